Context: an optimization exercise on an open-source flow, tuned for small area, a short achievable clock period and few clock cycles. The choices shown serve that exercise and are no tape-out recipe.
Where RTL was checked, it was by simulation tests only, not by an equivalence proof against the original.
Runs are listed by start time; runs that overlapped did not see each other's results, and the first one shown may already differ from the original design.
The series may have gaps, and a smaller design here may also do less where the tests do not look.
Function not checked in runs 6, 7, 13, 16 and 17: the RTL went through the layout flow alone.
No activity file was given, so power comes from the tool's default toggle rates.

`design/flow/config.mk`:
```
export PLATFORM = sky130hd
export DESIGN_NAME = alu
export DESIGN_NICKNAME = alu
export VERILOG_FILES = /design/flow/design.v
export SDC_FILE = /design/flow/constraint.sdc
export NUM_CORES = 4
export LEC_CHECK = 0
export CAP_MARGIN = 20
export CORE_MARGIN = 2
export CORE_UTILIZATION = 40
export SLEW_MARGIN = 20
```
`design/flow/constraint.sdc`:
```
create_clock -name core_clock -period 18.0 [get_ports {clk}]
set_input_delay 3.6000 -clock core_clock [delete_from_list [all_inputs] [get_ports {clk}]]
set_output_delay 3.6000 -clock core_clock [all_outputs]
set_load 0.01 [all_outputs]
```
`design/flow/design.v`:
```
module full_adder(
    input a, 
    input b, 
    input cin, 
    output sum, 
    output cout
);
    wire ab, bc, ca, ab_xor_cin;
    xor (ab_xor_cin, a, b);     
    xor (sum, ab_xor_cin, cin);  
    and (ab, a, b);             
    and (bc, b, cin);           
    and (ca, cin, a);           
    or (cout, ab, bc, ca);      
endmodule
module cla_4bit(
    input [3:0] a, 
    input [3:0] b, 
    input cin, 
    output [3:0] sum, 
    output cout
);
    wire [3:0] g, p, c;
    and g0(g[0], a[0], b[0]);  
    and g1(g[1], a[1], b[1]);  
    and g2(g[2], a[2], b[2]);  
    and g3(g[3], a[3], b[3]);  
    xor p0(p[0], a[0], b[0]);  
    xor p1(p[1], a[1], b[1]);  
    xor p2(p[2], a[2], b[2]);  
    xor p3(p[3], a[3], b[3]);  
    buf (c[0], cin);
    or  c1_generate(c[1], g[0], (p[0] & c[0]));
    or  c2_generate(c[2], g[1], (p[1] & c[1]));
    or  c3_generate(c[3], g[2], (p[2] & c[2]));
    or  cout_generate(cout, g[3], (p[3] & c[3]));
    full_adder fa0(a[0], b[0], c[0], sum[0], );
    full_adder fa1(a[1], b[1], c[1], sum[1], );
    full_adder fa2(a[2], b[2], c[2], sum[2], );
    full_adder fa3(a[3], b[3], c[3], sum[3], );
endmodule
module adder(
    input [31:0] a, 
    input [31:0] b, 
    input cin,
    output [31:0] sum,
    output cout
);
    wire [7:0] carry;
    cla_4bit cla0(a[3:0], b[3:0], cin, sum[3:0], carry[0]);
    cla_4bit cla1(a[7:4], b[7:4], carry[0], sum[7:4], carry[1]);
    cla_4bit cla2(a[11:8], b[11:8], carry[1], sum[11:8], carry[2]);
    cla_4bit cla3(a[15:12], b[15:12], carry[2], sum[15:12], carry[3]);
    cla_4bit cla4(a[19:16], b[19:16], carry[3], sum[19:16], carry[4]);
    cla_4bit cla5(a[23:20], b[23:20], carry[4], sum[23:20], carry[5]);
    cla_4bit cla6(a[27:24], b[27:24], carry[5], sum[27:24], carry[6]);
    cla_4bit cla7(a[31:28], b[31:28], carry[6], sum[31:28], carry[7]);
    buf (cout, carry[7]);
endmodule
module subtractor(
    input [31:0] a,
    input [31:0] b,
    output [31:0] diff,
    output borrow_out
);
    wire [31:0] b_neg;
    wire cout;
    not inv0(b_neg[0], b[0]);
    not inv1(b_neg[1], b[1]);
    not inv2(b_neg[2], b[2]);
	 not inv3(b_neg[3], b[3]);
	 not inv4(b_neg[4], b[4]);
	 not inv5(b_neg[5], b[5]);
	 not inv6(b_neg[6], b[6]);
	 not inv7(b_neg[7], b[7]);
	 not inv8(b_neg[8], b[8]);
	 not inv9(b_neg[9], b[9]);
	 not inv10(b_neg[10], b[10]);
	 not inv11(b_neg[11], b[11]);
	 not inv12(b_neg[12], b[12]);
	 not inv13(b_neg[13], b[13]);
	 not inv14(b_neg[14], b[14]);
	 not inv15(b_neg[15], b[15]);
	 not inv16(b_neg[16], b[16]);
	 not inv17(b_neg[17], b[17]);
	 not inv18(b_neg[18], b[18]);
	 not inv19(b_neg[19], b[19]);
	 not inv20(b_neg[20], b[20]);
	 not inv21(b_neg[21], b[21]);
	 not inv22(b_neg[22], b[22]);
	 not inv23(b_neg[23], b[23]);
	 not inv24(b_neg[24], b[24]);
	 not inv25(b_neg[25], b[25]);
	 not inv26(b_neg[26], b[26]);
	 not inv27(b_neg[27], b[27]);
	 not inv28(b_neg[28], b[28]);
	 not inv29(b_neg[29], b[29]); 
    not inv30(b_neg[30], b[30]);
    not inv31(b_neg[31], b[31]);
    adder subtract_adder(
        .a(a),
        .b(b_neg),
        .cin(1'b1),  
        .sum(diff),
        .cout(cout)  
    );
    not borrow_not_gate(borrow_out, cout);
endmodule
module and_gate(
    input [31:0] a,
    input [31:0] b,
    output [31:0] y
);
    and and_gate_0(y[0], a[0], b[0]);
    and and_gate_1(y[1], a[1], b[1]);
	 and and_gate_2(y[2], a[2], b[2]);
	 and and_gate_3(y[3], a[3], b[3]);
	 and and_gate_4(y[4], a[4], b[4]);
	 and and_gate_5(y[5], a[5], b[5]);
	 and and_gate_6(y[6], a[6], b[6]);
	 and and_gate_7(y[7], a[7], b[7]);
	 and and_gate_8(y[8], a[8], b[8]);
	 and and_gate_9(y[9], a[9], b[9]);
	 and and_gate_10(y[10], a[10], b[10]);
    and and_gate_11(y[11], a[11], b[11]);
	 and and_gate_12(y[12], a[12], b[12]);
	 and and_gate_13(y[13], a[13], b[13]);
	 and and_gate_14(y[14], a[14], b[14]);
	 and and_gate_15(y[15], a[15], b[15]);
	 and and_gate_16(y[16], a[16], b[16]);
	 and and_gate_17(y[17], a[17], b[17]);
	 and and_gate_18(y[18], a[18], b[18]);
	 and and_gate_19(y[19], a[19], b[19]);
	 and and_gate_20(y[20], a[20], b[20]);
	 and and_gate_21(y[21], a[21], b[21]);
	 and and_gate_22(y[22], a[22], b[22]);
	 and and_gate_23(y[23], a[23], b[23]);
	 and and_gate_24(y[24], a[24], b[24]);
	 and and_gate_25(y[25], a[25], b[25]);
	 and and_gate_26(y[26], a[26], b[26]);
	 and and_gate_27(y[27], a[27], b[27]);
	 and and_gate_28(y[28], a[28], b[28]);
	 and and_gate_29(y[29], a[29], b[29]);
	 and and_gate_30(y[30], a[30], b[30]);
    and and_gate_31(y[31], a[31], b[31]);
endmodule
module or_gate(
    input [31:0] a,
    input [31:0] b,
    output [31:0] y
);
    or or_gate_0(y[0], a[0], b[0]);
    or or_gate_1(y[1], a[1], b[1]);
	 or or_gate_2(y[2], a[2], b[2]);
	 or or_gate_3(y[3], a[3], b[3]);
	 or or_gate_4(y[4], a[4], b[4]);
	 or or_gate_5(y[5], a[5], b[5]);
	 or or_gate_6(y[6], a[6], b[6]);
	 or or_gate_7(y[7], a[7], b[7]);
	 or or_gate_8(y[8], a[8], b[8]);
	 or or_gate_9(y[9], a[9], b[9]);
	 or or_gate_10(y[10], a[10], b[10]);
    or or_gate_11(y[11], a[11], b[11]);
	 or or_gate_12(y[12], a[12], b[12]);
	 or or_gate_13(y[13], a[13], b[13]);
	 or or_gate_14(y[14], a[14], b[14]);
	 or or_gate_15(y[15], a[15], b[15]);
	 or or_gate_16(y[16], a[16], b[16]);
	 or or_gate_17(y[17], a[17], b[17]);
	 or or_gate_18(y[18], a[18], b[18]);
	 or or_gate_19(y[19], a[19], b[19]);
	 or or_gate_20(y[20], a[20], b[20]);
	 or or_gate_21(y[21], a[21], b[21]);
	 or or_gate_22(y[22], a[22], b[22]);
	 or or_gate_23(y[23], a[23], b[23]);
	 or or_gate_24(y[24], a[24], b[24]);
	 or or_gate_25(y[25], a[25], b[25]);
	 or or_gate_26(y[26], a[26], b[26]);
	 or or_gate_27(y[27], a[27], b[27]);
	 or or_gate_28(y[28], a[28], b[28]);
	 or or_gate_29(y[29], a[29], b[29]);
	 or or_gate_30(y[30], a[30], b[30]);
    or or_gate_31(y[31], a[31], b[31]);
endmodule
module xor_gate(
    input [31:0] a,
    input [31:0] b,
    output [31:0] y
);
    xor xor_gate_0(y[0], a[0], b[0]);
    xor xor_gate_1(y[1], a[1], b[1]);
	 xor xor_gate_2(y[2], a[2], b[2]);
	 xor xor_gate_3(y[3], a[3], b[3]);
	 xor xor_gate_4(y[4], a[4], b[4]);
	 xor xor_gate_5(y[5], a[5], b[5]);
	 xor xor_gate_6(y[6], a[6], b[6]);
	 xor xor_gate_7(y[7], a[7], b[7]);
	 xor xor_gate_8(y[8], a[8], b[8]);
	 xor xor_gate_9(y[9], a[9], b[9]);
	 xor xor_gate_10(y[10], a[10], b[10]);
    xor xor_gate_11(y[11], a[11], b[11]);
	 xor xor_gate_12(y[12], a[12], b[12]);
	 xor xor_gate_13(y[13], a[13], b[13]);
	 xor xor_gate_14(y[14], a[14], b[14]);
	 xor xor_gate_15(y[15], a[15], b[15]);
	 xor xor_gate_16(y[16], a[16], b[16]);
	 xor xor_gate_17(y[17], a[17], b[17]);
	 xor xor_gate_18(y[18], a[18], b[18]);
	 xor xor_gate_19(y[19], a[19], b[19]);
	 xor xor_gate_20(y[20], a[20], b[20]);
	 xor xor_gate_21(y[21], a[21], b[21]);
	 xor xor_gate_22(y[22], a[22], b[22]);
	 xor xor_gate_23(y[23], a[23], b[23]);
	 xor xor_gate_24(y[24], a[24], b[24]);
	 xor xor_gate_25(y[25], a[25], b[25]);
	 xor xor_gate_26(y[26], a[26], b[26]);
	 xor xor_gate_27(y[27], a[27], b[27]);
	 xor xor_gate_28(y[28], a[28], b[28]);
	 xor xor_gate_29(y[29], a[29], b[29]);
	 xor xor_gate_30(y[30], a[30], b[30]);
    xor xor_gate_31(y[31], a[31], b[31]);
endmodule
module nor_gate(
    input [31:0] a,
    input [31:0] b,
    output [31:0] y
);
    nor nor_gate_0(y[0], a[0], b[0]);
    nor nor_gate_1(y[1], a[1], b[1]);
	 nor nor_gate_2(y[2], a[2], b[2]);
	 nor nor_gate_3(y[3], a[3], b[3]);
	 nor nor_gate_4(y[4], a[4], b[4]);
	 nor nor_gate_5(y[5], a[5], b[5]);
	 nor nor_gate_6(y[6], a[6], b[6]);
	 nor nor_gate_7(y[7], a[7], b[7]);
	 nor nor_gate_8(y[8], a[8], b[8]);
	 nor nor_gate_9(y[9], a[9], b[9]);
	 nor nor_gate_10(y[10], a[10], b[10]);
    nor nor_gate_11(y[11], a[11], b[11]);
	 nor nor_gate_12(y[12], a[12], b[12]);
	 nor nor_gate_13(y[13], a[13], b[13]);
	 nor nor_gate_14(y[14], a[14], b[14]);
	 nor nor_gate_15(y[15], a[15], b[15]);
	 nor nor_gate_16(y[16], a[16], b[16]);
	 nor nor_gate_17(y[17], a[17], b[17]);
	 nor nor_gate_18(y[18], a[18], b[18]);
	 nor nor_gate_19(y[19], a[19], b[19]);
	 nor nor_gate_20(y[20], a[20], b[20]);
	 nor nor_gate_21(y[21], a[21], b[21]);
	 nor nor_gate_22(y[22], a[22], b[22]);
	 nor nor_gate_23(y[23], a[23], b[23]);
	 nor nor_gate_24(y[24], a[24], b[24]);
	 nor nor_gate_25(y[25], a[25], b[25]);
	 nor nor_gate_26(y[26], a[26], b[26]);
	 nor nor_gate_27(y[27], a[27], b[27]);
	 nor nor_gate_28(y[28], a[28], b[28]);
	 nor nor_gate_29(y[29], a[29], b[29]);
	 nor nor_gate_30(y[30], a[30], b[30]);
    nor nor_gate_31(y[31], a[31], b[31]);
endmodule
module mux2to1(
    input sel,
    input in0,
    input in1,
    output out
);
    wire not_sel, and0, and1;
    not not_gate(not_sel, sel);
    and and_gate0(and0, in0, not_sel);
    and and_gate1(and1, in1, sel);
    or or_gate(out, and0, and1);
endmodule
module mux8to1(
    input [31:0] in0, in1, in2, in3, in4, in5, in6, in7,
    input [2:0] sel,
    output [31:0] out
);
    wire [2:0] sel_not;
    wire [31:0] and_out[7:0];
    not(sel_not[0], sel[0]);
    not(sel_not[1], sel[1]);
    not(sel_not[2], sel[2]);
    genvar i;
    generate
        for (i = 0; i < 32; i = i + 1) begin: and_conditions
            and(and_out[0][i], in0[i], sel_not[2], sel_not[1], sel_not[0]);
            and(and_out[1][i], in1[i], sel_not[2], sel_not[1], sel[0]);
            and(and_out[2][i], in2[i], sel_not[2], sel[1], sel_not[0]);
            and(and_out[3][i], in3[i], sel_not[2], sel[1], sel[0]);
            and(and_out[4][i], in4[i], sel[2], sel_not[1], sel_not[0]);
            and(and_out[5][i], in5[i], sel[2], sel_not[1], sel[0]);
            and(and_out[6][i], in6[i], sel[2], sel[1], sel_not[0]);
            and(and_out[7][i], in7[i], sel[2], sel[1], sel[0]);
        end
    endgenerate
    generate
        for (i = 0; i < 32; i = i + 1) begin: or_conditions
            or(out[i], and_out[0][i], and_out[1][i], and_out[2][i], and_out[3][i], and_out[4][i], and_out[5][i], and_out[6][i], and_out[7][i]);
        end
    endgenerate
endmodule
module mod_cu(
    input clk,
    input rst,
    input start,
    input done_calc,  
    output reg subtract,  
    output reg load,  
    output reg done  
);
    localparam IDLE = 1'b0,
               CALC = 1'b1;
    reg current_state;
    reg next_state;
    always @(posedge clk) begin
        if (rst)
            current_state <= IDLE;
        else
            current_state <= next_state;
    end
    always @(*) begin
        load = 1'b0;
        subtract = 1'b0;
        done = 1'b0;
        next_state = current_state;
        case (current_state)
            IDLE: begin
                if (start) begin
                    load = 1'b1;
                    next_state = CALC;
                end
            end
            CALC: begin
                if (!done_calc) begin
                    subtract = 1'b1;
                end else begin
                    done = 1'b1;
                    next_state = IDLE;
                end
            end
        endcase
    end
endmodule
module mod_dp(
    input clk,
    input [31:0] A,
    input [31:0] B,
    input subtract,
    input load,
    output reg [31:0] tempA,
    output reg done_calc  
);
    wire [31:0] subtracted_value;
    wire borrow_out;
    subtractor sub(
        .a(tempA),
        .b(B),
        .diff(subtracted_value),
        .borrow_out(borrow_out)
    );
    always @(posedge clk) begin
        if (load) begin
            tempA <= A;   
            done_calc <= 0;
        end
        else if (subtract) begin
            if (!borrow_out) begin
                tempA <= subtracted_value;   
            end
            else begin
                done_calc <= 1;   
            end
        end
    end
endmodule
module mod(
    input clk,
    input rst,
    input start,
    input [31:0] A,
    input [31:0] B,
    output [31:0] ModResult,
    output done
);
    wire subtract, load, done_calc;
    wire [31:0] tempA;
    mod_cu control_unit(
        .clk(clk),
        .rst(rst),
        .start(start),
        .done_calc(done_calc),
        .subtract(subtract),
        .load(load),
        .done(done)
    );
    mod_dp datapath(
        .clk(clk),
        .A(A),
        .B(B),
        .subtract(subtract),
        .load(load),
        .tempA(tempA),
        .done_calc(done_calc)
    );
    mux2to1 mux0(done, 1'b0, tempA[0], ModResult[0]);
    mux2to1 mux1(done, 1'b0, tempA[1], ModResult[1]);
    mux2to1 mux2(done, 1'b0, tempA[2], ModResult[2]);
	 mux2to1 mux3(done, 1'b0, tempA[3], ModResult[3]);
	 mux2to1 mux4(done, 1'b0, tempA[4], ModResult[4]);
	 mux2to1 mux5(done, 1'b0, tempA[5], ModResult[5]);
    mux2to1 mux6(done, 1'b0, tempA[6], ModResult[6]);
	 mux2to1 mux7(done, 1'b0, tempA[7], ModResult[7]);
	 mux2to1 mux8(done, 1'b0, tempA[8], ModResult[8]);
	 mux2to1 mux9(done, 1'b0, tempA[9], ModResult[9]);
	 mux2to1 mux10(done, 1'b0, tempA[10], ModResult[10]);
	 mux2to1 mux11(done, 1'b0, tempA[11], ModResult[11]);
	 mux2to1 mux12(done, 1'b0, tempA[12], ModResult[12]);
	 mux2to1 mux13(done, 1'b0, tempA[13], ModResult[13]);
	 mux2to1 mux14(done, 1'b0, tempA[14], ModResult[14]);
	 mux2to1 mux15(done, 1'b0, tempA[15], ModResult[15]);
	 mux2to1 mux16(done, 1'b0, tempA[16], ModResult[16]);
	 mux2to1 mux17(done, 1'b0, tempA[17], ModResult[17]);
	 mux2to1 mux18(done, 1'b0, tempA[18], ModResult[18]);
	 mux2to1 mux19(done, 1'b0, tempA[19], ModResult[19]);
	 mux2to1 mux20(done, 1'b0, tempA[20], ModResult[20]);
	 mux2to1 mux21(done, 1'b0, tempA[21], ModResult[21]);
	 mux2to1 mux22(done, 1'b0, tempA[22], ModResult[22]);
	 mux2to1 mux23(done, 1'b0, tempA[23], ModResult[23]);
	 mux2to1 mux24(done, 1'b0, tempA[24], ModResult[24]);
	 mux2to1 mux25(done, 1'b0, tempA[25], ModResult[25]);
	 mux2to1 mux26(done, 1'b0, tempA[26], ModResult[26]);
	 mux2to1 mux27(done, 1'b0, tempA[27], ModResult[27]);
	 mux2to1 mux28(done, 1'b0, tempA[28], ModResult[28]);
	 mux2to1 mux29(done, 1'b0, tempA[29], ModResult[29]);
	 mux2to1 mux30(done, 1'b0, tempA[30], ModResult[30]);
    mux2to1 mux31(done, 1'b0, tempA[31], ModResult[31]);
endmodule
module alu(
    input clk,
    input rst,
    input start,
    input [31:0] A,
    input [31:0] B,
    input [2:0] ALUop,
    output reg [31:0] Result,
    output reg done
);
    wire [31:0] and_result, or_result, xor_result, nor_result, sub_result;
    wire cout_add, cout_sub;
    wire borrow_out;
    and_gate and_inst(.a(A), .b(B), .y(and_result));
    or_gate or_inst(.a(A), .b(B), .y(or_result));
    nor_gate nor_inst(.a(A), .b(B), .y(nor_result));
    xor_gate xor_inst(.a(A), .b(B), .y(xor_result));
    subtractor alu_subtractor(
        .a(A),
        .b(B),
        .diff(sub_result),
        .borrow_out(borrow_out)  
    );
    wire [31:0] add_result;
    adder alu_adder(
        .a(A),
        .b(B),
        .cin(1'b0),
        .sum(add_result),
        .cout(cout_add)
    );
    wire [31:0] ModResult;
    wire mod_done;
    wire start_mod;
    mod mod_inst(
        .clk(clk),
        .rst(rst),
        .start(start_mod),
        .A(A),
        .B(B),
        .ModResult(ModResult),
        .done(mod_done)
    );
    wire aluop_eq_7;
    wire [2:0] aluop_and_7;
    and (aluop_and_7[0], ALUop[0], 1'b1);
    and (aluop_and_7[1], ALUop[1], 1'b1);
    and (aluop_and_7[2], ALUop[2], 1'b1);
    and (aluop_eq_7, aluop_and_7[0], aluop_and_7[1], aluop_and_7[2]);
    and (start_mod, aluop_eq_7, start);
	 wire [31:0] mux_output;
   mux8to1 alu_mux(
    .in0(and_result),
    .in1(or_result),
    .in2(xor_result),
    .in3(nor_result),
    .in4({31'b0, borrow_out}),  
    .in5(add_result),
    .in6(sub_result),
    .in7(ModResult),
    .sel(ALUop),
    .out(mux_output)
);
always @(posedge clk) begin
        if (rst) begin
            done <= 1'b0;
        end else if (ALUop == 3'b111 && mod_done) begin
            done <= 1'b1;
        end else begin
            done <= 1'b0;
        end
        Result <= mux_output;
    end
endmodule 
```
`design/flow/run.sh`:
```
#!/bin/bash
# synth_recipe.tcl (not shown) runs the flow's synth.tcl, then flattens the netlist and writes it again
# the make line also repeats each setting of config.mk as NAME=value (left out here)
make -C /OpenROAD-flow-scripts/flow DESIGN_CONFIG=/design/flow/config.mk WORK_HOME=/design/flow/orfs CLKGATE_MAP_FILE= SYNTH_SCRIPT=/design/flow/synth_recipe.tcl finish
```
==> impl_metrics.tcl, run 1 <==
set metrics [dict create \
    status "timing/DRC/antenna clean" \
    areaGrowthSynthToFinish_pct 20.0 \
    overflow 0 \
    synthCells 602 \
    synth_xor_area_frac 0.0394 \
    rr_worst_depth 35 \
    use_met1 0.230 \
    vias 4538 \
    routed_wl_um 15300 \
    stdcell_area_sq_um 8540 \
    grt_pass1_wl_um 25400 \
    cp_max_fo 32 \
    min_from "mod_inst.datapath.done_calc" \
    initial_core_util 0.410 \
    setup_ws_ns 0.742 \
    finalCriticalPeriod_ns 17.26 \
    end_kind "flop" \
    ir_worst_vdd_mv 0.0438 \
    p_switching_mw 0.159 \
    leakage_nw 3.76 \
    hold_slack_ns 0.494 \
    critPathSlowestCell "clkdlybuf4s50_1" \
    coreArea_sq_um 17400 \
    drc 0 \
    cts_inserted_buffers 9 \
    whs_endpoint "mod_inst.datapath.done_calc" \
    grt_max_degree 66 \
    die_h_um 137 \
    post_cts_buffers 0 \
    hold_path.class "reg2reg" \
    antenna_left 0 \
    detail_route.wl_per_cell_um 16.7 \
    grt_use_total 0.177 \
    place_ws_ns 0.397 \
    n_antenna_cell 0 \
    clkPwrFrac 0.310 \
    cts_tree "built" \
    clk_pin_slew_worst_paths_ns 0.06 \
    layout-drive-gt1-share 0.0748 \
    rr_endpoint "mod_inst.datapath.tempA[13]" \
    crit_type "in2reg" \
    std_cell_rows 48 \
    synth_top_cell_area_share 0.259 \
    dieArea_sq_um 18900 \
    p_comb_frac 0.346 \
    synth_top_family_by_area "adder cells" \
    cp-start-kind "input port" \
    p_int_mw 0.371 \
    swShare 0.300 \
    dpl.hpwl_um 11900 \
    cp_common_cell "fa_1" \
    yosysSeqAreaShare 0.233 \
    yosysWarnings 4 \
    die_w_um 137 \
    synth_compound_area_frac 0.0371 \
    clockBufferDepth 2 \
    ys_seq_elements 67 \
    period_share 0.959 \
    yosysUniqueCellTypes 34 \
    synth_area_leaders "fa_1 (26%), edfxtp_1 (13%), ha_1 (12%)" \
    cap_violations 0 \
    postCtsResizedCells 0 \
    synth_top_area_cell "fa_1" \
    drt-pass1-iter-count 4 \
    fin_nets 918 \
    syn_nets 830 \
    synth-adder-area-share 0.375 \
    path_delay_family "adder cells" \
    slew_headroom 0.299 \
    via_per_inst 4.93 \
    rsz0062_at_grt "no" \
    final_common_cell "inv_1" \
    met2_usage 0.302 \
    drt-initial-drc-count 183 \
    critPathRequiredTime_ns 17.99 \
    startpoint "B[0]" \
    power_mw 0.530 \
    tns_ns 0 \
    setup_viol 0 \
    synth_mux_area_frac 0.177 \
    ios 103 \
    clk-insertion-delay-late_ns 0.34 \
    place_area_sq_um 8280 \
    pwr-share-seq 0.344 \
    power_density_nw_per_um2 62.1 \
    r2r-start "mod_inst.datapath.tempA[0]" \
    cp.arrival_ns 17.25 \
    antenna_found_initial 0 \
    grt-busiest-layer "met2" \
    cp_num_buf_inv 2 \
    place_congestion 0.803 \
    synthesis.area_sq_um 7120 \
    clock_sinks 67 \
    port_buffers 102 \
    holdPathStages 1 \
    max_stage_delay_ns 0.50 \
    yosys.area_share.simple 0.0592 \
    finalHoldViolations 0 \
    grt_pass1_vias 5009 \
    fmax_mhz 57.9 \
    slew_viol_final 0 \
    clock-root-buffer "clkbuf_16" \
    rrSetupSlack_ns 4.16 \
    cts.htree.levels 3 \
    synth.avg_cell_area_sq_um 11.8 \
    met3_usage 0.0210 \
    skew_ns 0.00620 \
    cts_hold_buf 0 \
    final_cell_mix "inv_1 (102), clkdlybuf4s50_1 (99), fa_1 (92), ha_1 (66), mux2i_1 (63)" \
    worstMarginPinSlew_ns 1.05 \
]
==> power groups by stage <==
| stage | registers (mW) | clock network, mW | logic (mW) |
|---|---|---|---|
| after floorplan | 0.191 | 0 | 0.106 |
| after detailed placement | 0.186 | 0 | 0.185 |
| after CTS | 0.183 | 0.170 | 0.187 |
| after global placement | 0.185 | 0 | 0.178 |
| after global routing | 0.184 | 0.177 | 0.208 |
| final | 0.183 | 0.164 | 0.183 |
==> state kept, by name, indices dropped and copies added, names as in the netlist <==
name                                 flops
done                                     1
mod_inst.control_unit.current_state      1
Result                                  32
mod_inst.datapath.tempA                 32
mod_inst.datapath.done_calc              1
==> final cells by class <==
type,instances,area (sq um)
Timing Repair Buffer,107,1050
Multi-Input combinational cell,403,4910
Fill cell,1533,8810
Clock inverter,3,15.0
Tap cell,225,282
Clock buffer,13,250
Inverter,102,383
Sequential cell,67,1660
==> worst max-delay path by stage <==
| stage | endpoint | cells past startpoint | slack, ns |
|---|---|---|---|
| after global placement | mod_inst.datapath.tempA[10] | 35 | 0.54 |
| final | mod_inst.datapath.tempA[13] | 35 | 0.74 |
| after global routing | mod_inst.datapath.tempA[17] | 35 | 0.30 |
| after floorplan | mod_inst.datapath.tempA[0] | 33 | 0.53 |
| after detailed placement | mod_inst.datapath.tempA[18] | 35 | 0.40 |
| after CTS | mod_inst.datapath.tempA[17] | 35 | 0.74 |
==> cell families after synthesis <==
group                      Yosys count
xor gates and xnor gates            32
adders and majority gates          158
DFF                                 67
AOI/OAI and AO/OA                   45
buffers and inverters              132
and+or+nand+nor                     75
muxes                               93
==> synthesized netlist by cell type <==
library cell and number:
ha_1 66, nor3b_1 4, buf_1 1, mux2i_1 63, mux2_2 4, inv_1 102
and3b_1 6, xnor2_1 4, mux4_2 26, nor2_1 1, fa_1 92, nand3b_1 2
a22o_1 1, or2_1 4, o21ai_1 19, clkbuf_2 1, and2_1 2, o221ai_1 4
a21oi_1 2, a211o_1 2, dfxtp_1 35, clkbuf_1 7, buf_6 1, buf_2 7
o21ai_0 14, or2_0 21, xor2_1 28, nand2_1 27, buf_4 13, and3_1 3
edfxtp_1 32, o2111ai_1 2, a221o_1 1, nand2b_1 5
==> layer usage <==
metal,vias to the layer above,wire length (um)
met5,-,0
met4,0,320
met3,20,511
met2,90,7810
met1,2277,6700
li1,2151,-
==> through the flow <==
step,util,std cells
finish,0.492,920
global route,0.492,920
global placement,0.477,904
detailed placement,0.477,904
floorplan,-,602
CTS,0.492,920
Testbench counts, summed over its fixed seeds: cycles 941,888.
==> run 2: changes to the inputs <==
==> design/flow/design.v (replaced) <==
module alu(
    input clk,
    input rst,
    input start,
    input [31:0] A,
    input [31:0] B,
    input [2:0] ALUop,
    output reg [31:0] Result,
    output reg done
);
    reg        busy;    
    reg  [4:0] cnt;     
    reg        abit;    
    wire mod_start = start & (ALUop == 3'd7) & ~busy;
    wire        add_op = ~busy & (ALUop == 3'd5);
    wire [31:0] rs     = {Result[30:0], abit};
    wire [31:0] x      = busy ? rs : A;
    wire [31:0] y      = add_op ? B : ~B;
    wire [32:0] s      = {1'b0, x} + {1'b0, y} + {32'd0, ~add_op};
    wire        carry  = s[32];           
    wire        ge     = Result[31] | carry;
    wire lt8  = (B[31:24] != 8'd0)  | (A[31:8]  < B[23:0]);
    wire lt16 = (B[31:16] != 16'd0) | (A[31:16] < B[15:0]);
    wire lt24 = (B[31:8]  != 24'd0) | (A[31:24] < B[7:0]);
    reg  [4:0]  j0;
    reg  [31:0] r0;
    always @(*) begin
        if (lt8)       begin j0 = 5'd7;  r0 = {8'd0,  A[31:8]};  end
        else if (lt16) begin j0 = 5'd15; r0 = {16'd0, A[31:16]}; end
        else if (lt24) begin j0 = 5'd23; r0 = {24'd0, A[31:24]}; end
        else           begin j0 = 5'd31; r0 = 32'd0;             end
    end
    wire [4:0] cnt_next = busy ? cnt - 5'd1 : j0;
    reg [31:0] res_next;
    always @(*) begin
        if (busy)
            res_next = ge ? s[31:0] : rs;
        else case (ALUop)
            3'd0: res_next = A & B;
            3'd1: res_next = A | B;
            3'd2: res_next = A ^ B;
            3'd3: res_next = ~(A | B);
            3'd4: res_next = {31'd0, ~carry};
            3'd5: res_next = s[31:0];
            3'd6: res_next = s[31:0];
            default: res_next = r0;
        endcase
    end
    always @(posedge clk) begin
        Result <= res_next;
        abit   <= A[cnt_next];
        if (busy | mod_start)
            cnt <= cnt_next;
        if (rst) begin
            busy <= 1'b0;
            done <= 1'b0;
        end else begin
            done <= busy & (cnt == 5'd0);
            if (mod_start)
                busy <= 1'b1;
            else if (busy & (cnt == 5'd0))
                busy <= 1'b0;
        end
    end
endmodule
==> run 2 against run 1 <==
Global-route usage up 11 points. Die area up 10%. Clock-buffer cell count down 8. Worst hold slack better by 0.0043 ns. Core utilization down 1.6 points.
==> impl_metrics.tcl, run 2 <==
set metrics [dict create \
    status "timing/DRC/antenna clean" \
    tns_ns 0 \
    synth_top_area_cell "ha_1" \
    synthArstFlopShare 0 \
    ios 103 \
    largestRegisters "Result x32, cnt x5" \
    swShare 0.449 \
    finalCriticalPeriod_ns 8.26 \
    yosysWarnings 1 \
    clk_pin_slew_worst_paths_ns 0.08 \
    rsz0062_at_grt "no" \
    clkPwrFrac 0.193 \
    synth.avg_cell_area_sq_um 7.17 \
    clk-insertion-delay-late_ns 0.32 \
    cp_max_fo 33 \
    die_w_um 144 \
    whs_endpoint "done" \
    num-fill-cells 2031 \
    areaGrowthSynthToFinish_pct 17.5 \
    skew_ns 0.00945 \
    place_congestion 0.922 \
    synth_top_cell_area_share 0.226 \
    leakage_nw 4.13 \
    clock-root-buffer "clkbuf_16" \
    path_delay_family "buffers and inverters" \
    fmax_mhz 121 \
    stdcell_area_sq_um 9240 \
    end_kind "flop" \
    setup_ws_ns 9.74 \
    r2r-start "busy" \
    grt_max_degree 86 \
    max_stage_delay_ns 0.61 \
    layout-drive-gt1-share 0.0353 \
    drt-pass1-iter-count 7 \
    cap_violations 0 \
    postCtsResizedCells 0 \
    std_cell_rows 51 \
    final_core_util 0.476 \
    p_comb_frac 0.582 \
    grt_pass1_wl_um 45300 \
    critPathSlowestCell "nand2_1" \
    crit_type "in2reg" \
    grt_pass1_vias 7798 \
    synthCells 1096 \
    fin_nets 1374 \
    setup_viol 0 \
    antenna_found_initial 0 \
    clockBufferDepth 2 \
    synth_area_leaders "ha_1 (23%), dfxtp_1 (8.9%), o21ai_0 (6.6%)" \
    syn_nets 1309 \
    power_density_nw_per_um2 56.8 \
    pwr-share-seq 0.225 \
    final_common_cell "ha_1" \
    die_h_um 144 \
    place_ws_ns 9.43 \
    rr_worst_depth 14 \
    yosys-top-cells-count "ha_1 (142), nand2_1 (124), o21ai_0 (104), inv_1 (100), a21oi_1 (87)" \
    synth_ff_type "dfxtp_1" \
    n_antenna_cell 0 \
    cp.arrival_ns 8.44 \
    worstPathCellList "clkdlybuf4s50_1 > buf_4 > and4bb_2 > buf_4 > xnor2_1 > inv_1 > fa_1 > nor2b_4 > o31ai_4 > a31oi_1 > o211ai_1 > a21o_1 > nand2_1 > buf_4 > mux2i_1 > o221ai_1" \
    p_int_mw 0.289 \
    cts_hold_buf 0 \
    slew_viol_final 0 \
    hold_path.class "reg2reg" \
    synth-edff-count 5 \
    initial_core_util 0.405 \
    period_share 0.459 \
    cts_inserted_buffers 5 \
    worstMarginPinSlew_ns 1.09 \
    critPathRequiredTime_ns 18.18 \
    cts_tree "built" \
    largest_reg_flops 32 \
    overflow 0 \
    finalHoldViolations 0 \
    antenna_left 0 \
    coreArea_sq_um 19400 \
    drt-initial-drc-count 673 \
    ir_worst_vdd_mv 0.0385 \
    detail_route.wl_per_cell_um 20.9 \
    rrSetupSlack_ns 13.39 \
    final_cell_mix "ha_1 (142), nand2_1 (124), o21ai_0 (104), inv_1 (100), clkdlybuf4s50_1 (100)" \
    place_area_sq_um 9090 \
    synthesis.area_sq_um 7860 \
    yosysMostFrequentCell "ha_1" \
    ys_seq_elements 40 \
    holdPathStages 1 \
    yosysSeqAreaShare 0.108 \
    top_register "Result" \
    drc 0 \
    min_from "cnt[4]" \
    yosysUniqueCellTypes 64 \
    slew_headroom 0.267 \
    p_switching_mw 0.236 \
    post_cts_buffers 0 \
    cp_common_cell "buf_4" \
    cp-start-kind "input port" \
    grt_use_total 0.289 \
    cp_num_buf_inv 5 \
    dieArea_sq_um 20800 \
    routed_wl_um 29800 \
    via_per_inst 5.81 \
    clock_sinks 40 \
    rr_endpoint "Result[9]" \
    dpl.hpwl_um 23000 \
    worstSetupPathDepth 16 \
    port_buffers 102 \
    vias 8286 \
    hold_slack_ns 0.498 \
    cts.htree.levels 2 \
]
==> run 2: power groups by stage <==
stage                     combinational (mW)  clock [mW]  sequential [mW]
after floorplan                        0.190           0            0.121
after global placement                 0.298           0            0.120
after detailed placement               0.301           0            0.119
after CTS                              0.303       0.103            0.118
after global routing                   0.336       0.104            0.119
final                                  0.305       0.101            0.118
==> run 2: worst max-delay path by stage <==
stage	from	endpoint	slack, ns
global placement	ALUop[2]	Result[9]	9.51
CTS	ALUop[2]	Result[9]	9.78
global route	ALUop[2]	Result[14]	9.44
detailed placement	ALUop[2]	Result[9]	9.43
floorplan	ALUop[2]	Result[26]	11.14
finish	ALUop[2]	Result[9]	9.74
==> run 2: logic make-up after synthesis <==
family / count (synthesis) / synth area share
AO/OA/AOI/OAI: 362 / 0.287
AND/OR/NAND/NOR: 277 / 0.156
XOR/XNOR: 66 / 0.0736
multiplexers: 48 / 0.0675
buffers and inverters: 160 / 0.0783
flip-flops: 40 / 0.108
adder cells (fa/ha/maj): 143 / 0.229
==> run 2: area by class of cell <==
cell class | count | area [sq um] | area share
clock buffer | 5 | 125 | 0.0135
clock inverter | 3 | 23.8 | 0.00257
inverter | 101 | 379 | 0.0410
multi-input combinational | 896 | 6400 | 0.693
sequential | 40 | 852 | 0.0923
tap | 265 | 332 | 0.0359
timing repair buffer | 117 | 1130 | 0.122
==> run 2: routing by layer <==
| layer | routed length (um) | vias up | global-route usage | share of wire |
|---|---|---|---|---|
| met3 | 1900 | 68 | 0.0318 | 0.064 |
| met4 | 1230 | 0 | 0.115 | 0.041 |
| met2 | 13700 | 346 | 0.492 | 0.46 |
| li1 | - | 4058 | - | - |
| met5 | 0 | - | 0 | 0 |
| met1 | 12900 | 3814 | 0.375 | 0.43 |
==> run 2: metrics by stage <==
step           total power, mW  instances
6_report                 0.525       1427
5_1_grt                  0.559       1427
4_1_cts                  0.523       1427
3_5_place_dp             0.420       1419
3_3_place_gp             0.418       1418
2_1_floorplan            0.310       1096
Testbench counts for the RTL of run 2, summed over its fixed seeds: cycles 4,808.
==> run 3: changes to the inputs <==
==> design/flow/design.v (replaced) <==
module adder(
    input  [31:0] a,
    input  [31:0] b,
    input         cin,
    output [31:0] sum,
    output        cout
);
    wire [31:0] p = a ^ b;
    wire [31:0] g = a & b;
    wire [31:0] g0 = {g[31:1], g[0] | (p[0] & cin)};
    wire [31:0] g1, p1, g2, p2, g3, p3, g4, p4, g5, p5;
    sklansky_level #(0) l0(.gi(g0), .pi(p),  .go(g1), .po(p1));
    sklansky_level #(1) l1(.gi(g1), .pi(p1), .go(g2), .po(p2));
    sklansky_level #(2) l2(.gi(g2), .pi(p2), .go(g3), .po(p3));
    sklansky_level #(3) l3(.gi(g3), .pi(p3), .go(g4), .po(p4));
    sklansky_level #(4) l4(.gi(g4), .pi(p4), .go(g5), .po(p5));
    assign sum  = p ^ {g5[30:0], cin};
    assign cout = g5[31];
endmodule
module sklansky_level #(parameter L = 0) (
    input  [31:0] gi,
    input  [31:0] pi,
    output [31:0] go,
    output [31:0] po
);
    genvar i;
    generate
        for (i = 0; i < 32; i = i + 1) begin : bt
            if ((i >> L) & 1) begin : comb
                localparam integer J = ((i >> L) << L) - 1;
                assign go[i] = gi[i] | (pi[i] & gi[J]);
                assign po[i] = pi[i] & pi[J];
            end else begin : pass
                assign go[i] = gi[i];
                assign po[i] = pi[i];
            end
        end
    endgenerate
endmodule
module alu(
    input clk,
    input rst,
    input start,
    input [31:0] A,
    input [31:0] B,
    input [2:0] ALUop,
    output reg [31:0] Result,
    output reg done
);
    reg        busy;    
    reg        a_lt_b;   
    reg  [4:0] cnt;     
    reg        abit;    
    wire mod_start = start & (ALUop == 3'd7) & ~busy;
    wire        inv   = busy | ~ALUop[0] | ALUop[1];
    wire        xsel  = ~busy | a_lt_b;
    wire [31:0] x     = xsel ? A : {Result[30:0], abit};
    wire [31:0] y     = inv ? ~B : B;
    wire [31:0] sum;
    wire        carry;                    
    adder add0(.a(x), .b(y), .cin(inv), .sum(sum), .cout(carry));
    wire        ge    = (Result[31] | carry) & ~a_lt_b;
    wire lt8  = (B[31:24] != 8'd0)  | (A[31:8]  < B[23:0]);
    wire lt16 = (B[31:16] != 16'd0) | (A[31:16] < B[15:0]);
    wire [31:0] r0 = lt8 ? {8'd0, A[31:8]} : lt16 ? {16'd0, A[31:16]} : 32'd0;
    wire [4:0]  j0 = lt8 ? 5'd7 : lt16 ? 5'd15 : 5'd31;
    wire        a0 = lt8 ? A[7] : lt16 ? A[15] : A[31];
    wire        last = a_lt_b | (cnt == 5'd0);
    wire [4:0]  cnt_m1 = cnt - 5'd1;
    reg [31:0] res_next;
    always @(*) begin
        if (busy)
            res_next = ge ? sum : x;
        else case (ALUop)
            3'd0: res_next = A & B;
            3'd1: res_next = A | B;
            3'd2: res_next = A ^ B;
            3'd3: res_next = ~(A | B);
            3'd4: res_next = {31'd0, ~carry};
            3'd5: res_next = sum;
            3'd6: res_next = sum;
            default: res_next = r0;
        endcase
    end
    always @(posedge clk) begin
        Result <= res_next;
        if (busy) begin
            cnt  <= cnt_m1;
            abit <= A[cnt_m1];
        end else begin
            cnt  <= j0;
            abit <= a0;
            a_lt_b <= ~carry;
        end
        if (rst) begin
            busy <= 1'b0;
            done <= 1'b0;
        end else begin
            done <= busy & last;
            if (mod_start)
                busy <= 1'b1;
            else if (busy & last)
                busy <= 1'b0;
        end
    end
endmodule
==> run 3 against run 2 <==
Still clean on timing, DRC and antenna. Setup slack better by 0.072 ns. First-iteration DRC count up 12%. Combinational power hardly changed. Non-clock buffer count shrank 1. Global-route usage down 0.62 points. Clock power grew 14%. Via count down 9.1%. Clock skew rose by 0.0042 ns. Sequential power about the same. Worst hold slack improved by 0.17 ns. Routed wire length decreased by 4.3%. Total power rose by 2.1%. Critical endpoint is now Result[16]. Largest cell class unchanged.
==> impl_metrics.tcl, run 3 <==
set metrics [dict create \
    status "timing/DRC/antenna clean" \
    ios 103 \
    cp_common_cell "a21oi_1" \
    post_cts_buffers 0 \
    grt_pass1_wl_um 42300 \
    place_area_sq_um 8760 \
    final_cell_mix "ha_1 (134), clkdlybuf4s50_1 (100), inv_1 (80), nor2_1 (72), xnor2_1 (71)" \
    largestRegisters "Result x32, cnt x5" \
    synth_top_area_cell "ha_1" \
    path_delay_family "compound AO/OA/AOI/OAI gates" \
    holdPathStages 2 \
    dpl.hpwl_um 21200 \
    synth.avg_cell_area_sq_um 8.03 \
    r2r-start "busy" \
    yosys-top-cells-count "ha_1 (134), inv_1 (80), nor2_1 (73), xnor2_1 (71), nand2_1 (56)" \
    coreArea_sq_um 18600 \
    skew_ns 0.0137 \
    fmax_mhz 122 \
    syn_nets 1146 \
    grt_use_total 0.283 \
    final_core_util 0.481 \
    worstPathCellList "buf_4 > nand2b_1 > nor2_4 > buf_4 > mux2_2 > fa_1 > nand2b_1 > a211oi_1 > o21ai_0 > nand3_1 > inv_1 > fa_1 > a211oi_1 > a21oi_1 > a21oi_1 > a311oi_1 > a21oi_1" \
    rrSetupSlack_ns 13.10 \
    synth-edff-count 1 \
    slew_viol_final 0 \
    synth_top_cell_area_share 0.223 \
    grt_max_degree 70 \
    worstSetupPathDepth 17 \
    finalCriticalPeriod_ns 8.19 \
    cp_num_buf_inv 3 \
    fin_nets 1223 \
    cts_hold_buf 0 \
    yosysSeqAreaShare 0.110 \
    layout-drive-gt1-share 0.0778 \
    antenna_left 0 \
    routed_wl_um 28500 \
    yosysUniqueCellTypes 64 \
    synthesis.area_sq_um 7530 \
    cp-start-kind "input port" \
    critPathSlowestCell "buf_4" \
    period_share 0.455 \
    drt-initial-drc-count 755 \
    cts_inserted_buffers 5 \
    cts.htree.levels 2 \
    met2_usage 0.401 \
    tns_ns 0 \
    overflow 0 \
    drc 0 \
    largest_reg_flops 32 \
    std_cell_rows 50 \
    cp-endpoint "Result[16]" \
    yosysWarnings 1 \
    rsz0062_at_grt "no" \
    top_register "Result" \
    slew_headroom 0.232 \
    dieArea_sq_um 19900 \
    synthArstFlopShare 0 \
    finalHoldViolations 0 \
    worstMarginPinSlew_ns 1.15 \
    synth_area_leaders "ha_1 (22%), dfxtp_1 (11%), xnor2_1 (8.3%)" \
    die_w_um 141 \
    final_common_cell "ha_1" \
    clk_pin_slew_worst_paths_ns 0.07 \
    vias 7533 \
    setup_viol 0 \
    n_antenna_cell 0 \
    clk-insertion-delay-late_ns 0.32 \
    startpoint "ALUop[1]" \
    grt-busiest-layer "met1" \
    cp.arrival_ns 8.36 \
    ys_seq_elements 41 \
    die_h_um 141 \
    detail_route.wl_per_cell_um 22.8 \
    max_stage_delay_ns 0.73 \
    cp_max_fo 69 \
    synthCells 937 \
    min_from "cnt[4]" \
    synth_ff_type "dfxtp_1" \
    clockBufferDepth 2 \
    hold_path.class "reg2reg" \
    stdcell_area_sq_um 8930 \
    critPathRequiredTime_ns 18.18 \
    place_congestion 0.972 \
    instances_no_fill 1249 \
    hold_slack_ns 0.665 \
    postCtsResizedCells 0 \
    antenna_found_initial 0 \
    rr_endpoint "Result[16]" \
    use_met1 0.427 \
    rr_worst_depth 17 \
    crit_type "in2reg" \
    cap_violations 0 \
    leakage_nw 3.95 \
    drt-pass1-iter-count 5 \
    end_kind "flop" \
    clock-root-buffer "clkbuf_16" \
    power_density_nw_per_um2 60.0 \
    initial_core_util 0.405 \
    areaGrowthSynthToFinish_pct 18.7 \
    yosysMostFrequentCell "ha_1" \
    grt_pass1_vias 6772 \
    met3_usage 0.0622 \
    ir_worst_vdd_mv 0.0304 \
    place_inst 1241 \
    cts_tree "built" \
    via_per_inst 6.03 \
    clock_sinks 41 \
    port_buffers 102 \
]
## run 3: cell types whose count changed in the layout (fill, tap and decap cells not counted), moves of 12 or more
cell,previous run,this run
o21a_1,13,1
a21oi_1,87,53
nand2_1,124,56
o21ai_0,104,31
o211ai_1,31,15
mux2_2,0,32
inv_1,100,80
xnor2_1,48,71
## run 3: cell families (layout without fill, tap and decap cells)
kind of cell / Yosys count / count (layout) / share of synthesized area
xor+xnor: 80 / 80 / 0.0931
fa+ha+maj: 139 / 139 / 0.236
mux: 80 / 80 / 0.128
buf+inv: 127 / 205 / 0.0668
simple gates: 216 / 216 / 0.133
flops: 41 / 41 / 0.110
compound gates: 254 / 254 / 0.233
## run 3: worst register-to-register path, delay by kind of cell (launching register included)
family          cells  cell delay [ns]
simple gates        3             0.80
buf+inv             3             0.87
fa+ha+maj           2             0.94
flops               1             0.31
mux                 2             0.58
compound gates      7             1.28
## run 3: report_power, final
part | internal, mW | switching (mW) | leakage [nW]
clock | 0.0661 | 0.0491 | 0.0842
sequential | 0.105 | 0.0118 | 0.343
combinational | 0.135 | 0.168 | 3.52
## run 3: layout make-up
class | instances | area [sq um]
Clock buffer | 5 | 125
Timing Repair Buffer | 116 | 1120
Inverter | 81 | 304
Sequential cell | 41 | 831
Fill cell | 1831 | 9650
Clock inverter | 3 | 43.8
Tap cell | 234 | 293
Multi-Input combinational cell | 769 | 6220
## run 3: worst min path at each step
stage | to | slack [ns]
global route | cnt[4] | 0.68
CTS | cnt[4] | 0.66
finish | cnt[4] | 0.66
detailed placement | cnt[4] | 0.65
floorplan | done | 0.53
global placement | cnt[4] | 0.61
## run 3: stage by stage
stage / power, mW / setup slack [ns]
CTS: 0.529 / 9.90
global route: 0.568 / 9.53
detailed placement: 0.415 / 9.57
finish: 0.536 / 9.81
floorplan: 0.305 / 10.57
global placement: 0.413 / 9.70
## run 3: routing by layer
layer | share of wire | routed length, um | vias to the layer above
li1 | - | - | 3601
met1 | 0.47 | 13500 | 3530
met2 | 0.41 | 11600 | 356
met3 | 0.095 | 2700 | 46
met4 | 0.026 | 733 | 0
met5 | 0 | 0 | -
Testbench counts for the RTL of run 3, summed over its fixed seeds: cycles 4,605.
==> run 4: changes to the inputs <==
==> design/flow/flow/run.sh (new file) <==
#!/bin/bash
# The standard ORFS layout, with repair_timing asked to leave extra setup
# slack so that it shortens the paths the 18 ns clock never pressures.
# The clock period and all constraints stay those of the design.
set -euo pipefail
bash standard.sh SETUP_SLACK_MARGIN=11.5 finish > standard_flow.log 2>&1
==> design/flow/standard.sh (new file) <==
#!/bin/bash
# synth_recipe.tcl (not shown) runs the flow's synth.tcl, then flattens the netlist and writes it again
# the make line also repeats each setting of config.mk as NAME=value (left out here)
make -C /OpenROAD-flow-scripts/flow DESIGN_CONFIG=/design/flow/config.mk WORK_HOME=/design/flow/orfs CLKGATE_MAP_FILE= SYNTH_SCRIPT=/design/flow/synth_recipe.tcl "${@:-finish}"
removed: design/flow/run.sh
==> run 4 against run 3 <==
Register-to-register slack gained 0.73 ns. Critical path depth fell by 1. Die area unchanged. Largest power group unchanged. Clock-buffer cell count rose by 1. Worst hold slack worse by 0.022 ns. Core utilization increased by 7.2 points. Synthesized cell count unchanged.
==> impl_metrics.tcl, run 4 <==
set metrics [dict create \
    synth_top_family_by_area "adder cells" \
    synth_mux_area_frac 0.128 \
    clockBufferDepth 2 \
    finalCriticalPeriod_ns 6.66 \
    synth.avg_cell_area_sq_um 8.03 \
    yosysSeqAreaShare 0.110 \
    cp_max_fo 8 \
    multi_input_area_sq_um 6800 \
    grt_max_degree 38 \
    power_density_nw_per_um2 58.7 \
    hold_path.class "reg2reg" \
    skew_ns 0.00576 \
    die_h_um 141 \
    place_congestion 0.921 \
    clock_sinks 41 \
    yosysWarnings 1 \
    grt_use_total 0.309 \
    routed_wl_um 32000 \
    finalHoldViolations 0 \
    cap_violations 0 \
    coreArea_sq_um 18600 \
    synth-adder-area-share 0.236 \
    rr_endpoint "Result[3]" \
    synth_ff_type "dfxtp_1" \
    dpl.hpwl_um 21500 \
    place_area_sq_um 8810 \
    slew_headroom 0.155 \
    synth_xor_area_frac 0.0931 \
    final_cell_mix "ha_1 (124), inv_1 (79), clkdlybuf4s50_1 (76), buf_4 (60), nor2_1 (59)" \
    drt-initial-drc-count 920 \
    critPathRequiredTime_ns 18.19 \
    detail_route.wl_per_cell_um 24.3 \
    fmax_mhz 150 \
    port_buffers 102 \
    cp-start-kind "input port" \
    dieArea_sq_um 19900 \
    overflow 0 \
    top_register "Result" \
    syn_nets 1146 \
    leakage_nw 4.58 \
    status "timing/DRC/antenna clean" \
    grt_pass1_vias 7495 \
    rr_worst_depth 14 \
    drc 0 \
    cts_hold_buf 0 \
    cts.htree.levels 2 \
    cp.arrival_ns 6.85 \
    holdPathStages 2 \
    worstMarginPinSlew_ns 1.27 \
    largest_reg_flops 32 \
    drt-pass1-iter-count 6 \
    end_kind "flop" \
    cts_tree "built" \
    final_common_cell "ha_1" \
    fin_nets 1294 \
    ios 103 \
    cts_inserted_buffers 5 \
    rsz0062_at_grt "yes" \
    num-fill-cells 1678 \
    synth_top_cell_area_share 0.223 \
    synth_top_area_cell "ha_1" \
    seq_area_sq_um 831 \
    crit_type "in2reg" \
    slew_viol_final 0 \
    yosysMostFrequentCell "ha_1" \
    synthCells 937 \
    ir_worst_vdd_mv 0.0328 \
    vias 8200 \
    yosysUniqueCellTypes 64 \
    via_per_inst 6.21 \
    synth-edff-count 1 \
    min_from "cnt[4]" \
    std_cell_rows 50 \
    largestRegisters "Result x32, cnt x5" \
    areaGrowthSynthToFinish_pct 36.3 \
    layout-drive-gt1-share 0.210 \
    period_share 0.370 \
    clk-insertion-delay-late_ns 0.31 \
    synthArstFlopShare 0 \
    synth_area_leaders "ha_1 (22%), dfxtp_1 (11%), xnor2_1 (8.3%)" \
    antenna_left 0 \
    setup_viol 0 \
    synthesis.area_sq_um 7530 \
    clock-root-buffer "clkbuf_16" \
    n_antenna_cell 0 \
    clk_pin_slew_worst_paths_ns 0.07 \
    die_w_um 141 \
    antenna_found_initial 0 \
    stdcell_area_sq_um 10300 \
    initial_core_util 0.405 \
    yosys-top-cells-count "ha_1 (134), inv_1 (80), nor2_1 (73), xnor2_1 (71), nand2_1 (56)" \
    r2r-start "a_lt_b" \
    synth_compound_area_frac 0.233 \
    ys_seq_elements 41 \
    tns_ns 0 \
    rrSetupSlack_ns 13.83 \
    yosys.area_share.simple 0.133 \
    grt_pass1_wl_um 46000 \
    whs_endpoint "cnt[4]" \
]
run 4: cell counts after synthesis:
No cell type changed its count.
run 4: logic make-up (layout without fill, tap and decap cells):
group | count (synthesis) | count (layout)
compound gates | 254 | 257
xor+xnor | 80 | 80
fa+ha+maj | 139 | 139
buf+inv | 127 | 273
flops | 41 | 41
mux | 80 | 80
simple gates | 216 | 216
run 4: final cells by class:
| type | count | share of cell area |
|---|---|---|
| Multi-Input combinational cell | 772 | 0.663 |
| Timing Repair Buffer | 184 | 0.184 |
| Sequential cell | 41 | 0.0810 |
| Inverter | 81 | 0.0296 |
| Tap cell | 234 | 0.0285 |
| Clock buffer | 6 | 0.0126 |
| Clock inverter | 2 | 0.00146 |
run 4: how the worst max path moves through the flow:
| stage | startpoint | endpoint | slack, ns | depth (start not counted) |
|---|---|---|---|---|
| 5_1_grt | ALUop[1] | Result[29] | 11.20 | 18 |
| 6_report | ALUop[1] | Result[3] | 11.34 | 16 |
| 3_3_place_gp | ALUop[0] | Result[8] | 9.66 | 15 |
| 4_1_cts | ALUop[0] | Result[16] | 11.39 | 19 |
| 2_1_floorplan | ALUop[1] | Result[0] | 11.06 | 16 |
| 3_5_place_dp | ALUop[0] | Result[5] | 9.87 | 15 |
run 4: per-layer routing:
metal | track usage | part of all wire
met1 | 0.443 | 0.42
met2 | 0.464 | 0.43
met3 | 0.0618 | 0.11
met4 | 0.0974 | 0.039
met5 | 0 | 0.0014
run 4: where the power goes:
part           internal, mW  total [mW]  switching [mW]  leakage [nW]
Clock                0.0518      0.0992          0.0474        0.0631
Sequential            0.105       0.119          0.0136         0.343
Combinational         0.180       0.384           0.204          4.17
run 4: through the flow:
step           power, mW  instances  hold WS [ns]   util  setup WS, ns
3_5_place_dp       0.418       1245         0.627  0.474          9.87
3_3_place_gp       0.416       1245         0.625  0.474          9.66
5_1_grt            0.629       1320         0.678  0.552         11.20
6_report           0.602       1320         0.643  0.552         11.34
2_1_floorplan      0.308        937         0.529      -         11.06
4_1_cts            0.553       1295         0.644  0.521         11.39
run 4: worst max-delay path, cell delays in order:
cell and delay (ns):
buf_16 0.10, nand2b_4 0.15, nor2_4 0.15, buf_12 0.16
buf_12 0.15, xnor2_1 0.08, ha_1 0.38, and3_4 0.19
a221o_1 0.37, o211ai_1 0.18, buf_4 0.16, a31oi_4 0.12
o41a_4 0.59, nor2_2 0.11, a211oi_1 0.05, a221o_1 0.30
run 4: timing repair:
action	CTS	global route
gates resized for setup	99	68
pin swaps	29	35
setup buffers	33	23
endpoints found under the setup margin	35	33
gates cloned	9	2
==> run 5: changes to the inputs <==
==> design/flow/flow/run.sh (replaced) <==
#!/bin/bash
# The standard ORFS layout, with repair_timing asked to leave extra setup
# slack so that it shortens the paths the 18 ns clock never pressures.
# The clock period and all constraints stay those of the design.
set -euo pipefail
bash standard.sh SETUP_SLACK_MARGIN=12.5 finish > standard_flow.log 2>&1
==> run 5 against run 4 <==
Synthesized cell count stayed put. Total power increased by 4.2%. Die area unchanged. First-iteration DRC count is 12% higher. Clock skew rose by 0.0040 ns. Via count is 2.8% higher. Critical path type unchanged.
==> impl_metrics.tcl, run 5 <==
set metrics [dict create \
    status "timing/DRC/antenna clean" \
    clk_pin_slew_worst_paths_ns 0.07 \
    std_cell_rows 50 \
    clockBufferDepth 2 \
    yosysSeqAreaShare 0.110 \
    detail_route.wl_per_cell_um 25.0 \
    cap_violations 0 \
    drt-initial-drc-count 1031 \
    hold_path.class "reg2reg" \
    r2r-start "busy" \
    seq_area_sq_um 831 \
    place_ws_ns 9.97 \
    antenna_found_initial 1 \
    skew_ns 0.00972 \
    path_delay_family "buffers and inverters" \
    rrSetupSlack_ns 13.79 \
    cts_hold_buf 0 \
    initial_core_util 0.405 \
    synthesis.area_sq_um 7530 \
    period_share 0.369 \
    multi_input_area_sq_um 7040 \
    grt_max_degree 53 \
    rr_endpoint "Result[18]" \
    slew_headroom 0.227 \
    critPathRequiredTime_ns 18.22 \
    yosys-top-cells-count "ha_1 (134), inv_1 (80), nor2_1 (73), xnor2_1 (71), nand2_1 (56)" \
    cp_max_fo 8 \
    place_congestion 0.955 \
    coreArea_sq_um 18600 \
    overflow 0 \
    grt_use_total 0.329 \
    finalCriticalPeriod_ns 6.63 \
    ios 103 \
    die_w_um 141 \
    synth_top_cell_area_share 0.223 \
    dpl.hpwl_um 21300 \
    n_antenna_cell 0 \
    via_per_inst 6.24 \
    num-fill-cells 1622 \
    setup_ws_ns 11.37 \
    rsz0062_at_grt "yes" \
    top_register "Result" \
    largestRegisters "Result x32, cnt x5" \
    antenna_left 0 \
    yosysWarnings 1 \
    yosysUniqueCellTypes 64 \
    yosysMostFrequentCell "ha_1" \
    cp_num_buf_inv 8 \
    clock_sinks 41 \
    cts_tree "built" \
    areaGrowthSynthToFinish_pct 45.1 \
    leakage_nw 4.83 \
    synthArstFlopShare 0 \
    cp-endpoint "Result[2]" \
    rr_worst_depth 15 \
    cp-start-kind "input port" \
    finalHoldViolations 0 \
    setup_viol 0 \
    fmax_mhz 151 \
    syn_nets 1146 \
    worstPathCellList "buf_8 > buf_12 > nand2b_4 > nor2_4 > buf_12 > buf_16 > buf_12 > xnor2_2 > ha_1 > nand4_1 > a211oi_4 > o211ai_1 > buf_4 > a31oi_4 > o41a_1 > buf_12 > buf_8 > nor2_1 > or3_1 > o221ai_1" \
    final_cell_mix "ha_1 (112), inv_1 (74), nor2_1 (66), buf_4 (64), xnor2_1 (57)" \
    grt_pass1_vias 7657 \
    clock-root-buffer "clkbuf_16" \
    worstSetupPathDepth 20 \
    cp.arrival_ns 6.86 \
    synthCells 937 \
    synth_top_area_cell "ha_1" \
    vias 8430 \
    end_kind "flop" \
    port_buffers 102 \
    clk-insertion-delay-late_ns 0.31 \
    layout-drive-gt1-share 0.284 \
    max_stage_delay_ns 0.33 \
    fin_nets 1326 \
    ys_seq_elements 41 \
    routed_wl_um 33800 \
    tns_ns 0 \
    power_density_nw_per_um2 57.5 \
    final_core_util 0.588 \
    cts.htree.levels 2 \
    largest_reg_flops 32 \
    crit_type "in2reg" \
    critPathSlowestCell "or3_1" \
    cts_inserted_buffers 5 \
    worstMarginPinSlew_ns 1.13 \
    slew_viol_final 0 \
    dieArea_sq_um 19900 \
    die_h_um 141 \
    drt-pass1-iter-count 6 \
    synth.avg_cell_area_sq_um 8.03 \
    synth-edff-count 1 \
    startpoint "ALUop[0]" \
    synth_ff_type "dfxtp_1" \
    cp_common_cell "buf_12" \
    grt_pass1_wl_um 49000 \
    synth_area_leaders "ha_1 (22%), dfxtp_1 (11%), xnor2_1 (8.3%)" \
    drc 0 \
    ir_worst_vdd_mv 0.0308 \
    final_common_cell "ha_1" \
]
==> run 5: cell types whose count changed in the layout (fill, tap and decap cells not counted), sizes merged, moves of 2 or more <==
cell and delta:
dlymetal6s2s -2, o41a -3, buf +49, clkbuf +9, clkdlybuf4s50 -29, clkdlybuf4s15 +11, dlygate4sd2 -3
==> run 5: logic make-up (layout without fill, tap and decap cells) <==
| logic type | Yosys count | in the layout | synth area share |
|---|---|---|---|
| AOI/OAI and AO/OA | 254 | 254 | 0.233 |
| and+or+nand+nor | 216 | 217 | 0.133 |
| adders and majority gates | 139 | 139 | 0.236 |
| buffers and inverters | 127 | 307 | 0.0668 |
| xor gates and xnor gates | 80 | 80 | 0.0931 |
| muxes | 80 | 80 | 0.128 |
| DFF | 41 | 41 | 0.110 |
==> run 5: timing repair <==
action,4_1_cts,5_1_grt
setup endpoints to repair,36,36
gates cloned,8,1
buffers inserted,64,28
pin swaps,52,20
gates resized for setup,304,73
==> run 5: worst min path at each step <==
| stage | end | startpoint | cells past startpoint | slack (ns) |
|---|---|---|---|---|
| final | cnt[4] | cnt[4] | 2 | 0.65 |
| after global routing | cnt[2] | cnt[2] | 2 | 0.69 |
| after floorplan | done | a_lt_b | 2 | 0.53 |
| after detailed placement | cnt[4] | cnt[4] | 2 | 0.63 |
| after CTS | cnt[4] | cnt[4] | 2 | 0.63 |
| after global placement | cnt[4] | cnt[4] | 2 | 0.61 |
==> run 5: routing by layer <==
metal | GRT usage | up-vias | wire length (um) | share of wire
li1 | - | 3822 | - | -
met1 | 0.458 | 3977 | 14400 | 0.43
met2 | 0.481 | 517 | 14400 | 0.42
met3 | 0.0890 | 112 | 3560 | 0.11
met4 | 0.132 | 2 | 1520 | 0.045
met5 | 0 | - | 8 | 0.00024
==> run 5: power by group <==
group	internal (mW)	total [mW]	leakage [nW]	switching, mW
Sequential	0.105	0.118	0.343	0.0127
Clock	0.0519	0.100	0.0674	0.0482
Combinational	0.199	0.410	4.42	0.210
Total	0.357	0.628	4.83	0.271
==> run 5: area by class of cell <==
cell class / instances / share of cell area
inverter: 81 / 0.0285
multi-input combinational: 770 / 0.645
clock buffer: 6 / 0.0118
clock inverter: 2 / 0.00126
timing repair buffer: 218 / 0.211
tap: 234 / 0.0268
sequential: 41 / 0.0761
==> run 5: tightest hold or removal path, delay by kind of cell, from the launching register on <==
kind           cells  cell delay [ns]
AO/OA/AOI/OAI      1             0.14
XOR/XNOR           1             0.13
flip-flops         1             0.34
==> run 5: stage by stage <==
step                      power (mW)  hold WS (ns)  area, sq um  instances
after CTS                      0.581         0.625        10500       1323
after global routing           0.658         0.692        10900       1352
final                          0.628         0.646        10900       1352
after detailed placement       0.416         0.632         8810       1243
after global placement         0.414         0.610         8810       1243
after floorplan                0.308         0.529         7630        937
==> run 6: changes to the inputs <==
--- a/design/flow/design.v
+++ b/design/flow/design.v
@@ -3,10 +3,12 @@
     input  [31:0] b,
     input         cin,
     output [31:0] sum,
-    output        cout
+    output        cout,
+    output [31:0] p,         
+    output [31:0] g          
 );
-    wire [31:0] p = a ^ b;
-    wire [31:0] g = a & b;
+    assign p = a ^ b;
+    assign g = a & b;
     wire [31:0] g0 = {g[31:1], g[0] | (p[0] & cin)};
     wire [31:0] g1, p1, g2, p2, g3, p3, g4, p4, g5, p5;
     sklansky_level #(0) l0(.gi(g0), .pi(p),  .go(g1), .po(p1));
@@ -52,13 +54,14 @@
     reg  [4:0] cnt;     
     reg        abit;    
     wire mod_start = start & (ALUop == 3'd7) & ~busy;
-    wire        inv   = busy | ~ALUop[0] | ALUop[1];
+    wire        inv   = busy | (ALUop[2] & (~ALUop[0] | ALUop[1]));
     wire        xsel  = ~busy | a_lt_b;
     wire [31:0] x     = xsel ? A : {Result[30:0], abit};
     wire [31:0] y     = inv ? ~B : B;
     wire [31:0] sum;
     wire        carry;                    
-    adder add0(.a(x), .b(y), .cin(inv), .sum(sum), .cout(carry));
+    wire [31:0] p, g;
+    adder add0(.a(x), .b(y), .cin(inv), .sum(sum), .cout(carry), .p(p), .g(g));
     wire        ge    = (Result[31] | carry) & ~a_lt_b;
     wire lt8  = (B[31:24] != 8'd0)  | (A[31:8]  < B[23:0]);
     wire lt16 = (B[31:16] != 16'd0) | (A[31:16] < B[15:0]);
@@ -72,10 +75,10 @@
         if (busy)
             res_next = ge ? sum : x;
         else case (ALUop)
-            3'd0: res_next = A & B;
-            3'd1: res_next = A | B;
-            3'd2: res_next = A ^ B;
-            3'd3: res_next = ~(A | B);
+            3'd0: res_next = g;
+            3'd1: res_next = p | g;
+            3'd2: res_next = p;
+            3'd3: res_next = ~(p | g);
             3'd4: res_next = {31'd0, ~carry};
             3'd5: res_next = sum;
             3'd6: res_next = sum;
==> design/flow/flow/run.sh (replaced) <==
#!/bin/bash
# The standard ORFS layout with two changes in how it is made (the clock
# period and all constraints stay those of the design):
#  - every port still gets a buffer, but a plain buf_1 instead of the
#    larger delay buffer buffer_ports picks by itself; the resizer upsizes
#    the ones on critical paths;
#  - repair_timing is asked to leave extra setup slack, so that it shortens
#    the paths that the 18 ns clock never pressures.
set -euo pipefail
bash standard.sh "BUFFER_PORTS_ARGS=-buffer_cell sky130_fd_sc_hd__buf_1" \
    SETUP_SLACK_MARGIN=11.5 finish > standard_flow.log 2>&1
==> run 6 against run 5 <==
Non-clock buffer count fell by 41. Combinational power grew 4%. Total power up 6.7%. Via count fell by 6.5%. Synthesized cell count decreased by 0.85%. Worst hold slack worse by 0.073 ns. Routed wire length decreased by 13%. Synthesized area fell by 0.85%. Register-to-register slack worse by 0.67 ns. Clock power rose by 24%. Global-route usage is 3.9 points lower. Cell area decreased by 9.7%. Critical path type unchanged.
==> impl_metrics.tcl, run 6 <==
set metrics [dict create \
    skew_ns 0.0107 \
    finalCriticalPeriod_ns 6.90 \
    synthesis.area_sq_um 7460 \
    yosysSeqAreaShare 0.111 \
    antenna_left 0 \
    place_ws_ns 8.67 \
    grt_max_degree 59 \
    via_per_inst 6.12 \
    finalHoldViolations 0 \
    clockBufferDepth 2 \
    std_cell_rows 49 \
    port_buffers 102 \
    num-fill-cells 1664 \
    drt-pass1-iter-count 7 \
    top_register "Result" \
    rrSetupSlack_ns 13.12 \
    place_congestion 0.934 \
    fmax_mhz 145 \
    cp.arrival_ns 7.10 \
    synth-edff-count 1 \
    synth.avg_cell_area_sq_um 8.03 \
    cts_inserted_buffers 5 \
    synth_ff_type "dfxtp_1" \
    leakage_nw 4.44 \
    holdPathStages 2 \
    initial_core_util 0.411 \
    yosysMostFrequentCell "ha_1" \
    final_common_cell "buf_1" \
    setup_viol 0 \
    yosysUniqueCellTypes 73 \
    synth_top_cell_area_share 0.174 \
    wl_met2_um 12700 \
    synthArstFlopShare 0 \
    areaGrowthSynthToFinish_pct 32.1 \
    cts_tree "built" \
    tns_ns 0 \
    cts_hold_buf 0 \
    critPathRequiredTime_ns 18.20 \
    fin_nets 1238 \
    slew_headroom 0.289 \
    die_w_um 141 \
    path_delay_family "compound AO/OA/AOI/OAI gates" \
    whs_endpoint "done" \
    yosys.area_share.simple 0.136 \
    ios 103 \
    period_share 0.383 \
    routed_wl_um 29500 \
    synth_xor_area_frac 0.0939 \
    slew_viol_final 0 \
    cp-start-kind "input port" \
    rsz0062_at_grt "yes" \
    grt_pass1_wl_um 44000 \
    synthCells 929 \
    rr_endpoint "Result[31]" \
    synth-adder-area-share 0.189 \
    synth_top_family_by_area "compound AO/OA/AOI/OAI gates" \
    cap_violations 0 \
    dieArea_sq_um 19800 \
    grt_use_total 0.290 \
    coreArea_sq_um 18100 \
    top_layer "met4" \
    largest_reg_flops 32 \
    final_cell_mix "buf_1 (99), inv_1 (92), ha_1 (76), mux2i_1 (64), nor2_1 (63)" \
    clk-insertion-delay-late_ns 0.32 \
    min_from "a_lt_b" \
    r2r-start "busy" \
    clock_sinks 41 \
    cp_max_fo 7 \
    wl_met1_um 12800 \
    yosys-top-cells-count "ha_1 (104), inv_1 (99), mux2i_1 (64), nor2_1 (64), xnor2_1 (61)" \
    place_area_sq_um 8320 \
    crit_type "in2reg" \
    yosysWarnings 1 \
    synth_top_area_cell "ha_1" \
    power_density_nw_per_um2 67.9 \
    synth_area_leaders "ha_1 (17%), dfxtp_1 (11%), mux2i_1 (8.6%)" \
    ys_seq_elements 41 \
    end_kind "flop" \
    antenna_found_initial 0 \
    hold_path.class "reg2reg" \
    cp_common_cell "buf_12" \
    dr_wl_met3_um 3010 \
    n_antenna_cell 0 \
    synth_mux_area_frac 0.152 \
    detail_route.wl_per_cell_um 22.9 \
    cts.htree.levels 2 \
    stdcell_area_sq_um 9860 \
    clock-root-buffer "clkbuf_16" \
    critPathSlowestCell "o311a_1" \
    layout-drive-gt1-share 0.204 \
    drc 0 \
    die_h_um 141 \
    synth_compound_area_frac 0.235 \
    worstMarginPinSlew_ns 1.07 \
    cp_num_buf_inv 7 \
    ir_worst_vdd_mv 0.0426 \
    drt-initial-drc-count 736 \
    worstPathCellList "clkbuf_16 > buf_12 > nand2b_4 > a21oi_4 > buf_6 > buf_12 > buf_12 > xnor2_4 > inv_2 > ha_4 > o211ai_1 > nor3_4 > o21ai_4 > o311a_1 > a211oi_2 > o31a_4 > buf_12 > mux2_4 > a221o_1" \
    largestRegisters "Result x32, cnt x5" \
    grt_pass1_vias 7183 \
    overflow 0 \
    setup_ws_ns 11.11 \
    clk_pin_slew_worst_paths_ns 0.07 \
    vias 7885 \
    status "timing/DRC/antenna clean" \
    syn_nets 1108 \
    max_stage_delay_ns 0.34 \
    dpl.hpwl_um 19500 \
    rr_worst_depth 17 \
]
[run 6: changes by cell type in the layout (fill, tap and decap cells not counted), moves of 19 or more]
cell             change
buf_1               +99
clkdlybuf4s50_1     -47
ha_1                -36
mux2i_1             +30
a211oi_1            +21
buf_6               -21
buf_4               -19
[run 6: report_power, final]
part	internal (mW)	leakage (nW)	switching, mW
clock	0.0740	0.0920	0.0496
combinational	0.203	4.00	0.224
sequential	0.107	0.344	0.0121
[run 6: layout make-up]
cell class / count / area (sq um) / share of cell area
Multi-Input combinational cell: 735 / 6830 / 0.692
Timing Repair Buffer: 177 / 1360 / 0.138
Sequential cell: 41 / 832 / 0.0844
Inverter: 99 / 372 / 0.0377
Tap cell: 229 / 287 / 0.0291
Clock buffer: 6 / 150 / 0.0152
Clock inverter: 2 / 35.0 / 0.00355
[run 6: through the flow]
stage          hold slack [ns]   util  power [mW]  cells
3_3_place_gp             0.561  0.458       0.453   1220
6_report                 0.574  0.543       0.670   1289
4_1_cts                  0.581  0.526       0.638   1274
3_5_place_dp             0.565  0.458       0.455   1220
2_1_floorplan            0.520      -       0.376    929
5_1_grt                  0.616  0.543       0.703   1289
[run 6: worst max-delay path by stage]
stage | endpoint | start | cells past startpoint | slack, ns
after floorplan | Result[10] | ALUop[1] | 18 | 10.84
after global placement | Result[4] | ALUop[0] | 17 | 8.81
after detailed placement | Result[2] | ALUop[0] | 17 | 8.67
after CTS | Result[4] | ALUop[0] | 18 | 11.20
after global routing | Result[31] | ALUop[1] | 19 | 11.01
final | Result[13] | ALUop[0] | 19 | 11.11
[run 6: worst min-delay path, stage by stage (launching register included)]
cell and delay [ns]:
edfxtp_1 0.35, o21ai_0 0.11, nor2_1 0.09
[run 6: kinds of logic (layout without fill, tap and decap cells)]
logic type               after synthesis  in the layout
flip-flops                            41             41
multiplexers                          96             96
adder cells (fa/ha/maj)              110            110
AND/OR/NAND/NOR                      203            203
buffers and inverters                153            284
AO/OA/AOI/OAI                        246            246
XOR/XNOR                              80             80
[run 6: timing repair]
action	CTS	global route
endpoints found under the setup margin	33	32
cloned	9	0
resized for setup	84	38
buffers inserted	37	15
pin swaps	18	29
[run 6: routing by layer]
metal,GRT usage,up-vias
met4,0.0884,0
met2,0.444,416
met1,0.417,3742
li1,-,3650
met3,0.0513,77
met5,0,-
==> run 7: changes to the inputs <==
--- a/design/flow/design.v
+++ b/design/flow/design.v
@@ -3,12 +3,10 @@
     input  [31:0] b,
     input         cin,
     output [31:0] sum,
-    output        cout,
-    output [31:0] p,         
-    output [31:0] g          
+    output        cout
 );
-    assign p = a ^ b;
-    assign g = a & b;
+    wire [31:0] p = a ^ b;
+    wire [31:0] g = a & b;
     wire [31:0] g0 = {g[31:1], g[0] | (p[0] & cin)};
     wire [31:0] g1, p1, g2, p2, g3, p3, g4, p4, g5, p5;
     sklansky_level #(0) l0(.gi(g0), .pi(p),  .go(g1), .po(p1));
@@ -54,17 +52,23 @@
     reg  [4:0] cnt;     
     reg        abit;    
     wire mod_start = start & (ALUop == 3'd7) & ~busy;
-    wire        inv   = busy | (ALUop[2] & (~ALUop[0] | ALUop[1]));
+    wire        inv   = busy | ~ALUop[0] | ALUop[1];
     wire        xsel  = ~busy | a_lt_b;
     wire [31:0] x     = xsel ? A : {Result[30:0], abit};
     wire [31:0] y     = inv ? ~B : B;
     wire [31:0] sum;
     wire        carry;                    
-    wire [31:0] p, g;
-    adder add0(.a(x), .b(y), .cin(inv), .sum(sum), .cout(carry), .p(p), .g(g));
+    adder add0(.a(x), .b(y), .cin(inv), .sum(sum), .cout(carry));
     wire        ge    = (Result[31] | carry) & ~a_lt_b;
-    wire lt8  = (B[31:24] != 8'd0)  | (A[31:8]  < B[23:0]);
-    wire lt16 = (B[31:16] != 16'd0) | (A[31:16] < B[15:0]);
+    wire [31:0] bm;
+    genvar k;
+    generate
+        for (k = 0; k < 32; k = k + 1) begin : smear
+            assign bm[k] = |B[31:k];
+        end
+    endgenerate
+    wire lt8  = &(~A[31:8]  | bm[24:1]);
+    wire lt16 = &(~A[31:16] | bm[16:1]);
     wire [31:0] r0 = lt8 ? {8'd0, A[31:8]} : lt16 ? {16'd0, A[31:16]} : 32'd0;
     wire [4:0]  j0 = lt8 ? 5'd7 : lt16 ? 5'd15 : 5'd31;
     wire        a0 = lt8 ? A[7] : lt16 ? A[15] : A[31];
@@ -75,10 +79,10 @@
         if (busy)
             res_next = ge ? sum : x;
         else case (ALUop)
-            3'd0: res_next = g;
-            3'd1: res_next = p | g;
-            3'd2: res_next = p;
-            3'd3: res_next = ~(p | g);
+            3'd0: res_next = A & B;
+            3'd1: res_next = A | B;
+            3'd2: res_next = A ^ B;
+            3'd3: res_next = ~(A | B);
             3'd4: res_next = {31'd0, ~carry};
             3'd5: res_next = sum;
             3'd6: res_next = sum;
==> run 7 against run 6 <==
Worst hold slack gained 0.073 ns. Core utilization shrank 2.3 points. Global-route usage grew 2.1 points. Sequential power is essentially flat. Flip-flop and latch count is the same. Clock-buffer cell count is the same. Combinational power shrank 16%. Still clean on timing, DRC and antenna.
==> impl_metrics.tcl, run 7 <==
set metrics [dict create \
    hold_slack_ns 0.646 \
    ios 103 \
    hold_path.class "reg2reg" \
    instances_no_fill 1287 \
    yosysMostFrequentCell "ha_1" \
    yosysWarnings 1 \
    slew_viol_final 0 \
    whs_endpoint "cnt[4]" \
    synth-edff-count 1 \
    clock_sinks 41 \
    status "timing/DRC/antenna clean" \
    place_inst 1208 \
    synth_top_cell_area_share 0.164 \
    cts.htree.levels 2 \
    rrSetupSlack_ns 13.27 \
    leakage_nw 3.98 \
    finalHoldViolations 0 \
    synth_area_leaders "ha_1 (16%), dfxtp_1 (11%), xnor2_1 (5.5%)" \
    cts_tree "built" \
    final_common_cell "buf_1" \
    largestRegisters "Result x32, cnt x5" \
    dieArea_sq_um 19400 \
    rsz0062_at_grt "yes" \
    drc 0 \
    vias 8342 \
    period_share 0.382 \
    ys_seq_elements 41 \
    power_density_nw_per_um2 61.9 \
    max_stage_delay_ns 0.40 \
    drt-initial-drc-count 1029 \
    clk-insertion-delay-late_ns 0.32 \
    yosysSeqAreaShare 0.114 \
    multi_input_area_sq_um 6590 \
    min_from "cnt[4]" \
    finalCriticalPeriod_ns 6.87 \
    fmax_mhz 146 \
    synth_ff_type "dfxtp_1" \
    rr_worst_depth 14 \
    cp_common_cell "buf_6" \
    areaGrowthSynthToFinish_pct 27.8 \
    holdPathStages 2 \
    dpl.hpwl_um 21100 \
    synth.avg_cell_area_sq_um 8.01 \
    antenna_found_initial 0 \
    final_cell_mix "buf_1 (100), ha_1 (86), inv_1 (85), buf_4 (56), nand2_1 (49)" \
    skew_ns 0.0123 \
    grt_pass1_vias 7801 \
    fin_nets 1228 \
    top_register "Result" \
    drt-pass1-iter-count 6 \
    routed_wl_um 31500 \
    ir_worst_vdd_mv 0.0346 \
    coreArea_sq_um 18000 \
    critPathRequiredTime_ns 18.21 \
    grt_pass1_wl_um 46900 \
    clock-root-buffer "clkbuf_16" \
    rr_endpoint "Result[27]" \
    cts_inserted_buffers 5 \
    worstPathCellList "clkbuf_16 > clkinvlp_4 > nand2_8 > nor2_4 > buf_6 > buf_16 > xnor2_4 > fa_2 > nand2b_4 > a211oi_4 > o21ai_4 > buf_6 > a311oi_4 > o211ai_2 > and3_1 > a41o_1 > a221o_1" \
    worstMarginPinSlew_ns 0.943 \
    yosys-top-cells-count "ha_1 (96), inv_1 (86), nand2_1 (52), o21ai_0 (47), xnor2_1 (46)" \
    layout-drive-gt1-share 0.217 \
    synth_top_area_cell "ha_1" \
    std_cell_rows 49 \
    overflow 0 \
    cp.arrival_ns 7.08 \
    grt_use_total 0.311 \
    setup_viol 0 \
    crit_type "in2reg" \
    yosysUniqueCellTypes 84 \
    clockBufferDepth 2 \
    cts_hold_buf 0 \
    place_congestion 0.987 \
    end_kind "flop" \
    synthArstFlopShare 0 \
    syn_nets 1083 \
    synthCells 912 \
    detail_route.wl_per_cell_um 24.5 \
    r2r-start "busy" \
    cap_violations 0 \
    tns_ns 0 \
    synthesis.area_sq_um 7310 \
    cp-start-kind "input port" \
    cp_max_fo 4 \
    critPathSlowestCell "fa_2" \
    antenna_left 0 \
    seq_area_sq_um 832 \
    slew_headroom 0.371 \
    n_antenna_cell 0 \
    die_w_um 139 \
    die_h_um 139 \
    grt_max_degree 62 \
    initial_core_util 0.407 \
    via_per_inst 6.48 \
    num-fill-cells 1686 \
    clk_pin_slew_worst_paths_ns 0.08 \
    port_buffers 102 \
    largest_reg_flops 32 \
]
## run 7: worst max-delay path by stage
stage                   from    endpoint  slack (ns)  depth (start not counted)
CTS                 ALUop[1]  Result[16]       11.30                         19
global placement    ALUop[1]  Result[30]        9.58                         15
floorplan           ALUop[0]  Result[16]       11.23                         18
detailed placement  ALUop[1]  Result[30]        9.33                         15
global route        ALUop[1]  Result[27]       11.09                         18
finish              ALUop[1]  Result[27]       11.13                         17
## run 7: critical path: cells and delay by family
kind            cells  cell delay (ns)
fa+ha+maj           1             0.40
buf+inv             5             0.68
compound gates      6             1.61
simple gates        4             0.72
xor+xnor            1             0.06
## run 7: kinds of logic after synthesis
group / share of synthesized area
and+or+nand+nor: 0.132
AOI/OAI and AO/OA: 0.297
muxes: 0.129
DFF: 0.114
adders and majority gates: 0.182
buffers and inverters: 0.0734
xor gates and xnor gates: 0.0731
## run 7: through the flow
stage | util | worst slack, ns | area, sq um | power (mW)
global placement | 0.447 | 9.58 | 8030 | 0.395
global route | 0.520 | 11.09 | 9340 | 0.606
floorplan | - | 11.23 | 7530 | 0.317
finish | 0.520 | 11.13 | 9340 | 0.578
detailed placement | 0.447 | 9.33 | 8030 | 0.397
CTS | 0.494 | 11.30 | 8870 | 0.538
## run 7: routing by layer
layer | vias to the layer above | share of wire | GRT usage
met3 | 123 | 0.11 | 0.0780
met4 | 0 | 0.050 | 0.131
li1 | 3726 | - | -
met2 | 561 | 0.43 | 0.467
met5 | - | 0 | 0
met1 | 3932 | 0.41 | 0.424
## run 7: area by class of cell
class                           count  area share
Multi-Input combinational cell    741       0.706
Clock inverter                      2     0.00107
Sequential cell                    41      0.0891
Inverter                           87      0.0354
Timing Repair Buffer              181       0.124
Tap cell                          229      0.0307
Clock buffer                        6      0.0138
## run 7: where the power goes
group | total (mW) | internal, mW | switching [mW] | leakage [nW]
logic | 0.359 | 0.151 | 0.208 | 3.56
clock network | 0.101 | 0.0514 | 0.0500 | 0.0706
registers | 0.118 | 0.107 | 0.0114 | 0.345
## run 7: timing repair
item	in CTS	in global routing
gates resized for setup	41	50
cloned	7	2
buffers inserted	43	18
pin swaps	22	39
setup endpoints to repair	33	32
==> run 8: changes to the inputs <==
--- a/design/flow/design.v
+++ b/design/flow/design.v
@@ -67,11 +67,20 @@
             assign bm[k] = |B[31:k];
         end
     endgenerate
+    wire lt4  = &(~A[31:4]  | bm[28:1]);
     wire lt8  = &(~A[31:8]  | bm[24:1]);
+    wire lt12 = &(~A[31:12] | bm[20:1]);
     wire lt16 = &(~A[31:16] | bm[16:1]);
-    wire [31:0] r0 = lt8 ? {8'd0, A[31:8]} : lt16 ? {16'd0, A[31:16]} : 32'd0;
-    wire [4:0]  j0 = lt8 ? 5'd7 : lt16 ? 5'd15 : 5'd31;
-    wire        a0 = lt8 ? A[7] : lt16 ? A[15] : A[31];
+    reg [31:0] r0;
+    reg [4:0]  j0;
+    reg        a0;
+    always @(*) begin
+        if (lt4)       begin r0 = {4'd0,  A[31:4]};  j0 = 5'd3;  a0 = A[3];  end
+        else if (lt8)  begin r0 = {8'd0,  A[31:8]};  j0 = 5'd7;  a0 = A[7];  end
+        else if (lt12) begin r0 = {12'd0, A[31:12]}; j0 = 5'd11; a0 = A[11]; end
+        else if (lt16) begin r0 = {16'd0, A[31:16]}; j0 = 5'd15; a0 = A[15]; end
+        else           begin r0 = 32'd0;             j0 = 5'd31; a0 = A[31]; end
+    end
     wire        last = a_lt_b | (cnt == 5'd0);
     wire [4:0]  cnt_m1 = cnt - 5'd1;
     reg [31:0] res_next;
==> run 8 against run 7 <==
First-iteration DRC count up 8.7%. Die area up 8.7%. Cell area up 3.2%. Largest power group unchanged. Critical path depth unchanged. Clock skew down 0.0050 ns. Total power about the same. Core utilization down 2.6 points. Worst hold slack better by 0.013 ns. Synthesized cell count up 12%. Via count up 9.6%. Clock-buffer cell count unchanged.
==> impl_metrics.tcl, run 8 <==
set metrics [dict create \
    synth_top_area_cell "ha_1" \
    fin_nets 1300 \
    place_congestion 0.969 \
    grt_max_degree 64 \
    fmax_mhz 147 \
    setup_viol 0 \
    leakage_nw 3.98 \
    antenna_left 0 \
    cts_tree "built" \
    initial_core_util 0.408 \
    cp_max_fo 5 \
    yosysWarnings 1 \
    cap_violations 0 \
    via_per_inst 6.56 \
    drt-pass1-iter-count 9 \
    grt_pass1_vias 8615 \
    grt_pass1_wl_um 51100 \
    seq_area_sq_um 831 \
    synthesis.area_sq_um 7960 \
    end_kind "flop" \
    routed_wl_um 34800 \
    grt-busiest-layer "met2" \
    cp-start-kind "input port" \
    clock_sinks 41 \
    top_register "Result" \
    synth_ff_type "dfxtp_1" \
    yosysSeqAreaShare 0.104 \
    vias 9147 \
    setup_ws_ns 11.22 \
    drt-initial-drc-count 1119 \
    clk-insertion-delay-late_ns 0.30 \
    rr_worst_depth 18 \
    dpl.hpwl_um 23100 \
    worstMarginPinSlew_ns 1.21 \
    max_stage_delay_ns 0.57 \
    syn_nets 1190 \
    place_ws_ns 9.58 \
    synthArstFlopShare 0 \
    synth-edff-count 1 \
    cts_inserted_buffers 5 \
    drc 0 \
    critPathRequiredTime_ns 18.18 \
    detail_route.wl_per_cell_um 24.9 \
    holdPathStages 2 \
    ios 103 \
    cp.arrival_ns 6.96 \
    status "timing/DRC/antenna clean" \
    port_buffers 102 \
    antenna_found_initial 0 \
    clk_pin_slew_worst_paths_ns 0.07 \
    slew_headroom 0.188 \
    period_share 0.377 \
    clock-root-buffer "clkbuf_16" \
    hold_path.class "reg2reg" \
    die_w_um 145 \
    synthCells 1019 \
    critPathSlowestCell "fa_1" \
    met2_usage 0.481 \
    multi_input_area_sq_um 6860 \
    dieArea_sq_um 21100 \
    grt_use_total 0.310 \
    std_cell_rows 51 \
    yosysMostFrequentCell "ha_1" \
    yosys-top-cells-count "ha_1 (96), nand2_1 (79), inv_1 (78), a21oi_1 (70), nor2_1 (63)" \
    synth.avg_cell_area_sq_um 7.81 \
    yosysUniqueCellTypes 86 \
    areaGrowthSynthToFinish_pct 21.0 \
    finalHoldViolations 0 \
    cts.htree.levels 2 \
    final_common_cell "buf_1" \
    crit_type "in2reg" \
    synth_area_leaders "ha_1 (15%), dfxtp_1 (10%), xnor2_1 (6.8%)" \
    use_met1 0.415 \
    rrSetupSlack_ns 13.43 \
    power_density_nw_per_um2 60.0 \
    largest_reg_flops 32 \
    clockBufferDepth 2 \
    slew_viol_final 0 \
    largestRegisters "Result x32, cnt x5" \
    n_antenna_cell 0 \
    final_cell_mix "buf_1 (97), ha_1 (92), inv_1 (76), nand2_1 (75)" \
    layout-drive-gt1-share 0.175 \
    coreArea_sq_um 19500 \
    overflow 0 \
    ys_seq_elements 41 \
    met3_usage 0.0629 \
    whs_endpoint "cnt[1]" \
    rsz0062_at_grt "yes" \
    synth_top_cell_area_share 0.151 \
    min_from "busy" \
    rr_endpoint "Result[16]" \
    die_h_um 145 \
    num-fill-cells 1929 \
    skew_ns 0.00733 \
    finalCriticalPeriod_ns 6.78 \
    r2r-start "busy" \
    ir_worst_vdd_mv 0.0422 \
    worstPathCellList "clkbuf_16 > buf_12 > and3_4 > mux2_4 > fa_2 > nand2b_4 > a21oi_4 > o21a_4 > or2_4 > nand2_2 > fa_1 > o21ai_1 > a221oi_1 > a21oi_1 > a31oi_1 > nor2_1 > a221o_1" \
    tns_ns 0 \
]
==> run 8: changes by cell type in the layout (fill, tap and decap cells not counted), sizes merged, moves of 11 or more <==
cell    delta
a211oi    -11
nor2      +35
nor4      +12
nand2     +23
buf       -14
a22oi     +11
mux2i     +18
a222oi    +16
o31ai     -26
a31oi     -11
xnor2     +16
a21oi     +27
==> run 8: timing repair <==
action / 4_1_cts / 5_1_grt
pin swaps: 33 / 32
hold buffers: 0 / 0
resized for setup: 47 / 42
cloned: 4 / 3
setup buffers: 29 / 15
endpoints found under the setup margin: 33 / 32
==> run 8: cells by family after synthesis <==
kind of cell	synth area share
AND/OR/NAND/NOR	0.167
multiplexers	0.134
AO/OA/AOI/OAI	0.272
flip-flops	0.104
buffers and inverters	0.0746
adder cells (fa/ha/maj)	0.163
XOR/XNOR	0.0847
==> run 8: worst max path at each step <==
stage                   from         end  slack [ns]  depth (start not counted)
finish              ALUop[0]  Result[16]       11.22                         17
global route        ALUop[0]  Result[16]       11.14                         18
CTS                 ALUop[0]  Result[16]       11.26                         17
detailed placement  ALUop[0]  Result[13]        9.58                         15
global placement    ALUop[0]  Result[13]        9.62                         15
floorplan           ALUop[0]  Result[16]       11.03                         19
==> run 8: power by group <==
group / internal, mW / switching (mW)
clock: 0.0739 / 0.0445
sequential: 0.106 / 0.0111
combinational: 0.145 / 0.198
==> run 8: through the flow <==
step | hold slack [ns] | total power, mW | utilization | area [sq um] | instances
after global routing | 0.683 | 0.605 | 0.494 | 9640 | 1395
final | 0.659 | 0.578 | 0.494 | 9640 | 1395
after CTS | 0.651 | 0.542 | 0.477 | 9320 | 1377
after global placement | 0.632 | 0.392 | 0.440 | 8600 | 1336
after floorplan | 0.576 | 0.313 | - | 8080 | 1019
after detailed placement | 0.634 | 0.394 | 0.440 | 8600 | 1336
==> run 8: area by class of cell <==
cell class                      count  share of cell area
Clock buffer                        6              0.0156
Clock inverter                      2             0.00364
Inverter                           80              0.0319
Multi-Input combinational cell    830               0.712
Sequential cell                    41              0.0862
Tap cell                          265              0.0344
Timing Repair Buffer              171               0.116
==> run 8: critical path, delay by kind of cell <==
family                     cells  cell delay, ns
AOI/OAI and AO/OA              7            1.26
adders and majority gates      2            0.94
and+or+nand+nor                5            0.59
muxes                          1            0.29
buffers and inverters          2            0.25
==> run 8: metal layers <==
layer  vias up  part of all wire
li1       4007                 -
met1      4341              0.40
met2       668              0.44
met3       131              0.12
met4         0             0.045
met5         -                 0
Testbench counts for the RTL of run 8, summed over its fixed seeds: cycles 4,341.
==> run 9: changes to the inputs <==
==> design/flow/flow/run.sh (replaced) <==
#!/bin/bash
# The standard ORFS layout with these changes in how it is made (the clock
# period and all constraints stay those of the design):
#  - Yosys maps the adder logic through ABC instead of onto the library's
#    full/half adder cells (ADDER_MAP_FILE empty); registers are unchanged;
#  - every port still gets a buffer, but a plain buf_1 instead of the
#    larger delay buffer buffer_ports picks by itself; the resizer upsizes
#    the ones on critical paths;
#  - repair_timing is asked to leave extra setup slack, so that it shortens
#    the paths that the 18 ns clock never pressures.
set -euo pipefail
bash standard.sh "ADDER_MAP_FILE=" "BUFFER_PORTS_ARGS=-buffer_cell sky130_fd_sc_hd__buf_1" \
    SETUP_SLACK_MARGIN=11.5 finish > standard_flow.log 2>&1
==> run 9 against run 8 <==
Still clean on timing, DRC and antenna. Flip-flop and latch count unchanged. Critical path depth down 1. Register-to-register slack worse by 0.45 ns. Synthesized area up 12%.
==> impl_metrics.tcl, run 9 <==
set metrics [dict create \
    status "timing/DRC/antenna clean" \
    rr_endpoint "Result[17]" \
    clk_pin_slew_worst_paths_ns 0.08 \
    clockBufferDepth 2 \
    place_congestion 0.981 \
    ios 103 \
    finalCriticalPeriod_ns 6.81 \
    critPathSlowestCell "a211oi_1" \
    stdcell_area_sq_um 11100 \
    largest_reg_flops 32 \
    ys_seq_elements 41 \
    min_from "cnt[3]" \
    grt_use_total 0.331 \
    grt_max_degree 65 \
    cp_common_cell "o21ai_4" \
    rrSetupSlack_ns 12.98 \
    std_cell_rows 54 \
    synth_top_area_cell "xnor2_1" \
    path_delay_family "compound AO/OA/AOI/OAI gates" \
    yosysMostFrequentCell "nand2_1" \
    crit_type "in2reg" \
    finalHoldViolations 0 \
    slew_headroom 0.246 \
    hold_slack_ns 0.619 \
    areaGrowthSynthToFinish_pct 25.5 \
    cts_inserted_buffers 5 \
    yosysSeqAreaShare 0.0935 \
    final_cell_mix "nand2_1 (117), a21oi_1 (103), xnor2_1 (95), o21ai_0 (95), buf_4 (78)" \
    synthCells 1270 \
    largestRegisters "Result x32, cnt x5" \
    met3_usage 0.0692 \
    skew_ns 0.0121 \
    synth_area_leaders "xnor2_1 (9.9%), dfxtp_1 (9.0%), a21oi_1 (6.5%)" \
    vias 11200 \
    cp_num_buf_inv 4 \
    synth_top_cell_area_share 0.0986 \
    met2_usage 0.521 \
    setup_ws_ns 11.19 \
    cts_tree "built" \
    die_h_um 153 \
    fmax_mhz 147 \
    cp.arrival_ns 7.01 \
    dieArea_sq_um 23400 \
    synth.avg_cell_area_sq_um 6.99 \
    via_per_inst 6.83 \
    dpl.hpwl_um 25700 \
    synth_ff_type "dfxtp_1" \
    holdPathStages 2 \
    detail_route.wl_per_cell_um 24.9 \
    use_met1 0.430 \
    cp-start-kind "input port" \
    max_stage_delay_ns 0.38 \
    routed_wl_um 40900 \
    r2r-start "busy" \
    die_w_um 153 \
    grt_pass1_vias 10300 \
    syn_nets 1340 \
    cts_hold_buf 0 \
    drc 0 \
    ir_worst_vdd_mv 0.0424 \
    fin_nets 1431 \
    layout-drive-gt1-share 0.236 \
    whs_endpoint "cnt[3]" \
    tns_ns 0 \
    worstPathCellList "clkbuf_16 > or3b_4 > bufbuf_16 > nor2_1 > a211oi_1 > a21oi_2 > o221a_4 > o21ai_4 > a21o_1 > o21ai_4 > a21oi_4 > o21ai_4 > buf_6 > buf_16 > or3b_1 > a31o_1" \
    overflow 0 \
    synthesis.area_sq_um 8880 \
    top_register "Result" \
    clk-insertion-delay-late_ns 0.32 \
    rsz0062_at_grt "yes" \
    period_share 0.379 \
    place_inst 1552 \
    drt-pass1-iter-count 6 \
    clock_sinks 41 \
    power_density_nw_per_um2 55.0 \
    synth-edff-count 1 \
    worstSetupPathDepth 16 \
    synthArstFlopShare 0 \
    hold_path.class "reg2reg" \
    instances_no_fill 1644 \
    power_mw 0.613 \
    place_area_sq_um 9340 \
    port_buffers 102 \
    final_core_util 0.511 \
    grt-busiest-layer "met2" \
    antenna_found_initial 1 \
    cap_violations 0 \
    grt_pass1_wl_um 61400 \
    leakage_nw 4.10 \
    cts.htree.levels 2 \
    cp_max_fo 24 \
    rr_worst_depth 15 \
    final_common_cell "nand2_1" \
    yosysWarnings 1 \
    antenna_left 0 \
    drt-initial-drc-count 1590 \
    critPathRequiredTime_ns 18.20 \
    yosys-top-cells-count "nand2_1 (122), a21oi_1 (115), o21ai_0 (108), xnor2_1 (100), nor2_1 (85)" \
    slew_viol_final 0 \
    coreArea_sq_um 21800 \
    setup_viol 0 \
    yosysUniqueCellTypes 101 \
    end_kind "flop" \
    initial_core_util 0.407 \
    worstMarginPinSlew_ns 1.13 \
    place_ws_ns 9.64 \
    clock-root-buffer "clkbuf_16" \
]
-- run 9: cell types whose count changed in the layout (fill, tap and decap cells not counted), moves of 21 or more --
cell     change
mux2_2      -23
buf_1       -29
a21oi_1     +42
xnor2_1     +34
ha_1        -92
inv_1       -49
o21ai_0     +46
nand3_1     +22
xor2_1      +28
buf_4       +28
mux2i_1     -21
nand2_1     +42
buf_2       +21
-- run 9: kinds of logic after synthesis --
kind of cell,count (synthesis),share of synthesized area
XOR/XNOR,144,0.144
AND/OR/NAND/NOR,388,0.220
AO/OA/AOI/OAI,460,0.345
adder cells (fa/ha/maj),12,0.0137
buffers and inverters,159,0.0793
flip-flops,41,0.0935
multiplexers,66,0.105
-- run 9: power by group --
part / internal (mW) / switching [mW]
Sequential: 0.105 / 0.0177
Combinational: 0.165 / 0.222
Clock: 0.0514 / 0.0520
-- run 9: worst max path at each step --
stage / to / startpoint
2_1_floorplan: Result[17] / ALUop[0]
3_3_place_gp: Result[18] / ALUop[1]
3_5_place_dp: Result[18] / ALUop[0]
4_1_cts: Result[17] / ALUop[1]
5_1_grt: Result[17] / ALUop[0]
6_report: Result[17] / ALUop[0]
-- run 9: timing repair --
item / in CTS / in global routing
pin swaps: 54 / 38
gates cloned: 13 / 0
buffers inserted: 53 / 16
endpoints found under the setup margin: 35 / 33
gates resized for setup: 137 / 70
-- run 9: final cells by class --
| cell class | instances | area, sq um |
|---|---|---|
| Tap cell | 280 | 350 |
| Timing Repair inverter | 1 | 5.00 |
| Multi-Input combinational cell | 1072 | 8040 |
| Fill cell | 2126 | 10700 |
| Clock inverter | 3 | 17.5 |
| Inverter | 29 | 113 |
| Sequential cell | 41 | 832 |
| Timing Repair Buffer | 211 | 1660 |
| Clock buffer | 5 | 125 |
| Antenna cell | 2 | 5.00 |
-- run 9: layer usage --
metal | up-vias | wire (um)
li1 | 4916 | -
met1 | 5312 | 16200
met2 | 812 | 17900
met3 | 183 | 4590
met4 | 0 | 2250
met5 | - | 0
-- run 9: worst register-to-register path, cell delays in order, from the launching register on --
cell	delay, ns
dfxtp_2	0.31
buf_4	0.51
and2b_1	0.71
buf_4	0.38
mux2_2	0.47
xnor2_1	0.41
and4_1	0.28
a22oi_1	0.17
nor2_2	0.30
o21ai_4	0.13
a21oi_4	0.20
o21ai_4	0.12
buf_6	0.17
buf_16	0.15
or3b_1	0.38
a31o_1	0.23
==> run 10: changes to the inputs <==
==> design/flow/flow/run.sh (replaced) <==
#!/bin/bash
# The standard ORFS layout with two changes in how it is made (the clock
# period and all constraints stay those of the design):
#  - every port still gets a buffer, but a plain buf_1 instead of the
#    larger delay buffer buffer_ports picks by itself; the resizer upsizes
#    the ones on critical paths;
#  - repair_timing is asked to leave extra setup slack, so that it shortens
#    the paths that the 18 ns clock never pressures.
set -euo pipefail
bash standard.sh "BUFFER_PORTS_ARGS=-buffer_cell sky130_fd_sc_hd__buf_1" \
    SETUP_SLACK_MARGIN=10.5 finish > standard_flow.log 2>&1
==> run 10 against run 9 <==
Synthesized cell count decreased by 20%. Largest power group unchanged. Total power decreased by 19%. Critical path type unchanged. Die area decreased by 10%. Clock-buffer cell count unchanged. Combinational power decreased by 25%. Critical endpoint is now Result[14]. First-iteration DRC count decreased by 33%. Via count decreased by 23%. Routed wire length decreased by 21%. Clock power decreased by 11%. Non-clock buffer count decreased by 71.
==> impl_metrics.tcl, run 10 <==
set metrics [dict create \
    rrSetupSlack_ns 13.30 \
    max_stage_delay_ns 0.38 \
    worstMarginPinSlew_ns 1.19 \
    power_density_nw_per_um2 56.1 \
    rr_endpoint "Result[13]" \
    largestRegisters "Result x32, cnt x5" \
    synthArstFlopShare 0 \
    synth.avg_cell_area_sq_um 7.81 \
    synthesis.area_sq_um 7960 \
    clk_pin_slew_worst_paths_ns 0.06 \
    largest_reg_flops 32 \
    final_common_cell "buf_1" \
    cp-start-kind "input port" \
    areaGrowthSynthToFinish_pct 11.3 \
    dieArea_sq_um 21100 \
    clockBufferDepth 2 \
    yosysMostFrequentCell "ha_1" \
    finalHoldViolations 0 \
    cts.htree.levels 2 \
    synth_top_area_cell "ha_1" \
    rsz0062_at_grt "no" \
    clock-root-buffer "clkbuf_16" \
    skew_ns 0.0106 \
    port_buffers 102 \
    n_antenna_cell 0 \
    synthCells 1019 \
    slew_headroom 0.207 \
    antenna_left 0 \
    routed_wl_um 32200 \
    yosys.area_share.simple 0.167 \
    antenna_found_initial 0 \
    cp_common_cell "buf_4" \
    end_kind "flop" \
    vias 8653 \
    cts_inserted_buffers 5 \
    synth_xor_area_frac 0.0847 \
    top_register "Result" \
    critPathSlowestCell "o41a_1" \
    place_inst 1336 \
    ios 103 \
    synth_compound_area_frac 0.272 \
    stdcell_area_sq_um 8860 \
    yosysWarnings 1 \
    layout-drive-gt1-share 0.110 \
    yosys-top-cells-count "ha_1 (96), nand2_1 (79), inv_1 (78), a21oi_1 (70), nor2_1 (63)" \
    cts_tree "built" \
    cp.arrival_ns 7.47 \
    whs_endpoint "cnt[0]" \
    finalCriticalPeriod_ns 7.30 \
    via_per_inst 6.36 \
    slew_viol_final 0 \
    coreArea_sq_um 19500 \
    synth_top_family_by_area "compound AO/OA/AOI/OAI gates" \
    fin_nets 1268 \
    clock_sinks 41 \
    syn_nets 1190 \
    hold_path.class "reg2reg" \
    synth_mux_area_frac 0.134 \
    std_cell_rows 51 \
    grt_max_degree 67 \
    yosysSeqAreaShare 0.104 \
    crit_type "in2reg" \
    synth-edff-count 1 \
    drc 0 \
    status "timing/DRC/antenna clean" \
    initial_core_util 0.408 \
    synth_area_leaders "ha_1 (15%), dfxtp_1 (10%), xnor2_1 (6.8%)" \
    worstPathCellList "buf_12 > clkinvlp_4 > buf_4 > and3_4 > buf_4 > xnor2_1 > ha_1 > a21o_1 > a21o_1 > a221o_1 > a21oi_2 > a21oi_2 > o41a_1 > buf_4 > nand2_1 > a21oi_1 > a311o_1" \
    drt-initial-drc-count 1072 \
    period_share 0.405 \
    cap_violations 0 \
    holdPathStages 2 \
    overflow 0 \
    grt_pass1_wl_um 48200 \
    instances_no_fill 1361 \
    leakage_nw 3.64 \
    r2r-start "a_lt_b" \
    clk-insertion-delay-late_ns 0.30 \
    synth_top_cell_area_share 0.151 \
    ir_worst_vdd_mv 0.0322 \
    fmax_mhz 137 \
    final_cell_mix "buf_1 (99), ha_1 (96), nand2_1 (79), inv_1 (77), a21oi_1 (70)" \
    rr_worst_depth 14 \
    grt_use_total 0.293 \
    die_w_um 145 \
    place_congestion 0.988 \
    place_area_sq_um 8550 \
    power_mw 0.497 \
    grt_pass1_vias 8031 \
    drt-pass1-iter-count 9 \
    dpl.hpwl_um 23600 \
    cts_hold_buf 0 \
    ys_seq_elements 41 \
    min_from "busy" \
    num-fill-cells 2070 \
    cp_max_fo 28 \
    critPathRequiredTime_ns 18.17 \
    tns_ns 0 \
    setup_viol 0 \
    detail_route.wl_per_cell_um 23.7 \
    synth-adder-area-share 0.163 \
    yosysUniqueCellTypes 86 \
    hold_slack_ns 0.661 \
    synth_ff_type "dfxtp_1" \
    die_h_um 145 \
]
-- run 10: changes by cell type in the layout (fill, tap and decap cells not counted), sizes merged, moves of 22 or more --
| cell | previous run | this run |
|---|---|---|
| ha | 0 | 96 |
| o21ai | 117 | 60 |
| buf | 193 | 138 |
| inv | 28 | 79 |
| a21oi | 121 | 72 |
| nand2 | 122 | 79 |
| xnor2 | 102 | 62 |
| xor2 | 42 | 15 |
| nand3 | 40 | 16 |
| mux2 | 9 | 31 |
-- run 10: per-layer routing --
metal / routed length [um] / global-route usage / vias to the layer above
met5: 0 / 0 / -
met4: 1240 / 0.107 / 0
met3: 3580 / 0.0503 / 99
met2: 14000 / 0.461 / 540
met1: 13400 / 0.403 / 4077
li1: - / - / 3937
-- run 10: cell families (layout without fill, tap and decap cells) --
| group | count (synthesis) | after routing |
|---|---|---|
| muxes | 90 | 90 |
| DFF | 41 | 41 |
| and+or+nand+nor | 254 | 255 |
| buffers and inverters | 150 | 226 |
| xor gates and xnor gates | 77 | 77 |
| AOI/OAI and AO/OA | 306 | 306 |
| adders and majority gates | 101 | 101 |
-- run 10: area by class of cell --
class	count	area (sq um)	area share
clock buffers	5	125	0.0141
clock inverters	1	5.00	0.000565
inverters	80	304	0.0343
multi-input cells	829	6570	0.741
flip-flops and latches	41	831	0.0937
well taps	265	332	0.0374
repair buffers	140	699	0.0789
-- run 10: per-stage QoR --
stage,worst slack [ns],utilization
final,10.70,0.454
after global routing,10.54,0.454
after CTS,10.49,0.446
after detailed placement,9.38,0.438
after global placement,9.54,0.438
after floorplan,10.47,-
-- run 10: power by group --
part / switching [mW] / internal (mW)
clock network: 0.0421 / 0.0498
logic: 0.175 / 0.114
registers: 0.0105 / 0.106
-- run 10: what timing repair did --
action,in CTS,in global routing
endpoints found under the setup margin,32,19
gates cloned,1,0
buffers inserted,0,18
pin swaps,2,3
gates resized for setup,5,6
-- run 10: critical path, delay by kind of cell --
kind / cells / cell delay, ns
AOI/OAI and AO/OA: 8 / 1.94
buffers and inverters: 5 / 0.98
and+or+nand+nor: 2 / 0.43
adders and majority gates: 1 / 0.37
xor gates and xnor gates: 1 / 0.13
-- run 10: worst max-delay path by stage --
stage | startpoint | slack, ns | to | cells after the start
after detailed placement | ALUop[0] | 9.38 | Result[16] | 17
after floorplan | ALUop[0] | 10.47 | Result[16] | 19
after global routing | ALUop[0] | 10.54 | Result[14] | 16
final | ALUop[1] | 10.70 | Result[14] | 17
after global placement | ALUop[0] | 9.54 | Result[16] | 17
after CTS | ALUop[1] | 10.49 | Result[0] | 15
==> run 11: changes to the inputs <==
--- a/design/flow/design.v
+++ b/design/flow/design.v
@@ -83,21 +83,22 @@
     end
     wire        last = a_lt_b | (cnt == 5'd0);
     wire [4:0]  cnt_m1 = cnt - 5'd1;
-    reg [31:0] res_next;
+    wire       op_sum  = ALUop[2] & (ALUop[1] ^ ALUop[0]);      
+    wire       use_sum = busy ? ge : op_sum;
+    reg [31:0] other;
     always @(*) begin
         if (busy)
-            res_next = ge ? sum : x;
+            other = x;
         else case (ALUop)
-            3'd0: res_next = A & B;
-            3'd1: res_next = A | B;
-            3'd2: res_next = A ^ B;
-            3'd3: res_next = ~(A | B);
-            3'd4: res_next = {31'd0, ~carry};
-            3'd5: res_next = sum;
-            3'd6: res_next = sum;
-            default: res_next = r0;
+            3'd0: other = A & B;
+            3'd1: other = A | B;
+            3'd2: other = A ^ B;
+            3'd3: other = ~(A | B);
+            3'd4: other = {31'd0, ~carry};
+            default: other = r0;
         endcase
     end
+    wire [31:0] res_next = use_sum ? sum : other;
     always @(posedge clk) begin
         Result <= res_next;
         if (busy) begin
--- a/design/flow/flow/run.sh
+++ b/design/flow/flow/run.sh
@@ -8,4 +8,4 @@
 #    the paths that the 18 ns clock never pressures.
 set -euo pipefail
 bash standard.sh "BUFFER_PORTS_ARGS=-buffer_cell sky130_fd_sc_hd__buf_1" \
-    SETUP_SLACK_MARGIN=10.5 finish > standard_flow.log 2>&1
+    SETUP_SLACK_MARGIN=11.5 finish > standard_flow.log 2>&1
==> run 11 against run 10 <==
Fmax up 12%. Setup slack improved by 0.80 ns. Worst hold slack worse by 0.023 ns. Final cell count rose by 5.3%. Sequential power grew 7%. Critical endpoint is now Result[2]. Largest cell class unchanged. Largest power group unchanged.
==> impl_metrics.tcl, run 11 <==
set metrics [dict create \
    r2r-start "a_lt_b" \
    final_core_util 0.503 \
    yosysUniqueCellTypes 80 \
    synthArstFlopShare 0 \
    fin_nets 1347 \
    rr_worst_depth 14 \
    clk-insertion-delay-late_ns 0.31 \
    synthCells 1053 \
    synth-edff-count 1 \
    startpoint "ALUop[0]" \
    power_mw 0.532 \
    dpl.hpwl_um 23500 \
    routed_wl_um 34500 \
    rsz0062_at_grt "yes" \
    antenna_left 0 \
    cp-start-kind "input port" \
    std_cell_rows 50 \
    yosysMostFrequentCell "ha_1" \
    period_share 0.361 \
    via_per_inst 6.40 \
    vias 9171 \
    hold_path.class "reg2reg" \
    detail_route.wl_per_cell_um 24.1 \
    ios 103 \
    cp_max_fo 15 \
    clock_sinks 41 \
    die_h_um 143 \
    grt_max_degree 64 \
    layout-drive-gt1-share 0.178 \
    n_antenna_cell 0 \
    areaGrowthSynthToFinish_pct 22.5 \
    fmax_mhz 154 \
    drt-initial-drc-count 1007 \
    tns_ns 0 \
    skew_ns 0.00639 \
    rrSetupSlack_ns 13.92 \
    synthesis.area_sq_um 7760 \
    initial_core_util 0.411 \
    slew_headroom 0.412 \
    synth_area_leaders "ha_1 (16%), dfxtp_1 (10%), o21ai_0 (5.4%)" \
    final_common_cell "nand2_1" \
    cts_inserted_buffers 5 \
    crit_type "in2reg" \
    grt_use_total 0.319 \
    top_register "Result" \
    finalCriticalPeriod_ns 6.50 \
    synth.avg_cell_area_sq_um 7.37 \
    instances_no_fill 1433 \
    synth_top_cell_area_share 0.161 \
    yosys-top-cells-count "ha_1 (100), nand2_1 (96), o21ai_0 (84), inv_1 (83)" \
    final_cell_mix "nand2_1 (95), ha_1 (91), buf_1 (85), inv_1 (79), o21ai_0 (76)" \
    cts_tree "built" \
    ys_seq_elements 41 \
    status "timing/DRC/antenna clean" \
    yosysWarnings 1 \
    synth_ff_type "dfxtp_1" \
    syn_nets 1228 \
    die_w_um 143 \
    drt-pass1-iter-count 7 \
    setup_viol 0 \
    grt_pass1_vias 8266 \
    antenna_found_initial 0 \
    leakage_nw 3.78 \
    end_kind "flop" \
    critPathRequiredTime_ns 18.18 \
    holdPathStages 2 \
    cap_violations 0 \
    slew_viol_final 0 \
    place_inst 1369 \
    yosysSeqAreaShare 0.107 \
    worstMarginPinSlew_ns 0.869 \
    ir_worst_vdd_mv 0.0309 \
    finalHoldViolations 0 \
    cts.htree.levels 2 \
    port_buffers 102 \
    place_congestion 0.977 \
    largestRegisters "Result x32, cnt x5" \
    coreArea_sq_um 18900 \
    clockBufferDepth 2 \
    drc 0 \
    synth_top_area_cell "ha_1" \
    largest_reg_flops 32 \
    overflow 0 \
    grt_pass1_wl_um 49400 \
    hold_slack_ns 0.638 \
    clock-root-buffer "clkbuf_16" \
    dieArea_sq_um 20500 \
    cp.arrival_ns 6.68 \
    clk_pin_slew_worst_paths_ns 0.06 \
    power_density_nw_per_um2 56.0 \
    min_from "cnt[4]" \
]
run 11: cell count changes after synthesis, sizes merged, moves of 12 or more:
cell	delta
nand3	+12
mux2	-29
nand2	+17
a222oi	-16
nor2	+17
a221oi	+20
mux2i	-39
o21ai	+26
xnor2	-21
run 11: cells by family (layout without fill, tap and decap cells):
group | count (synthesis) | in the layout | share of synthesized area
xor gates and xnor gates | 53 | 53 | 0.0598
and+or+nand+nor | 330 | 330 | 0.222
DFF | 41 | 41 | 0.107
buffers and inverters | 152 | 271 | 0.0803
adders and majority gates | 105 | 105 | 0.174
muxes | 22 | 22 | 0.0448
AOI/OAI and AO/OA | 350 | 351 | 0.312
run 11: final timing paths:
check | end
setup / recovery | Result[2]
setup reg to reg | Result[2]
hold / removal | cnt[4]
hold reg to reg | cnt[4]
run 11: cell type report:
class	instances	area, sq um
flip-flops and latches	41	831
multi-input cells	861	6680
inverters	83	318
repair buffers	180	1200
well taps	260	325
clock buffers	8	146
fillers	1933	9390
run 11: through the flow:
step	area [sq um]	setup slack [ns]
finish	9500	11.50
global placement	8360	10.06
global route	9500	11.42
CTS	8860	11.48
floorplan	7800	11.50
detailed placement	8370	10.04
run 11: what timing repair did:
item | CTS | global route
gates resized for setup | 42 | 84
pin swaps | 10 | 42
cloned | 3 | 3
setup buffers | 19 | 31
hold buffers | 0 | 0
setup endpoints to repair | 33 | 32
run 11: where the power goes:
part	internal (mW)	leakage, nW	switching, mW
sequential	0.110	0.345	0.0142
combinational	0.127	3.36	0.181
clock	0.0556	0.0712	0.0445
total	0.293	3.78	0.239
run 11: layer usage:
layer  track usage  up-vias  share of wire  routed length, um
met4         0.123        0          0.035               1220
met5             0        -              0                  0
met2         0.486      572           0.44              15000
li1              -     4163              -                  -
met3        0.0654       88           0.12               4050
met1         0.443     4348           0.41              14200
run 11: worst max-delay path: stages:
cell       delay (ns)
buf_8            0.10
inv_4            0.05
nor3_4           0.03
buf_6            0.16
buf_8            0.13
buf_16           0.14
buf_12           0.14
buf_6            0.11
xnor2_2          0.12
ha_2             0.20
a211oi_2         0.32
o21ai_2          0.12
a21oi_2          0.21
o2111ai_4        0.20
a31oi_4          0.29
a21oi_4          0.11
buf_4            0.18
buf_12           0.14
o31a_1           0.32
Testbench counts for the RTL of run 11, summed over its fixed seeds: cycles 4,341.
==> run 12: changes to the inputs <==
--- a/design/flow/flow/run.sh
+++ b/design/flow/flow/run.sh
@@ -8,4 +8,4 @@
 #    the paths that the 18 ns clock never pressures.
 set -euo pipefail
 bash standard.sh "BUFFER_PORTS_ARGS=-buffer_cell sky130_fd_sc_hd__buf_1" \
-    SETUP_SLACK_MARGIN=11.5 finish > standard_flow.log 2>&1
+    SETUP_SLACK_MARGIN=10.5 finish > standard_flow.log 2>&1
==> run 12 against run 11 <==
Critical path depth is 4 lower. Core utilization decreased by 4.8 points. Flip-flop and latch count stayed put. Routed wire length decreased by 6.6%. Global-route usage decreased by 0.81 points. Register-to-register slack got worse by 1.0 ns. Fmax shrank 8.1%. Sequential power is essentially flat. Sequential share of layout area up 0.92 points. Final cell count down 3.6%. Critical endpoint is now Result[19]. Synthesized area unchanged.
==> impl_metrics.tcl, run 12 <==
set metrics [dict create \
    status "timing/DRC/antenna clean" \
    vias 8727 \
    largestRegisters "Result x32, cnt x5" \
    initial_core_util 0.411 \
    detail_route.wl_per_cell_um 23.3 \
    end_kind "flop" \
    port_buffers 102 \
    ir_worst_vdd_mv 0.0373 \
    coreArea_sq_um 18900 \
    period_share 0.393 \
    yosysMostFrequentCell "ha_1" \
    crit_type "in2reg" \
    layout-drive-gt1-share 0.0759 \
    cp_max_fo 32 \
    fmax_mhz 141 \
    clockBufferDepth 2 \
    syn_nets 1228 \
    grt_max_degree 64 \
    cts_hold_buf 0 \
    p_int_mw 0.287 \
    ys_seq_elements 41 \
    power_density_nw_per_um2 59.1 \
    ios 103 \
    die_w_um 143 \
    clk-insertion-delay-late_ns 0.30 \
    hold_slack_ns 0.627 \
    routed_wl_um 32200 \
    synthesis.area_sq_um 7760 \
    final_common_cell "buf_1" \
    cap_violations 0 \
    p_comb_frac 0.510 \
    grt_pass1_vias 8223 \
    cp-start-kind "input port" \
    tns_ns 0 \
    clk_pin_slew_worst_paths_ns 0.07 \
    synth_ff_type "dfxtp_1" \
    clock_sinks 41 \
    met3_usage 0.0607 \
    final_cell_mix "buf_1 (102), ha_1 (100), nand2_1 (96), inv_1 (83), o21ai_0 (83)" \
    swShare 0.434 \
    top_register "Result" \
    areaGrowthSynthToFinish_pct 10.9 \
    drc 0 \
    yosys-top-cells-count "ha_1 (100), nand2_1 (96), o21ai_0 (84), inv_1 (83)" \
    clock-root-buffer "clkbuf_16" \
    dpl.hpwl_um 23800 \
    worstMarginPinSlew_ns 1.09 \
    via_per_inst 6.32 \
    grt_use_total 0.311 \
    antenna_found_initial 1 \
    synth_top_cell_area_share 0.161 \
    synth_top_area_cell "ha_1" \
    finalCriticalPeriod_ns 7.07 \
    setup_viol 0 \
    grt-busiest-layer "met2" \
    synthArstFlopShare 0 \
    std_cell_rows 50 \
    drt-pass1-iter-count 6 \
    place_congestion 1.02 \
    overflow 0 \
    drt-initial-drc-count 1047 \
    hold_path.class "reg2reg" \
    synth.avg_cell_area_sq_um 7.37 \
    cts_tree "built" \
    p_switching_mw 0.220 \
    grt_pass1_wl_um 48600 \
    critPathRequiredTime_ns 18.21 \
    largest_reg_flops 32 \
    yosysUniqueCellTypes 80 \
    yosysSeqAreaShare 0.107 \
    rsz0062_at_grt "no" \
    slew_viol_final 0 \
    clkPwrFrac 0.245 \
    pwr-share-seq 0.245 \
    slew_headroom 0.271 \
    synthCells 1053 \
    synth_area_leaders "ha_1 (16%), dfxtp_1 (10%), o21ai_0 (5.4%)" \
    antenna_left 0 \
    yosysWarnings 1 \
    skew_ns 0.00493 \
    cp.arrival_ns 7.28 \
    cts_inserted_buffers 5 \
    dieArea_sq_um 20500 \
    fin_nets 1294 \
    use_met1 0.429 \
    met2_usage 0.486 \
    finalHoldViolations 0 \
    die_h_um 143 \
    cts.htree.levels 2 \
    leakage_nw 3.37 \
    synth-edff-count 1 \
]
-- run 12: per-stage QoR --
step                      std cells  setup slack (ns)  instance area (sq um)  total power [mW]   util
final                          1381             10.93                   8600             0.508  0.455
after CTS                      1379             10.50                   8560             0.501  0.453
after detailed placement       1371             10.09                   8360             0.375  0.443
after global placement         1370             10.18                   8360             0.374  0.442
after global routing           1381             10.56                   8600             0.538  0.455
after floorplan                1053             10.87                   7760             0.289      -
-- run 12: critical path: stages --
cell       delay [ns]
buf_1            0.13
inv_1            0.10
nor3_2           0.17
buf_6            0.38
xnor2_1          0.12
ha_1             0.38
a21oi_1          0.19
o21bai_1         0.09
a221oi_2         0.40
o2111ai_1        0.35
a31oi_4          0.35
a21o_2           0.34
buf_4            0.29
o21ai_0          0.11
o32ai_1          0.24
-- run 12: power groups by stage --
stage | Combinational [mW] | Clock [mW] | Sequential, mW
floorplan | 0.160 | 0 | 0.129
global placement | 0.248 | 0 | 0.127
detailed placement | 0.249 | 0 | 0.126
CTS | 0.251 | 0.126 | 0.124
global route | 0.283 | 0.129 | 0.126
finish | 0.259 | 0.124 | 0.124
-- run 12: final timing paths --
| kind | startpoint | endpoint | slack, ns | depth (start not counted) |
|---|---|---|---|---|
| setup / recovery | ALUop[0] | Result[19] | 10.93 | 15 |
| hold reg to reg | cnt[4] | cnt[4] | 0.63 | 2 |
| setup reg to reg | busy | Result[19] | 12.90 | 16 |
| hold / removal | cnt[4] | cnt[4] | 0.63 | 2 |
-- run 12: kinds of logic (layout without fill, tap and decap cells) --
logic type,count (synthesis),after routing,synth area share
compound gates,350,350,0.312
simple gates,330,330,0.222
buf+inv,152,219,0.0803
fa+ha+maj,105,105,0.174
xor+xnor,53,53,0.0598
flops,41,41,0.107
mux,22,22,0.0448
other cells,0,1,0
-- run 12: timing repair --
action / CTS / global route
gates resized for setup: 1 / 6
setup endpoints to repair: 6 / 22
buffers inserted: 0 / 1
endpoints found under the hold margin: 0 / 0
pin swaps: 0 / 1
-- run 12: final cells by class --
cell class              instances  area (sq um)
fillers                      1987         10300
flip-flops and latches         41           831
well taps                     260           325
multi-input cells             860          6360
inverters                      83           312
diodes                          1          2.50
clock buffers                   5           125
clock inverters                 3          65.1
repair buffers                128           579
-- run 12: routing by layer --
layer / vias to the layer above / part of all wire
met5: - / 0
met4: 0 / 0.029
met3: 76 / 0.10
met2: 473 / 0.44
met1: 4133 / 0.43
li1: 4045 / -
==> run 13: changes to the inputs <==
--- a/design/flow/design.v
+++ b/design/flow/design.v
@@ -52,13 +52,12 @@
     reg  [4:0] cnt;     
     reg        abit;    
     wire mod_start = start & (ALUop == 3'd7) & ~busy;
-    wire        inv   = busy | ~ALUop[0] | ALUop[1];
     wire        xsel  = ~busy | a_lt_b;
     wire [31:0] x     = xsel ? A : {Result[30:0], abit};
-    wire [31:0] y     = inv ? ~B : B;
-    wire [31:0] sum;
-    wire        carry;                    
-    adder add0(.a(x), .b(y), .cin(inv), .sum(sum), .cout(carry));
+    wire [31:0] sum, add_sum;
+    wire        carry, add_cout;              
+    adder sub0(.a(x), .b(~B), .cin(1'b1), .sum(sum), .cout(carry));
+    adder add0(.a(A), .b(B),  .cin(1'b0), .sum(add_sum), .cout(add_cout));
     wire        ge    = (Result[31] | carry) & ~a_lt_b;
     wire [31:0] bm;
     genvar k;
@@ -83,8 +82,8 @@
     end
     wire        last = a_lt_b | (cnt == 5'd0);
     wire [4:0]  cnt_m1 = cnt - 5'd1;
-    wire       op_sum  = ALUop[2] & (ALUop[1] ^ ALUop[0]);      
-    wire       use_sum = busy ? ge : op_sum;
+    wire       use_add = ~busy & (ALUop == 3'd5);
+    wire       use_sum = busy ? ge : (ALUop == 3'd6);
     reg [31:0] other;
     always @(*) begin
         if (busy)
@@ -98,7 +97,7 @@
             default: other = r0;
         endcase
     end
-    wire [31:0] res_next = use_sum ? sum : other;
+    wire [31:0] res_next = use_sum ? sum : use_add ? add_sum : other;
     always @(posedge clk) begin
         Result <= res_next;
         if (busy) begin
--- a/design/flow/flow/run.sh
+++ b/design/flow/flow/run.sh
@@ -8,4 +8,4 @@
 #    the paths that the 18 ns clock never pressures.
 set -euo pipefail
 bash standard.sh "BUFFER_PORTS_ARGS=-buffer_cell sky130_fd_sc_hd__buf_1" \
-    SETUP_SLACK_MARGIN=10.5 finish > standard_flow.log 2>&1
+    SETUP_SLACK_MARGIN=11.5 finish > standard_flow.log 2>&1
==> run 13 against run 12 <==
Still clean on timing, DRC and antenna. Die area increased by 11%. Core utilization increased by 1.8 points. Critical endpoint is now Result[2]. Via count increased by 20%. First-iteration DRC count increased by 17%. Clock-buffer cell count increased by 2. Setup slack improved by 0.57 ns.
==> impl_metrics.tcl, run 13 <==
set metrics [dict create \
    status "timing/DRC/antenna clean" \
    clock-root-buffer "clkbuf_16" \
    drt-initial-drc-count 1224 \
    synth_top_cell_area_share 0.140 \
    end_kind "flop" \
    final_cell_mix "nand2_1 (133), o21ai_0 (115), inv_1 (102), ha_1 (95), a21oi_1 (83)" \
    largestRegisters "Result x32, cnt x5" \
    swShare 0.457 \
    drc 0 \
    p_comb_frac 0.554 \
    stdcell_area_sq_um 10000 \
    synthesis.area_sq_um 8660 \
    yosys-top-cells-count "nand2_1 (133), o21ai_0 (128), inv_1 (110), ha_1 (97), a21oi_1 (91)" \
    cts_hold_buf 0 \
    layout-drive-gt1-share 0.140 \
    dpl.hpwl_um 27800 \
    skew_ns 0.00374 \
    die_w_um 151 \
    cp_num_buf_inv 1 \
    pwr-share-seq 0.242 \
    setup_ws_ns 11.50 \
    synth_top_area_cell "ha_1" \
    antenna_found_initial 1 \
    rsz0062_at_grt "yes" \
    clock_sinks 41 \
    drt-pass1-iter-count 6 \
    cp-start-kind "input port" \
    overflow 0 \
    ir_worst_vdd_mv 0.0297 \
    cap_violations 0 \
    critPathSlowestCell "or4_4" \
    p_int_mw 0.262 \
    fin_nets 1484 \
    synthCells 1227 \
    p_switching_mw 0.221 \
    detail_route.wl_per_cell_um 23.6 \
    num-fill-cells 2137 \
    grt_pass1_vias 9554 \
    grt_use_total 0.321 \
    worstPathCellList "clkbuf_2 > nor2b_1 > o21ai_0 > a21boi_0 > a211o_1 > or4_4 > nor2_2 > a21oi_1 > o31a_1 > o31ai_1" \
    cp.arrival_ns 6.70 \
    grt_max_degree 74 \
    synth_ff_type "dfxtp_1" \
    synth.avg_cell_area_sq_um 7.06 \
    path_delay_family "compound AO/OA/AOI/OAI gates" \
    cts.htree.levels 2 \
    dieArea_sq_um 22900 \
    worstMarginPinSlew_ns 0.975 \
    coreArea_sq_um 21200 \
    startpoint "A[29]" \
    crit_type "in2reg" \
    std_cell_rows 53 \
    r2r-start "busy" \
    slew_viol_final 0 \
    yosysUniqueCellTypes 84 \
    finalCriticalPeriod_ns 6.50 \
    slew_headroom 0.341 \
    initial_core_util 0.410 \
    hold_path.class "reg2reg" \
    final_common_cell "nand2_1" \
    port_buffers 102 \
    yosysWarnings 1 \
    leakage_nw 4.18 \
    place_area_sq_um 9250 \
    largest_reg_flops 32 \
    clkPwrFrac 0.204 \
    yosysSeqAreaShare 0.0959 \
    critPathRequiredTime_ns 18.20 \
    die_h_um 151 \
    clk-insertion-delay-late_ns 0.31 \
    seq_area_sq_um 831 \
    vias 10400 \
    max_stage_delay_ns 0.72 \
    via_per_inst 6.59 \
    fmax_mhz 154 \
    clk_pin_slew_worst_paths_ns 0.07 \
    grt_pass1_wl_um 56100 \
    finalHoldViolations 0 \
    synth-edff-count 1 \
    tns_ns 0 \
    cts_tree "built" \
    syn_nets 1404 \
    synth_area_leaders "ha_1 (14%), dfxtp_1 (9.2%), o21ai_0 (7.4%)" \
    place_congestion 0.988 \
    routed_wl_um 37300 \
    power_density_nw_per_um2 48.3 \
    period_share 0.361 \
    place_ws_ns 10.35 \
    top_register "Result" \
    ios 103 \
    setup_viol 0 \
    ys_seq_elements 41 \
    synthArstFlopShare 0 \
    antenna_left 0 \
    min_from "cnt[4]" \
    clockBufferDepth 2 \
    areaGrowthSynthToFinish_pct 15.5 \
    multi_input_area_sq_um 7430 \
    cp_max_fo 30 \
    cts_inserted_buffers 5 \
    yosysMostFrequentCell "nand2_1" \
]
==> run 13: cell count changes in the layout (fill, tap and decap cells not counted), moves of 13 or more <==
cell | previous run | this run
buf_4 | 24 | 46
buf_2 | 1 | 14
inv_1 | 83 | 102
clkbuf_2 | 0 | 17
nand2_1 | 96 | 133
o31ai_1 | 10 | 25
mux2i_1 | 10 | 32
buf_1 | 102 | 66
o21ai_0 | 83 | 115
==> run 13: cell families (layout without fill, tap and decap cells) <==
logic type	count (synthesis)	count (layout)	synth area share
adder cells (fa/ha/maj)	107	107	0.163
multiplexers	42	42	0.0630
AND/OR/NAND/NOR	367	367	0.218
AO/OA/AOI/OAI	438	438	0.330
other	0	1	0
XOR/XNOR	45	45	0.0455
flip-flops	41	41	0.0959
buffers and inverters	187	267	0.0842
==> run 13: worst paths after layout <==
check | cells past startpoint | to | slack [ns]
min | 2 | cnt[4] | 0.66
min reg2reg | 2 | cnt[4] | 0.66
max reg2reg | 19 | Result[9] | 12.57
max | 10 | Result[2] | 11.50
==> run 13: timing repair <==
action	in CTS	in global routing
endpoints found under the hold margin	0	0
gates cloned	0	1
resized for setup	52	78
pin swaps	7	20
buffers inserted	10	17
endpoints found under the setup margin	33	31
==> run 13: worst register-to-register path: stages, from the launching register on <==
cell	delay [ns]
dfxtp_1	0.31
buf_4	0.50
inv_1	0.55
nor2_4	0.50
buf_4	0.57
nor2_4	0.07
a21oi_2	0.16
ha_2	0.19
inv_2	0.04
fa_2	0.41
a211oi_2	0.26
o211ai_1	0.23
nand3_2	0.16
a211oi_2	0.08
nor2_2	0.22
a21oi_4	0.11
o21a_4	0.24
buf_12	0.13
or4_4	0.52
o211ai_1	0.09
==> run 13: layer usage <==
layer,routed length (um),vias to the layer above,part of all wire,global-route usage
met1,15500,4915,0.42,0.443
met2,15900,701,0.43,0.482
li1,-,4707,-,-
met5,0,-,0,0
met4,1360,0,0.036,0.122
met3,4550,116,0.12,0.0789
==> run 13: per-stage QoR <==
| stage | hold WS [ns] | power [mW] | utilization | std cells |
|---|---|---|---|---|
| after floorplan | 0.543 | 0.282 | - | 1227 |
| after detailed placement | 0.626 | 0.362 | 0.437 | 1547 |
| after CTS | 0.656 | 0.467 | 0.455 | 1564 |
| final | 0.656 | 0.483 | 0.473 | 1583 |
| after global routing | 0.716 | 0.510 | 0.473 | 1582 |
| after global placement | 0.635 | 0.361 | 0.437 | 1547 |
==> run 13: power by group through the flow <==
stage / combinational (mW) / clock, mW / sequential [mW]
after floorplan: 0.161 / 0 / 0.121
after global placement: 0.243 / 0 / 0.118
after detailed placement: 0.243 / 0 / 0.119
after CTS: 0.251 / 0.0989 / 0.117
after global routing: 0.290 / 0.102 / 0.118
final: 0.268 / 0.0986 / 0.117
==> run 13: cell type report <==
cell class / instances / share of cell area
Multi-Input combinational cell: 999 / 0.742
Timing Repair Buffer: 150 / 0.0841
Sequential cell: 41 / 0.0830
Inverter: 110 / 0.0419
Tap cell: 275 / 0.0344
Clock buffer: 7 / 0.0143
Antenna cell: 1 / 0.000250
==> run 14: changes to the inputs <==
--- a/design/flow/design.v
+++ b/design/flow/design.v
@@ -52,12 +52,13 @@
     reg  [4:0] cnt;     
     reg        abit;    
     wire mod_start = start & (ALUop == 3'd7) & ~busy;
+    wire        inv   = busy | ~ALUop[0] | ALUop[1];
     wire        xsel  = ~busy | a_lt_b;
     wire [31:0] x     = xsel ? A : {Result[30:0], abit};
-    wire [31:0] sum, add_sum;
-    wire        carry, add_cout;              
-    adder sub0(.a(x), .b(~B), .cin(1'b1), .sum(sum), .cout(carry));
-    adder add0(.a(A), .b(B),  .cin(1'b0), .sum(add_sum), .cout(add_cout));
+    wire [31:0] y     = inv ? ~B : B;
+    wire [31:0] sum;
+    wire        carry;                    
+    adder add0(.a(x), .b(y), .cin(inv), .sum(sum), .cout(carry));
     wire        ge    = (Result[31] | carry) & ~a_lt_b;
     wire [31:0] bm;
     genvar k;
@@ -82,8 +83,8 @@
     end
     wire        last = a_lt_b | (cnt == 5'd0);
     wire [4:0]  cnt_m1 = cnt - 5'd1;
-    wire       use_add = ~busy & (ALUop == 3'd5);
-    wire       use_sum = busy ? ge : (ALUop == 3'd6);
+    wire       op_sum  = ALUop[2] & (ALUop[1] ^ ALUop[0]);      
+    wire       use_sum = busy ? ge : op_sum;
     reg [31:0] other;
     always @(*) begin
         if (busy)
@@ -97,7 +98,7 @@
             default: other = r0;
         endcase
     end
-    wire [31:0] res_next = use_sum ? sum : use_add ? add_sum : other;
+    wire [31:0] res_next = use_sum ? sum : other;
     always @(posedge clk) begin
         Result <= res_next;
         if (busy) begin
--- a/design/flow/flow/run.sh
+++ b/design/flow/flow/run.sh
@@ -8,4 +8,4 @@
 #    the paths that the 18 ns clock never pressures.
 set -euo pipefail
 bash standard.sh "BUFFER_PORTS_ARGS=-buffer_cell sky130_fd_sc_hd__buf_1" \
-    SETUP_SLACK_MARGIN=11.5 finish > standard_flow.log 2>&1
+    SETUP_SLACK_MARGIN=11 finish > standard_flow.log 2>&1
==> run 14 against run 13 <==
Clock skew increased by 0.0030 ns. Still clean on timing, DRC and antenna. Synthesized area shrank 10%. Cell area is 14% lower. Combinational power decreased by 1%. Via count fell by 15%. Register-to-register slack improved by 0.64 ns. Clock power barely moved. Routed wire length fell by 14%. Final cell count decreased by 13%. Critical path depth is 2 higher. Highest routed layer unchanged. Non-clock buffer count shrank 24.
==> impl_metrics.tcl, run 14 <==
set metrics [dict create \
    place_ws_ns 9.93 \
    synth.avg_cell_area_sq_um 7.37 \
    tns_ns 0 \
    clk-insertion-delay-late_ns 0.30 \
    synth-edff-count 1 \
    routed_wl_um 32100 \
    cp_num_buf_inv 2 \
    synthCells 1053 \
    clockBufferDepth 2 \
    ys_seq_elements 41 \
    layout-drive-gt1-share 0.0813 \
    cp_max_fo 8 \
    fin_nets 1293 \
    vias 8862 \
    power_density_nw_per_um2 56.7 \
    via_per_inst 6.43 \
    r2r-start "busy" \
    cp-start-kind "input port" \
    worstMarginPinSlew_ns 1.08 \
    syn_nets 1228 \
    slew_headroom 0.280 \
    path_delay_family "compound AO/OA/AOI/OAI gates" \
    multi_input_area_sq_um 6410 \
    status "timing/DRC/antenna clean" \
    clock_sinks 41 \
    hold_path.class "reg2reg" \
    cts_tree "built" \
    seq_area_sq_um 831 \
    yosys-top-cells-count "ha_1 (100), nand2_1 (96), o21ai_0 (84), inv_1 (83)" \
    fmax_mhz 146 \
    grt_max_degree 64 \
    hold_slack_ns 0.633 \
    dieArea_sq_um 20500 \
    ios 103 \
    grt_pass1_wl_um 48600 \
    synthesis.area_sq_um 7760 \
    yosysUniqueCellTypes 80 \
    synth_top_area_cell "ha_1" \
    cts_hold_buf 0 \
    critPathRequiredTime_ns 18.19 \
    final_cell_mix "buf_1 (101), ha_1 (99), nand2_1 (96), inv_1 (83), o21ai_0 (82)" \
    drt-pass1-iter-count 5 \
    yosysSeqAreaShare 0.107 \
    detail_route.wl_per_cell_um 23.3 \
    rsz0062_at_grt "no" \
    setup_ws_ns 11.15 \
    final_common_cell "buf_1" \
    slew_viol_final 0 \
    cts_inserted_buffers 5 \
    std_cell_rows 50 \
    largest_reg_flops 32 \
    top_register "Result" \
    setup_viol 0 \
    grt_use_total 0.308 \
    synthArstFlopShare 0 \
    ir_worst_vdd_mv 0.0372 \
    num-fill-cells 2024 \
    synth_area_leaders "ha_1 (16%), dfxtp_1 (10%), o21ai_0 (5.4%)" \
    clock-root-buffer "clkbuf_16" \
    n_antenna_cell 0 \
    clk_pin_slew_worst_paths_ns 0.07 \
    crit_type "in2reg" \
    drc 0 \
    leakage_nw 3.36 \
    finalHoldViolations 0 \
    cp_common_cell "o21ai_0" \
    initial_core_util 0.411 \
    cp.arrival_ns 7.05 \
    overflow 0 \
    antenna_left 0 \
    min_from "cnt[4]" \
    largestRegisters "Result x32, cnt x5" \
    max_stage_delay_ns 0.51 \
    antenna_found_initial 0 \
    end_kind "flop" \
    period_share 0.381 \
    skew_ns 0.00677 \
    synth_ff_type "dfxtp_1" \
    yosysWarnings 1 \
    finalCriticalPeriod_ns 6.85 \
    rrSetupSlack_ns 13.21 \
    startpoint "A[26]" \
    dpl.hpwl_um 23400 \
    yosysMostFrequentCell "ha_1" \
    cap_violations 0 \
    port_buffers 102 \
    place_congestion 0.998 \
    worstPathCellList "buf_1 > inv_1 > o21ai_0 > ha_1 > o21ai_0 > o21ai_0 > a21oi_1 > o2111ai_2 > a31oi_4 > o21ai_0 > o311a_1 > o32a_1" \
    drt-initial-drc-count 804 \
    areaGrowthSynthToFinish_pct 11.1 \
    grt_pass1_vias 8361 \
    synth_top_cell_area_share 0.161 \
    cts.htree.levels 2 \
    die_h_um 143 \
    final_core_util 0.456 \
    die_w_um 143 \
    coreArea_sq_um 18900 \
    critPathSlowestCell "buf_1" \
]
-- run 14: changes by cell type in the layout (fill, tap and decap cells not counted), sizes merged, moves of 7 or more --
cell,before,now
xnor2,31,41
inv,109,83
o21ai,130,86
clkbuf,27,10
o31ai,25,10
o2111ai,9,2
a21oi,91,81
a221o,7,16
nand4,18,8
mux2i,32,10
nand2,133,96
-- run 14: per-stage QoR --
stage               area (sq um)  power, mW  instances
floorplan                   7760      0.289       1053
global placement            8330      0.372       1366
detailed placement          8340      0.375       1366
CTS                         8540      0.478       1375
global route                8620      0.517       1379
finish                      8620      0.489       1379
-- run 14: final cells by class --
class                   instances  share of cell area
inverters                      83              0.0362
multi-input cells             861               0.744
flip-flops and latches         41              0.0964
well taps                     260              0.0378
repair buffers                126              0.0684
clock buffers                   8              0.0170
-- run 14: metal layers --
layer  track usage  routed length [um]
met2         0.483               14000
met5             0                   0
met4        0.0913                1070
met3        0.0526                3640
met1         0.433               13400
-- run 14: what timing repair did --
item | in CTS | in global routing
pin swaps | 1 | 1
setup buffers | 1 | 2
endpoints found under the setup margin | 32 | 28
gates resized for setup | 9 | 13
gates cloned | 0 | 2
-- run 14: final timing paths --
path / to / cells after the start
setup / recovery: Result[0] / 12
hold / removal: cnt[4] / 2
setup reg to reg: Result[0] / 17
hold reg to reg: cnt[4] / 2
-- run 14: kinds of logic after synthesis --
group                    Yosys count  share of synthesized area
flip-flops                        41                      0.107
multiplexers                      22                     0.0448
AO/OA/AOI/OAI                    350                      0.312
buffers and inverters            152                     0.0803
XOR/XNOR                          53                     0.0598
adder cells (fa/ha/maj)          105                      0.174
AND/OR/NAND/NOR                  330                      0.222
-- run 14: report_power, final --
| part | switching [mW] | internal [mW] |
|---|---|---|
| combinational | 0.164 | 0.100 |
| sequential | 0.0145 | 0.110 |
| clock | 0.0449 | 0.0557 |
-- run 14: worst reg2reg max path: stages (launching register included) --
cell       delay (ns)
dfxtp_1          0.31
buf_4            0.42
inv_1            0.08
buf_4            0.31
nor2_4           0.16
buf_4            0.51
nor2_1           0.09
a21oi_1          0.21
mux2i_1          0.18
fa_1             0.51
nand3_1          0.14
a21o_1           0.23
a211o_1          0.19
o2111ai_2        0.22
a31oi_4          0.33
o21ai_0          0.17
o311a_1          0.30
o32a_1           0.32
Testbench counts for the RTL of run 14, summed over its fixed seeds: cycles 4,341.
==> run 15: changes to the inputs <==
--- a/design/flow/config.mk
+++ b/design/flow/config.mk
@@ -7,5 +7,5 @@
 export LEC_CHECK = 0
 export CAP_MARGIN = 20
 export CORE_MARGIN = 2
-export CORE_UTILIZATION = 40
+export CORE_UTILIZATION = 50
 export SLEW_MARGIN = 20
==> run 15 against run 14 <==
Clock power rose by 24%. Synthesized area did not move. Clock skew rose by 0.0045 ns. Critical path type unchanged. Critical endpoint is now Result[17]. Largest cell class unchanged. Largest power group unchanged. Highest routed layer unchanged.
==> impl_metrics.tcl, run 15 <==
set metrics [dict create \
    status "timing/DRC/antenna clean" \
    final_common_cell "buf_1" \
    synth-adder-area-share 0.174 \
    drc 0 \
    power_density_nw_per_um2 59.2 \
    place_area_sq_um 8270 \
    largest_reg_flops 32 \
    detail_route.wl_per_cell_um 23.5 \
    cts.htree.levels 2 \
    areaGrowthSynthToFinish_pct 10.2 \
    synth_top_family_by_area "compound AO/OA/AOI/OAI gates" \
    clockBufferDepth 2 \
    place_congestion 0.959 \
    worstMarginPinSlew_ns 1.11 \
    grt_use_total 0.374 \
    seq_area_sq_um 831 \
    synthArstFlopShare 0 \
    stdcell_area_sq_um 8550 \
    skew_ns 0.0113 \
    wl_met2_um 13200 \
    antenna_left 0 \
    slew_headroom 0.253 \
    cts_hold_buf 0 \
    cts_tree "built" \
    clk_pin_slew_worst_paths_ns 0.07 \
    coreArea_sq_um 15200 \
    port_buffers 102 \
    synth_compound_area_frac 0.312 \
    power_mw 0.506 \
    antenna_found_initial 0 \
    max_stage_delay_ns 0.45 \
    num-fill-cells 1549 \
    post_cts_buffers 0 \
    synthCells 1053 \
    final_core_util 0.562 \
    top_register "Result" \
    synth_ff_type "dfxtp_1" \
    period_share 0.381 \
    syn_nets 1228 \
    cp-start-kind "input port" \
    layout-drive-gt1-share 0.0805 \
    ys_seq_elements 41 \
    leakage_nw 3.38 \
    cp.arrival_ns 7.04 \
    hold_path.class "reg2reg" \
    top_layer "met4" \
    rsz0062_at_grt "no" \
    dieArea_sq_um 16500 \
    tns_ns 0 \
    ir_worst_vdd_mv 0.0333 \
    die_w_um 129 \
    cap_violations 0 \
    grt_max_degree 64 \
    drt-initial-drc-count 913 \
    critPathSlowestCell "buf_1" \
    initial_core_util 0.510 \
    yosys-top-cells-count "ha_1 (100), nand2_1 (96), o21ai_0 (84), inv_1 (83)" \
    cts_inserted_buffers 5 \
    std_cell_rows 45 \
    crit_type "in2reg" \
    synthesis.area_sq_um 7760 \
    fin_nets 1292 \
    finalCriticalPeriod_ns 6.86 \
    vias 8646 \
    synth_xor_area_frac 0.0598 \
    synth.avg_cell_area_sq_um 7.37 \
    grt_pass1_wl_um 47300 \
    clock-root-buffer "clkbuf_16" \
    finalHoldViolations 0 \
    fmax_mhz 146 \
    wl_met1_um 13600 \
    yosysMostFrequentCell "ha_1" \
    yosys.area_share.simple 0.222 \
    worstPathCellList "buf_1 > inv_1 > o21ai_0 > ha_1 > nand4_1 > or3_1 > a211o_1 > o2111ai_2 > a31oi_4 > a21oi_2 > buf_12 > nor2_1 > a32o_1" \
    synth-edff-count 1 \
    multi_input_area_sq_um 6390 \
    synth_area_leaders "ha_1 (16%), dfxtp_1 (10%), o21ai_0 (5.4%)" \
    synth_mux_area_frac 0.0448 \
    n_antenna_cell 0 \
    clk-insertion-delay-late_ns 0.30 \
    place_ws_ns 10.07 \
    cp_max_fo 34 \
    place_inst 1298 \
    via_per_inst 6.62 \
    yosysSeqAreaShare 0.107 \
    clock_sinks 41 \
    dr_wl_met3_um 3110 \
    dpl.hpwl_um 22700 \
    grt_pass1_vias 8059 \
    slew_viol_final 0 \
    synth_top_cell_area_share 0.161 \
    die_h_um 129 \
    hold_slack_ns 0.626 \
    largestRegisters "Result x32, cnt x5" \
    final_cell_mix "buf_1 (101), ha_1 (98), nand2_1 (96), inv_1 (83), o21ai_0 (82)" \
    end_kind "flop" \
    drt-pass1-iter-count 6 \
    synth_top_area_cell "ha_1" \
    critPathRequiredTime_ns 18.18 \
    routed_wl_um 30700 \
    instances_no_fill 1306 \
    setup_ws_ns 11.14 \
    ios 103 \
    yosysUniqueCellTypes 80 \
    overflow 0 \
    yosysWarnings 1 \
    setup_viol 0 \
]
## run 15: cell types whose count changed in the layout (fill, tap and decap cells not counted), moves of 2 or more
cell,before,now
nor2_1,77,79
buf_6,2,0
clkbuf_1,2,0
nor2_2,4,2
bufinv_16,0,2
## run 15: layout make-up
cell class,instances,area share
multi-input combinational,860,0.747
clock inverter,3,0.00761
clock buffer,5,0.0146
inverter,83,0.0364
tap,188,0.0275
timing repair buffer,126,0.0695
sequential,41,0.0972
## run 15: timing repair
| item | in CTS | in global routing |
|---|---|---|
| pin swaps | 0 | 1 |
| setup endpoints to repair | 32 | 30 |
| resized for setup | 9 | 13 |
## run 15: routing by layer
metal	vias to the layer above	track usage
met1	4089	0.529
met2	446	0.575
met5	-	0
li1	4043	-
met3	68	0.0723
met4	0	0.118
## run 15: report_power, final
| part | switching (mW) | internal, mW | total, mW |
|---|---|---|---|
| registers | 0.0136 | 0.110 | 0.123 |
| logic | 0.159 | 0.0991 | 0.258 |
| clock network | 0.0459 | 0.0795 | 0.125 |
## run 15: logic make-up after synthesis
family / after synthesis
DFF: 41
xor gates and xnor gates: 53
AOI/OAI and AO/OA: 350
muxes: 22
buffers and inverters: 152
adders and majority gates: 105
and+or+nand+nor: 330
## run 15: critical path, delay by kind of cell
| kind | cells | cell delay (ns) |
|---|---|---|
| adders and majority gates | 1 | 0.28 |
| AOI/OAI and AO/OA | 6 | 1.53 |
| and+or+nand+nor | 3 | 0.64 |
| buffers and inverters | 3 | 0.95 |
## run 15: final timing paths
check,from,depth (start not counted),slack [ns],to
worst min register to register,cnt[4],2,0.63,cnt[4]
worst max-delay path,A[23],13,11.14,Result[17]
worst max register to register,busy,15,13.45,Result[17]
worst min-delay path,cnt[4],2,0.63,cnt[4]
==> run 16: changes to the inputs <==
--- a/design/flow/design.v
+++ b/design/flow/design.v
@@ -1,42 +1,3 @@
-module adder(
-    input  [31:0] a,
-    input  [31:0] b,
-    input         cin,
-    output [31:0] sum,
-    output        cout
-);
-    wire [31:0] p = a ^ b;
-    wire [31:0] g = a & b;
-    wire [31:0] g0 = {g[31:1], g[0] | (p[0] & cin)};
-    wire [31:0] g1, p1, g2, p2, g3, p3, g4, p4, g5, p5;
-    sklansky_level #(0) l0(.gi(g0), .pi(p),  .go(g1), .po(p1));
-    sklansky_level #(1) l1(.gi(g1), .pi(p1), .go(g2), .po(p2));
-    sklansky_level #(2) l2(.gi(g2), .pi(p2), .go(g3), .po(p3));
-    sklansky_level #(3) l3(.gi(g3), .pi(p3), .go(g4), .po(p4));
-    sklansky_level #(4) l4(.gi(g4), .pi(p4), .go(g5), .po(p5));
-    assign sum  = p ^ {g5[30:0], cin};
-    assign cout = g5[31];
-endmodule
-module sklansky_level #(parameter L = 0) (
-    input  [31:0] gi,
-    input  [31:0] pi,
-    output [31:0] go,
-    output [31:0] po
-);
-    genvar i;
-    generate
-        for (i = 0; i < 32; i = i + 1) begin : bt
-            if ((i >> L) & 1) begin : comb
-                localparam integer J = ((i >> L) << L) - 1;
-                assign go[i] = gi[i] | (pi[i] & gi[J]);
-                assign po[i] = pi[i] & pi[J];
-            end else begin : pass
-                assign go[i] = gi[i];
-                assign po[i] = pi[i];
-            end
-        end
-    endgenerate
-endmodule
 module alu(
     input clk,
     input rst,
@@ -58,7 +19,7 @@
     wire [31:0] y     = inv ? ~B : B;
     wire [31:0] sum;
     wire        carry;                    
-    adder add0(.a(x), .b(y), .cin(inv), .sum(sum), .cout(carry));
+    assign {carry, sum} = {1'b0, x} + {1'b0, y} + {32'd0, inv};
     wire        ge    = (Result[31] | carry) & ~a_lt_b;
     wire [31:0] bm;
     genvar k;
--- a/design/flow/config.mk
+++ b/design/flow/config.mk
@@ -7,5 +7,5 @@
 export LEC_CHECK = 0
 export CAP_MARGIN = 20
 export CORE_MARGIN = 2
-export CORE_UTILIZATION = 50
+export CORE_UTILIZATION = 40
 export SLEW_MARGIN = 20
==> run 16 against run 15 <==
Critical endpoint is now Result[21]. Sequential power about the same. Sequential share of layout area about the same. Critical path depth down 2. Still clean.
==> impl_metrics.tcl, run 16 <==
set metrics [dict create \
    overflow 0 \
    fin_nets 1283 \
    top_register "Result" \
    cts_hold_buf 0 \
    synthArstFlopShare 0 \
    hold_path.class "reg2reg" \
    seq_area_sq_um 831 \
    dieArea_sq_um 20400 \
    ys_seq_elements 41 \
    coreArea_sq_um 18800 \
    rr_worst_depth 14 \
    period_share 0.381 \
    synth_top_area_cell "ha_1" \
    cp.arrival_ns 7.05 \
    cp_max_fo 25 \
    worstMarginPinSlew_ns 1.01 \
    r2r-start "busy" \
    worstPathCellList "buf_1 > inv_1 > a21oi_1 > o21ai_0 > a2111oi_0 > a211oi_1 > and3_1 > buf_4 > a221o_1 > a221oi_1 > a21oi_1" \
    detail_route.wl_per_cell_um 22.9 \
    place_inst 1334 \
    clockBufferDepth 2 \
    via_per_inst 6.44 \
    place_congestion 1.03 \
    largest_reg_flops 32 \
    skew_ns 0.0133 \
    critPathSlowestCell "a2111oi_0" \
    multi_input_area_sq_um 6390 \
    cts_inserted_buffers 5 \
    cap_violations 0 \
    synth_ff_type "dfxtp_1" \
    die_h_um 143 \
    initial_core_util 0.410 \
    antenna_found_initial 0 \
    ios 103 \
    status "timing/DRC/antenna clean" \
    synth.avg_cell_area_sq_um 7.31 \
    port_buffers 102 \
    slew_viol_final 0 \
    num-fill-cells 1936 \
    cts_tree "built" \
    startpoint "A[27]" \
    antenna_left 0 \
    dpl.hpwl_um 22100 \
    syn_nets 1225 \
    finalCriticalPeriod_ns 6.87 \
    vias 8671 \
    cp_common_cell "a21oi_1" \
    final_common_cell "a21oi_1" \
    synth-edff-count 1 \
    drc 0 \
    final_cell_mix "a21oi_1 (104), ha_1 (100), buf_1 (95), o21ai_0 (94), nor2_1 (81)" \
    power_density_nw_per_um2 59.6 \
    instances_no_fill 1346 \
    grt_pass1_wl_um 46200 \
    yosys-top-cells-count "a21oi_1 (105), ha_1 (101), o21ai_0 (96), nor2_1 (82), inv_1 (74)" \
    drt-pass1-iter-count 6 \
    leakage_nw 3.48 \
    yosysWarnings 1 \
    clock-root-buffer "clkbuf_16" \
    grt_use_total 0.296 \
    yosysSeqAreaShare 0.108 \
    rr_endpoint "Result[25]" \
    dr_wl_met3_um 2850 \
    yosysMostFrequentCell "a21oi_1" \
    cp-start-kind "input port" \
    clk_pin_slew_worst_paths_ns 0.07 \
    rrSetupSlack_ns 13.30 \
    n_antenna_cell 0 \
    grt_max_degree 40 \
    top_layer "met4" \
    end_kind "flop" \
    finalHoldViolations 0 \
    cts.htree.levels 2 \
    routed_wl_um 30800 \
    die_w_um 143 \
    rsz0062_at_grt "no" \
    largestRegisters "Result x32, cnt x5" \
    areaGrowthSynthToFinish_pct 11.1 \
    clk-insertion-delay-late_ns 0.31 \
    max_stage_delay_ns 0.82 \
    yosysUniqueCellTypes 79 \
    clock_sinks 41 \
    std_cell_rows 50 \
    fmax_mhz 146 \
    synthesis.area_sq_um 7690 \
    wl_met2_um 13800 \
    ir_worst_vdd_mv 0.0314 \
    wl_met1_um 13200 \
    slew_headroom 0.328 \
    cp-endpoint "Result[21]" \
    setup_viol 0 \
    grt_pass1_vias 7953 \
    drt-initial-drc-count 943 \
    critPathRequiredTime_ns 18.18 \
    layout-drive-gt1-share 0.0890 \
    synth_top_cell_area_share 0.164 \
    synthCells 1053 \
    tns_ns 0 \
    synth_area_leaders "ha_1 (16%), dfxtp_1 (10%), a21oi_1 (6.8%)" \
    crit_type "in2reg" \
]
## run 16: changes by cell type in the layout (fill, tap and decap cells not counted), sizes merged, moves of 9 or more
cell and change:
o221ai -12, inv -9, nor4 -9, o21ai +17
a22o +13, clkbuf +10, nor3 -11, a21oi +24
nand2 -25, buf -9
## run 16: per-layer routing
metal / global-route usage / up-vias
met5: 0 / -
met4: 0.103 / 0
met3: 0.0590 / 70
met2: 0.461 / 456
met1: 0.406 / 4116
li1: - / 4029
## run 16: cell type report
type	instances	area share
multi-input cells	864	0.748
flip-flops and latches	41	0.0972
clock buffers	8	0.0196
well taps	234	0.0343
inverters	75	0.0329
repair buffers	124	0.0681
## run 16: worst min path at each step
stage,from,endpoint,cells past startpoint
2_1_floorplan,cnt[4],cnt[4],2
3_3_place_gp,cnt[4],cnt[4],2
3_5_place_dp,cnt[4],cnt[4],2
4_1_cts,cnt[4],cnt[4],2
5_1_grt,cnt[4],cnt[4],2
6_report,cnt[4],cnt[4],2
## run 16: repair_timing
item / in CTS / in global routing
cloned: 0 / 1
gates resized for setup: 8 / 23
setup buffers: 2 / 1
setup endpoints to repair: 33 / 32
pin swaps: 2 / 4
## run 16: stage by stage
step	power, mW	hold WS (ns)	cell area [sq um]	setup slack [ns]	utilization
after CTS	0.498	0.646	8440	10.94	0.450
final	0.509	0.650	8540	11.13	0.455
after detailed placement	0.385	0.627	8230	9.44	0.438
after floorplan	0.303	0.567	7690	11.05	-
after global routing	0.539	0.679	8540	11.00	0.455
after global placement	0.385	0.619	8230	9.57	0.438
## run 16: cells by family after synthesis
group,share of synthesized area
adder cells (fa/ha/maj),0.167
flip-flops,0.108
multiplexers,0.0520
buffers and inverters,0.0774
AND/OR/NAND/NOR,0.184
AO/OA/AOI/OAI,0.343
XOR/XNOR,0.0683
## run 16: where the power goes
part / switching [mW] / leakage [nW] / total, mW / internal, mW
Sequential: 0.0127 / 0.345 / 0.123 / 0.110
Clock: 0.0464 / 0.0823 / 0.110 / 0.0641
Combinational: 0.168 / 3.06 / 0.276 / 0.107
## run 16: worst max-delay path, delay by kind of cell
kind,cells,cell delay (ns)
compound gates,7,2.01
buf+inv,3,1.01
simple gates,1,0.41
==> run 17: changes to the inputs <==
--- a/design/flow/design.v
+++ b/design/flow/design.v
@@ -1,3 +1,105 @@
+module adder(
+    input  [31:0] a,
+    input  [31:0] b,
+    input         cin,
+    output [31:0] sum,
+    output        cout
+);
+    wire [31:0] p  = a ^ b;
+    wire [31:0] g  = a & b;
+    wire [31:0] g0 = {g[31:1], g[0] | (p[0] & cin)};
+    wire gg0 = g0[1] | (p[1] & g0[0]);
+    wire pp0 = p[1] & p[0];
+    wire gg1 = g0[3] | (p[3] & g0[2]);
+    wire pp1 = p[3] & p[2];
+    wire gg2 = g0[5] | (p[5] & g0[4]);
+    wire pp2 = p[5] & p[4];
+    wire gg3 = g0[7] | (p[7] & g0[6]);
+    wire pp3 = p[7] & p[6];
+    wire gg4 = g0[9] | (p[9] & g0[8]);
+    wire pp4 = p[9] & p[8];
+    wire gg5 = g0[11] | (p[11] & g0[10]);
+    wire pp5 = p[11] & p[10];
+    wire gg6 = g0[13] | (p[13] & g0[12]);
+    wire pp6 = p[13] & p[12];
+    wire gg7 = g0[15] | (p[15] & g0[14]);
+    wire pp7 = p[15] & p[14];
+    wire gg8 = g0[17] | (p[17] & g0[16]);
+    wire pp8 = p[17] & p[16];
+    wire gg9 = g0[19] | (p[19] & g0[18]);
+    wire pp9 = p[19] & p[18];
+    wire gg10 = g0[21] | (p[21] & g0[20]);
+    wire pp10 = p[21] & p[20];
+    wire gg11 = g0[23] | (p[23] & g0[22]);
+    wire pp11 = p[23] & p[22];
+    wire gg12 = g0[25] | (p[25] & g0[24]);
+    wire pp12 = p[25] & p[24];
+    wire gg13 = g0[27] | (p[27] & g0[26]);
+    wire pp13 = p[27] & p[26];
+    wire gg14 = g0[29] | (p[29] & g0[28]);
+    wire pp14 = p[29] & p[28];
+    wire gg15 = g0[31] | (p[31] & g0[30]);
+    wire pp15 = p[31] & p[30];
+    wire gg16 = gg1 | (pp1 & gg0);
+    wire pp16 = pp1 & pp0;
+    wire gg17 = gg3 | (pp3 & gg2);
+    wire pp17 = pp3 & pp2;
+    wire gg18 = gg5 | (pp5 & gg4);
+    wire pp18 = pp5 & pp4;
+    wire gg19 = gg7 | (pp7 & gg6);
+    wire pp19 = pp7 & pp6;
+    wire gg20 = gg9 | (pp9 & gg8);
+    wire pp20 = pp9 & pp8;
+    wire gg21 = gg11 | (pp11 & gg10);
+    wire pp21 = pp11 & pp10;
+    wire gg22 = gg13 | (pp13 & gg12);
+    wire pp22 = pp13 & pp12;
+    wire gg23 = gg15 | (pp15 & gg14);
+    wire pp23 = pp15 & pp14;
+    wire gg24 = gg17 | (pp17 & gg16);
+    wire pp24 = pp17 & pp16;
+    wire gg25 = gg19 | (pp19 & gg18);
+    wire pp25 = pp19 & pp18;
+    wire gg26 = gg21 | (pp21 & gg20);
+    wire pp26 = pp21 & pp20;
+    wire gg27 = gg23 | (pp23 & gg22);
+    wire pp27 = pp23 & pp22;
+    wire gg28 = gg25 | (pp25 & gg24);
+    wire pp28 = pp25 & pp24;
+    wire gg29 = gg27 | (pp27 & gg26);
+    wire pp29 = pp27 & pp26;
+    wire gg30 = gg29 | (pp29 & gg28);
+    wire pp30 = pp29 & pp28;
+    wire gg31 = gg26 | (pp26 & gg28);
+    wire gg32 = gg18 | (pp18 & gg24);
+    wire gg33 = gg20 | (pp20 & gg28);
+    wire gg34 = gg22 | (pp22 & gg31);
+    wire gg35 = gg2 | (pp2 & gg16);
+    wire gg36 = gg4 | (pp4 & gg24);
+    wire gg37 = gg6 | (pp6 & gg32);
+    wire gg38 = gg8 | (pp8 & gg28);
+    wire gg39 = gg10 | (pp10 & gg33);
+    wire gg40 = gg12 | (pp12 & gg31);
+    wire gg41 = gg14 | (pp14 & gg34);
+    wire gg42 = g0[2] | (p[2] & gg0);
+    wire gg43 = g0[4] | (p[4] & gg16);
+    wire gg44 = g0[6] | (p[6] & gg35);
+    wire gg45 = g0[8] | (p[8] & gg24);
+    wire gg46 = g0[10] | (p[10] & gg36);
+    wire gg47 = g0[12] | (p[12] & gg32);
+    wire gg48 = g0[14] | (p[14] & gg37);
+    wire gg49 = g0[16] | (p[16] & gg28);
+    wire gg50 = g0[18] | (p[18] & gg38);
+    wire gg51 = g0[20] | (p[20] & gg33);
+    wire gg52 = g0[22] | (p[22] & gg39);
+    wire gg53 = g0[24] | (p[24] & gg31);
+    wire gg54 = g0[26] | (p[26] & gg40);
+    wire gg55 = g0[28] | (p[28] & gg34);
+    wire gg56 = g0[30] | (p[30] & gg41);
+    wire [31:0] c = {gg30, gg56, gg41, gg55, gg34, gg54, gg40, gg53, gg31, gg52, gg39, gg51, gg33, gg50, gg38, gg49, gg28, gg48, gg37, gg47, gg32, gg46, gg36, gg45, gg24, gg44, gg35, gg43, gg16, gg42, gg0, g0[0]};
+    assign sum  = p ^ {c[30:0], cin};
+    assign cout = c[31];
+endmodule
 module alu(
     input clk,
     input rst,
@@ -19,7 +121,7 @@
     wire [31:0] y     = inv ? ~B : B;
     wire [31:0] sum;
     wire        carry;                    
-    assign {carry, sum} = {1'b0, x} + {1'b0, y} + {32'd0, inv};
+    adder add0(.a(x), .b(y), .cin(inv), .sum(sum), .cout(carry));
     wire        ge    = (Result[31] | carry) & ~a_lt_b;
     wire [31:0] bm;
     genvar k;
==> run 17 against run 16 <==
Flip-flop and latch count unchanged. Largest power group unchanged. Worst hold slack improved by 0.0075 ns. Global-route usage grew 0.66 points. Setup slack worse by 0.043 ns. Routed wire length grew 1.2%. Cell area rose by 0.15%. Clock-buffer cell count fell by 3.
==> impl_metrics.tcl, run 17 <==
set metrics [dict create \
    cts_hold_buf 0 \
    finalHoldViolations 0 \
    synth_top_cell_area_share 0.166 \
    grt_pass1_wl_um 46300 \
    synth.avg_cell_area_sq_um 7.57 \
    synth-edff-count 1 \
    clk_pin_slew_worst_paths_ns 0.08 \
    tns_ns 0 \
    yosysSeqAreaShare 0.110 \
    antenna_found_initial 0 \
    initial_core_util 0.406 \
    drt-pass1-iter-count 5 \
    n_antenna_cell 0 \
    synth_top_area_cell "ha_1" \
    dieArea_sq_um 20000 \
    instances_no_fill 1305 \
    holdPathStages 2 \
    routed_wl_um 31100 \
    cts.htree.levels 2 \
    ys_seq_elements 41 \
    final_cell_mix "ha_1 (99), nand2_1 (91), buf_1 (90), inv_1 (78), a21oi_1 (78)" \
    clk-insertion-delay-late_ns 0.31 \
    largest_reg_flops 32 \
    whs_endpoint "cnt[4]" \
    power_density_nw_per_um2 57.8 \
    largestRegisters "Result x32, cnt x5" \
    slew_headroom 0.398 \
    via_per_inst 6.40 \
    coreArea_sq_um 18600 \
    end_kind "flop" \
    synthCells 996 \
    period_share 0.384 \
    grt_max_degree 46 \
    rr_worst_depth 19 \
    drc 0 \
    cts_tree "built" \
    synth_ff_type "dfxtp_1" \
    detail_route.wl_per_cell_um 23.9 \
    place_congestion 0.994 \
    ir_worst_vdd_mv 0.0434 \
    crit_type "in2reg" \
    cp-start-kind "input port" \
    yosysWarnings 1 \
    clock-root-buffer "clkbuf_16" \
    hold_path.class "reg2reg" \
    fin_nets 1256 \
    synthesis.area_sq_um 7540 \
    cap_violations 0 \
    clock_sinks 41 \
    setup_viol 0 \
    yosysUniqueCellTypes 73 \
    grt_use_total 0.302 \
    slew_viol_final 0 \
    num-fill-cells 1957 \
    die_h_um 141 \
    status "timing/DRC/antenna clean" \
    synthArstFlopShare 0 \
    finalCriticalPeriod_ns 6.91 \
    vias 8358 \
    fmax_mhz 145 \
    rsz0062_at_grt "yes" \
    clockBufferDepth 2 \
    overflow 0 \
    final_common_cell "ha_1" \
    rrSetupSlack_ns 12.38 \
    r2r-start "busy" \
    critPathRequiredTime_ns 18.21 \
    dpl.hpwl_um 22200 \
    top_register "Result" \
    cp.arrival_ns 7.12 \
    syn_nets 1182 \
    min_from "cnt[4]" \
    ios 103 \
    std_cell_rows 50 \
    port_buffers 102 \
    cts_inserted_buffers 5 \
    layout-drive-gt1-share 0.120 \
    die_w_um 141 \
    place_inst 1281 \
    drt-initial-drc-count 882 \
    skew_ns 0.0175 \
    yosysMostFrequentCell "ha_1" \
    rr_endpoint "Result[15]" \
    final_core_util 0.461 \
    areaGrowthSynthToFinish_pct 13.5 \
    leakage_nw 3.66 \
    antenna_left 0 \
    synth_area_leaders "ha_1 (17%), dfxtp_1 (11%), a21oi_1 (5.4%)" \
    cp_max_fo 28 \
    grt_pass1_vias 7711 \
    worstMarginPinSlew_ns 0.902 \
    yosys-top-cells-count "ha_1 (100), nand2_1 (91), a21oi_1 (82), inv_1 (80), nor2_1 (73)" \
]
-- run 17: cell count changes after synthesis, sizes merged, moves of 13 or more --
cell,before,now
a21oi,105,82
a221o,23,10
a31oi,20,35
fa,1,16
nand2,71,91
nor3,21,34
o211ai,10,24
o21ai,103,52
-- run 17: how the worst max path moves through the flow --
stage                         from  slack (ns)  cells after the start          to
after global routing      ALUop[1]       10.96                     17  Result[15]
after detailed placement  ALUop[0]        9.61                     15  Result[29]
after CTS                    A[18]       11.00                     13  Result[10]
after global placement    ALUop[0]        9.68                     15  Result[31]
final                        B[20]       11.09                     10  Result[21]
after floorplan           ALUop[0]       11.01                     16  Result[22]
-- run 17: logic make-up after synthesis --
logic type	Yosys count	synth area share
adder cells (fa/ha/maj)	116	0.209
multiplexers	48	0.0827
AND/OR/NAND/NOR	286	0.186
AO/OA/AOI/OAI	304	0.271
buffers and inverters	151	0.0838
XOR/XNOR	50	0.0581
flip-flops	41	0.110
-- run 17: final cells by class --
type / count / area, sq um / area share
Clock buffer: 5 / 125 / 0.0146
Clock inverter: 3 / 22.5 / 0.00263
Inverter: 81 / 304 / 0.0355
Multi-Input combinational cell: 804 / 6250 / 0.731
Sequential cell: 41 / 831 / 0.0971
Tap cell: 234 / 293 / 0.0342
Timing Repair Buffer: 137 / 731 / 0.0854
-- run 17: stage by stage --
step | total power, mW | setup WS (ns) | hold slack (ns) | cell area [sq um]
2_1_floorplan | 0.288 | 11.01 | 0.542 | 7570
3_3_place_gp | 0.371 | 9.68 | 0.626 | 8050
3_5_place_dp | 0.372 | 9.61 | 0.638 | 8050
4_1_cts | 0.481 | 11.00 | 0.653 | 8410
5_1_grt | 0.521 | 10.96 | 0.673 | 8560
6_report | 0.495 | 11.09 | 0.658 | 8560
-- run 17: critical path, stage by stage --
cell	delay, ns
buf_1	0.48
nor4_1	0.18
and4_4	0.27
a222oi_1	0.63
nand4_4	0.49
or2_1	0.36
buf_4	0.25
a311o_1	0.39
a22o_1	0.18
mux2_2	0.26
-- run 17: repair_timing --
action	CTS	global route
resized for setup	23	36
setup buffers	10	5
pin swaps	6	13
gates cloned	1	0
setup endpoints to repair	32	32
-- run 17: metal layers --
layer / global-route usage / vias to the layer above / wire [um]
met1: 0.421 / 3996 / 13000
met3: 0.0472 / 82 / 2950
li1: - / 3790 / -
met4: 0.111 / 0 / 1090
met5: 0 / - / 0
met2: 0.474 / 490 / 14100
-- run 17: power by group --
part / internal [mW] / switching (mW) / leakage (nW)
combinational: 0.109 / 0.160 / 3.24
clock: 0.0519 / 0.0465 / 0.0738
sequential: 0.112 / 0.0155 / 0.345
total: 0.273 / 0.222 / 3.66

port drivers added, routing unchanged:
The results above use ideal ports. As a check the final layouts listed here were re-extracted and re-timed, cells and wires unchanged.
Step 1 sets driving cells, clkbuf_16 on the clock port and buf_2 on the other inputs (assumed; they add their load-dependent delay and slew).
Step 2 adds t to the input delays and takes it off the output delays; t is the mean of the earliest and latest rising clock arrival at the registers after step 1. Input paths then give back, and output paths get back, about the clock's delay inside the block.
Slacks: ideal / step 1 / step 2; pairs: ideal / step 1.
run	t, ns	setup slack, ns	hold slack, ns	slew at the worst register clock pin (ns)	worst data-port slew with drivers (ns)
run 1	0.380	0.742 / 0.758 / 0.379	0.494 / 0.494 / 0.494	0.06 / 0.06	0.04
run 2	0.355	9.741 / 9.757 / 9.402	0.498 / 0.498 / 0.498	0.08 / 0.08	0.04
run 3	0.349	9.812 / 9.827 / 9.478	0.665 / 0.665 / 0.665	0.08 / 0.08	0.04
run 4	0.349	11.338 / 11.279 / 10.930	0.643 / 0.643 / 0.643	0.07 / 0.07	0.15
run 5	0.351	11.366 / 11.370 / 11.019	0.646 / 0.646 / 0.646	0.07 / 0.07	0.09
run 6	0.355	11.105 / 11.063 / 10.708	0.574 / 0.574 / 0.574	0.08 / 0.08	0.14
run 7	0.353	11.129 / 11.027 / 10.673	0.646 / 0.646 / 0.646	0.08 / 0.08	0.14
run 8	0.336	11.219 / 11.219 / 10.883	0.659 / 0.659 / 0.659	0.07 / 0.07	0.06
run 9	0.359	11.185 / 11.121 / 10.762	0.619 / 0.619 / 0.619	0.08 / 0.08	0.17
run 10	0.335	10.702 / 10.677 / 10.342	0.661 / 0.661 / 0.661	0.07 / 0.07	0.07
run 11	0.346	11.502 / 11.505 / 11.159	0.638 / 0.638 / 0.638	0.07 / 0.07	0.05
run 12	0.342	10.930 / 10.950 / 10.608	0.627 / 0.627 / 0.627	0.07 / 0.07	0.07
run 13	0.350	11.496 / 11.520 / 11.170	0.656 / 0.656 / 0.656	0.07 / 0.07	0.05
run 14	0.346	11.146 / 11.152 / 10.806	0.633 / 0.633 / 0.633	0.07 / 0.07	0.04
run 15	0.342	11.142 / 11.162 / 10.820	0.626 / 0.626 / 0.626	0.07 / 0.07	0.03
run 16	0.345	11.135 / 11.150 / 10.805	0.650 / 0.650 / 0.650	0.08 / 0.08	0.05
run 17	0.347	11.092 / 11.109 / 10.763	0.658 / 0.658 / 0.658	0.08 / 0.08	0.04
After both steps every run listed still meets setup and hold. The setup slack of run 7, which loses most, moves by -0.102 ns with the drivers and by -0.456 ns with both steps.
